Context: an optimization exercise on an open-source flow, tuned for small area, a short achievable clock period and few clock cycles per item. The choices shown serve that exercise and are no tape-out recipe. Where RTL was checked, it was by simulation tests only, not by an equivalence proof against the original. Runs are listed by start time; runs that overlapped did not see each other's results, and the first one shown may already differ from the original design. Some runs may be left out. An edit can pass the tests and still lose a function that they never use. Only the layout flow was run in runs 2, 4, 9, 15, 18 and 20; the RTL was not checked for function there. No activity file was given, so power comes from the tool's default toggle rates.

**config.mk**
```make
export PLATFORM = sky130hd
export DESIGN_NAME = ALU
export DESIGN_NICKNAME = ALU
export VERILOG_FILES = /design/flow/design.v
export SDC_FILE = /design/flow/constraint.sdc
export NUM_CORES = 4
export LEC_CHECK = 0
export CAP_MARGIN = 20
export CORE_MARGIN = 2
export CORE_UTILIZATION = 40
export PLACE_DENSITY = 0.6
export SLEW_MARGIN = 20
```
**constraint.sdc**
```tcl
create_clock -name core_clock -period 11.0 [get_ports {clk}]
set_input_delay 2.2000 -clock core_clock [delete_from_list [all_inputs] [get_ports {clk}]]
set_output_delay 2.2000 -clock core_clock [all_outputs]
set_load 0.01 [all_outputs]
```
**design.v**
```verilog
module add(
    input [31:0] A_in,
    input [31:0] B_in,
    input Ctr_in,  
    input en,
    input clk,
    output [31:0] S,
    output Cout,
    output reg done,
    output reg [3:0] flag
);  
    parameter OVERFLOW=3;
    parameter ZERO=2;
    parameter SIGN=1;
    parameter CARRY=0;
    reg [31:0] A;
    reg [31:0] B;
    reg Ctr;
    reg counter;
    always @(posedge clk) begin
        if(en) begin
            if(counter == 0) begin
                A <= A_in;
                Ctr <= Ctr_in;
                if(Ctr_in) begin
                    B <= ~B_in;
                end else begin
                    B <= B_in;
                end
                done <= 0;
                counter <= 1;
            end else begin
                if(Cout) begin
                    flag[CARRY] <= 1;
                    flag[OVERFLOW] <= 1;
                end else begin
                    flag[CARRY] <= 0;
                    flag[OVERFLOW] <= 0;
                end
                if(S[31]) begin
                    flag[SIGN] <= 1;
                end else begin
                    flag[SIGN] <= 0;
                end
                if(S == 0) begin
                    flag[ZERO] <= 1;
                end else begin
                    flag[ZERO] <= 0;
                end
                done <= 1;
                counter <= 0;
            end
        end else begin
            done <= 0;
            counter <= 0;
        end
    end
    genvar i;
    wire [6:0] Cout_temp;
    generate
        for(i = 0; i < 7; i = i + 1) begin : CLA_i_gen
            CLA CLA_i(
                .A(A[4*i+3:4*i]),
                .B(B[4*i+3:4*i]),
                .Cin(i == 0 ? Ctr : Cout_temp[i-1]),
                .S(S[4*i+3:4*i]),
                .Cout(Cout_temp[i])
            );
        end
        CLA CLA_7(
            .A(A[31:28]),
            .B(B[31:28]),
            .Cin(Cout_temp[6]),
            .S(S[31:28])
        );
    endgenerate
    assign Cout = A[31]&B[31]&(~S[31]) | (~A[31])&(~B[31])&S[31];
endmodule
module CLA(
    input [3:0] A,
    input [3:0] B,
    input Cin,
    output [3:0] S,
    output Cout
);  
    wire [3:0] G;
    wire [3:0] P;
    genvar i;
    generate
        for(i = 0; i < 4; i = i + 1) begin : P_G_gen
            assign G[i] = A[i] & B[i];  
            assign P[i] = A[i] | B[i];  
        end
    endgenerate
    wire [3:0] Gi_0;
    wire P3_0 = P[3] & P[2] & P[1] & P[0];
    genvar j;
    generate
        assign Gi_0[0] = G[0];
        for(j = 1; j < 4; j = j + 1) begin : Gi_gen
            assign Gi_0[j] = G[j] | (P[j] & Gi_0[j-1]);
        end
    endgenerate
    assign Cout = Gi_0[3] | (P3_0 & Cin);
    wire [2:0] Cout_temp;
    genvar k;
    generate
        FA Sum_0(
            .A(A[0]),
            .B(B[0]),
            .Cin(Cin),
            .S(S[0]),
            .Cout(Cout_temp[0])
        );
        for(k = 1; k < 3; k = k + 1) begin : Sum_gen
            FA Sum_i(
                .A(A[k]),
                .B(B[k]),
                .Cin(Cout_temp[k-1]),  
                .S(S[k]),
                .Cout(Cout_temp[k])
            );
        end
        FA Sum_3(
            .A(A[3]),
            .B(B[3]),
            .Cin(Cout_temp[2]),
            .S(S[3])
        );
    endgenerate
endmodule  
module FA(
    input A,
    input B,
    input Cin,
    output S,
    output Cout
);
    assign S = A ^ B ^ Cin;
    assign Cout = (A & B) | (A & Cin) | (B & Cin); 
endmodule
module mul(
    input [31:0] M_in,
    input [31:0] Q_in,
    input clk,
    input reset,
    input en,
    output reg done,
    output [63:0] A_out,  
    output reg [3:0] flag  
);
    parameter OVERFLOW=3;
    parameter ZERO=2;
    parameter SIGN=1;
    parameter CARRY=0;
reg [5:0] counter;
reg signed [31:0] M;
reg signed [31:0] Q;
reg signed [66:0] temp;  
wire signed [1:0] temp_s = {temp[66], temp[66]};  
assign A_out = temp[64:1];
wire signed [33:0] b_M;
wire signed [33:0] b_2M;
wire signed [33:0] b_M_in;
wire signed [33:0] b_2M_in;
assign b_2M = -2*M;  
assign b_M = - M;  
assign b_2M_in = -2*M_in;  
assign b_M_in = - M_in;  
reg signed [33:0] booth_p;  
always @(*) begin  
    if((counter == 0)) begin
        case ({Q_in[1:0],1'b0})  
            3'b000: booth_p <= 0;
            3'b001: booth_p <= {M_in[31], M_in[31], M_in};  
            3'b010: booth_p <= {M_in[31], M_in[31], M_in};
            3'b011: booth_p <= {M_in[31],M_in, 1'b0};  
            3'b100: booth_p <= b_2M_in; 
            3'b101: booth_p <= {b_M_in};  
            3'b110: booth_p <= b_M_in;
            3'b111: booth_p <= 0;
        endcase
    end else begin  
        case (temp[2:0])  
            3'b000: booth_p <= 0;
            3'b001: booth_p <= {M[31], M[31], M};  
            3'b010: booth_p <= {M[31], M[31], M};
            3'b011: booth_p <= {M[31], M, 1'b0};  
            3'b100: booth_p <= b_2M;
            3'b101: booth_p <= b_M;
            3'b110: booth_p <= b_M;
            3'b111: booth_p <= 0;
        endcase
    end
end
parameter MUL_CYCLE = 17;
always @(posedge clk) begin
    if(reset) begin
        M <= 0;
        Q <= 0;
        temp <= 0;
        counter <= 0;
        done <= 0;
    end else begin
        if(en) begin
            if(counter == 0) begin
                M <= M_in;
                Q <= Q_in;
                temp[66:35] <= 0;
                temp[34:0] <= {Q_in[31], Q_in[31],Q_in, 1'b0}; 
                done <= 0;
                counter <= counter + 1;
            end else if(counter == MUL_CYCLE) begin
                temp[66:33] <= {temp_s, temp[66:35]} + booth_p;  
                temp[32:0] <= temp[34:2];
                counter <= 0;
                done <= 1;
            end else begin
                temp[66:33] <= {temp_s, temp[66:35]} + booth_p;
                temp[32:0] <= temp[34:2];
                done <= 0;
                counter <= counter + 1;
            end
        end else begin
            temp <= temp;
            M <= M;
            Q <= Q;
            counter <= 0;
            done <= 0;
        end
    end
end
always @(*) begin
    flag[OVERFLOW] = 0;
    flag[CARRY] = 0;
    if(A_out == 0) begin
        flag[ZERO] = 1;
    end else begin
        flag[ZERO] = 0;
    end
    if(A_out[63]) begin
        flag[SIGN] = 1;
    end else begin
        flag[SIGN] = 0;
    end
end
endmodule
module div #(
        parameter WIDTH = 32
    )(
    input [2*WIDTH-1:0] Z_in,
    input [WIDTH-1:0] D_in,
    input clk,
    input reset,
    input en,
    output reg [WIDTH-1:0] Q,
    output reg [WIDTH-1:0] R,
    output reg done,
    output reg [3:0] flag  
);
    parameter OVERFLOW=3;
    parameter ZERO=2;
    parameter SIGN=1;
    parameter CARRY=0;
    parameter MAX_DIV_CYCLE = WIDTH+1;
    parameter MAX_CORRECT_CYCLE = 2;
    parameter CHECK_OVERFLOW = 2;
    reg [6:0] div_counter;  
    reg [4:0] correct_counter;  
    reg signed [2*WIDTH:0] S;  
    reg signed [WIDTH:0] D;  
    reg signed [WIDTH:0] Q_t;  
    reg signed [WIDTH:0] D_c;  
    reg Z_in_sign;    
    reg overflow;
    wire [2*WIDTH-1:0] Z_mag = Z_in[2*WIDTH-1] ? (~Z_in + 1'b1) : Z_in;
    wire [2*WIDTH-1:0] D_mag = D_in[WIDTH-1] ? {{WIDTH{1'b0}}, (~D_in + 1'b1)} : {{WIDTH{1'b0}}, D_in};
    wire [2*WIDTH-1:0] D_lim = (D_mag << (WIDTH-1)) + ((Z_in[2*WIDTH-1] ^ D_in[WIDTH-1]) ? D_mag : {2*WIDTH{1'b0}});
    wire div_overflow = (D_in == 0) || (Z_mag >= D_lim);
    wire signed [WIDTH:0] D_abs = (D_in[WIDTH-1] == 1) ? D_c : D;
    wire signed [WIDTH:0] S_abs = (S[2*WIDTH] == 1) ? (~S[2*WIDTH:WIDTH] + 1) : S[2*WIDTH:WIDTH];
    always @(posedge clk) begin
        if(div_counter == 0) begin
            D_c <= ~{D_in[WIDTH-1],D_in}+1;
        end else begin
            D_c <= ~D + 1;
        end
        if(div_counter == 0) begin
            Z_in_sign <= Z_in[2*WIDTH-1];
        end else begin
            Z_in_sign <= Z_in_sign;
        end
    end
    always @(posedge clk) begin
        if(reset) begin
            S <= 0;
            D <= 0;
            Q_t <= 0;
            div_counter <= 0;
            correct_counter <= 0;
            Q <= 0;
            R <= 0;
            done <= 0;
            overflow <= 0;
        end else begin
            if(en) begin
                if(div_counter == 0) begin
                    S <= {Z_in[2*WIDTH-1], Z_in};  
                    D <= {D_in[WIDTH-1], D_in};  
                    Q_t <= 0;
                    div_counter <= div_counter + 1;
                    correct_counter <= 0;
                    Q <= 0;
                    R <= 0;
                    done <= 0;
                    overflow <= 0;
                end else if(correct_counter == MAX_CORRECT_CYCLE) begin  
                    S <= 0;
                    D <= 0;
                    Q_t <= 0;
                    div_counter <= 0;
                    correct_counter <= 0;
                    Q <= Q_t[WIDTH-1:0];
                    R <= S[2*WIDTH-1:WIDTH];
                    done <= 1;
                    overflow <= 0;
                end else if((div_counter == MAX_DIV_CYCLE) && (correct_counter != 0) && (correct_counter != MAX_CORRECT_CYCLE)) begin  
                    if(S[2*WIDTH] ^ D[WIDTH]) begin  
                        Q_t <= Q_t - 1;
                        S[2*WIDTH:WIDTH] <= S[2*WIDTH:WIDTH] + D;
                    end else begin  
                        Q_t <= Q_t + 1;
                        S[2*WIDTH:WIDTH] <= S[2*WIDTH:WIDTH] + D_c;
                    end
                    div_counter <= div_counter;
                    correct_counter <= correct_counter + 1;  
                    Q <= 0;
                    R <= 0;
                    done <= 0;
                    overflow <= 0;
                end else if((div_counter == MAX_DIV_CYCLE) && (correct_counter == 0)) begin  
                    if((S_abs >= D_abs)||((Z_in_sign ^ S[2*WIDTH]) && (S[2*WIDTH:WIDTH] != 0))) begin  
                        S <= S;
                        D <= D;
                        Q_t[WIDTH] <= ~Q_t[WIDTH-1];  
                        Q_t[WIDTH-1:1] <= Q_t[WIDTH-2:0];  
                        Q_t[0] <= 1;  
                        div_counter <= div_counter;
                        correct_counter <= correct_counter + 1;  
                        Q <= 0;
                        R <= 0;
                        done <= 0;
                        overflow <= 0;  
                    end else begin  
                        S <= S;
                        D <= D;
                        Q_t <= 0;
                        div_counter <= 0;
                        correct_counter <= correct_counter + 1;  
                        Q[WIDTH-1:1] <= Q_t[WIDTH-2:0];  
                        Q[0] <= 1;  
                        R <= S[2*WIDTH-1:WIDTH];
                        done <= 1;
                        overflow <= 0;   
                    end 
                end else if(div_counter == CHECK_OVERFLOW )begin  
                    if(div_overflow) begin  
                        S <= 0;
                        D <= 0;
                        Q_t <= 0;
                        div_counter <= 0;
                        correct_counter <= 0;
                        Q <= 0;
                        R <= 0;
                        done <= 1;
                        overflow <= 1;
                    end else begin
                        if(S[2*WIDTH] ^ D[WIDTH]) begin  
                            S[2*WIDTH:WIDTH] <= S[2*WIDTH-1:WIDTH-1] + D;  
                            Q_t[0] <= 0; 
                        end else begin
                            S[2*WIDTH:WIDTH] <= S[2*WIDTH-1:WIDTH-1] + D_c;  
                            Q_t[0] <= 1; 
                        end
                        S[WIDTH-1:0] <= {S[WIDTH-2:0],1'b0};  
                        Q_t[WIDTH:1] <= Q_t[WIDTH-1:0];  
                        D <= D; 
                        div_counter <= div_counter + 1;
                        correct_counter <= 0;
                        Q <= 0;
                        R <= 0;
                        done <= 0;
                        overflow <= 0;
                    end
                end else begin  
                    if(S[2*WIDTH] ^ D[WIDTH]) begin  
                        S[2*WIDTH:WIDTH] <= S[2*WIDTH-1:WIDTH-1] + D;  
                        Q_t[0] <= 0; 
                    end else begin
                        S[2*WIDTH:WIDTH] <= S[2*WIDTH-1:WIDTH-1] + D_c;  
                        Q_t[0] <= 1; 
                    end
                    S[WIDTH-1:0] <= {S[WIDTH-2:0],1'b0};  
                    Q_t[WIDTH:1] <= Q_t[WIDTH-1:0];  
                    D <= D; 
                    div_counter <= div_counter + 1;
                    correct_counter <= 0;
                    Q <= 0;
                    R <= 0;
                    done <= 0;
                    overflow <= 0;
                end
            end else begin
                    S <= 0;
                    D <= 0;
                    Q_t <= 0;
                    div_counter <= 0;
                    correct_counter <= 0;
                    Q <= 0;
                    R <= 0;
                    done <= 0;
                    overflow <= 0;
            end
        end
    end
    always @(*) begin
        flag[OVERFLOW] = overflow;
        if(Q[WIDTH-1] == 1) begin
            flag[SIGN] = 1;
        end else begin
            flag[SIGN] = 0;
        end
        if(Q == 0) begin
            flag[ZERO] = 1;
        end else begin
            flag[ZERO] = 0;
        end
        flag[CARRY] = 0;
    end
endmodule
module ALU #(
    parameter WIDTH = 32
)(
    input [WIDTH-1:0] num_1,
    input [WIDTH-1:0] num_2,
    input [WIDTH-1:0] sub_reg_input,
    input [3:0] opcode,  
    input clk,
    output reg [WIDTH-1:0] result,
    output reg [WIDTH-1:0] sub_reg_result,
    output reg done,
    output reg [3:0] flag  
);
    parameter OVERFLOW=3;
    parameter ZERO=2;
    parameter SIGN=1;
    parameter CARRY=0;
    parameter ADD = 4'b0000;
    parameter SUB = 4'b0001;
    parameter MUL = 4'b0010;
    parameter DIV = 4'b0011;  
    parameter NEG = 4'b0100;  
    parameter AND = 4'b0101;
    parameter OR  = 4'b0110;
    parameter XOR = 4'b0111;
    parameter NOT = 4'b1000;  
    parameter ADD_CTR = 1'b0;
    parameter SUB_CTR = 1'b1;
    reg ADD_input_en;
    reg ADD_input_Ctr;
    wire signed [WIDTH-1:0] ADD_output_S;
    wire ADD_output_Cout;
    wire ADD_output_done;
    wire [3:0] ADD_output_flag;
    reg SUB_input_en;
    reg SUB_input_Ctr;
    wire signed [WIDTH-1:0] SUB_output_S;
    wire SUB_output_Cout;
    wire SUB_output_done;
    wire [3:0] SUB_output_flag;
    reg NEG_input_en;
    reg NEG_input_Ctr;
    wire signed [WIDTH-1:0] NEG_output_S;
    wire NEG_output_Cout;
    wire NEG_output_done;
    wire [3:0] NEG_output_flag;
    reg MUL_input_en;
    reg MUL_input_reset;
    wire signed [WIDTH*2-1:0] MUL_output_A;
    wire [3:0] MUL_output_flag;
    wire MUL_done;
    reg DIV_input_en;
    reg DIV_input_reset;
    wire signed [WIDTH-1:0] DIV_output_Q;
    wire signed [WIDTH-1:0] DIV_output_R;
    wire DIV_done;
    wire [3:0] DIV_flag;
    reg AND_en;
    reg [WIDTH-1:0] AND_output;
    reg [3:0] AND_flag;
    reg OR_en;
    reg [WIDTH-1:0] OR_output;
    reg [3:0] OR_flag;
    reg XOR_en;
    reg [WIDTH-1:0] XOR_output;
    reg [3:0] XOR_flag;
    reg NOT_en;
    reg [WIDTH-1:0] NOT_output;
    reg [3:0] NOT_flag;
    add ALU_ADD(
        .A_in(num_1),
        .B_in(num_2),
        .Ctr_in(ADD_CTR),
        .en(ADD_input_en),
        .clk(clk),
        .S(ADD_output_S),
        .Cout(ADD_output_Cout),
        .done(ADD_output_done),
        .flag(ADD_output_flag)
    );
    add ALU_SUB(
        .A_in(num_1),
        .B_in(num_2),
        .Ctr_in(SUB_CTR),
        .en(SUB_input_en),
        .clk(clk),
        .S(SUB_output_S),
        .Cout(SUB_output_Cout),
        .done(SUB_output_done),
        .flag(SUB_output_flag)
    );
    add ALU_NEG(
        .A_in(0),
        .B_in(num_1),
        .Ctr_in(SUB_CTR),
        .en(NEG_input_en),
        .clk(clk),
        .S(NEG_output_S),
        .Cout(NEG_output_Cout),
        .done(NEG_output_done),
        .flag(NEG_output_flag)
    );
    mul ALU_MUL(
        .M_in(num_1),
        .Q_in(num_2),
        .clk(clk),
        .reset(0),
        .en(MUL_input_en),
        .done(MUL_done),
        .A_out(MUL_output_A),
        .flag(MUL_output_flag)
    );
    div #(.WIDTH(WIDTH)) ALU_DIV(
        .Z_in({sub_reg_input, num_1}),
        .D_in(num_2),
        .clk(clk),
        .reset(DIV_input_reset),
        .en(DIV_input_en),
        .done(DIV_done),
        .Q(DIV_output_Q),
        .R(DIV_output_R),
        .flag(DIV_flag)
    );
    always @(*) begin : AND_module
        if(AND_en) begin
            AND_output = num_1 & num_2;
            if(AND_output == 0) begin
                AND_flag[ZERO] = 1;  
            end else begin
                AND_flag[ZERO] = 0;
            end
            AND_flag[OVERFLOW] = 0;
            AND_flag[SIGN] = AND_output[WIDTH-1];
            AND_flag[CARRY] = 0;
        end else begin
            AND_flag = 4'b0000;
            AND_output = 0;
        end
    end
    always @(*) begin : OR_module
        if(OR_en) begin
            OR_output = num_1 | num_2;
            if(OR_output == 0) begin
                OR_flag[ZERO] = 1;  
            end else begin
                OR_flag[ZERO] = 0;
            end
            OR_flag[OVERFLOW] = 0;
            OR_flag[SIGN] = OR_output[WIDTH-1];
            OR_flag[CARRY] = 0;
        end else begin
            OR_flag = 4'b0000;
            OR_output = 0;
        end
    end
    always @(*) begin : XOR_module
        if(XOR_en) begin
            XOR_output = num_1 ^ num_2;
            if(XOR_output == 0) begin
                XOR_flag[ZERO] = 1;  
            end else begin
                XOR_flag[ZERO] = 0;
            end
            XOR_flag[OVERFLOW] = 0;
            XOR_flag[SIGN] = XOR_output[WIDTH-1];
            XOR_flag[CARRY] = 0;
        end else begin
            XOR_flag = 4'b0000;
            XOR_output = 0;
        end
    end
    always @(*) begin : NOT_module
        if(NOT_en) begin
            NOT_output = ~num_1;
            if(NOT_output == 0) begin
                NOT_flag[ZERO] = 1;  
            end else begin
                NOT_flag[ZERO] = 0;
            end
            NOT_flag[OVERFLOW] = 0;
            NOT_flag[SIGN] = NOT_output[WIDTH-1];
            NOT_flag[CARRY] = 0;
        end else begin
            NOT_flag = 4'b0000;
            NOT_output = 0;
        end
    end
    always @(*) begin : OPCODE_drive_output
        ADD_input_en = 0;
        SUB_input_en = 0;
        NEG_input_en = 0;
        MUL_input_en = 0;
        DIV_input_en = 0;
        DIV_input_reset = 0;
        AND_en = 0;
        OR_en = 0;
        XOR_en = 0;
        NOT_en = 0;
        sub_reg_result = 0;
        case(opcode)
            ADD: begin
                ADD_input_en = ~ADD_output_done;  
                flag = ADD_output_flag;
                result = ADD_output_S;
                done = ADD_output_done;
            end
            SUB: begin
                SUB_input_en = ~SUB_output_done;  
                flag = SUB_output_flag;
                result = SUB_output_S;
                done = SUB_output_done;
            end
            NEG: begin
                NEG_input_en = ~NEG_output_done;  
                flag = NEG_output_flag;
                result = NEG_output_S;
                done = NEG_output_done;
            end
            MUL: begin
                MUL_input_en = ~MUL_done;  
                flag = MUL_output_flag;
                {sub_reg_result, result} = MUL_output_A;
                done = MUL_done;
            end
            DIV: begin
                DIV_input_en = ~DIV_done;  
                flag = DIV_flag;
                result = DIV_output_Q;
                sub_reg_result = DIV_output_R;
                done = DIV_done;
            end
            AND: begin
                AND_en = 1;
                flag = AND_flag;
                result = AND_output;
                done = 1;
            end
            OR: begin
                OR_en = 1;
                flag = OR_flag;
                result = OR_output;
                done = 1;
            end
            XOR: begin
                XOR_en = 1;
                flag = XOR_flag;
                result = XOR_output;
                done = 1;
            end
            NOT: begin
                NOT_en = 1;
                flag = NOT_flag;
                result = NOT_output;
                done = 1;
            end 
            default: begin
                result = 0;
                flag = 4'b1111;
                sub_reg_result = 0;
                done = 0;
            end
        endcase
    end
endmodule
```
**run.sh**
```bash
#!/bin/bash
# synth_recipe.tcl (not shown) runs the flow's synth.tcl, then flattens the netlist and writes it again
# the make line also repeats each setting of config.mk as NAME=value (left out here)
make -C /OpenROAD-flow-scripts/flow DESIGN_CONFIG=/design/flow/config.mk WORK_HOME=/design/flow/orfs CLKGATE_MAP_FILE= SYNTH_SCRIPT=/design/flow/synth_recipe.tcl finish
```
==> qor.yml, run 1 <==
dp_hpwl_mm: 161
clk_pin_slew_ns: 0.06
synth_cells: 5563
fin_util_pct: 46.6
start_util_pct: 40.3
io_pins: 170
cts-hold-fix-buffers: 0
worstPathMaxFanout: 4
area_delta_synth_final_pct: 15.7
ys_seq_elements: 522
grt_overflow_total: 0
synth-compound-area-share_pct: 18.7
finalNetCount: 6706
setup_viol: 0
yosysWarnings: 5
critPathCaptureType: "flop"
finalClockSkew_ns: 0.0580
crit_arrival_ns: 11.07
cpPeakStageDelay_ns: 0.62
status: "finished clean"
track_usage_pct: 32.8
synth_top_family_by_area: "adder cells"
slowest_stage: "fa_2"
ant_nets: 0
async_reset_ff_share_pct: 0
die_y_um: 351
drc_errors: 0
grt_pass1_wl_mm: 296
critPathLaunch: "num_1[8]"
worst_slew_pin_slew_ns: 1.26
drive_above_1_share_pct: 9.15
synth_nets: 6425
cpMostUsedCell: "fa_1"
wirelength_mm: 206
wl_per_cell_um: 27.5
synth_edf_count: 269
post-route-period-util_pct: 97.3
cap_violations: 0
synth_flop_cell: "edfxtp_1"
required_ns: 11.37
register_area_sq_mm: 0.0131
die_width_um: 351
core_area_sq_mm: 0.120
synthXorXnorAreaFrac_pct: 7.39
cts.path.max_buffers: 3
setup.worst_path.start_class: "primary input"
rsz0062_at_grt: "yes"
synthAdderAreaFrac_pct: 22.8
dieArea_sq_mm: 0.124
clock.fmax_mhz: 93.5
first_pass_iters: 7
synth.area.top_cells: "edfxtp_1 17%, ha_1 15%, dfxtp_1 10%"
hp-class: "reg -> reg"
drt-initial-drc-count: 5334
syn_avg_cell_area_sq_um: 8.68
cts_tree: "done"
max-slew-margin-rel_pct: 15.3
cts_sinks: 522
grt_pass1_vias: 43100
finalHoldViolCount: 0
fin_crit_ns: 10.70
fillers: 11700
rows: 127
path_class: "in -> reg"
final_cell_mix: "574 x ha_1, 537 x nand2_1, 487 x inv_1, 376 x nor2_1, 328 x a21oi_1"
vias: 45500
yosysSeqAreaShare_pct: 27.2
min-delay-start: "ALU_DIV.correct_counter[0]$_SDFF_PP0_"
multi_input_area_sq_mm: 0.0324
reg2reg_from: "ALU_MUL.temp[1]$_DFFE_PP_"
viasPerCell: 6.05
cts.htree.levels: 3
port-buffer-count: 169
slew_violations: 0
layout_commonest_cell: "ha_1"
synth_top_area_share_pct: 16.7
root_buffer: "clkbuf_16"
synth_top_cell_by_area: "edfxtp_1"
synth_simple_gate_area_share_pct: 16.7
cts_buffers: 68
syn_area_sq_mm: 0.0483
synth.distinct_cells: 102
gp_congestion: 1.04
clkLatencyLatePin_ns: 0.69
grt_max_degree: 83
synth.area.mux_share_pct: 1.21
antenna_found_initial: 6
-- kinds of logic after synthesis --
group | Yosys count
AO/OA/AOI/OAI | 1369
XOR/XNOR | 406
adder cells (fa/ha/maj) | 768
buffers and inverters | 769
flip-flops | 522
multiplexers | 58
AND/OR/NAND/NOR | 1671
-- synth_stat cells, types with 12 or more instances --
library cell	instances
o211ai_1	16
mux2i_1	54
xor2_1	116
o2111ai_1	13
nand2_1	538
o21ai_0	317
nor2b_1	33
nor4_1	96
a211o_1	14
fa_1	187
and3_1	47
nor2_1	382
xnor2_1	288
or2_2	14
a211oi_1	36
o22ai_1	41
a22oi_1	70
o41ai_1	17
a21boi_0	12
o221ai_1	21
a21o_1	94
dfxtp_1	253
edfxtp_1	269
ha_1	574
and2_1	42
a221oi_1	92
a31oi_1	43
nand2b_1	45
a22o_1	64
nor3_1	129
nand3_1	139
o21bai_1	27
clkbuf_1	234
buf_1	28
nand4_1	77
o31ai_1	37
inv_1	491
a21oi_1	329
or3_1	44
o21a_1	26
or4_1	22
-- sequential cells by signal, summed over array words and instances (netlist names), 3 cells and up --
signal	cells
ALU_ADD.A	32
ALU_ADD.B	32
ALU_ADD.flag	3
ALU_DIV.D	32
ALU_DIV.D_c	33
ALU_DIV.Q	32
ALU_DIV.Q_t	32
ALU_DIV.R	32
ALU_DIV.S	65
ALU_DIV.correct_counter	5
ALU_DIV.div_counter	7
ALU_MUL.M	32
ALU_MUL.counter	6
ALU_MUL.temp	67
ALU_NEG.B	32
ALU_NEG.flag	3
ALU_SUB.A	32
ALU_SUB.B	32
ALU_SUB.flag	3
-- cell type report --
type                    count  area share, %
repair buffers            486           7.32
flip-flops and latches    522           23.5
well taps                1612           3.61
inverters                 494           3.34
diodes                      4         0.0179
multi-input cells        4272           58.0
clock buffers              80           3.23
clock inverters            46          0.911
-- metal layers --
metal | share of wire, % | GRT usage, % | routed length (um)
met1 | 42 | 44.8 | 86100
met5 | 0 | 0 | 0
met2 | 42 | 49.3 | 87400
met4 | 6.3 | 17.9 | 13000
met3 | 9.6 | 5.44 | 19900
-- metrics by stage --
stage | setup slack [ns] | area, sq um | hold slack, ns | cells | TNS [ns]
after global placement | -0.501 | 53500 | 0.450 | 7385 | -4.40
after floorplan | 0.0619 | 48300 | 0.426 | 5563 | 0
after CTS | 0.0490 | 55800 | 0.476 | 7511 | 0
after global routing | -0.0837 | 55900 | 0.500 | 7512 | -0.226
final | 0.302 | 55900 | 0.468 | 7516 | 0
after detailed placement | -0.536 | 53500 | 0.463 | 7385 | -4.99
-- what timing repair did --
item	CTS	global route
hold endpoints to repair	0	0
endpoints found under the setup margin	0	13
resized for setup	0	22
setup buffers	0	1
-- critical path, delay by kind of cell --
kind                     cells  cell delay [ns]
adder cells (fa/ha/maj)     10             4.41
AO/OA/AOI/OAI               11             1.95
buffers and inverters        8             1.25
AND/OR/NAND/NOR              5             0.87
XOR/XNOR                     3             0.38
-- final timing paths --
| path | endpoint | slack [ns] | cells after the start |
|---|---|---|---|
| max reg2reg | ALU_MUL.temp[66]$_SDFFCE_PP0P_ | 4.66 | 20 |
| max | ALU_MUL.temp[66]$_SDFFCE_PP0P_ | 0.30 | 37 |
| min | ALU_DIV.correct_counter[0]$_SDFF_PP0_ | 0.47 | 1 |
| min reg2reg | ALU_DIV.correct_counter[0]$_SDFF_PP0_ | 0.47 | 1 |
Testbench counts, summed over its fixed seeds: cycles 286,387, ops 24,000.
Power of run 1 is not shown: default switching activity piles up to over one toggle a cycle in this logic, so the estimate is an artifact.
==> inputs of run 2 (changes only) <==
==> design.v (replaced) <==
module ALU #(
    parameter WIDTH = 32
)(
    input [WIDTH-1:0] num_1,
    input [WIDTH-1:0] num_2,
    input [WIDTH-1:0] sub_reg_input,
    input [3:0] opcode,
    input clk,
    output [WIDTH-1:0] result,
    output [WIDTH-1:0] sub_reg_result,
    output done,
    output [3:0] flag
);
    reg  [3:0] op_r;      
    reg        first_r;   
    reg        rdy_r;     
    reg  [3:0] cnt;
    reg        mul_r;     
    reg        div_r;     
    wire same = (opcode == op_r);
    assign done = rdy_r & same;
    wire s_add = (opcode == 4'd0);
    wire s_sub = (opcode == 4'd1);
    wire s_mul = (opcode == 4'd2);
    wire s_div = (opcode == 4'd3);
    wire s_neg = (opcode == 4'd4);
    wire s_and = (opcode == 4'd5);
    wire s_or  = (opcode == 4'd6);
    wire s_xor = (opcode == 4'd7);
    wire s_not = (opcode == 4'd8);
    wire s_idle = opcode[3] & (opcode[2:0] != 3'd0);
    reg [33:0] H;       
    reg [32:0] L;       
    reg        qm1;     
    reg [31:0] Yr;      
    reg        ovf_r;   
    reg        sz_r;    
    reg        neg_r;   
    reg        w_r;     
    always @(posedge clk) Yr <= opcode[0] ? num_2 : num_1;
    wire [35:0] ys = {{4{Yr[31]}}, Yr};
    wire        sz = sub_reg_input[31];
    wire        sd = num_2[31];
    wire [31:0] n_hi = sub_reg_input ^ {32{sz}};
    wire [31:0] n_lo = num_1 ^ {32{sz}};
    wire [35:0] a_s = {{4{num_1[31]}}, num_1};
    wire [35:0] b_s = {{4{num_2[31]}}, num_2};
    wire        st_b   = s_add | s_sub | s_div;
    wire        st_inv = s_sub | s_neg | (s_div & ~sd);
    wire [35:0] st_m   = (st_b ? b_s : 36'd0) | (s_neg ? a_s : 36'd0);
    wire [35:0] st_x   = ((s_add | s_sub) ? a_s : 36'd0) | (s_div ? {4'b0, n_hi} : 36'd0);
    function [2:0] booth;   
        input b1, b0, bm;
        booth = {b1, (b1 & ~b0 & ~bm) | (~b1 & b0 & bm), b0 ^ bm};
    endfunction
    wire [2:0] bt0 = booth(L[2], L[1], qm1);
    wire [2:0] bt1 = booth(L[4], L[3], L[2]);
    wire       dinv = ~Yr[31];           
    wire        i0 = div_r ? dinv : bt0[2];
    wire        i1 = div_r ? dinv : bt1[2];
    wire [35:0] M0 = div_r ? {ys[34:0], 1'b0} :
                     ((bt0[0] ? ys : 36'd0) | (bt0[1] ? {ys[34:0], 1'b0} : 36'd0));
    wire [35:0] M1 = div_r ? ys :
                     ((bt1[0] ? {ys[33:0], 2'b0} : 36'd0) | (bt1[1] ? {ys[32:0], 3'b0} : 36'd0));
    wire [35:0] X0 = mul_r ? {{2{H[33]}}, H} : {H, L[32], L[31]};
    wire [35:0] S0 = X0 + (M0 ^ {36{i0}}) + {35'd0, i0};
    wire [35:0] O0 = (div_r & S0[35]) ? X0 : S0;
    wire        c1 = first_r ? st_inv : i1;
    wire [35:0] Y1 = (first_r ? st_m : M1) ^ {36{c1}};
    wire [35:0] X1 = first_r ? st_x : O0;
    wire [35:0] S1 = X1 + Y1 + {35'd0, c1};
    wire [35:0] O1 = (div_r & S1[35]) ? X1 : S1;
    wire w0 = (&S0[35:1]) | (w_r & L[32]);
    wire w1 = (&S1) | (w0 & L[31]);
    always @(posedge clk) begin
        op_r  <= opcode;
        mul_r <= s_mul;
        div_r <= s_div;
        if (s_idle) begin
            first_r <= 1'b1;
            rdy_r   <= 1'b0;
        end else if (first_r) begin
            first_r <= 1'b0;
            rdy_r   <= ~(s_mul | s_div) | (s_div & ~S1[35]);
            cnt     <= 4'd0;
        end else if (rdy_r | ~same) begin
            first_r <= 1'b1;
            rdy_r   <= 1'b0;
        end else begin
            cnt     <= cnt + 4'd1;
            rdy_r   <= mul_r ? (cnt == 4'd7) : (cnt == 4'd15);
        end
    end
    always @(posedge clk) begin
        if (first_r) begin
            H     <= s_div ? {2'b0, n_hi} : 34'd0;
            L[32:1] <= s_mul ? num_2 :
                       s_div ? n_lo :
                       s_and ? (num_1 & num_2) :
                       s_or  ? (num_1 | num_2) :
                       s_xor ? (num_1 ^ num_2) :
                       s_not ? ~num_1 : S1[31:0];
            L[0]  <= 1'b0;
            qm1   <= 1'b0;
            ovf_r <= ((s_add | s_sub | s_neg) & (S1[32] ^ S1[31])) | (s_div & ~S1[35]);
            sz_r  <= s_div & sz;
            neg_r <= s_div & (sz ^ sd);
            w_r   <= s_div & sz & (&S1);
        end else begin
            H     <= mul_r ? {{2{S1[35]}}, S1[35:4]} : O1[33:0];
            L     <= mul_r ? {S1[3:0], L[32:5], L[0]} : {L[30:1], ~S0[35], ~S1[35], L[0]};
            qm1   <= L[4];
            w_r   <= sz_r & w1;
        end
    end
    wire [32:0] q = {1'b0, L[32:1] ^ {32{neg_r}}} + {32'd0, neg_r ^ w_r};
    wire l_nz = |L[32:1];
    wire range_ovf = neg_r ? (~q[31] & (l_nz | w_r)) : (q[31] | q[32]);
    wire div_ovf = div_r & (ovf_r | range_ovf);
    assign result = div_ovf ? 32'd0 : q[31:0];
    assign sub_reg_result = (mul_r | (div_r & ~div_ovf & ~w_r)) ? (H[31:0] ^ {32{sz_r}}) : 32'd0;
    assign flag[3] = div_ovf | (~div_r & ovf_r);
    assign flag[2] = div_ovf | (~l_nz & ~w_r & (~mul_r | (H[31:0] == 32'd0)));
    assign flag[1] = ~div_ovf & (mul_r ? H[31] : q[31]);
    assign flag[0] = ~div_r & ovf_r;
endmodule
--- a/config.mk
+++ b/config.mk
@@ -10,3 +10,4 @@
 export CORE_UTILIZATION = 40
 export PLACE_DENSITY = 0.6
+export SETUP_SLACK_MARGIN = 5
 export SLEW_MARGIN = 20
==> qor.yml, run 2 <==
synth_top_area_share_pct: 11.8  # -4.9 points
reg2reg_depth: 35  # +75%
hp-class: "reg -> reg"
antenna_found_initial: 7  # +1
r2r-end: "w_r$_DFF_P_"
wirelength_mm: 105  # -49%
cts.htree.levels: 4  # +1
largest_reg_flops: 34  # -49%
clock.fmax_mhz: 137  # +47%
r2r_slack_ns: 3.71  # -0.95 ns
register_area_sq_mm: 0.00240  # -82%
synth_cells: 2563  # -54%
rsz0062_at_grt: "yes"
cts_buffers: 17  # -75%
finalClockSkew_ns: 0.0179  # -0.0402 ns
regMostFlops: "H"
synth_top_cell_by_area: "dfxtp_1"
max-slew-margin-rel_pct: 19.2  # +3.8 points
syn_avg_cell_area_sq_um: 7.14  # -18%
reg2reg_from: "L[1]$_DFF_P_"
dieArea_sq_mm: 0.0474  # -62%
wl_per_cell_um: 30.0  # +9.2%
core_area_sq_mm: 0.0453  # -62%
io_pins: 170  # unchanged
area_delta_synth_final_pct: 50.8
min-delay-start: "cnt[0]$_SDFFCE_PP0P_"
final_area_sq_mm: 0.0276  # -51%
status: "finished clean"
cpPeakStageDelay_ns: 0.50  # -0.12 ns
synth_nets: 2801  # -56%
grt_pass1_wl_mm: 149  # -50%
track_usage_pct: 42.8  # +10 points
worst_hold_slack_ns: 0.591  # +0.122 ns
crit_arrival_ns: 7.68  # -3.39 ns
synth.distinct_cells: 90  # -12%
cts_tree: "done"
cts.path.max_buffers: 2  # -1
synth_edf_count: 7  # -97%
path_class: "reg -> reg"
yosys-top-cells-count: "230 x nand2_1, 218 x o21ai_0, 206 x a21oi_1"
critPathLaunch: "L[1]$_DFF_P_"
postPlaceCellArea_sq_mm: 0.0210  # -61%
grt_max_degree: 91  # +9.6%
cts_sinks: 115  # -78%
fillers: 4078  # -65%
synth_flop_cell: "dfxtp_1"
synth.area.top_cells: "dfxtp_1 12%, ha_1 9.2%, xnor2_1 8.3%"
cts-hold-fix-buffers: 0  # unchanged
synth.most_common_cell: "nand2_1"
die_width_um: 218  # -38%
slew_violations: 0  # unchanged
grt_overflow_total: 0  # unchanged
async_reset_ff_share_pct: 0  # unchanged
whs_endpoint: "cnt[0]$_SDFFCE_PP0P_"
drc_errors: 0  # unchanged
cap_violations: 0  # unchanged
final_cell_mix: "223 x buf_4, 214 x nand2_1, 160 x xnor2_1, 158 x o21ai_0, 153 x nor2_1"
die_y_um: 218  # -38%
yosysWarnings: 1  # -4
drt-initial-drc-count: 2997  # -44%
rows: 78  # -39%
min_path_cells: 1  # unchanged
vias: 23300  # -49%
critPathCaptureType: "flop"
cpMostUsedCell: "buf_12"
grt_pass1_vias: 21900  # -49%
layout_commonest_cell: "buf_4"
drive_above_1_share_pct: 33.2  # +24 points
post-route-period-util_pct: 66.3  # -31 points
ys_seq_elements: 115  # -78%
worstPathMaxFanout: 7  # +3
clkLatencyLatePin_ns: 0.47  # -0.22 ns
root_buffer: "clkbuf_16"
setup.worst_path.start_class: "flop"
finalHoldViolCount: 0  # unchanged
multi_input_area_sq_mm: 0.0181  # -44%
reg_top3: "H (34), L (32), Yr (32)"
placed_cells: 3195  # -57%
gp_congestion: 1.08  # +3.7%
viasPerCell: 6.65  # +9.9%
dp_hpwl_mm: 75.0  # -53%
clk_pin_slew_ns: 0.08  # +0.02 ns
fin_setup_tns_ns: 0  # unchanged
yosysSeqAreaShare_pct: 13.0  # -14 points
slowest_stage: "or4_1"
ant_nets: 0  # unchanged
syn_area_sq_mm: 0.0183  # -62%
fin_crit_ns: 7.29  # -3.41 ns
port-buffer-count: 169  # unchanged
required_ns: 11.40  # +0.03 ns
first_pass_iters: 7  # unchanged
setup_viol: 0  # unchanged
start_util_pct: 40.4  # +0.075 points
worst_slew_pin_slew_ns: 1.21  # -0.0506 ns
finalNetCount: 3130  # -53%
finalNonFillerCells: 3509  # -53%
## run 2: changes by cell type after synthesis, sizes merged, moves of 78 or more
cell / before / now
nor4: 99 / 21
o21ai: 318 / 222
fa: 187 / 2
clkbuf: 235 / 156
edfxtp: 269 / 7
inv: 492 / 112
nor2: 384 / 202
ha: 574 / 135
nand2: 540 / 232
xnor2: 290 / 174
a21oi: 329 / 206
dfxtp: 253 / 108
nand3: 139 / 44
nor3: 133 / 38
## run 2: worst max path at each step
stage | depth (start not counted) | to | slack [ns]
final | 35 | w_r$_DFF_P_ | 3.71
after CTS | 31 | w_r$_DFF_P_ | 3.96
after global routing | 34 | w_r$_DFF_P_ | 3.55
after global placement | 27 | H[30]$_DFF_P_ | 1.54
after floorplan | 20 | w_r$_DFF_P_ | 4.45
after detailed placement | 27 | H[30]$_DFF_P_ | 1.43
## run 2: repair_timing
action | in CTS | in global routing
buffers inserted | 187 | 70
endpoints found under the setup margin | 137 | 136
resized for setup | 836 | 195
cloned | 20 | 1
pin swaps | 164 | 103
## run 2: layer usage
metal	vias to the layer above	part of all wire, %	global-route usage [%]	wire [um]
li1	10100	-	-	-
met5	-	0.038	0	40
met1	11400	39	54.4	41100
met4	6	6.7	24.2	7000
met2	1486	43	64.2	44800
met3	357	12	13.0	12200
## run 2: layout make-up
class / instances / share of cell area, %
Clock buffer: 17 / 1.54
Sequential cell: 115 / 8.70
Tap cell: 600 / 2.72
Multi-Input combinational cell: 2145 / 65.6
Antenna cell: 4 / 0.0363
Timing Repair Buffer: 500 / 19.1
Inverter: 113 / 1.66
Clock inverter: 15 / 0.662
## run 2: cell families (layout without fill, tap and decap cells)
family	after synthesis	after routing	share of synthesized area [%]
xor gates and xnor gates	269	269	13.0
DFF	115	115	13.0
AOI/OAI and AO/OA	889	890	32.3
buffers and inverters	308	645	6.49
other	0	4	0
and+or+nand+nor	731	735	19.3
adders and majority gates	137	137	9.45
muxes	114	114	6.54
## run 2: worst max-delay path, delay by kind of cell (launching register included)
| kind | cells | cell delay (ns) |
|---|---|---|
| DFF | 1 | 0.39 |
| and+or+nand+nor | 9 | 1.79 |
| AOI/OAI and AO/OA | 13 | 2.77 |
| xor gates and xnor gates | 1 | 0.19 |
| buffers and inverters | 9 | 1.09 |
| adders and majority gates | 2 | 0.61 |
| muxes | 1 | 0.33 |
## run 2: metrics by stage
stage                     util, %  setup slack, ns
final                        60.9             3.71
after global routing         60.9             3.55
after global placement       46.4             1.54
after floorplan                 -             4.45
after CTS                    57.8             3.96
after detailed placement     46.4             1.43
Power of run 2 is not shown: the default activity estimate is doubtful for this run.
==> inputs of run 3 (changes only) <==
--- a/design.v
+++ b/design.v
@@ -71,6 +71,11 @@
     wire [35:0] S1 = X1 + Y1 + {35'd0, c1};
     wire [35:0] O1 = (div_r & S1[35]) ? X1 : S1;
-    wire w0 = (&S0[35:1]) | (w_r & L[32]);
-    wire w1 = (&S1) | (w0 & L[31]);
+    wire [35:0] a0 = X0, b0 = M0 ^ {36{i0}};
+    wire [35:0] a1 = X1, b1 = Y1;
+    wire e0 = (~(a0[1] ^ b0[1]) == ((a0[0] & b0[0]) | ((a0[0] | b0[0]) & i0))) &
+              (&(~(a0[35:2] ^ b0[35:2]) ~^ (a0[34:1] & b0[34:1])));
+    wire e1 = (~(a1[0] ^ b1[0]) == c1) & (&(~(a1[35:1] ^ b1[35:1]) ~^ (a1[34:0] & b1[34:0])));
+    wire w0 = e0 | (w_r & L[32]);
+    wire w1 = e1 | (w0 & L[31]);
     always @(posedge clk) begin
         op_r  <= opcode;
@@ -106,5 +111,5 @@
             sz_r  <= s_div & sz;
             neg_r <= s_div & (sz ^ sd);
-            w_r   <= s_div & sz & (&S1);
+            w_r   <= s_div & sz & e1;
         end else begin
             H     <= mul_r ? {{2{S1[35]}}, S1[35:4]} : O1[33:0];
==> qor.yml, run 3 <==
yosysWarnings: 1  # unchanged
cts_tree: "done"
drive_above_1_share_pct: 28.7  # -4.5 points
crit_arrival_ns: 7.41  # -0.27 ns
synth_top_area_share_pct: 11.4  # -0.40 points
synth.distinct_cells: 89  # -1.1%
slew_violations: 0  # unchanged
area_delta_synth_final_pct: 42.3
hp-class: "reg -> reg"
layout_commonest_cell: "inv_1"
port-buffer-count: 169  # unchanged
async_reset_ff_share_pct: 0  # unchanged
synth_top_cell_by_area: "dfxtp_1"
clock.fmax_mhz: 142  # +3.5%
reg_top3: "H (34), L (32), Yr (32)"
clk_pin_slew_ns: 0.06  # -0.02 ns
regMostFlops: "H"
finalNetCount: 3248  # +3.8%
worst_slew_pin_slew_ns: 1.31  # +0.107 ns
cts.htree.levels: 4  # unchanged
die_y_um: 222  # +1.7%
rows: 79  # +1.3%
worstPathMaxFanout: 8  # +1
antenna_found_initial: 3  # -4
gp_congestion: 1.04  # -3.3%
largest_reg_flops: 34  # unchanged
path_class: "reg -> reg"
synth.most_common_cell: "nor2_1"
cpPeakStageDelay_ns: 0.38  # -0.12 ns
fin_crit_ns: 7.04  # -0.244 ns
track_usage_pct: 38.9  # -3.9 points
synth_edf_count: 7  # unchanged
required_ns: 11.37  # -0.03 ns
cts_buffers: 17  # unchanged
max-slew-margin-rel_pct: 11.7  # -7.4 points
wl_per_cell_um: 28.1  # -6.1%
finalClockSkew_ns: 0.0149  # -0.00296 ns
yosysSeqAreaShare_pct: 12.5  # -0.44 points
vias: 22600  # -3.0%
root_buffer: "clkbuf_16"
syn_area_sq_mm: 0.0189  # +3.5%
start_util_pct: 40.6  # +0.20 points
first_pass_iters: 25  # +18
synth.area.top_cells: "dfxtp_1 11%, ha_1 9.0%, xnor2_1 8.6%"
setup_viol: 0  # unchanged
grt_overflow_total: 0  # unchanged
clkLatencyLatePin_ns: 0.46  # about the same
synth_cells: 2649  # +3.4%
grt_max_degree: 68  # -25%
status: "finished clean"
synth_nets: 2954  # +5.5%
io_pins: 170  # unchanged
drt-initial-drc-count: 2879  # -3.9%
cts.path.max_buffers: 2  # unchanged
yosys-top-cells-count: "266 x nor2_1, 261 x inv_1, 251 x nand2_1"
cap_violations: 0  # unchanged
finalHoldViolCount: 0  # unchanged
grt_pass1_vias: 21100  # -3.4%
dp_hpwl_mm: 72.3  # -3.7%
slowest_stage: "dfxtp_4"
rsz0062_at_grt: "yes"
viasPerCell: 6.34  # -4.5%
ant_nets: 0  # unchanged
synth_flop_cell: "dfxtp_1"
wirelength_mm: 100  # -4.6%
final_cell_mix: "252 x inv_1, 235 x nand2_1, 194 x nor2_1, 184 x buf_4, 155 x xnor2_1"
critical-path-top-delay-family: "compound AO/OA/AOI/OAI gates"
fin_setup_tns_ns: 0  # unchanged
cpMostUsedCell: "o21ai_4"
critPathCaptureType: "flop"
worst_hold_slack_ns: 0.591  # +0.000763 ns
ys_seq_elements: 115  # unchanged
cts_sinks: 115  # unchanged
critPathBufInv: 5  # -4
drc_errors: 0  # unchanged
core_area_sq_mm: 0.0467  # +3.0%
die_width_um: 222  # +1.7%
post-route-period-util_pct: 64.0  # -2.2 points
syn_avg_cell_area_sq_um: 7.15  # +0.18%
grt_pass1_wl_mm: 142  # -4.9%
setup.worst_path.start_class: "flop"
dieArea_sq_mm: 0.0491  # +3.5%
run 3: cell count changes in the layout (fill, tap and decap cells not counted), sizes merged, moves of 19 or more:
| cell | delta |
|---|---|
| a22o | +25 |
| buf | -52 |
| inv | +140 |
| and2 | -24 |
| fa | +66 |
| o21ai | -35 |
| nand2 | +19 |
| a21oi | -27 |
| nor2 | +64 |
| a221o | -24 |
| a221oi | -32 |
run 3: logic make-up (layout without fill, tap and decap cells):
family / count (synthesis) / after routing / share of synthesized area [%]
compound gates: 745 / 745 / 25.5
xor+xnor: 290 / 290 / 13.5
fa+ha+maj: 204 / 204 / 16.2
buf+inv: 451 / 743 / 9.20
flops: 115 / 115 / 12.5
mux: 90 / 92 / 4.98
other cells: 0 / 1 / 0
simple gates: 754 / 767 / 18.1
run 3: timing repair:
action / CTS / global route
setup buffers: 135 / 101
hold buffers: 0 / 0
resized for setup: 542 / 404
endpoints found under the setup margin: 137 / 136
pin swaps: 112 / 202
endpoints found under the hold margin: 0 / 0
cloned: 22 / 2
run 3: metrics by stage:
step	instances	cell area, sq um	setup WS (ns)	util, %
after global placement	3269	21200	2.06	45.5
after floorplan	2649	19400	4.79	-
after CTS	3459	24500	4.06	52.4
final	3564	26900	3.96	57.7
after global routing	3563	26900	3.79	57.7
after detailed placement	3270	21200	1.92	45.5
run 3: layout make-up:
type	instances	area [sq um]
fill	4287	19700
clock buffer	22	464
tap	607	759
sequential	115	2400
timing repair buffer	449	4380
clock inverter	10	108
antenna	1	2.50
inverter	262	992
multi-input combinational	2098	17800
run 3: worst register-to-register path, delay by kind of cell (launching register included):
kind / cells / cell delay [ns]
buffers and inverters: 5 / 0.54
flip-flops: 1 / 0.38
AND/OR/NAND/NOR: 7 / 1.37
multiplexers: 2 / 0.43
adder cells (fa/ha/maj): 4 / 1.12
AO/OA/AOI/OAI: 14 / 2.70
XOR/XNOR: 2 / 0.43
run 3: path summary, 6_finish.rpt:
kind	endpoint	cells past startpoint	slack, ns	from
min reg2reg	cnt[0]$_SDFFCE_PP0P_	1	0.59	cnt[0]$_SDFFCE_PP0P_
max reg2reg	H[28]$_DFF_P_	34	3.96	L[2]$_DFF_P_
max	H[28]$_DFF_P_	34	3.96	L[2]$_DFF_P_
min	cnt[0]$_SDFFCE_PP0P_	1	0.59	cnt[0]$_SDFFCE_PP0P_
run 3: metal layers:
layer	GRT usage, %	part of all wire [%]
met1	50.6	38
met2	59.6	43
met3	7.74	12
met4	23.2	7.5
met5	0	0.0090
Testbench counts for the RTL of run 3, summed over its fixed seeds: cycles 159,008, ops 24,000.
Power of run 3 is not shown: the default activity estimate is doubtful for this run.
==> inputs of run 4 (changes only) <==
==> design.v (replaced) <==
module ALU #(
    parameter WIDTH = 32
)(
    input [WIDTH-1:0] num_1,
    input [WIDTH-1:0] num_2,
    input [WIDTH-1:0] sub_reg_input,
    input [3:0] opcode,
    input clk,
    output [WIDTH-1:0] result,
    output [WIDTH-1:0] sub_reg_result,
    output done,
    output [3:0] flag
);
    reg  [3:0] op_r;      
    reg        first_r;   
    reg        rdy_r;     
    reg  [3:0] cnt;
    reg        mul_r;     
    reg        div_r;     
    wire same = (opcode == op_r);
    assign done = rdy_r & same;
    wire s_add = (opcode == 4'd0);
    wire s_sub = (opcode == 4'd1);
    wire s_mul = (opcode == 4'd2);
    wire s_div = (opcode == 4'd3);
    wire s_neg = (opcode == 4'd4);
    wire s_and = (opcode == 4'd5);
    wire s_or  = (opcode == 4'd6);
    wire s_xor = (opcode == 4'd7);
    wire s_not = (opcode == 4'd8);
    wire s_idle = opcode[3] & (opcode[2:0] != 3'd0);
    reg [33:0] H;       
    reg [32:0] L;       
    reg [31:0] Yr;      
    reg        ovf_r;   
    reg        sz_r;    
    reg        neg_r;   
    reg        w_r;     
    always @(posedge clk) Yr <= opcode[0] ? num_2 : num_1;
    wire [35:0] ys = {{4{Yr[31]}}, Yr};
    wire        sz = sub_reg_input[31];
    wire        sd = num_2[31];
    wire [31:0] n_hi = sub_reg_input ^ {32{sz}};
    wire [31:0] n_lo = num_1 ^ {32{sz}};
    wire [35:0] a_s = {{4{num_1[31]}}, num_1};
    wire [35:0] b_s = {{4{num_2[31]}}, num_2};
    wire        st_inv = opcode[2] | (opcode[1] ? ~sd : opcode[0]);
    wire [35:0] st_x   = opcode[2] ? 36'd0 : (opcode[1] ? {4'b0, n_hi} : a_s);
    wire [35:0] st_y   = opcode[2] ? ~a_s : (b_s ^ {36{st_inv}});
    function [2:0] booth;   
        input b1, b0, bm;
        booth = {b1, (b1 & ~b0 & ~bm) | (~b1 & b0 & bm), b0 ^ bm};
    endfunction
    reg  [2:0]  bt0, bt1;    
    wire [35:0] y0 = ((bt0[0] ? ys : 36'd0) | (bt0[1] ? {ys[34:0], 1'b0} : 36'd0)) ^ {36{bt0[2]}};
    wire [35:0] y1 = ((bt1[0] ? {ys[33:0], 2'b0} : 36'd0) | (bt1[1] ? {ys[32:0], 3'b0} : 36'd0)) ^ {36{bt1[2]}};
    wire [35:0] hx = {{2{H[33]}}, H};
    wire [35:0] cs_s = hx ^ y0 ^ y1;
    wire [35:0] cs_c = {(hx[34:0] & y0[34:0]) | (hx[34:0] & y1[34:0]) | (y0[34:0] & y1[34:0]), bt1[2]};
    wire        dinv = ~Yr[31];               
    wire [35:0] P = {H, L[32], L[31]};        
    wire [35:0] dm1 = ys ^ {36{dinv}};                   
    wire [35:0] dm2 = {ys[34:0], 1'b0} ^ {36{dinv}};     
    wire [35:0] a1 = mul_r ? cs_s : P;
    wire [35:0] b1 = mul_r ? cs_c : dm1;
    wire        c1 = mul_r ? bt0[2] : dinv;
    wire [35:0] S1 = a1 + b1 + {35'd0, c1};
    wire [35:0] S2 = P + dm2 + {35'd0, dinv};
    wire [35:0] d3_s = P ^ dm1 ^ dm2;
    wire [35:0] d3_c = {(P[34:0] & dm1[34:0]) | (P[34:0] & dm2[34:0]) | (dm1[34:0] & dm2[34:0]), dinv};
    wire [35:0] a3 = first_r ? st_x : d3_s;
    wire [35:0] b3 = first_r ? st_y : d3_c;
    wire        c3 = first_r ? st_inv : dinv;
    wire [35:0] S3 = a3 + b3 + {35'd0, c3};
    wire e1 = &S1, e2 = &S2, e3 = &S3;
    wire        st_arith = s_add | s_sub | s_neg;
    wire [31:0] l_other = s_mul ? num_2 :
                          s_div ? n_lo :
                          s_and ? (num_1 & num_2) :
                          s_or  ? (num_1 | num_2) :
                          s_xor ? (num_1 ^ num_2) : ~num_1;
    wire g1 = ~S1[35], g2 = ~S2[35], g3 = ~S3[35];
    wire [33:0] r_new = g3 ? S3[33:0] : g2 ? S2[33:0] : g1 ? S1[33:0] : P[33:0];
    always @(posedge clk) begin
        op_r  <= opcode;
        mul_r <= s_mul;
        div_r <= s_div;
        if (s_idle) begin
            first_r <= 1'b1;
            rdy_r   <= 1'b0;
        end else if (first_r) begin
            first_r <= 1'b0;
            rdy_r   <= ~(s_mul | s_div) | (s_div & ~S3[32]);
            cnt     <= 4'd0;
        end else if (rdy_r | ~same) begin
            first_r <= 1'b1;
            rdy_r   <= 1'b0;
        end else begin
            cnt     <= cnt + 4'd1;
            rdy_r   <= mul_r ? (cnt == 4'd7) : (cnt == 4'd15);
        end
    end
    always @(posedge clk) begin
        if (first_r) begin
            H     <= s_div ? {2'b0, n_hi} : 34'd0;
            L[32:1] <= st_arith ? S3[31:0] : l_other;
            L[0]  <= 1'b0;
            bt0   <= booth(num_2[1], num_2[0], 1'b0);
            bt1   <= booth(num_2[3], num_2[2], num_2[1]);
            ovf_r <= (st_arith & (S3[32] ^ S3[31])) | (s_div & ~S3[32]);
            sz_r  <= s_div & sz;
            neg_r <= s_div & (sz ^ sd);
            w_r   <= s_div & sz & (&S3[32:0]);
        end else begin
            H     <= mul_r ? {{2{S1[35]}}, S1[35:4]} : r_new;
            L     <= mul_r ? {S1[3:0], L[32:5], L[0]} : {L[30:1], g2, g3 | (g1 & ~g2), L[0]};
            bt0   <= booth(L[6], L[5], L[4]);
            bt1   <= booth(L[8], L[7], L[6]);
            w_r   <= sz_r & (e1 | e2 | e3 | (w_r & L[32] & L[31]));
        end
    end
    wire [32:0] q = {1'b0, L[32:1] ^ {32{neg_r}}} + {32'd0, neg_r ^ w_r};
    wire l_nz = |L[32:1];
    wire lo_nz  = |L[31:1];
    wire lo_one = &L[31:1];
    wire range_ovf = L[32] & (neg_r ? (lo_nz | w_r) : 1'b1) | (~neg_r & w_r & lo_one);
    wire div_ovf = div_r & (ovf_r | range_ovf);
    assign result = div_ovf ? 32'd0 : q[31:0];
    assign sub_reg_result = (mul_r | (div_r & ~div_ovf & ~w_r)) ? (H[31:0] ^ {32{sz_r}}) : 32'd0;
    assign flag[3] = div_ovf | (~div_r & ovf_r);
    assign flag[2] = div_ovf | (~l_nz & ~w_r & (~mul_r | (H[31:0] == 32'd0)));
    assign flag[1] = ~div_ovf & (mul_r ? H[31] : q[31]);
    assign flag[0] = ~div_r & ovf_r;
endmodule
==> qor.yml, run 4 <==
status: "finished clean"
port-buffer-count: 169  # unchanged
reg_top3: "H (34), L (32), Yr (32)"
grt_pass1_vias: 22400  # +6.0%
wirelength_mm: 103  # +2.9%
rsz0062_at_grt: "yes"
grt_max_degree: 140  # +110%
ant_nets: 0  # unchanged
slew_violations: 0  # unchanged
post-route-period-util_pct: 56.8  # -7.2 points
finalHoldViolCount: 0  # unchanged
critPathCaptureType: "flop"
cts.htree.levels: 4  # unchanged
fin_util_pct: 50.0  # -7.7 points
yosysWarnings: 1  # unchanged
p_leak_nw: 10.7
power.density_mw_per_mm2: 270
finalClockSkew_ns: 0.0129  # -0.00203 ns
ys_seq_elements: 120  # +4.3%
drive_above_1_share_pct: 12.1  # -17 points
setup.worst_path.start_class: "primary input"
setup_viol: 0  # unchanged
path_depth: 20  # -41%
dieArea_sq_mm: 0.0559  # +14%
grt_overflow_total: 0  # unchanged
clk_pin_slew_ns: 0.07  # about the same
largest_reg_flops: 34  # unchanged
syn_area_sq_mm: 0.0216  # +14%
die_y_um: 237  # +6.7%
finalNetCount: 3469  # +6.8%
reg2reg_depth: 18  # -47%
cts_sinks: 120  # +4.3%
die_width_um: 237  # +6.7%
synth_top_area_share_pct: 12.1  # +0.65 points
synth.most_common_cell: "nand2_1"
start_util_pct: 40.3  # -0.24 points
gp_congestion: 0.973  # -6.9%
cts_tree: "done"
cts_buffers: 17  # unchanged
clkLatencyLatePin_ns: 0.46  # about the same
grt_pass1_wl_mm: 148  # +4.4%
cap_violations: 0  # unchanged
top_layer_used: "met5"
fin_crit_ns: 6.25  # -0.792 ns
yosysSeqAreaShare_pct: 11.4  # -1.1 points
synth_flop_cell: "dfxtp_1"
wl_per_cell_um: 26.9  # -4.5%
first_pass_iters: 6  # -76%
layout_commonest_cell: "nand2_1"
wl_met1_mm: 45.9  # +20%
min-delay-start: "cnt[0]$_SDFFCE_PP0P_"
antenna_found_initial: 4  # +1
synth_edf_count: 7  # unchanged
max-slew-margin-rel_pct: 30.6  # +19 points
crit_arrival_ns: 6.61  # -0.80 ns
dr_wl_met3_mm: 12.2  # +3.0%
synth_top_cell_by_area: "xnor2_1"
fin_setup_tns_ns: 0  # unchanged
critPathBufInv: 4  # -1
rows: 85  # +7.6%
reg2reg_from: "bt1[2]$_DFF_P_"
drt-initial-drc-count: 3494  # +21%
core_area_sq_mm: 0.0536  # +15%
io_pins: 170  # unchanged
root_buffer: "clkbuf_16"
worst_slew_pin_slew_ns: 1.03  # -0.287 ns
ir_drop_mv: 0.271
track_usage_pct: 34.9  # -3.9 points
synth_cells: 3044  # +15%
syn_avg_cell_area_sq_um: 7.10  # -0.61%
clock.fmax_mhz: 160  # +13%
synth_nets: 3385  # +15%
cpPeakStageDelay_ns: 0.57  # +0.19 ns
worst_hold_slack_ns: 0.593  # +0.00138 ns
crit_chain: "clkbuf_8, buf_12, xnor2_1, nand2_1, o21ai_0, o22ai_1, ha_1, a21oi_1, o21ai_1, nand3_1, a21oi_2, o31ai_4, buf_6, o21ai_4, mux2i_2, and2_4, buf_12, nor4_1, a2111oi_1, o2bb2ai_1"
viasPerCell: 6.41  # +1.1%
worstPathMaxFanout: 35  # +27
required_ns: 11.36  # about the same
slowest_stage: "xnor2_1"
async_reset_ff_share_pct: 0  # unchanged
dp_hpwl_mm: 76.8  # +6.2%
drc_errors: 0  # unchanged
vias: 24600  # +8.9%
met2_wirelength_mm: 41.4  # -3.0%
area_delta_synth_final_pct: 24.0
min_path_cells: 1  # unchanged
regMostFlops: "H"
synth.area.top_cells: "xnor2_1 12%, dfxtp_1 10%, ha_1 9.8%"
yosys-top-cells-count: "329 x nand2_1, 298 x xnor2_1, 279 x nor2_1"
hp-class: "reg -> reg"
cts-hold-fix-buffers: 0  # unchanged
cts.path.max_buffers: 2  # unchanged
synth.distinct_cells: 82  # -7.9%
path_class: "in -> reg"
critical-path-top-delay-family: "compound AO/OA/AOI/OAI gates"
final_cell_mix: "321 x nand2_1, 278 x xnor2_1, 261 x nor2_1, 238 x a21oi_1, 192 x o21ai_0"
cpMostUsedCell: "buf_12"
critPathLaunch: "sub_reg_input[31]"
==> run 4: cell types whose count changed after synthesis, moves of 23 or more <==
cell      change
a21o_1       +41
a21oi_1      +80
a222oi_1     +28
a22o_1       -30
clkbuf_1     +54
ha_1         +34
inv_1       -100
nand2_1      +78
o211ai_1     +62
o21ai_0      +38
o22ai_1      +36
xnor2_1     +112
xor2_1       -23
==> run 4: final timing paths <==
kind / slack (ns) / endpoint
setup / recovery: 4.75 / H[20]$_DFF_P_
hold / removal: 0.59 / cnt[0]$_SDFFCE_PP0P_
setup reg to reg: 4.81 / w_r$_DFF_P_
hold reg to reg: 0.59 / cnt[0]$_SDFFCE_PP0P_
==> run 4: power by group <==
group	leakage [nW]	switching (mW)	internal [mW]
Sequential	1.02	0.337	0.545
Combinational	9.38	3.50	2.26
Clock	0.295	0.272	0.328
Total	10.7	4.11	3.13
==> run 4: final cells by class <==
cell class / count / area, sq um
timing repair buffer: 301 / 3300
multi-input combinational: 2525 / 18900
sequential: 120 / 2490
clock inverter: 14 / 150
fill: 5356 / 26800
clock buffer: 18 / 439
tap: 696 / 871
antenna: 3 / 7.51
inverter: 163 / 618
==> run 4: repair_timing <==
item / CTS / global route
cloned: 10 / 7
hold endpoints to repair: 0 / 0
pin swaps: 38 / 106
gates resized for setup: 102 / 183
endpoints found under the setup margin: 132 / 89
setup buffers: 39 / 44
==> run 4: worst reg2reg max path: stages, from the launching register on <==
cell and delay (ns):
dfxtp_1 0.31, buf_4 0.32, inv_2 0.36, fa_1 0.64, a21oi_1 0.09, fa_1 0.46
fa_1 0.50, a21o_1 0.22, nand4_1 0.15, a31oi_1 0.19, o31ai_2 0.56, o21bai_1 0.22
a31oi_1 0.42, xor2_1 0.27, or3_1 0.35, or4_1 0.50, nor4_1 0.19, a31oi_1 0.21
o31ai_2 0.12
==> run 4: logic make-up after synthesis <==
logic type	count (synthesis)	synth area share [%]
flip-flops	120	11.4
AO/OA/AOI/OAI	987	29.5
multiplexers	53	2.53
buffers and inverters	401	7.06
XOR/XNOR	377	15.3
AND/OR/NAND/NOR	866	17.9
adder cells (fa/ha/maj)	240	16.3
==> run 4: through the flow <==
step	area [sq um]	power, mW	setup WS (ns)	instances
4_1_cts	25400	6.38	4.88	3786
3_3_place_gp	23800	5.46	2.98	3705
5_1_grt	26800	7.59	4.64	3837
2_1_floorplan	21900	3.92	4.97	3044
6_report	26800	7.25	4.75	3840
3_5_place_dp	23800	5.45	2.90	3705
==> run 4: metal layers <==
metal	vias to the layer above	GRT usage, %
met2	1561	48.7
met4	4	10.7
met3	206	7.57
met1	11800	52.8
li1	11000	-
met5	-	0
==> inputs of run 5 (changes only) <==
--- a/design.v
+++ b/design.v
@@ -46,6 +46,7 @@
     wire [35:0] b_s = {{4{num_2[31]}}, num_2};
     wire        st_inv = opcode[2] | (opcode[1] ? ~sd : opcode[0]);
-    wire [35:0] st_x   = opcode[2] ? 36'd0 : (opcode[1] ? {4'b0, n_hi} : a_s);
-    wire [35:0] st_y   = opcode[2] ? ~a_s : (b_s ^ {36{st_inv}});
+    wire [32:0] st_x   = opcode[2] ? 33'd0 : (opcode[1] ? {1'b0, n_hi} : a_s[32:0]);
+    wire [32:0] st_y   = opcode[2] ? ~a_s[32:0] : (b_s[32:0] ^ {33{st_inv}});
+    wire [32:0] S0     = st_x + st_y + {32'd0, st_inv};    
     function [2:0] booth;   
         input b1, b0, bm;
@@ -69,8 +70,5 @@
     wire [35:0] d3_s = P ^ dm1 ^ dm2;
     wire [35:0] d3_c = {(P[34:0] & dm1[34:0]) | (P[34:0] & dm2[34:0]) | (dm1[34:0] & dm2[34:0]), dinv};
-    wire [35:0] a3 = first_r ? st_x : d3_s;
-    wire [35:0] b3 = first_r ? st_y : d3_c;
-    wire        c3 = first_r ? st_inv : dinv;
-    wire [35:0] S3 = a3 + b3 + {35'd0, c3};
+    wire [35:0] S3 = d3_s + d3_c + {35'd0, dinv};
     wire e1 = &S1, e2 = &S2, e3 = &S3;
     wire        st_arith = s_add | s_sub | s_neg;
@@ -91,5 +89,5 @@
         end else if (first_r) begin
             first_r <= 1'b0;
-            rdy_r   <= ~(s_mul | s_div) | (s_div & ~S3[32]);
+            rdy_r   <= ~(s_mul | s_div) | (s_div & ~S0[32]);
             cnt     <= 4'd0;
         end else if (rdy_r | ~same) begin
@@ -104,12 +102,12 @@
         if (first_r) begin
             H     <= s_div ? {2'b0, n_hi} : 34'd0;
-            L[32:1] <= st_arith ? S3[31:0] : l_other;
+            L[32:1] <= st_arith ? S0[31:0] : l_other;
             L[0]  <= 1'b0;
             bt0   <= booth(num_2[1], num_2[0], 1'b0);
             bt1   <= booth(num_2[3], num_2[2], num_2[1]);
-            ovf_r <= (st_arith & (S3[32] ^ S3[31])) | (s_div & ~S3[32]);
+            ovf_r <= (st_arith & (S0[32] ^ S0[31])) | (s_div & ~S0[32]);
             sz_r  <= s_div & sz;
             neg_r <= s_div & (sz ^ sd);
-            w_r   <= s_div & sz & (&S3[32:0]);
+            w_r   <= s_div & sz & (&S0);
         end else begin
             H     <= mul_r ? {{2{S1[35]}}, S1[35:4]} : r_new;
==> flow/run.sh (new file) <==
#!/bin/bash
# The standard layout (standard.sh: ORFS synth .. finish), with the
# ports buffered by buf_2 cells instead of the delay cells buffer_ports picks.
# Clock period and constraints unchanged.
set -euo pipefail
bash standard.sh finish "BUFFER_PORTS_ARGS=-buffer_cell sky130_fd_sc_hd__buf_2" > standard.log 2>&1
==> standard.sh (new file) <==
#!/bin/bash
# synth_recipe.tcl (not shown) runs the flow's synth.tcl, then flattens the netlist and writes it again
# the make line also repeats each setting of config.mk as NAME=value (left out here)
make -C /OpenROAD-flow-scripts/flow DESIGN_CONFIG=/design/flow/config.mk WORK_HOME=/design/flow/orfs CLKGATE_MAP_FILE= SYNTH_SCRIPT=/design/flow/synth_recipe.tcl "${@:-finish}"
removed: run.sh
==> qor.yml, run 5 <==
yosysWarnings: 1  # unchanged
core_area_sq_mm: 0.0577  # +7.6%
track_usage_pct: 30.4  # -4.5 points
drt-initial-drc-count: 2897  # -17%
drive_above_1_share_pct: 10.2  # -1.9 points
synth_nets: 3667  # +8.3%
crit_arrival_ns: 6.49  # -0.12 ns
ant_nets: 0  # unchanged
share_seq_of_total_power_pct: 13.0  # +0.8 points
io_pins: 170  # unchanged
cpMostUsedCell: "nand4_1"
finalClockSkew_ns: 0.0164  # +0.00354 ns
first_pass_iters: 6  # unchanged
worst_slew_pin_slew_ns: 1.10  # +0.0738 ns
cts_buffers: 17  # unchanged
r2r-end: "w_r$_DFF_P_"
post-route-period-util_pct: 55.3  # -1.5 points
cts.htree.levels: 4  # unchanged
synth.most_common_cell: "nor2_1"
intPower_mw: 2.59  # -17%
cts-hold-fix-buffers: 0  # unchanged
reg_top3: "H (34), L (32), Yr (32)"
setup.worst_path.start_class: "flop"
cts_sinks: 120  # unchanged
clk_pin_slew_ns: 0.07  # about the same
grt_pass1_wl_mm: 142  # -4.4%
combPwrFrac_pct: 77.5  # -2.0 points
async_reset_ff_share_pct: 0  # unchanged
synth_flop_cell: "dfxtp_1"
antenna_cells: 0  # -3
largest_reg_flops: 34  # unchanged
reg2reg_depth: 15  # -3
required_ns: 11.41  # +0.05 ns
cap_violations: 0  # unchanged
endpoint: "w_r$_DFF_P_"
crit_chain: "buf_4, xnor2_1, fa_1, ha_1, o211ai_1, o21ai_0, nand4_1, a21o_1, a211oi_1, nand4_1, nor4_1, nand4_1, nor4_1, a211oi_1, nand2_1"
critPathLaunch: "Yr[31]$_DFF_P_"
layout_commonest_cell: "nor2_1"
clockPowerShare_pct: 9.4  # +1.1 points
fin_crit_ns: 6.08  # -0.170 ns
die_width_um: 246  # +3.8%
viasPerCell: 6.07  # -5.3%
p_sw_mw: 3.49  # -15%
synth.area.top_cells: "xnor2_1 12%, ha_1 11%, dfxtp_1 9.7%"
cts_tree: "done"
p_sw_share_pct: 57.4  # +0.64 points
gp_congestion: 1.01  # +4.1%
wl_per_cell_um: 22.9  # -15%
setup_viol: 0  # unchanged
syn_avg_cell_area_sq_um: 7.08  # -0.30%
slew_violations: 0  # unchanged
finalHoldViolCount: 0  # unchanged
status: "finished clean"
grt_overflow_total: 0  # unchanged
finalNetCount: 3672  # +5.9%
vias: 24800  # +0.61%
min_path_cells: 1  # unchanged
yosys-top-cells-count: "346 x nor2_1, 332 x nand2_1, 310 x xnor2_1"
path_depth: 15  # -25%
synth_top_cell_by_area: "xnor2_1"
antenna_found_initial: 2  # -2
dieArea_sq_mm: 0.0603  # +7.8%
slowest_stage: "xnor2_1"
wirelength_mm: 93.4  # -9.5%
clock.fmax_mhz: 164  # +2.8%
hp-class: "reg -> reg"
clkLatencyLatePin_ns: 0.47  # about the same
start_util_pct: 40.5  # +0.12 points
rows: 88  # +3.5%
p_leak_nw: 10.4  # -3.0%
synth_top_area_share_pct: 11.6  # -0.44 points
critical-path-top-delay-family: "compound AO/OA/AOI/OAI gates"
cts.path.max_buffers: 2  # unchanged
cpPeakStageDelay_ns: 0.72  # +0.15 ns
root_buffer: "clkbuf_16"
fin_setup_tns_ns: 0  # unchanged
drc_errors: 0  # unchanged
finalNonFillerCells: 4079  # +6.2%
reg2reg_from: "Yr[31]$_DFF_P_"
yosysSeqAreaShare_pct: 10.6  # -0.84 points
final_cell_mix: "341 x nor2_1, 331 x nand2_1, 309 x xnor2_1, 287 x a21oi_1, 225 x o21ai_0"
worstPathMaxFanout: 40  # +14%
grt_pass1_vias: 23000  # +2.6%
dp_hpwl_mm: 73.5  # -4.3%
die_y_um: 246  # +3.8%
path_class: "reg -> reg"
critPathCaptureType: "flop"
syn_area_sq_mm: 0.0233  # +7.9%
r2r_slack_ns: 4.92  # +0.11 ns
power.density_mw_per_mm2: 239  # -12%
ys_seq_elements: 120  # unchanged
placed_cells: 4024  # +8.6%
synth_edf_count: 7  # unchanged
fillers: 6159  # +15%
critPathBufInv: 1  # -3
rsz0062_at_grt: "yes"
ir_drop_mv: 0.135  # -50%
max-slew-margin-rel_pct: 26.5  # -4.1 points
synth_cells: 3296  # +8.3%
port-buffer-count: 169  # unchanged
regMostFlops: "H"
grt_max_degree: 101  # -28%
synth.distinct_cells: 93  # +13%
area_delta_synth_final_pct: 9.33
-- run 5: layout make-up --
cell class	count	area (sq um)	share of cell area, %
multi-input combinational	2804	19600	76.8
sequential	120	2480	9.73
timing repair buffer	224	1400	5.48
tap	765	957	3.75
inverter	134	512	2.01
clock buffer	18	429	1.68
clock inverter	14	139	0.544
-- run 5: repair_timing --
action                                  in CTS  in global routing
endpoints found under the setup margin      42                 27
resized for setup                           21                 35
gates cloned                                 3                  0
setup buffers                                6                 14
pin swaps                                    3                 10
-- run 5: cell families after synthesis --
family	count (synthesis)	share of synthesized area (%)
AO/OA/AOI/OAI	1064	29.2
XOR/XNOR	398	14.9
adder cells (fa/ha/maj)	270	16.8
buffers and inverters	373	6.09
multiplexers	59	2.61
AND/OR/NAND/NOR	1012	19.8
flip-flops	120	10.6
-- run 5: per-stage QoR --
stage               hold WS [ns]  cell area (sq um)  power, mW  worst slack [ns]  utilization [%]
finish                     0.587              25500       6.09              4.92             44.2
global route               0.609              25500       6.53              4.94             44.2
CTS                        0.589              25300       5.94              4.99             43.8
detailed placement         0.585              24500       5.33              3.35             42.5
global placement           0.581              24500       5.35              3.50             42.5
floorplan                  0.492              23400       4.02              4.94                -
-- run 5: worst min path at each step --
stage | startpoint | slack, ns | to
floorplan | first_r$_SDFF_PP1_ | 0.49 | neg_r$_DFFE_PP_
global placement | cnt[0]$_SDFFCE_PP0P_ | 0.58 | cnt[0]$_SDFFCE_PP0P_
detailed placement | cnt[0]$_SDFFCE_PP0P_ | 0.59 | cnt[0]$_SDFFCE_PP0P_
CTS | cnt[0]$_SDFFCE_PP0P_ | 0.59 | cnt[0]$_SDFFCE_PP0P_
global route | cnt[0]$_SDFFCE_PP0P_ | 0.61 | cnt[0]$_SDFFCE_PP0P_
finish | cnt[0]$_SDFFCE_PP0P_ | 0.59 | cnt[0]$_SDFFCE_PP0P_
-- run 5: per-layer routing --
layer	vias to the layer above	part of all wire, %	GRT usage (%)
met5	-	0	0
met4	0	3.9	11.3
met3	152	8.0	4.32
met2	1071	44	47.2
met1	11700	44	42.6
li1	11800	-	-
-- run 5: power by group through the flow --
| stage | sequential [mW] | clock [mW] | combinational, mW |
|---|---|---|---|
| 2_1_floorplan | 0.642 | 0 | 3.37 |
| 3_3_place_gp | 0.801 | 0 | 4.55 |
| 3_5_place_dp | 0.799 | 0 | 4.53 |
| 6_report | 0.795 | 0.575 | 4.72 |
| 5_1_grt | 0.809 | 0.592 | 5.12 |
| 4_1_cts | 0.789 | 0.577 | 4.57 |
Testbench counts for the RTL of run 5, summed over its fixed seeds: cycles 159,008, ops 24,000.
==> inputs of run 6 (changes only) <==
==> run.sh (new file) <==
#!/bin/bash
# synth_recipe.tcl (not shown) runs the flow's synth.tcl, then flattens the netlist and writes it again
# the make line also repeats each setting of config.mk as NAME=value (left out here)
make -C /OpenROAD-flow-scripts/flow DESIGN_CONFIG=/design/flow/config.mk WORK_HOME=/design/flow/orfs CLKGATE_MAP_FILE= SYNTH_SCRIPT=/design/flow/synth_recipe.tcl finish
--- a/config.mk
+++ b/config.mk
@@ -8,6 +8,6 @@
 export CAP_MARGIN = 20
 export CORE_MARGIN = 2
-export CORE_UTILIZATION = 40
-export PLACE_DENSITY = 0.6
+export CORE_UTILIZATION = 60
+export PLACE_DENSITY = 0.75
 export SETUP_SLACK_MARGIN = 5
 export SLEW_MARGIN = 20
removed: flow/run.sh
removed: standard.sh
==> qor.yml, run 6 <==
status: "finished clean"
finalHoldViolCount: 0  # unchanged
finalClockSkew_ns: 0.0189  # +0.00252 ns
ant_nets: 0  # unchanged
dp_hpwl_mm: 71.3  # -3.0%
largest_reg_flops: 34  # unchanged
setup.worst_path.start_class: "flop"
yosysWarnings: 1  # unchanged
cts.path.max_buffers: 2  # unchanged
async_reset_ff_share_pct: 0  # unchanged
fin_setup_tns_ns: 0  # unchanged
grt_max_degree: 85  # -16%
cts_tree: "done"
post-route-period-util_pct: 53.6  # -1.7 points
port-buffer-count: 169  # unchanged
regMostFlops: "H"
synth_top_area_share_pct: 11.6  # unchanged
layout_commonest_cell: "nor2_1"
fin_util_pct: 68.1  # +24 points
ir_drop_mv: 0.110  # -19%
r2r_slack_ns: 5.15  # +0.23 ns
vias: 26200  # +5.7%
final_cell_mix: "343 x nor2_1, 331 x nand2_1, 302 x xnor2_1, 287 x a21oi_1, 229 x o21ai_0"
cts-hold-fix-buffers: 0  # unchanged
rows: 72  # -18%
power.density_mw_per_mm2: 235  # -1.6%
dieArea_sq_mm: 0.0405  # -33%
io_pins: 170  # unchanged
clk_pin_slew_ns: 0.06  # about the same
finalNetCount: 3674  # +0.054%
cts_buffers: 17  # unchanged
area_delta_synth_final_pct: 12.5
yosys-top-cells-count: "346 x nor2_1, 332 x nand2_1, 310 x xnor2_1"
max-slew-margin-rel_pct: 39.3  # +13 points
cts.htree.levels: 4  # unchanged
cts_sinks: 120  # unchanged
wl_per_cell_um: 24.5  # +6.9%
clkLatencyLatePin_ns: 0.45  # -0.02 ns
critPathCaptureType: "output port"
drt-initial-drc-count: 3364  # +16%
fin_crit_ns: 5.90  # -0.182 ns
gp_congestion: 1.09  # +7.5%
hp-class: "reg -> reg"
crit_arrival_ns: 3.70  # -2.79 ns
slew_violations: 0  # unchanged
die_width_um: 201  # -18%
p_leak_nw: 10.5  # +0.99%
worstPathMaxFanout: 9  # -78%
yosysSeqAreaShare_pct: 10.6  # unchanged
synth.most_common_cell: "nor2_1"
syn_area_sq_mm: 0.0233  # unchanged
synth_flop_cell: "dfxtp_1"
grt_pass1_wl_mm: 143  # +0.81%
grt_overflow_total: 0  # unchanged
grt_pass1_vias: 24600  # +7.1%
synth.area.top_cells: "xnor2_1 12%, ha_1 11%, dfxtp_1 9.7%"
clock.fmax_mhz: 169  # +3.1%
synth.distinct_cells: 93  # unchanged
antenna_found_initial: 4  # +2
setup_viol: 0  # unchanged
synth_cells: 3296  # unchanged
track_usage_pct: 44.8  # +14 points
drive_above_1_share_pct: 5.79  # -4.4 points
first_pass_iters: 7  # +1
synth_top_cell_by_area: "xnor2_1"
required_ns: 8.80  # -2.61 ns
syn_avg_cell_area_sq_um: 7.08  # unchanged
die_y_um: 201  # -18%
core_area_sq_mm: 0.0386  # -33%
root_buffer: "clkbuf_16"
path_class: "reg -> out"
synth_edf_count: 7  # unchanged
cap_violations: 0  # unchanged
start_util_pct: 60.5  # +20 points
ys_seq_elements: 120  # unchanged
wirelength_mm: 93.9  # +0.54%
worst_slew_pin_slew_ns: 0.905  # -0.197 ns
synth_nets: 3667  # unchanged
viasPerCell: 6.83  # +12%
rsz0062_at_grt: "yes"
drc_errors: 0  # unchanged
reg_top3: "H (34), L (32), Yr (32)"
## run 6: timing repair
action | 4_1_cts | 5_1_grt
setup endpoints to repair | 63 | 56
setup buffers | 7 | 10
gates resized for setup | 54 | 47
pin swaps | 9 | 13
gates cloned | 3 | 3
hold endpoints to repair | 0 | 0
## run 6: kinds of logic (layout without fill, tap and decap cells)
logic type	count (synthesis)	in the layout	share of synthesized area (%)
AO/OA/AOI/OAI	1064	1064	29.2
adder cells (fa/ha/maj)	270	270	16.8
AND/OR/NAND/NOR	1012	1012	19.8
XOR/XNOR	398	398	14.9
flip-flops	120	120	10.6
multiplexers	59	59	2.61
buffers and inverters	373	393	6.09
other	0	2	0
## run 6: path summary, 6_finish.rpt
kind              depth (start not counted)            startpoint                    to
setup / recovery                         14       neg_r$_DFFE_PP_            result[31]
hold / removal                            1  cnt[0]$_SDFFCE_PP0P_  cnt[0]$_SDFFCE_PP0P_
setup reg to reg                         17        bt0[2]$_DFF_P_           w_r$_DFF_P_
hold reg to reg                           1  cnt[0]$_SDFFCE_PP0P_  cnt[0]$_SDFFCE_PP0P_
## run 6: through the flow
stage	setup WS [ns]	power, mW	hold slack, ns	std cells	cell area [sq um]
floorplan	4.94	4.02	0.492	3296	23400
global placement	3.47	5.24	0.573	3779	25000
detailed placement	3.26	5.32	0.609	3779	25000
CTS	4.85	5.92	0.620	3821	25900
global route	4.91	6.56	0.637	3834	26300
finish	5.10	6.17	0.612	3836	26300
## run 6: critical path: stages, from the launching register on
cell and delay (ns):
edfxtp_1 0.43, buf_12 0.17, buf_4 0.17, and4b_1 0.28, a22o_1 0.18, nand2_2 0.14
nor3_4 0.31, nand2b_4 0.11, nor2_4 0.18, nand3_1 0.14, mux2_2 0.32, nand2_1 0.08
xnor2_1 0.08, nor2_1 0.12, clkdlybuf4s50_1 0.54
## run 6: where the power goes
part / switching [mW] / internal (mW) / leakage, nW
Sequential: 0.264 / 0.536 / 1.02
Combinational: 2.98 / 1.82 / 9.18
Clock: 0.253 / 0.315 / 0.274
Total: 3.49 / 2.67 / 10.5
## run 6: final cells by class
class	instances	area (sq um)
Antenna cell	2	5.00
Clock buffer	17	425
Clock inverter	15	138
Fill cell	3412	12300
Inverter	134	509
Multi-Input combinational cell	2803	19700
Sequential cell	120	2480
Tap cell	518	648
Timing Repair Buffer	227	2350
## run 6: per-layer routing
metal  routed length, um  GRT usage, %  up-vias
met3               11000          8.33      373
met5                   0             0        -
li1                    -             -    11800
met1               34500          56.0    12200
met2               42200          72.7     1806
met4                6270          25.1        0
==> inputs of run 7 (changes only) <==
--- a/config.mk
+++ b/config.mk
@@ -8,6 +8,6 @@
 export CAP_MARGIN = 20
 export CORE_MARGIN = 2
-export CORE_UTILIZATION = 60
-export PLACE_DENSITY = 0.75
+export CORE_UTILIZATION = 40
+export PLACE_DENSITY = 0.6
 export SETUP_SLACK_MARGIN = 5
 export SLEW_MARGIN = 20
==> qor.yml, run 7 <==
status: "finished clean"
synth.most_common_cell: "nor2_1"
synth.area.top_cells: "xnor2_1 12%, ha_1 11%, dfxtp_1 9.7%"
postPlaceCellArea_sq_mm: 0.0254  # +1.3%
synth_cells: 3296  # unchanged
power.density_mw_per_mm2: 231  # -1.5%
worstPathMaxFanout: 15  # +6
wl_per_cell_um: 22.6  # -7.8%
finalNonFillerCells: 4077  # +6.3%
syn_area_sq_mm: 0.0233  # unchanged
power_mw: 6.09  # -1.2%
ys_seq_elements: 120  # unchanged
setup.worst_path.start_class: "flop"
wirelength_mm: 92.1  # -2.0%
track_usage_pct: 29.7  # -15 points
grt_max_degree: 79  # -7.1%
ir_drop_mv: 0.180  # +65%
path_depth: 15  # +1
critical-path-top-delay-family: "buffers and inverters"
placed_cells: 4028  # +6.6%
rows: 88  # +22%
cts.htree.levels: 4  # unchanged
gp_congestion: 1.01  # -7.4%
async_reset_ff_share_pct: 0  # unchanged
required_ns: 8.80  # about the same
final_area_sq_mm: 0.0263  # +0.29%
dp_hpwl_mm: 72.2  # +1.3%
worst_slew_pin_slew_ns: 1.10  # +0.195 ns
fin_util_pct: 45.7  # -22 points
synth.area.mux_share_pct: 2.61  # unchanged
grt_pass1_wl_mm: 138  # -3.1%
max-slew-margin-rel_pct: 26.7  # -13 points
fin_setup_tns_ns: 0  # unchanged
cts_tree: "done"
vias: 24700  # -5.7%
io_pins: 170  # unchanged
slowest_stage: "clkdlybuf4s50_1"
synth_flop_cell: "dfxtp_1"
clk_pin_slew_ns: 0.06  # about the same
cts_buffers: 17  # unchanged
port-buffer-count: 169  # unchanged
slew_violations: 0  # unchanged
first_pass_iters: 6  # -1
reg2reg_depth: 15  # -2
clock.fmax_mhz: 168  # -1.2%
finalNetCount: 3669  # -0.14%
path_class: "reg -> out"
hp-class: "reg -> reg"
yosysWarnings: 1  # unchanged
critPathCaptureType: "output port"
reg_top3: "H (34), L (32), Yr (32)"
finalHoldViolCount: 0  # unchanged
clkLatencyLatePin_ns: 0.45  # about the same
synth.distinct_cells: 93  # unchanged
synth_top_cell_by_area: "xnor2_1"
crit_chain: "buf_12, clkinvlp_4, ha_1, inv_1, ha_4, ha_4, inv_1, or4b_4, nor3_4, buf_4, nor2_1, a21oi_1, xor2_1, nor2_1, clkdlybuf4s50_1"
ant_nets: 0  # unchanged
cts_sinks: 120  # unchanged
fin_crit_ns: 5.97  # +0.0686 ns
start_util_pct: 40.5  # -20 points
cts-hold-fix-buffers: 0  # unchanged
min_path_cells: 1  # unchanged
viasPerCell: 6.06  # -11%
synthXorXnorAreaFrac_pct: 14.9  # unchanged
synth_simple_gate_area_share_pct: 19.8  # unchanged
die_y_um: 246  # +22%
crit_arrival_ns: 3.77  # +0.07 ns
synth-compound-area-share_pct: 29.2  # unchanged
largest_reg_flops: 34  # unchanged
worst_slack_ns: 5.03  # -0.0686 ns
synth_edf_count: 7  # unchanged
synthAdderAreaFrac_pct: 16.8  # unchanged
drc_errors: 0  # unchanged
drive_above_1_share_pct: 5.10  # -0.69 points
synth_top_family_by_area: "compound AO/OA/AOI/OAI gates"
setup_viol: 0  # unchanged
finalClockSkew_ns: 0.00823  # -0.0107 ns
synth_top_area_share_pct: 11.6  # unchanged
synth_nets: 3667  # unchanged
final_cell_mix: "343 x nor2_1, 331 x nand2_1, 310 x xnor2_1, 287 x a21oi_1, 227 x o21ai_0"
cts.path.max_buffers: 2  # unchanged
cpPeakStageDelay_ns: 0.56  # +0.02 ns
dieArea_sq_mm: 0.0603  # +49%
syn_avg_cell_area_sq_um: 7.08  # unchanged
grt_overflow_total: 0  # unchanged
pre_cts_slack_ns: 3.24  # -0.0172 ns
critPathBufInv: 6  # +3
post-route-period-util_pct: 54.3  # +0.62 points
worst_hold_slack_ns: 0.587  # -0.0252 ns
grt_pass1_vias: 22500  # -8.6%
cap_violations: 0  # unchanged
yosysSeqAreaShare_pct: 10.6  # unchanged
layout_commonest_cell: "nor2_1"
core_area_sq_mm: 0.0577  # +50%
drt-initial-drc-count: 2555  # -24%
root_buffer: "clkbuf_16"
die_width_um: 246  # +22%
rsz0062_at_grt: "yes"
area_delta_synth_final_pct: 12.8
antenna_found_initial: 2  # -2
regMostFlops: "H"
yosys-top-cells-count: "346 x nor2_1, 332 x nand2_1, 310 x xnor2_1"
p_leak_nw: 10.3  # -1.2%
-- run 7: cell type report --
cell class                      count  area, sq um
Fill cell                        6052        31400
Clock inverter                     14          140
Sequential cell                   120         2480
Antenna cell                        1         2.50
Multi-Input combinational cell   2803        19600
Inverter                          134          509
Tap cell                          765          957
Clock buffer                       18          429
Timing Repair Buffer              222         2220
-- run 7: kinds of logic after synthesis --
kind of cell,count (synthesis)
adder cells (fa/ha/maj),270
AND/OR/NAND/NOR,1012
multiplexers,59
AO/OA/AOI/OAI,1064
flip-flops,120
XOR/XNOR,398
buffers and inverters,373
-- run 7: what timing repair did --
action / CTS / global route
setup buffers: 10 / 2
pin swaps: 9 / 5
cloned: 4 / 0
setup endpoints to repair: 51 / 15
resized for setup: 35 / 25
-- run 7: worst reg2reg max path: stages (launching register included) --
cell and delay, ns:
dfxtp_2 0.31, buf_4 0.32, xnor2_1 0.73, fa_1 0.56, ha_1 0.42, o211ai_1 0.14
o21ai_0 0.54, nand4_1 0.41, a21o_1 0.31, a211oi_1 0.60, nand4_1 0.21, nor4_1 0.37
nand4_1 0.14, nor4_1 0.44, a211oi_1 0.16, nand2_1 0.09
-- run 7: path summary, 6_finish.rpt --
| check | end | startpoint | slack (ns) |
|---|---|---|---|
| max | result[22] | neg_r$_DFFE_PP_ | 5.03 |
| min | cnt[0]$_SDFFCE_PP0P_ | cnt[0]$_SDFFCE_PP0P_ | 0.59 |
| max reg2reg | w_r$_DFF_P_ | Yr[31]$_DFF_P_ | 5.19 |
| min reg2reg | cnt[0]$_SDFFCE_PP0P_ | cnt[0]$_SDFFCE_PP0P_ | 0.59 |
-- run 7: layer usage --
layer  share of wire (%)  track usage (%)  vias to the layer above
met1                  45             41.2                    11800
met3                 7.1             3.51                      141
li1                    -                -                    11800
met4                 3.7             10.8                        0
met2                  45             47.2                      993
met5                   0                0                        -
-- run 7: power by group --
group	internal [mW]	leakage, nW	total [mW]	switching (mW)
combinational	1.81	9.06	4.74	2.93
clock	0.316	0.268	0.559	0.243
sequential	0.536	1.02	0.796	0.260
==> inputs of run 8 (changes only) <==
==> flow/run.sh (new file) <==
#!/bin/bash
# The standard layout (standard.sh: ORFS synth .. finish), with the
# ports buffered by buf_2 cells instead of the delay cells buffer_ports picks.
# Setup repair aims 5.6 ns below the period. Clock period and constraints unchanged.
set -euo pipefail
bash standard.sh finish "BUFFER_PORTS_ARGS=-buffer_cell sky130_fd_sc_hd__buf_2" SETUP_SLACK_MARGIN=5.6 > standard.log 2>&1
==> standard.sh (new file) <==
#!/bin/bash
# synth_recipe.tcl (not shown) runs the flow's synth.tcl, then flattens the netlist and writes it again
# the make line also repeats each setting of config.mk as NAME=value (left out here)
make -C /OpenROAD-flow-scripts/flow DESIGN_CONFIG=/design/flow/config.mk WORK_HOME=/design/flow/orfs CLKGATE_MAP_FILE= SYNTH_SCRIPT=/design/flow/synth_recipe.tcl "${@:-finish}"
removed: run.sh
==> qor.yml, run 8 <==
post-route-period-util_pct: 51.9  # -2.4 points
slowest_stage: "or4b_4"
fin_setup_tns_ns: 0  # unchanged
drc_errors: 0  # unchanged
wirelength_mm: 94.2  # +2.3%
dp_hpwl_mm: 72.3  # +0.12%
min_path_cells: 1  # unchanged
cts.htree.levels: 4  # unchanged
area_delta_synth_final_pct: 15.2
vias: 25100  # +1.6%
yosysWarnings: 1  # unchanged
syn_area_sq_mm: 0.0233  # unchanged
power_mw: 6.17  # +1.3%
grt_overflow_total: 0  # unchanged
synth_top_cell_by_area: "xnor2_1"
reg_top3: "H (34), L (32), Yr (32)"
finalNetCount: 3737  # +1.9%
clkLatencyLatePin_ns: 0.46  # about the same
cts_buffers: 17  # unchanged
wl_per_cell_um: 22.7  # +0.64%
power.density_mw_per_mm2: 229  # -0.77%
status: "finished clean"
r2r-end: "w_r$_DFF_P_"
r2r_slack_ns: 5.32  # +0.13 ns
rows: 88  # unchanged
setup.worst_path.start_class: "flop"
cts_tree: "done"
first_pass_iters: 6  # unchanged
root_buffer: "clkbuf_16"
crit_arrival_ns: 3.51  # -0.26 ns
finalNonFillerCells: 4146  # +1.7%
cts.path.max_buffers: 2  # unchanged
die_y_um: 246  # unchanged
synth_top_area_share_pct: 11.6  # unchanged
required_ns: 8.80  # about the same
synth_flop_cell: "dfxtp_1"
synth.distinct_cells: 93  # unchanged
finalHoldViolCount: 0  # unchanged
crit_chain: "buf_12, or4b_4, o32ai_4, o21ai_2, or4b_4, nor3_4, a21boi_4, and2_4, a21o_1, a22oi_2, xnor2_1, nor2_1, buf_2"
clk_pin_slew_ns: 0.06  # about the same
grt_max_degree: 98  # +24%
min-delay-start: "cnt[0]$_SDFFCE_PP0P_"
gp_congestion: 0.989  # -1.9%
ys_seq_elements: 120  # unchanged
async_reset_ff_share_pct: 0  # unchanged
worst_hold_slack_ns: 0.592  # +0.00459 ns
finalClockSkew_ns: 0.0110  # +0.00273 ns
drt-initial-drc-count: 2518  # -1.4%
setup_viol: 0  # unchanged
pre_cts_slack_ns: 4.14  # +0.901 ns
path_depth: 13  # -2
viasPerCell: 6.05  # -0.12%
synth_cells: 3296  # unchanged
layout_commonest_cell: "nor2_1"
hp-class: "reg -> reg"
core_area_sq_mm: 0.0577  # unchanged
yosys-top-cells-count: "346 x nor2_1, 332 x nand2_1, 310 x xnor2_1"
grt_pass1_wl_mm: 140  # +1.3%
largest_reg_flops: 34  # unchanged
cpPeakStageDelay_ns: 0.55  # about the same
synth.most_common_cell: "nor2_1"
cts_sinks: 120  # unchanged
fin_crit_ns: 5.71  # -0.264 ns
postPlaceCellArea_sq_mm: 0.0246  # -2.9%
reg2reg_depth: 15  # unchanged
synth_nets: 3667  # unchanged
path_class: "reg -> out"
cap_violations: 0  # unchanged
fin_util_pct: 46.6  # +0.94 points
die_width_um: 246  # unchanged
drive_above_1_share_pct: 14.1  # +9.0 points
max-slew-margin-rel_pct: 35.6  # +8.9 points
track_usage_pct: 30.2  # +0.47 points
ir_drop_mv: 0.149  # -18%
ant_nets: 0  # unchanged
critical-path-top-delay-family: "simple AND/OR/NAND/NOR gates"
final_area_sq_mm: 0.0269  # +2.1%
reg2reg_from: "Yr[31]$_DFF_P_"
syn_avg_cell_area_sq_um: 7.08  # unchanged
worst_slack_ns: 5.29  # +0.264 ns
regMostFlops: "H"
yosysSeqAreaShare_pct: 10.6  # unchanged
slew_violations: 0  # unchanged
grt_pass1_vias: 22900  # +1.7%
placed_cells: 4033  # +0.12%
synth_edf_count: 7  # unchanged
worstPathMaxFanout: 5  # -10
cpMostUsedCell: "or4b_4"
start_util_pct: 40.5  # unchanged
synth.area.top_cells: "xnor2_1 12%, ha_1 11%, dfxtp_1 9.7%"
rsz0062_at_grt: "yes"
p_leak_nw: 11.1  # +7.0%
antenna_found_initial: 5  # +3
worst_slew_pin_slew_ns: 0.959  # -0.141 ns
port-buffer-count: 169  # unchanged
whs_endpoint: "cnt[0]$_SDFFCE_PP0P_"
final_cell_mix: "340 x nor2_1, 326 x nand2_1, 294 x xnor2_1, 273 x a21oi_1, 221 x o21ai_0"
critPathCaptureType: "output port"
dieArea_sq_mm: 0.0603  # unchanged
clock.fmax_mhz: 175  # +4.6%
io_pins: 170  # unchanged
critPathBufInv: 2  # -4
[run 8: cell counts after synthesis]
Identical to the previous run, type by type.
[run 8: final cells by class]
class,count,area [sq um]
Fill cell,5962,30800
Multi-Input combinational cell,2803,20100
Sequential cell,120,2480
Timing Repair Buffer,290,2280
Tap cell,765,957
Inverter,134,512
Clock buffer,17,425
Clock inverter,15,155
Antenna cell,2,5.00
[run 8: worst max path at each step]
stage / start / endpoint / slack, ns
after global routing: neg_r$_DFFE_PP_ / result[30] / 5.16
after detailed placement: sub_reg_input[31] / w_r$_DFF_P_ / 4.14
after CTS: neg_r$_DFFE_PP_ / result[30] / 5.29
after global placement: sub_reg_input[31] / w_r$_DFF_P_ / 4.41
final: neg_r$_DFFE_PP_ / result[30] / 5.29
after floorplan: opcode[1] / w_r$_DFF_P_ / 5.51
[run 8: worst register-to-register path, stage by stage (launching register included)]
cell and delay, ns:
dfxtp_2 0.31, clkbuf_8 0.30, xnor2_1 0.85, fa_1 0.59
ha_1 0.48, nand2_1 0.08, o21ai_0 0.25, a221o_1 0.30
mux2_2 0.36, a211oi_1 0.58, nand4_1 0.19, nor4_1 0.45
nand4_1 0.17, nor4_1 0.43, a211oi_1 0.18, nand2_1 0.11
[run 8: repair_timing]
item | in CTS | in global routing
cloned | 10 | 0
pin swaps | 37 | 34
hold endpoints to repair | 0 | 0
setup endpoints to repair | 121 | 85
hold buffers | 0 | 0
gates resized for setup | 97 | 71
setup buffers | 45 | 24
[run 8: per-layer routing]
layer / vias up / GRT usage, % / part of all wire (%)
met5: - / 0 / 0.034
met4: 4 / 12.1 / 4.0
met3: 155 / 3.85 / 7.8
met2: 1033 / 47.5 / 44
met1: 12000 / 41.6 / 44
li1: 12000 / - / -
[run 8: logic make-up after synthesis]
logic type               Yosys count  share of synthesized area, %
AO/OA/AOI/OAI                   1064                          29.2
AND/OR/NAND/NOR                 1012                          19.8
XOR/XNOR                         398                          14.9
buffers and inverters            373                          6.09
adder cells (fa/ha/maj)          270                          16.8
flip-flops                       120                          10.6
multiplexers                      59                          2.61
[run 8: where the power goes]
part / internal [mW] / total, mW / switching [mW]
combinational: 1.81 / 4.80 / 2.98
clock: 0.319 / 0.576 / 0.256
sequential: 0.535 / 0.796 / 0.261
==> inputs of run 9 (changes only) <==
--- a/design.v
+++ b/design.v
@@ -33,9 +33,13 @@
     reg [32:0] L;       
     reg [31:0] Yr;      
+    reg        dinv;    
     reg        ovf_r;   
     reg        sz_r;    
     reg        neg_r;   
     reg        w_r;     
-    always @(posedge clk) Yr <= opcode[0] ? num_2 : num_1;
+    always @(posedge clk) begin
+        Yr   <= opcode[0] ? (num_2 ^ {32{~num_2[31]}}) : num_1;
+        dinv <= ~num_2[31];
+    end
     wire [35:0] ys = {{4{Yr[31]}}, Yr};
     wire        sz = sub_reg_input[31];
@@ -59,8 +63,7 @@
     wire [35:0] cs_s = hx ^ y0 ^ y1;
     wire [35:0] cs_c = {(hx[34:0] & y0[34:0]) | (hx[34:0] & y1[34:0]) | (y0[34:0] & y1[34:0]), bt1[2]};
-    wire        dinv = ~Yr[31];               
     wire [35:0] P = {H, L[32], L[31]};        
-    wire [35:0] dm1 = ys ^ {36{dinv}};                   
-    wire [35:0] dm2 = {ys[34:0], 1'b0} ^ {36{dinv}};     
+    wire [35:0] dm1 = ys;                     
+    wire [35:0] dm2 = {ys[34:0], dinv};       
     wire [35:0] a1 = mul_r ? cs_s : P;
     wire [35:0] b1 = mul_r ? cs_c : dm1;
==> run.sh (new file) <==
#!/bin/bash
# synth_recipe.tcl (not shown) runs the flow's synth.tcl, then flattens the netlist and writes it again
# the make line also repeats each setting of config.mk as NAME=value (left out here)
make -C /OpenROAD-flow-scripts/flow DESIGN_CONFIG=/design/flow/config.mk WORK_HOME=/design/flow/orfs CLKGATE_MAP_FILE= SYNTH_SCRIPT=/design/flow/synth_recipe.tcl finish
removed: flow/run.sh
removed: standard.sh
==> qor.yml, run 9 <==
status: "finished clean"
hp-class: "reg -> reg"
rsz0062_at_grt: "no"
fillers: 6049  # +1.5%
final_area_sq_mm: 0.0269  # about the same
synth_cells: 3297  # +0.030%
ir_drop_mv: 0.134  # -9.9%
clk_pin_slew_ns: 0.07  # about the same
path_class: "reg -> out"
worst_slew_pin_slew_ns: 1.28  # +0.321 ns
power.density_mw_per_mm2: 223  # -2.8%
port-buffer-count: 169  # unchanged
synth.area.top_cells: "ha_1 11%, xnor2_1 9.8%, dfxtp_1 9.6%"
grt_overflow_total: 0  # unchanged
finalNetCount: 3675  # -1.7%
dieArea_sq_mm: 0.0617  # +2.2%
fin_setup_tns_ns: 0  # unchanged
finalNonFillerCells: 4082  # -1.5%
grt_pass1_vias: 23100  # +1.1%
synth_top_cell_by_area: "ha_1"
drc_errors: 0  # unchanged
met2_wirelength_mm: 43.1  # +3.3%
r2r-end: "w_r$_DFF_P_"
r2r_slack_ns: 5.25  # -0.07 ns
antenna_found_initial: 5  # unchanged
core_area_sq_mm: 0.0590  # +2.3%
critPathCaptureType: "output port"
first_pass_iters: 6  # unchanged
die_width_um: 248  # +1.1%
postPlaceCellArea_sq_mm: 0.0258  # +4.9%
grt_max_degree: 77  # -21%
reg2reg_from: "bt0[0]$_DFF_P_"
ant_nets: 0  # unchanged
cts.htree.levels: 4  # unchanged
cts_tree: "done"
worst_slack_ns: 5.16  # -0.130 ns
gp_congestion: 1.01  # +2.6%
synth.most_common_cell: "nor2_1"
synth.distinct_cells: 100  # +7.5%
async_reset_ff_share_pct: 0  # unchanged
cts_buffers: 17  # unchanged
placed_cells: 4026  # -0.17%
start_util_pct: 40.4  # about the same
crit_arrival_ns: 3.64  # +0.13 ns
viasPerCell: 6.22  # +2.7%
worstPathMaxFanout: 14  # +9
vias: 25400  # +1.1%
die_y_um: 248  # +1.1%
grt_pass1_wl_mm: 145  # +3.1%
final_cell_mix: "368 x nor2_1, 272 x a21oi_1, 264 x xnor2_1, 246 x nand2_1, 203 x ha_1"
cts_sinks: 121  # +0.83%
max-slew-margin-rel_pct: 13.5  # -22 points
setup.worst_path.start_class: "flop"
min-delay-start: "rdy_r$_SDFF_PP0_"
area_delta_synth_final_pct: 12.7
setup_viol: 0  # unchanged
largest_reg_flops: 34  # unchanged
synth_flop_cell: "dfxtp_1"
top_layer_used: "met5"
p_leak_nw: 10.4  # -6.5%
min_path_cells: 3  # +2
drt-initial-drc-count: 2466  # -2.1%
post-route-period-util_pct: 53.0  # +1.2 points
io_pins: 170  # unchanged
reg2reg_depth: 17  # +2
register_area_sq_mm: 0.00250  # +0.81%
fin_crit_ns: 5.84  # +0.130 ns
finalClockSkew_ns: 0.0153  # +0.00429 ns
power_mw: 6.00  # -2.7%
whs_endpoint: "rdy_r$_SDFF_PP0_"
rows: 89  # +1.1%
layout_commonest_cell: "nor2_1"
track_usage_pct: 30.8  # +0.57 points
dp_hpwl_mm: 75.8  # +4.8%
regMostFlops: "H"
yosysSeqAreaShare_pct: 10.4  # -0.15 points
syn_area_sq_mm: 0.0239  # +2.3%
required_ns: 8.80  # about the same
yosys-top-cells-count: "372 x nor2_1, 274 x a21oi_1, 266 x xnor2_1"
clock.fmax_mhz: 171  # -2.2%
synth_edf_count: 7  # unchanged
synth_nets: 3677  # +0.27%
slew_violations: 0  # unchanged
finalHoldViolCount: 0  # unchanged
syn_avg_cell_area_sq_um: 7.24  # +2.2%
root_buffer: "clkbuf_16"
pre_cts_slack_ns: 4.09  # -0.0534 ns
ys_seq_elements: 121  # +0.83%
dr_wl_met3_mm: 7.73  # +5.7%
multi_input_area_sq_mm: 0.0201  # about the same
yosysWarnings: 1  # unchanged
cts.path.max_buffers: 2  # unchanged
drive_above_1_share_pct: 6.95  # -7.1 points
cap_violations: 0  # unchanged
synth_top_area_share_pct: 10.8  # -0.83 points
wl_per_cell_um: 23.8  # +4.5%
reg_top3: "H (34), L (32), Yr (32)"
wirelength_mm: 97.0  # +2.9%
wl_met1_mm: 41.4  # about the same
clkLatencyLatePin_ns: 0.46  # about the same
[run 9: cell count changes after synthesis, sizes merged, moves of 14 or more]
cell    delta
a211oi    +15
a221oi    +31
a31oi     -14
buf       +22
mux2      +31
nand2     -84
nor2      +26
nor3      +14
o21a      +15
o21ai     -26
o221ai    +15
xnor2     -42
[run 9: final cells by class]
class | instances | area share [%]
antenna | 1 | 0.00930
clock buffer | 19 | 1.65
clock inverter | 13 | 0.460
inverter | 140 | 1.98
multi-input combinational | 2787 | 74.5
sequential | 121 | 9.30
tap | 773 | 3.60
timing repair buffer | 228 | 8.47
[run 9: cell families after synthesis]
logic type | after synthesis | synth area share [%]
compound gates | 1093 | 30.5
simple gates | 978 | 19.0
buf+inv | 390 | 6.45
xor+xnor | 354 | 13.1
fa+ha+maj | 279 | 16.9
flops | 121 | 10.4
mux | 82 | 3.68
[run 9: through the flow]
stage / hold slack [ns] / utilization (%)
after floorplan: 0.492 / -
after global placement: 0.547 / 43.7
after detailed placement: 0.533 / 43.8
after CTS: 0.552 / 45.1
after global routing: 0.596 / 45.6
final: 0.554 / 45.6
[run 9: critical path, stage by stage, from the launching register on]
cell and delay [ns]:
edfxtp_1 0.40, buf_12 0.16, clkinvlp_4 0.11, ha_1 0.31
inv_1 0.06, ha_2 0.23, ha_4 0.18, o211ai_1 0.13
or2_4 0.32, a211oi_4 0.27, mux2i_1 0.24, xor2_1 0.09
nor2_1 0.12, clkdlybuf4s50_1 0.55
[run 9: repair_timing]
| action | in CTS | in global routing |
|---|---|---|
| gates resized for setup | 37 | 27 |
| pin swaps | 3 | 5 |
| buffers inserted | 10 | 9 |
| endpoints found under the setup margin | 68 | 38 |
| cloned | 1 | 3 |
| hold buffers | 0 | 0 |
[run 9: report_power, final]
| part | total, mW | internal (mW) | switching [mW] |
|---|---|---|---|
| sequential | 0.836 | 0.540 | 0.296 |
| combinational | 4.62 | 1.76 | 2.85 |
| clock | 0.546 | 0.317 | 0.229 |
[run 9: metal layers]
layer / vias to the layer above / GRT usage, %
li1: 12000 / -
met1: 12000 / 42.0
met2: 1167 / 48.1
met3: 193 / 4.15
met4: 4 / 13.6
met5: - / 0
[run 9: worst max path at each step]
stage                    startpoint           to  cells after the start
floorplan                 opcode[0]  w_r$_DFF_P_                     20
global placement          num_2[31]  w_r$_DFF_P_                     20
detailed placement        num_2[31]  w_r$_DFF_P_                     20
CTS                 neg_r$_DFFE_PP_   result[30]                     15
global route        neg_r$_DFFE_PP_   result[24]                     13
finish              neg_r$_DFFE_PP_   result[24]                     13
==> inputs of run 10 (changes only) <==
--- a/design.v
+++ b/design.v
@@ -66,13 +66,14 @@
     wire [35:0] dm1 = ys;                     
     wire [35:0] dm2 = {ys[34:0], dinv};       
-    wire [35:0] a1 = mul_r ? cs_s : P;
-    wire [35:0] b1 = mul_r ? cs_c : dm1;
+    wire [35:0] S2 = P + dm2 + {35'd0, dinv};
+    wire        g2 = ~S2[35];
+    wire [35:0] d3_s = P ^ dm1 ^ dm2;
+    wire [35:0] d3_c = {(P[34:0] & dm1[34:0]) | (P[34:0] & dm2[34:0]) | (dm1[34:0] & dm2[34:0]), dinv};
+    wire [35:0] a1 = mul_r ? cs_s : (g2 ? d3_s : P);
+    wire [35:0] b1 = mul_r ? cs_c : (g2 ? d3_c : dm1);
     wire        c1 = mul_r ? bt0[2] : dinv;
     wire [35:0] S1 = a1 + b1 + {35'd0, c1};
-    wire [35:0] S2 = P + dm2 + {35'd0, dinv};
-    wire [35:0] d3_s = P ^ dm1 ^ dm2;
-    wire [35:0] d3_c = {(P[34:0] & dm1[34:0]) | (P[34:0] & dm2[34:0]) | (dm1[34:0] & dm2[34:0]), dinv};
-    wire [35:0] S3 = d3_s + d3_c + {35'd0, dinv};
-    wire e1 = &S1, e2 = &S2, e3 = &S3;
+    wire        g1 = ~S1[35];
+    wire e1 = &S1, e2 = &S2;
     wire        st_arith = s_add | s_sub | s_neg;
     wire [31:0] l_other = s_mul ? num_2 :
@@ -81,6 +82,5 @@
                           s_or  ? (num_1 | num_2) :
                           s_xor ? (num_1 ^ num_2) : ~num_1;
-    wire g1 = ~S1[35], g2 = ~S2[35], g3 = ~S3[35];
-    wire [33:0] r_new = g3 ? S3[33:0] : g2 ? S2[33:0] : g1 ? S1[33:0] : P[33:0];
+    wire [33:0] r_new = g1 ? S1[33:0] : g2 ? S2[33:0] : P[33:0];
     always @(posedge clk) begin
         op_r  <= opcode;
@@ -115,8 +115,8 @@
         end else begin
             H     <= mul_r ? {{2{S1[35]}}, S1[35:4]} : r_new;
-            L     <= mul_r ? {S1[3:0], L[32:5], L[0]} : {L[30:1], g2, g3 | (g1 & ~g2), L[0]};
+            L     <= mul_r ? {S1[3:0], L[32:5], L[0]} : {L[30:1], g2, g1, L[0]};
             bt0   <= booth(L[6], L[5], L[4]);
             bt1   <= booth(L[8], L[7], L[6]);
-            w_r   <= sz_r & (e1 | e2 | e3 | (w_r & L[32] & L[31]));
+            w_r   <= sz_r & (e1 | e2 | (w_r & L[32] & L[31]));
         end
     end
==> qor.yml, run 10 <==
finalNonFillerCells: 3760  # -7.9%
io_pins: 170  # unchanged
root_buffer: "clkbuf_16"
max-slew-margin-rel_pct: 24.2  # +11 points
vias: 24000  # -5.6%
wl_per_cell_um: 25.1  # +5.7%
synth_edf_count: 7  # unchanged
fillers: 5336  # -12%
drive_above_1_share_pct: 11.7  # +4.7 points
worst_slack_ns: 5.00  # -0.162 ns
setup.worst_path.start_class: "primary input"
reg2reg_depth: 23  # +6
hp-class: "reg -> reg"
worst_slew_pin_slew_ns: 1.13  # -0.155 ns
cts.htree.levels: 4  # unchanged
wirelength_mm: 94.4  # -2.6%
setup_viol: 0  # unchanged
status: "finished clean"
required_ns: 11.37  # +2.57 ns
synth.distinct_cells: 79  # -21%
antenna_found_initial: 7  # +2
min-delay-start: "cnt[0]$_SDFFCE_PP0P_"
ir_drop_mv: 0.172  # +28%
fin_crit_ns: 6.00  # +0.162 ns
cts-hold-fix-buffers: 0  # unchanged
cts.path.max_buffers: 2  # unchanged
yosysWarnings: 1  # unchanged
synth_cells: 2992  # -9.3%
finalHoldViolCount: 0  # unchanged
syn_avg_cell_area_sq_um: 7.22  # -0.29%
path_class: "in -> reg"
synth_top_cell_by_area: "xnor2_1"
intPower_mw: 3.12  # +19%
grt_pass1_vias: 22600  # -2.3%
finalClockSkew_ns: 0.0179  # +0.00263 ns
pre_cts_slack_ns: 3.28  # -0.803 ns
placed_cells: 3668  # -8.9%
regMostFlops: "H"
power.density_mw_per_mm2: 270  # +21%
yosys-top-cells-count: "312 x nor2_1, 278 x nand2_1, 271 x xnor2_1"
reg2reg_from: "Yr[27]$_DFF_P_"
finalNetCount: 3391  # -7.7%
cts_tree: "done"
rsz0062_at_grt: "yes"
share_seq_of_total_power_pct: 12.6  # -1.3 points
synth.most_common_cell: "nor2_1"
synth_nets: 3334  # -9.3%
critPathBufInv: 1  # -3
clk_pin_slew_ns: 0.07  # about the same
post-route-period-util_pct: 54.5  # +1.5 points
grt_pass1_wl_mm: 140  # -3.4%
start_util_pct: 40.3  # -0.15 points
track_usage_pct: 32.5  # +1.7 points
grt_max_degree: 83  # +7.8%
synth_top_area_share_pct: 11.0  # +0.19 points
r2r_slack_ns: 5.12  # -0.13 ns
clock.fmax_mhz: 167  # -2.7%
p_sw_mw: 3.90  # +16%
dieArea_sq_mm: 0.0559  # -9.4%
core_area_sq_mm: 0.0536  # -9.2%
synth_flop_cell: "dfxtp_1"
dp_hpwl_mm: 68.6  # -9.4%
crit_arrival_ns: 6.37  # +2.73 ns
ys_seq_elements: 121  # unchanged
power_mw: 7.02  # +17%
die_width_um: 236  # -4.8%
postPlaceCellArea_sq_mm: 0.0237  # -8.5%
async_reset_ff_share_pct: 0  # unchanged
ant_nets: 0  # unchanged
r2r-end: "w_r$_DFF_P_"
gp_congestion: 0.990  # -2.5%
final_cell_mix: "302 x nor2_1, 273 x nand2_1, 257 x xnor2_1, 166 x a21oi_1, 150 x clkdlybuf4s50_1"
grt_overflow_total: 0  # unchanged
worst_hold_slack_ns: 0.587  # +0.0325 ns
p_sw_share_pct: 55.6  # -0.71 points
drt-initial-drc-count: 2447  # -0.77%
syn_area_sq_mm: 0.0216  # -9.5%
first_pass_iters: 7  # +1
layout_commonest_cell: "nor2_1"
viasPerCell: 6.37  # +2.4%
combPwrFrac_pct: 79.3  # +2.3 points
area_delta_synth_final_pct: 20.4
die_y_um: 236  # -4.8%
drc_errors: 0  # unchanged
crit_chain: "clkdlybuf4s50_1, nor2_1, a211oi_2, ha_1, a211oi_1, o21ai_1, a21o_1, o21bai_1, o22a_1, o2111ai_1, a31oi_1, nand4_1, nor4_4, nor3_2, o31ai_2"
port-buffer-count: 169  # unchanged
rows: 85  # -4.5%
slew_violations: 0  # unchanged
cpPeakStageDelay_ns: 0.70  # +0.15 ns
worstPathMaxFanout: 6  # -8
slowest_stage: "clkdlybuf4s50_1"
critical-path-top-delay-family: "compound AO/OA/AOI/OAI gates"
clockPowerShare_pct: 8.1  # -1.0 points
largest_reg_flops: 34  # unchanged
critPathCaptureType: "flop"
cap_violations: 0  # unchanged
multi_input_area_sq_mm: 0.0188  # -6.3%
reg_top3: "H (34), L (32), Yr (32)"
register_area_sq_mm: 0.00263  # +5.3%
yosysSeqAreaShare_pct: 11.5  # +1.1 points
p_leak_nw: 9.91  # -4.3%
cts_buffers: 17  # unchanged
cts_sinks: 121  # unchanged
min_path_cells: 1  # -2
fin_setup_tns_ns: 0  # unchanged
whs_endpoint: "cnt[0]$_SDFFCE_PP0P_"
final_area_sq_mm: 0.0260  # -3.3%
fin_util_pct: 48.5  # +2.9 points
clkLatencyLatePin_ns: 0.46  # about the same
synth.area.top_cells: "xnor2_1 11%, dfxtp_1 11%, ha_1 9.8%"
==> run 10: cell types whose count changed after synthesis, sizes merged, moves of 22 or more <==
cell / delta
a21oi: -94
xor2: -35
inv: -29
o21ai: +37
nor3b: +35
ha: -37
nor2: -61
mux2: -43
nand4: -22
a211oi: -82
nand2: +30
mux2i: +33
a2111oi: +34
==> run 10: cell type report <==
cell class,count,area share [%]
clock inverters,15,0.544
inverters,110,1.61
clock buffers,17,1.64
diodes,2,0.0192
repair buffers,260,10.5
multi-input cells,2539,72.2
flip-flops and latches,121,10.1
well taps,696,3.35
==> run 10: cell families after synthesis <==
family,share of synthesized area [%]
adder cells (fa/ha/maj),16.5
XOR/XNOR,13.1
multiplexers,3.35
buffers and inverters,5.84
AND/OR/NAND/NOR,20.7
flip-flops,11.5
AO/OA/AOI/OAI,29.1
==> run 10: power groups by stage <==
| stage | clock (mW) | sequential (mW) | combinational (mW) |
|---|---|---|---|
| after floorplan | 0 | 0.683 | 3.47 |
| after global placement | 0 | 0.861 | 4.78 |
| after detailed placement | 0 | 0.862 | 4.79 |
| after CTS | 0.570 | 0.865 | 5.01 |
| after global routing | 0.590 | 0.902 | 5.96 |
| final | 0.570 | 0.882 | 5.57 |
==> run 10: worst max path at each step <==
stage                     cells past startpoint            end               from  slack (ns)
final                                        15    w_r$_DFF_P_           num_1[1]        5.00
after global routing                         26  H[11]$_DFF_P_      H[26]$_DFF_P_        4.93
after CTS                                    24    w_r$_DFF_P_     Yr[27]$_DFF_P_        4.84
after detailed placement                     24    w_r$_DFF_P_      L[31]$_DFF_P_        3.28
after global placement                       25    w_r$_DFF_P_      L[31]$_DFF_P_        3.39
after floorplan                              18    w_r$_DFF_P_  sub_reg_input[31]        5.02
==> run 10: timing repair <==
item                                    in CTS  in global routing
resized for setup                          145                162
endpoints found under the hold margin        0                  0
buffers inserted                            11                 38
pin swaps                                   13                 47
cloned                                       6                  3
endpoints found under the setup margin     125                109
==> run 10: per-layer routing <==
metal,track usage [%],part of all wire (%),up-vias,wire length (um)
met4,14.9,4.9,6,4650
met2,52.5,46,1155,43400
met1,41.3,40,11600,38100
li1,-,-,11000,-
met3,6.82,8.6,241,8130
met5,0,0.035,-,33
Testbench counts for the RTL of run 10, summed over its fixed seeds: cycles 159,008, ops 24,000.
==> inputs of run 11 (changes only) <==
==> flow/run.sh (new file) <==
#!/bin/bash
# The standard layout (standard.sh: ORFS synth .. finish), with the
# ports buffered by buf_2 cells instead of the delay cells buffer_ports picks.
# Setup repair aims 5.3 ns below the period. Clock period and constraints unchanged.
set -euo pipefail
bash standard.sh finish "BUFFER_PORTS_ARGS=-buffer_cell sky130_fd_sc_hd__buf_2" SETUP_SLACK_MARGIN=5.3 > standard.log 2>&1
==> standard.sh (new file) <==
#!/bin/bash
# synth_recipe.tcl (not shown) runs the flow's synth.tcl, then flattens the netlist and writes it again
# the make line also repeats each setting of config.mk as NAME=value (left out here)
make -C /OpenROAD-flow-scripts/flow DESIGN_CONFIG=/design/flow/config.mk WORK_HOME=/design/flow/orfs CLKGATE_MAP_FILE= SYNTH_SCRIPT=/design/flow/synth_recipe.tcl "${@:-finish}"
removed: run.sh
==> qor.yml, run 11 <==
die_width_um: 236  # unchanged
synth.area.mux_share_pct: 3.35  # unchanged
dr_wl_met3_mm: 9.10  # +12%
grt_max_degree: 74  # -11%
rows: 85  # unchanged
worst_slack_ns: 5.17  # +0.163 ns
root_buffer: "clkbuf_16"
clk_pin_slew_ns: 0.06  # about the same
gp_congestion: 0.985  # -0.52%
synth_top_family_by_area: "compound AO/OA/AOI/OAI gates"
placed_cells: 3665  # -0.082%
path_class: "reg -> reg"
post-route-period-util_pct: 53.0  # -1.5 points
area_delta_synth_final_pct: 23.5
synth_top_area_share_pct: 11.0  # unchanged
rsz0062_at_grt: "yes"
synth.most_common_cell: "nor2_1"
required_ns: 11.37  # about the same
met2_wirelength_mm: 43.2  # -0.45%
synth_flop_cell: "dfxtp_1"
core_area_sq_mm: 0.0536  # unchanged
critPathCaptureType: "flop"
dp_hpwl_mm: 67.4  # -1.9%
largest_reg_flops: 34  # unchanged
drc_errors: 0  # unchanged
p_leak_nw: 10.5  # +5.8%
finalClockSkew_ns: 0.00995  # -0.00794 ns
worst_slew_pin_slew_ns: 1.10  # -0.0218 ns
status: "finished clean"
finalNetCount: 3477  # +2.5%
fin_setup_tns_ns: 0  # unchanged
final_area_sq_mm: 0.0267  # +2.6%
synthXorXnorAreaFrac_pct: 13.1  # unchanged
slew_violations: 0  # unchanged
synth-compound-area-share_pct: 29.1  # unchanged
pre_cts_slack_ns: 3.26  # -0.0190 ns
worstPathMaxFanout: 6  # unchanged
cts.path.max_buffers: 2  # unchanged
cap_violations: 0  # unchanged
power.density_mw_per_mm2: 301  # +11%
p_sw_mw: 4.35  # +11%
io_pins: 170  # unchanged
whs_endpoint: "cnt[0]$_SDFFCE_PP0P_"
synth.distinct_cells: 79  # unchanged
dieArea_sq_mm: 0.0559  # unchanged
top_layer_used: "met5"
reg_top3: "H (34), L (32), Yr (32)"
finalHoldViolCount: 0  # unchanged
synth_nets: 3334  # unchanged
grt_overflow_total: 0  # unchanged
synth_simple_gate_area_share_pct: 20.7  # unchanged
clock.fmax_mhz: 171  # +2.8%
worst_hold_slack_ns: 0.591  # +0.00398 ns
viasPerCell: 6.49  # +1.9%
layout_commonest_cell: "nor2_1"
start_util_pct: 40.3  # unchanged
cts_tree: "done"
max-slew-margin-rel_pct: 26.2  # +2.1 points
min-delay-start: "cnt[0]$_SDFFCE_PP0P_"
antenna_found_initial: 7  # unchanged
grt_pass1_vias: 23300  # +3.0%
r2r-end: "w_r$_DFF_P_"
track_usage_pct: 32.9  # +0.40 points
first_pass_iters: 8  # +1
yosys-top-cells-count: "312 x nor2_1, 278 x nand2_1, 271 x xnor2_1"
ant_nets: 0  # unchanged
cts-hold-fix-buffers: 0  # unchanged
combPwrFrac_pct: 82.2  # +2.9 points
setup_viol: 0  # unchanged
finalNonFillerCells: 3849  # +2.4%
synth_cells: 2992  # unchanged
synthAdderAreaFrac_pct: 16.5  # unchanged
postPlaceCellArea_sq_mm: 0.0229  # -3.1%
power_mw: 8.02  # +14%
synth.area.top_cells: "xnor2_1 11%, dfxtp_1 11%, ha_1 9.8%"
wirelength_mm: 97.2  # +3.0%
reg2reg_depth: 24  # +4.3%
yosysSeqAreaShare_pct: 11.5  # unchanged
grt_pass1_wl_mm: 142  # +1.6%
ys_seq_elements: 121  # unchanged
fin_crit_ns: 5.83  # -0.163 ns
syn_avg_cell_area_sq_um: 7.22  # unchanged
drt-initial-drc-count: 2662  # +8.8%
crit_arrival_ns: 6.21  # -0.16 ns
async_reset_ff_share_pct: 0  # unchanged
final_cell_mix: "301 x nor2_1, 267 x nand2_1, 260 x xnor2_1, 164 x buf_2, 157 x a21oi_1"
port-buffer-count: 169  # unchanged
synth_edf_count: 7  # unchanged
vias: 25000  # +4.3%
ir_drop_mv: 0.192  # +12%
hp-class: "reg -> reg"
share_seq_of_total_power_pct: 10.9  # -1.7 points
synth_top_cell_by_area: "xnor2_1"
r2r_slack_ns: 5.17  # +0.05 ns
reg2reg_from: "H[6]$_DFF_P_"
wl_per_cell_um: 25.2  # +0.57%
setup.worst_path.start_class: "flop"
cts_sinks: 121  # unchanged
clkLatencyLatePin_ns: 0.46  # about the same
intPower_mw: 3.67  # +18%
die_y_um: 236  # unchanged
yosysWarnings: 1  # unchanged
p_sw_share_pct: 54.3  # -1.3 points
wl_met1_mm: 38.6  # +1.2%
cts_buffers: 17  # unchanged
regMostFlops: "H"
cts.htree.levels: 4  # unchanged
clockPowerShare_pct: 6.9  # -1.2 points
syn_area_sq_mm: 0.0216  # unchanged
fin_util_pct: 49.8  # +1.3 points
drive_above_1_share_pct: 21.4  # +9.8 points
min_path_cells: 1  # unchanged
==> run 11: cell counts after synthesis <==
Identical to the previous run, type by type.
==> run 11: worst max path at each step <==
stage	start	to	slack (ns)
after floorplan	opcode[1]	ovf_r$_DFFE_PP_	5.25
after global placement	L[31]$_DFF_P_	H[9]$_DFF_P_	3.36
after detailed placement	L[31]$_DFF_P_	w_r$_DFF_P_	3.26
after CTS	opcode[0]	w_r$_DFF_P_	5.20
after global routing	H[6]$_DFF_P_	w_r$_DFF_P_	5.00
final	H[6]$_DFF_P_	w_r$_DFF_P_	5.17
==> run 11: worst max-delay path, stage by stage, from the launching register on <==
cell,delay [ns]
dfxtp_4,0.44
ha_4,0.26
a21oi_4,0.19
o211ai_1,0.15
a211oi_2,0.22
buf_4,0.16
a21oi_4,0.07
o22ai_4,0.25
buf_12,0.17
xor2_4,0.26
mux2i_1,0.23
o21ai_1,0.11
fa_2,0.46
fa_2,0.38
a211oi_2,0.25
o21ai_2,0.12
o211ai_1,0.35
nand3_1,0.22
a31oi_2,0.30
xnor2_2,0.19
and4_1,0.28
and4_1,0.28
and4_1,0.26
nor3_2,0.07
o31ai_2,0.07
==> run 11: power groups by stage <==
stage / Clock [mW] / Combinational [mW] / Sequential [mW]
after floorplan: 0 / 3.49 / 0.684
after global placement: 0 / 4.69 / 0.849
after detailed placement: 0 / 4.72 / 0.851
after CTS: 0.557 / 5.49 / 0.861
after global routing: 0.578 / 6.93 / 0.887
final: 0.556 / 6.59 / 0.871
==> run 11: layout make-up <==
| class | instances | area [sq um] |
|---|---|---|
| sequential | 121 | 2680 |
| clock inverter | 14 | 124 |
| tap | 696 | 871 |
| multi-input combinational | 2544 | 19400 |
| clock buffer | 18 | 429 |
| fill | 5260 | 26900 |
| timing repair buffer | 341 | 2710 |
| inverter | 110 | 425 |
| antenna | 5 | 12.5 |
==> run 11: kinds of logic (layout without fill, tap and decap cells) <==
group                    count (synthesis)  in the layout
AND/OR/NAND/NOR                        955            957
AO/OA/AOI/OAI                          949            949
buffers and inverters                  332            483
XOR/XNOR                               322            325
adder cells (fa/ha/maj)                241            241
flip-flops                             121            121
multiplexers                            72             72
other                                    0              5
==> run 11: what timing repair did <==
item,in CTS,in global routing
gates resized for setup,234,176
gates cloned,10,8
endpoints found under the setup margin,124,79
setup buffers,57,71
pin swaps,42,69
==> run 11: per-layer routing <==
layer  vias up  GRT usage (%)
met4         4           17.6
met1     12000           41.8
met3       371           6.27
li1      11200              -
met5         -              0
met2      1425           52.5
==> inputs of run 12 (changes only) <==
==> flow/run.sh (replaced) <==
#!/bin/bash
# The standard layout (standard.sh: ORFS synth .. finish), with the
# ports buffered by buf_2 cells instead of the delay cells buffer_ports picks.
# Clock period and constraints unchanged.
set -euo pipefail
bash standard.sh finish "BUFFER_PORTS_ARGS=-buffer_cell sky130_fd_sc_hd__buf_2" > standard.log 2>&1
--- a/config.mk
+++ b/config.mk
@@ -12,2 +12,3 @@
 export SETUP_SLACK_MARGIN = 5
 export SLEW_MARGIN = 20
+export TNS_END_PERCENT = 10
==> qor.yml, run 12 <==
layout_commonest_cell: "nor2_1"
dieArea_sq_mm: 0.0559  # unchanged
status: "finished clean"
p_sw_share_pct: 56.2  # +1.9 points
syn_area_sq_mm: 0.0216  # unchanged
track_usage_pct: 31.8  # -1.0 points
synth_top_area_share_pct: 11.0  # unchanged
grt_max_degree: 75  # +1.4%
hp-class: "reg -> reg"
cpPeakStageDelay_ns: 0.39  # -0.07 ns
required_ns: 11.37  # about the same
fin_setup_tns_ns: 0  # unchanged
synth_cells: 2992  # unchanged
ant_nets: 0  # unchanged
critPathCaptureType: "flop"
ir_drop_mv: 0.162  # -16%
clock.fmax_mhz: 166  # -3.4%
fin_crit_ns: 6.04  # +0.205 ns
cts.htree.levels: 4  # unchanged
grt_pass1_wl_mm: 138  # -2.9%
wl_per_cell_um: 24.9  # -1.5%
slowest_stage: "a2111o_1"
antenna_found_initial: 2  # -5
start_util_pct: 40.3  # unchanged
synth.area.top_cells: "xnor2_1 11%, dfxtp_1 11%, ha_1 9.8%"
pre_cts_slack_ns: 2.83  # -0.433 ns
area_delta_synth_final_pct: 16.2
syn_avg_cell_area_sq_um: 7.22  # unchanged
finalHoldViolCount: 0  # unchanged
gp_congestion: 1.01  # +2.6%
share_seq_of_total_power_pct: 12.5  # +1.6 points
yosysSeqAreaShare_pct: 11.5  # unchanged
yosysWarnings: 1  # unchanged
rsz0062_at_grt: "yes"
cpMostUsedCell: "buf_4"
synth_edf_count: 7  # unchanged
first_pass_iters: 10  # +2
yosys-top-cells-count: "312 x nor2_1, 278 x nand2_1, 271 x xnor2_1"
max-slew-margin-rel_pct: 23.2  # -3.0 points
cts-hold-fix-buffers: 0  # unchanged
synth.distinct_cells: 79  # unchanged
synth_top_cell_by_area: "xnor2_1"
clockPowerShare_pct: 7.7  # +0.8 points
grt_pass1_vias: 22900  # -1.6%
worstPathMaxFanout: 8  # +2
finalNetCount: 3396  # -2.3%
wirelength_mm: 93.6  # -3.7%
reg_top3: "H (34), L (32), Yr (32)"
clk_pin_slew_ns: 0.07  # about the same
port-buffer-count: 169  # unchanged
worst_slack_ns: 4.96  # -0.205 ns
final_cell_mix: "303 x nor2_1, 275 x nand2_1, 264 x xnor2_1, 165 x a21oi_1, 165 x buf_2"
vias: 24300  # -2.9%
crit_chain: "buf_4, buf_12, o21ai_4, nor2_4, buf_12, buf_4, a221oi_1, ha_1, o21ai_0, a21oi_1, o211ai_1, buf_4, a2111o_1, nand3_1, o211ai_1, nor4_4, nand4_1, nor4_4, nor3_2, o31ai_2"
finalClockSkew_ns: 0.0142  # +0.00424 ns
dp_hpwl_mm: 67.6  # +0.41%
crit_arrival_ns: 6.41  # +0.20 ns
ys_seq_elements: 121  # unchanged
rows: 85  # unchanged
setup.worst_path.start_class: "primary input"
worst_slew_pin_slew_ns: 1.14  # +0.0356 ns
async_reset_ff_share_pct: 0  # unchanged
intPower_mw: 3.08  # -16%
cts.path.max_buffers: 2  # unchanged
post-route-period-util_pct: 54.9  # +1.9 points
p_leak_nw: 9.93  # -5.3%
postPlaceCellArea_sq_mm: 0.0228  # -0.29%
path_class: "in -> reg"
setup_viol: 0  # unchanged
cap_violations: 0  # unchanged
p_sw_mw: 3.95  # -9.3%
viasPerCell: 6.45  # -0.68%
synth_flop_cell: "dfxtp_1"
io_pins: 170  # unchanged
combPwrFrac_pct: 79.9  # -2.3 points
synth.most_common_cell: "nor2_1"
drive_above_1_share_pct: 16.6  # -4.8 points
die_y_um: 236  # unchanged
drt-initial-drc-count: 2650  # -0.45%
slew_violations: 0  # unchanged
final_area_sq_mm: 0.0251  # -5.9%
synth_nets: 3334  # unchanged
die_width_um: 236  # unchanged
core_area_sq_mm: 0.0536  # unchanged
drc_errors: 0  # unchanged
clkLatencyLatePin_ns: 0.46  # about the same
root_buffer: "clkbuf_16"
grt_overflow_total: 0  # unchanged
cts_tree: "done"
cts_sinks: 121  # unchanged
largest_reg_flops: 34  # unchanged
power.density_mw_per_mm2: 280  # -6.9%
regMostFlops: "H"
cts_buffers: 17  # unchanged
[run 12: final cells by class]
cell class / instances / area [sq um]
Clock buffer: 17 / 425
Sequential cell: 121 / 2600
Fill cell: 5425 / 28500
Antenna cell: 1 / 2.50
Timing Repair Buffer: 265 / 2010
Tap cell: 696 / 871
Multi-Input combinational cell: 2539 / 18700
Clock inverter: 15 / 118
Inverter: 110 / 418
[run 12: final timing paths]
kind                            cells after the start  slack [ns]            endpoint             start
worst max-delay path                               20        4.96         w_r$_DFF_P_         opcode[1]
worst min-delay path                                2        0.59  first_r$_SDFF_PP1_  rdy_r$_SDFF_PP0_
worst max register to register                     26        5.04         w_r$_DFF_P_     Yr[7]$_DFF_P_
worst min register to register                      2        0.59  first_r$_SDFF_PP1_  rdy_r$_SDFF_PP0_
[run 12: cell families (layout without fill, tap and decap cells)]
logic type                 Yosys count  after routing  share of synthesized area [%]
AOI/OAI and AO/OA                  949            949                           29.1
xor gates and xnor gates           322            322                           13.1
adders and majority gates          241            241                           16.5
buffers and inverters              332            407                           5.84
DFF                                121            121                           11.5
muxes                               72             72                           3.35
other                                0              1                              0
and+or+nand+nor                    955            955                           20.7
[run 12: per-stage QoR]
| stage | utilization (%) | hold slack, ns | instances | power (mW) |
|---|---|---|---|---|
| finish | 46.8 | 0.593 | 3764 | 7.02 |
| global route | 46.8 | 0.637 | 3763 | 7.41 |
| CTS | 45.0 | 0.599 | 3718 | 6.43 |
| detailed placement | 42.6 | 0.587 | 3669 | 5.59 |
| global placement | 42.6 | 0.562 | 3669 | 5.55 |
| floorplan | - | 0.492 | 2992 | 4.16 |
[run 12: timing repair]
action / in CTS / in global routing
gates resized for setup: 124 / 131
endpoints found under the setup margin: 82 / 51
buffers inserted: 11 / 39
pin swaps: 10 / 43
gates cloned: 6 / 6
[run 12: power groups by stage]
stage / combinational, mW / clock (mW) / sequential [mW]
2_1_floorplan: 3.47 / 0 / 0.683
3_3_place_gp: 4.70 / 0 / 0.853
3_5_place_dp: 4.73 / 0 / 0.857
4_1_cts: 5.03 / 0.542 / 0.858
5_1_grt: 5.95 / 0.561 / 0.894
6_report: 5.61 / 0.538 / 0.876
[run 12: routing by layer]
layer | share of wire, % | global-route usage (%)
met3 | 9.0 | 4.82
met2 | 45 | 50.7
met5 | 0 | 0
met1 | 40 | 40.6
met4 | 6.4 | 19.2
[run 12: critical path, delay by kind of cell]
kind	cells	cell delay (ns)
adders and majority gates	1	0.33
and+or+nand+nor	6	1.29
AOI/OAI and AO/OA	8	1.78
buffers and inverters	5	0.78
==> inputs of run 13 (changes only) <==
--- a/config.mk
+++ b/config.mk
@@ -6,4 +6,5 @@
 export NUM_CORES = 4
 export LEC_CHECK = 0
+export ABC_AREA = 1
 export CAP_MARGIN = 20
 export CORE_MARGIN = 2
==> qor.yml, run 13 <==
antenna_found_initial: 4  # +2
pre_cts_slack_ns: 3.84  # +1.01 ns
synth_top_cell_by_area: "nand2_1"
cpPeakStageDelay_ns: 0.33  # -0.06 ns
multi_input_area_sq_mm: 0.0178  # -4.8%
wl_per_cell_um: 22.9  # -7.9%
synth_simple_gate_area_share_pct: 28.7  # +8.0 points
synth_nets: 4131  # +24%
fin_setup_tns_ns: 0  # unchanged
critPathCaptureType: "output port"
grt_pass1_wl_mm: 157  # +14%
critPathBufInv: 5  # unchanged
io_pins: 170  # unchanged
synth.area.top_cells: "nand2_1 14%, dfxtp_1 10%, ha_1 9.3%"
wirelength_mm: 106  # +13%
drc_errors: 0  # unchanged
setup.worst_path.start_class: "primary input"
final_cell_mix: "839 x nand2_1, 522 x inv_1, 363 x nor2_1, 325 x a21oi_1, 256 x o21ai_0"
ir_drop_mv: 0.135  # -17%
dieArea_sq_mm: 0.0590  # +5.6%
root_buffer: "clkbuf_16"
post-route-period-util_pct: 54.0  # -0.91 points
synth_flop_cell: "dfxtp_1"
synth_top_area_share_pct: 13.8  # +2.8 points
fin_util_pct: 44.8  # -2.1 points
p_sw_share_pct: 61.0  # +4.8 points
synth_edf_count: 7  # unchanged
layout_commonest_cell: "nand2_1"
cts_sinks: 121  # unchanged
worstPathMaxFanout: 44  # +36
power.density_mw_per_mm2: 265  # -5.1%
crit_arrival_ns: 3.74  # -2.67 ns
die_y_um: 243  # +2.8%
yosysWarnings: 1  # unchanged
grt_max_degree: 80  # +6.7%
required_ns: 8.80  # -2.57 ns
critical-path-top-delay-family: "buffers and inverters"
regMostFlops: "H"
combPwrFrac_pct: 79.6  # -0.3 points
cap_violations: 0  # unchanged
max-slew-margin-rel_pct: 26.8  # +3.5 points
synth.most_common_cell: "nand2_1"
viasPerCell: 5.83  # -9.6%
intPower_mw: 2.61  # -15%
die_width_um: 243  # +2.8%
clk_pin_slew_ns: 0.07  # about the same
synth.area.mux_share_pct: 0.132  # -3.2 points
dp_hpwl_mm: 82.2  # +22%
crit_chain: "buf_2, buf_8, buf_8, xor2_1, nor4_2, inv_1, nor2_1, buf_2"
drt-initial-drc-count: 2805  # +5.8%
final_area_sq_mm: 0.0252  # +0.52%
area_delta_synth_final_pct: 10.5
synthAdderAreaFrac_pct: 15.6  # -0.89 points
register_area_sq_mm: 0.00256  # -1.8%
cts.htree.levels: 4  # unchanged
ant_nets: 0  # unchanged
p_sw_mw: 4.09  # +3.6%
slew_violations: 0  # unchanged
clockPowerShare_pct: 8.9  # +1.2 points
worst_slew_pin_slew_ns: 1.10  # -0.0419 ns
slowest_stage: "buf_8"
clkLatencyLatePin_ns: 0.47  # about the same
cts.path.max_buffers: 2  # unchanged
setup_viol: 0  # unchanged
drive_above_1_share_pct: 10.5  # -6.1 points
track_usage_pct: 34.8  # +3.0 points
gp_congestion: 1.03  # +2.0%
largest_reg_flops: 34  # unchanged
clock.fmax_mhz: 168  # +1.7%
synth_cells: 3789  # +27%
power_mw: 6.70  # -4.6%
path_class: "in -> out"
synth_top_family_by_area: "simple AND/OR/NAND/NOR gates"
syn_avg_cell_area_sq_um: 6.03  # -17%
p_leak_nw: 12.3  # +24%
yosysSeqAreaShare_pct: 10.9  # -0.62 points
finalClockSkew_ns: 0.0170  # +0.00282 ns
share_seq_of_total_power_pct: 11.4  # -1.1 points
rsz0062_at_grt: "yes"
cts_tree: "done"
vias: 27000  # +11%
finalNetCount: 4199  # +24%
reg_top3: "H (34), L (32), Yr (32)"
synthXorXnorAreaFrac_pct: 8.47  # -4.6 points
core_area_sq_mm: 0.0564  # +5.2%
postPlaceCellArea_sq_mm: 0.0242  # +6.0%
fin_crit_ns: 5.94  # -0.101 ns
start_util_pct: 40.5  # +0.19 points
first_pass_iters: 6  # -4
grt_overflow_total: 0  # unchanged
cts_buffers: 17  # unchanged
yosys-top-cells-count: "841 x nand2_1, 526 x inv_1, 368 x nor2_1"
fillers: 6243  # +15%
syn_area_sq_mm: 0.0228  # +5.7%
finalHoldViolCount: 0  # unchanged
grt_pass1_vias: 25700  # +12%
synth-compound-area-share_pct: 24.1  # -5.0 points
ys_seq_elements: 121  # unchanged
status: "finished clean"
port-buffer-count: 169  # unchanged
hp-class: "reg -> reg"
rows: 87  # +2.4%
synth.distinct_cells: 62  # -22%
async_reset_ff_share_pct: 0  # unchanged
worst_slack_ns: 5.06  # +0.101 ns
run 13: cell types whose count changed after synthesis, sizes merged, moves of 47 or more:
| cell | delta |
|---|---|
| nand2 | +580 |
| inv | +423 |
| xnor2 | -171 |
| a21oi | +147 |
| o22ai | +121 |
| a211oi | -110 |
| nand3 | +97 |
| nor2 | +68 |
| mux2i | -66 |
| xor2 | +65 |
| a22oi | -63 |
| clkbuf | -53 |
| o211ai | +47 |
run 13: power by group through the flow:
stage               clock [mW]  sequential, mW  combinational [mW]
floorplan                    0           0.668                3.53
global placement             0           0.760                4.95
detailed placement           0           0.759                4.91
CTS                      0.597           0.750                5.00
global route             0.615           0.776                5.82
finish                   0.599           0.766                5.34
run 13: routing by layer:
| metal | track usage, % | vias to the layer above | routed length [um] |
|---|---|---|---|
| met3 | 5.90 | 333 | 9250 |
| met5 | 0 | - | 41 |
| met2 | 57.0 | 1480 | 48100 |
| met1 | 43.5 | 12500 | 42100 |
| li1 | - | 12700 | - |
| met4 | 18.8 | 6 | 6420 |
run 13: final timing paths:
| path | slack, ns | endpoint | cells after the start | from |
|---|---|---|---|---|
| hold reg to reg | 0.51 | first_r$_SDFF_PP1_ | 2 | rdy_r$_SDFF_PP0_ |
| setup reg to reg | 5.21 | w_r$_DFF_P_ | 26 | Yr[25]$_DFF_P_ |
| hold / removal | 0.51 | first_r$_SDFF_PP1_ | 2 | rdy_r$_SDFF_PP0_ |
| setup / recovery | 5.06 | done | 8 | opcode[0] |
run 13: kinds of logic (layout without fill, tap and decap cells):
logic type	Yosys count	in the layout
other	0	2
AO/OA/AOI/OAI	959	959
multiplexers	3	3
buffers and inverters	710	788
XOR/XNOR	216	216
AND/OR/NAND/NOR	1539	1542
flip-flops	121	121
adder cells (fa/ha/maj)	241	241
run 13: cell type report:
| type | instances | area share, % |
|---|---|---|
| multi-input combinational | 2961 | 70.4 |
| sequential | 121 | 10.1 |
| inverter | 537 | 8.03 |
| timing repair buffer | 219 | 5.30 |
| tap | 756 | 3.75 |
| clock buffer | 20 | 1.90 |
| clock inverter | 12 | 0.461 |
| antenna | 2 | 0.0198 |
run 13: metrics by stage:
stage	cells	hold WS, ns
2_1_floorplan	3789	0.467
3_3_place_gp	4582	0.496
3_5_place_dp	4582	0.493
4_1_cts	4616	0.510
5_1_grt	4627	0.550
6_report	4628	0.509
run 13: timing repair:
action / in CTS / in global routing
endpoints found under the setup margin: 53 / 48
gates cloned: 2 / 1
buffers inserted: 0 / 9
hold buffers: 0 / 0
pin swaps: 1 / 4
gates resized for setup: 32 / 67
run 13: worst register-to-register path: stages, from the launching register on:
cell and delay, ns:
dfxtp_1 0.56, ha_1 0.35, inv_1 0.09, o21ai_0 0.13
a21oi_1 0.19, nand2_1 0.13, a21oi_2 0.28, nand3_4 0.25
nand2_8 0.25, nand2_8 0.25, o21ai_0 0.24, a21oi_1 0.08
fa_2 0.45, fa_1 0.54, nand3_1 0.13, nand3_1 0.19
nand3_1 0.13, nand3_1 0.16, xor2_1 0.29, nand2_1 0.09
nor2_1 0.16, nand3_1 0.19, nor3_1 0.27, nand4_1 0.12
nand3_1 0.10, nand2_1 0.06, nand2_1 0.06
==> inputs of run 14 (changes only) <==
--- a/config.mk
+++ b/config.mk
@@ -6,5 +6,4 @@
 export NUM_CORES = 4
 export LEC_CHECK = 0
-export ABC_AREA = 1
 export CAP_MARGIN = 20
 export CORE_MARGIN = 2
@@ -13,3 +12,2 @@
 export SETUP_SLACK_MARGIN = 5
 export SLEW_MARGIN = 20
-export TNS_END_PERCENT = 10
==> qor.yml, run 14 <==
status: "finished clean"
multi_input_area_sq_mm: 0.0188  # +5.9%
yosysWarnings: 1  # unchanged
critPathBufInv: 3  # -2
grt.busiest_layer: "met2"
gr-usage-met1_pct: 41.1  # -2.4 points
die_width_um: 236  # -2.7%
cts.htree.levels: 4  # unchanged
cts-hold-fix-buffers: 0  # unchanged
dieArea_sq_mm: 0.0559  # -5.3%
p_leak_nw: 9.98  # -19%
synth.area.mux_share_pct: 3.35  # +3.2 points
yosys-top-cells-count: "312 x nor2_1, 278 x nand2_1, 271 x xnor2_1"
post-route-period-util_pct: 54.6  # +0.64 points
use_met3_pct: 4.65  # -1.3 points
async_reset_ff_share_pct: 0  # unchanged
rsz0062_at_grt: "yes"
synth.most_common_cell: "nor2_1"
synth.area.top_cells: "xnor2_1 11%, dfxtp_1 11%, ha_1 9.8%"
synth_simple_gate_area_share_pct: 20.7  # -8.0 points
slowest_stage: "or3b_4"
worstPathMaxFanout: 6  # -86%
wl_per_cell_um: 25.0  # +9.0%
root_buffer: "clkbuf_16"
crit_arrival_ns: 6.38  # +2.64 ns
clock.fmax_mhz: 166  # -1.2%
synth_flop_cell: "dfxtp_1"
layout_commonest_cell: "nor2_1"
pre_cts_slack_ns: 2.83  # -1.01 ns
dp_hpwl_mm: 67.6  # -18%
syn_area_sq_mm: 0.0216  # -5.4%
required_ns: 11.38  # +2.58 ns
regMostFlops: "H"
ant_nets: 0  # unchanged
first_pass_iters: 8  # +2
power.density_mw_per_mm2: 285  # +7.3%
start_util_pct: 40.3  # -0.19 points
hp-class: "reg -> reg"
fin_crit_ns: 6.01  # +0.0701 ns
syn_avg_cell_area_sq_um: 7.22  # +20%
path_class: "in -> reg"
io_pins: 170  # unchanged
synth_top_area_share_pct: 11.0  # -2.8 points
max-slew-margin-rel_pct: 24.3  # -2.4 points
synth_top_family_by_area: "compound AO/OA/AOI/OAI gates"
cap_violations: 0  # unchanged
synth-compound-area-share_pct: 29.1  # +5.0 points
clk_pin_slew_ns: 0.07  # about the same
die_y_um: 236  # -2.7%
postPlaceCellArea_sq_mm: 0.0228  # -5.7%
largest_reg_flops: 34  # unchanged
track_usage_pct: 32.0  # -2.8 points
area_delta_synth_final_pct: 17.2
cts_buffers: 17  # unchanged
setup_viol: 0  # unchanged
port-buffer-count: 169  # unchanged
cpPeakStageDelay_ns: 0.43  # +0.10 ns
reg_top3: "H (34), L (32), Yr (32)"
finalHoldViolCount: 0  # unchanged
antenna_cells: 0  # -2
register_area_sq_mm: 0.00261  # +2.0%
drive_above_1_share_pct: 17.1  # +6.6 points
setup.worst_path.start_class: "primary input"
antenna_found_initial: 3  # -1
fin_setup_tns_ns: 0  # unchanged
worst_hold_slack_ns: 0.596  # +0.0866 ns
viasPerCell: 6.48  # +11%
finalNetCount: 3396  # -19%
grt_pass1_vias: 23000  # -11%
synth_nets: 3334  # -19%
met2_usage_pct: 51.0  # -6.1 points
wirelength_mm: 94.0  # -11%
worst_slack_ns: 4.99  # -0.0701 ns
drt-initial-drc-count: 2665  # -5.0%
clkLatencyLatePin_ns: 0.46  # about the same
synth_edf_count: 7  # unchanged
fillers: 5413  # -13%
final_cell_mix: "302 x nor2_1, 273 x nand2_1, 263 x xnor2_1, 164 x buf_2, 163 x a21oi_1"
critPathCaptureType: "flop"
grt_overflow_total: 0  # unchanged
grt_max_degree: 75  # -6.3%
cts_sinks: 121  # unchanged
synthAdderAreaFrac_pct: 16.5  # +0.89 points
synthXorXnorAreaFrac_pct: 13.1  # +4.6 points
cts_tree: "done"
worst_slew_pin_slew_ns: 1.12  # +0.0259 ns
grt_pass1_wl_mm: 139  # -12%
synth_cells: 2992  # -21%
synth.distinct_cells: 79  # +27%
rows: 85  # -2.3%
core_area_sq_mm: 0.0536  # -4.9%
yosysSeqAreaShare_pct: 11.5  # +0.62 points
drc_errors: 0  # unchanged
cts.path.max_buffers: 2  # unchanged
synth_top_cell_by_area: "xnor2_1"
finalClockSkew_ns: 0.0155  # -0.00154 ns
critical-path-top-delay-family: "simple AND/OR/NAND/NOR gates"
final_area_sq_mm: 0.0253  # +0.32%
ir_drop_mv: 0.159  # +17%
gp_congestion: 1.01  # -1.9%
vias: 24400  # -9.6%
ys_seq_elements: 121  # unchanged
slew_violations: 0  # unchanged
crit_chain: "buf_6, buf_12, o21ai_4, nand2b_4, buf_12, nor2_4, a221oi_2, fa_2, fa_2, a211oi_2, nor2_2, o211a_4, o21ai_4, a21oi_1, or3b_4, nor4_4, nand4_1, nor4_4, nor3_2, o31ai_2"
## run 14: stage by stage
stage	utilization (%)	instances	power [mW]
finish	47.2	3763	7.21
CTS	45.5	3725	6.51
global route	47.2	3763	7.60
floorplan	-	2992	4.16
detailed placement	42.6	3669	5.59
global placement	42.6	3669	5.55
## run 14: worst reg2reg max path, stage by stage, from the launching register on
cell	delay (ns)
dfxtp_4	0.42
ha_2	0.34
a211oi_2	0.24
o21ai_1	0.12
a221oi_2	0.32
nand3_1	0.14
o22ai_2	0.15
buf_6	0.16
xnor2_4	0.14
buf_12	0.22
nand2_1	0.09
and3_1	0.17
a21oi_1	0.07
fa_2	0.47
fa_2	0.44
a211oi_2	0.26
o21ai_2	0.14
o21ai_2	0.24
a31oi_4	0.15
a41o_4	0.33
a221o_1	0.37
xnor2_2	0.19
nor4_2	0.30
and4_1	0.28
nor3_2	0.06
o31ai_2	0.07
## run 14: power breakdown
part / internal [mW] / switching (mW) / total [mW]
Combinational: 2.34 / 3.45 / 5.80
Clock: 0.291 / 0.246 / 0.538
Sequential: 0.558 / 0.322 / 0.880
## run 14: path summary, 6_finish.rpt
path | slack, ns | end | start | depth (start not counted)
worst max-delay path | 4.99 | w_r$_DFF_P_ | opcode[1] | 20
worst min-delay path | 0.60 | first_r$_SDFF_PP1_ | rdy_r$_SDFF_PP0_ | 2
worst max register to register | 5.06 | w_r$_DFF_P_ | Yr[27]$_DFF_P_ | 25
worst min register to register | 0.60 | first_r$_SDFF_PP1_ | rdy_r$_SDFF_PP0_ | 2
## run 14: final cells by class
type | count | share of cell area [%]
clock inverter | 15 | 0.465
sequential | 121 | 10.3
clock buffer | 17 | 1.68
inverter | 110 | 1.65
multi-input combinational | 2539 | 74.4
timing repair buffer | 265 | 8.11
tap | 696 | 3.44
## run 14: cell families after synthesis
logic type | after synthesis
compound gates | 949
xor+xnor | 322
fa+ha+maj | 241
buf+inv | 332
flops | 121
mux | 72
simple gates | 955
## run 14: repair_timing
item | 4_1_cts | 5_1_grt
setup buffers | 16 | 33
gates cloned | 8 | 5
gates resized for setup | 169 | 114
endpoints found under the hold margin | 0 | 0
pin swaps | 17 | 48
endpoints found under the setup margin | 82 | 49
## run 14: metal layers
| layer | wire length [um] | vias to the layer above |
|---|---|---|
| met1 | 37700 | 11800 |
| met4 | 5870 | 2 |
| met3 | 8130 | 268 |
| li1 | - | 11000 |
| met5 | 13 | - |
| met2 | 42200 | 1355 |
==> inputs of run 15 (changes only) <==
--- a/design.v
+++ b/design.v
@@ -68,8 +68,6 @@
     wire [35:0] S2 = P + dm2 + {35'd0, dinv};
     wire        g2 = ~S2[35];
-    wire [35:0] d3_s = P ^ dm1 ^ dm2;
-    wire [35:0] d3_c = {(P[34:0] & dm1[34:0]) | (P[34:0] & dm2[34:0]) | (dm1[34:0] & dm2[34:0]), dinv};
-    wire [35:0] a1 = mul_r ? cs_s : (g2 ? d3_s : P);
-    wire [35:0] b1 = mul_r ? cs_c : (g2 ? d3_c : dm1);
+    wire [35:0] a1 = mul_r ? cs_s : (g2 ? S2 : P);
+    wire [35:0] b1 = mul_r ? cs_c : dm1;
     wire        c1 = mul_r ? bt0[2] : dinv;
     wire [35:0] S1 = a1 + b1 + {35'd0, c1};
==> qor.yml, run 15 <==
layout_commonest_cell: "nor2_1"
reg_top3: "H (34), L (32), Yr (32)"
largest_reg_flops: 34  # unchanged
synth_nets: 3073  # -7.8%
worstPathMaxFanout: 5  # -1
vias: 22400  # -8.1%
root_buffer: "clkbuf_16"
cts_sinks: 121  # unchanged
area_delta_synth_final_pct: 24.3
die_width_um: 230  # -2.9%
setup_viol: 0  # unchanged
core_area_sq_mm: 0.0502  # -6.4%
yosys-top-cells-count: "281 x nor2_1, 253 x xnor2_1, 218 x nand2_1"
drc_errors: 0  # unchanged
max-slew-margin-rel_pct: 26.6  # +2.3 points
synth_top_area_share_pct: 11.2  # +0.23 points
worst_slew_pin_slew_ns: 1.10  # -0.0222 ns
yosysWarnings: 1  # unchanged
synth_edf_count: 7  # unchanged
synth.most_common_cell: "nor2_1"
die_y_um: 230  # -2.9%
rsz0062_at_grt: "yes"
cts_buffers: 17  # unchanged
regMostFlops: "H"
required_ns: 11.39  # about the same
p_leak_nw: 10.4  # +3.8%
grt_overflow_total: 0  # unchanged
final_cell_mix: "274 x nor2_1, 244 x xnor2_1, 210 x nand2_1, 164 x buf_2, 162 x o21ai_0"
r2r_slack_ns: 4.87  # -0.19 ns
drive_above_1_share_pct: 24.5  # +7.4 points
dieArea_sq_mm: 0.0527  # -5.7%
synth_top_cell_by_area: "dfxtp_1"
synth.distinct_cells: 84  # +6.3%
rows: 82  # -3.5%
synth_cells: 2763  # -7.7%
syn_area_sq_mm: 0.0203  # -5.8%
ir_drop_mv: 0.170  # +7.5%
clk_pin_slew_ns: 0.07  # about the same
setup.worst_path.start_class: "flop"
grt_pass1_vias: 21400  # -7.1%
grt.busiest_layer: "met2"
grt_pass1_wl_mm: 131  # -5.3%
first_pass_iters: 8  # unchanged
wirelength_mm: 87.8  # -6.6%
path_class: "reg -> reg"
finalNetCount: 3238  # -4.7%
placed_cells: 3429  # -6.5%
synth.area.top_cells: "dfxtp_1 11%, xnor2_1 11%, ha_1 10%"
cpPeakStageDelay_ns: 0.56  # +0.13 ns
clock.fmax_mhz: 163  # -2.0%
dp_hpwl_mm: 62.3  # -7.9%
finalClockSkew_ns: 0.00962  # -0.00584 ns
cts.path.max_buffers: 2  # unchanged
drt-initial-drc-count: 2250  # -16%
hp-class: "reg -> reg"
syn_avg_cell_area_sq_um: 7.36  # +2.0%
ant_nets: 0  # unchanged
power.density_mw_per_mm2: 272  # -4.3%
clkLatencyLatePin_ns: 0.45  # about the same
cpMostUsedCell: "a21o_1"
slowest_stage: "or4_1"
slew_violations: 0  # unchanged
cap_violations: 0  # unchanged
fin_setup_tns_ns: 0  # unchanged
wl_per_cell_um: 24.3  # -2.7%
critPathCaptureType: "flop"
viasPerCell: 6.20  # -4.3%
synth_flop_cell: "dfxtp_1"
status: "finished clean"
fillers: 4806  # -11%
grt_max_degree: 79  # +5.3%
use_met3_pct: 6.44  # +1.8 points
gp_congestion: 1.01  # -0.13%
start_util_pct: 40.5  # +0.25 points
io_pins: 170  # unchanged
crit_arrival_ns: 6.53  # +0.15 ns
port-buffer-count: 169  # unchanged
post-route-period-util_pct: 55.8  # +1.1 points
finalNonFillerCells: 3614  # -4.0%
yosysSeqAreaShare_pct: 12.3  # +0.71 points
fin_crit_ns: 6.13  # +0.125 ns
antenna_found_initial: 6  # +3
cts_tree: "done"
met2_usage_pct: 50.4  # -0.57 points
cts.htree.levels: 4  # unchanged
track_usage_pct: 32.2  # +0.18 points
gr-usage-met1_pct: 41.6  # +0.49 points
cts-hold-fix-buffers: 0  # unchanged
ys_seq_elements: 121  # unchanged
async_reset_ff_share_pct: 0  # unchanged
finalHoldViolCount: 0  # unchanged
run 15: changes by cell type in the layout (fill, tap and decap cells not counted), moves of 28 or more:
cell	delta
buf_4	+78
mux2_2	+49
fa_1	-32
o21ai_1	-81
nor2_1	-28
nand2_1	-63
run 15: timing repair:
item | in CTS | in global routing
endpoints found under the hold margin | 0 | 0
setup endpoints to repair | 76 | 46
pin swaps | 93 | 64
cloned | 12 | 1
resized for setup | 293 | 81
setup buffers | 106 | 33
run 15: report_power, final:
| part | internal [mW] | switching, mW | total, mW |
|---|---|---|---|
| Combinational | 2.49 | 3.05 | 5.54 |
| Sequential | 0.551 | 0.210 | 0.761 |
| Clock | 0.338 | 0.252 | 0.591 |
| Total | 3.38 | 3.51 | 6.89 |
run 15: final timing paths:
| path | cells after the start | to | startpoint |
|---|---|---|---|
| max | 28 | w_r$_DFF_P_ | H[2]$_DFF_P_ |
| max reg2reg | 28 | w_r$_DFF_P_ | H[2]$_DFF_P_ |
| min reg2reg | 2 | first_r$_SDFF_PP1_ | rdy_r$_SDFF_PP0_ |
| min | 2 | first_r$_SDFF_PP1_ | rdy_r$_SDFF_PP0_ |
run 15: cell type report:
cell class,count,area [sq um],share of cell area (%)
clock inverters,15,164,0.648
diodes,1,2.50,0.00990
multi-input cells,2323,18100,71.7
repair buffers,348,2670,10.6
clock buffers,17,425,1.68
inverters,117,444,1.76
flip-flops and latches,121,2600,10.3
well taps,672,841,3.32
run 15: per-layer routing:
layer  share of wire, %  vias to the layer above
met2                 44                     1145
li1                   -                    10300
met4                5.9                        6
met3                8.8                      252
met1                 41                    10700
met5              0.036                        -
run 15: kinds of logic (layout without fill, tap and decap cells):
kind of cell / count (synthesis) / count (layout) / synth area share, %
AO/OA/AOI/OAI: 784 / 784 / 25.6
multiplexers: 139 / 139 / 7.25
XOR/XNOR: 334 / 338 / 14.4
other: 0 / 1 / 0
flip-flops: 121 / 121 / 12.3
buffers and inverters: 323 / 497 / 6.08
AND/OR/NAND/NOR: 853 / 853 / 20.1
adder cells (fa/ha/maj): 209 / 209 / 14.3
run 15: critical path: cells and delay by family (launching register included):
kind                     cells  cell delay (ns)
AO/OA/AOI/OAI               12             2.19
XOR/XNOR                     2             0.30
adder cells (fa/ha/maj)      3             1.09
buffers and inverters        4             0.67
flip-flops                   1             0.36
multiplexers                 1             0.11
AND/OR/NAND/NOR              6             1.33
run 15: metrics by stage:
stage	worst slack, ns	area (sq um)	util (%)	hold WS (ns)	power, mW
after global placement	2.83	21600	43.0	0.571	4.56
after floorplan	4.80	20500	-	0.528	3.44
after detailed placement	2.91	21600	43.0	0.586	4.56
final	4.87	25300	50.4	0.589	6.89
after global routing	4.71	25300	50.4	0.614	7.21
after CTS	4.89	24700	49.2	0.599	6.34
==> inputs of run 16 (changes only) <==
--- a/design.v
+++ b/design.v
@@ -16,4 +16,6 @@
     reg        rdy_r;     
     reg  [3:0] cnt;
+    reg        skp;       
+    reg        noskip;    
     reg        mul_r;     
     reg        div_r;     
@@ -68,6 +70,8 @@
     wire [35:0] S2 = P + dm2 + {35'd0, dinv};
     wire        g2 = ~S2[35];
-    wire [35:0] a1 = mul_r ? cs_s : (g2 ? S2 : P);
-    wire [35:0] b1 = mul_r ? cs_c : dm1;
+    wire [35:0] d3_s = P ^ dm1 ^ dm2;
+    wire [35:0] d3_c = {(P[34:0] & dm1[34:0]) | (P[34:0] & dm2[34:0]) | (dm1[34:0] & dm2[34:0]), dinv};
+    wire [35:0] a1 = mul_r ? cs_s : (g2 ? d3_s : P);
+    wire [35:0] b1 = mul_r ? cs_c : (g2 ? d3_c : dm1);
     wire        c1 = mul_r ? bt0[2] : dinv;
     wire [35:0] S1 = a1 + b1 + {35'd0, c1};
@@ -75,5 +79,7 @@
     wire e1 = &S1, e2 = &S2;
     wire        st_arith = s_add | s_sub | s_neg;
+    wire        skp_st = s_div & ~noskip & (n_hi == 32'd0) & ((num_2 ^ {32{sd}}) >= 32'd8);
     wire [31:0] l_other = s_mul ? num_2 :
+                          skp_st ? {n_lo[17:0], 14'd0} :
                           s_div ? n_lo :
                           s_and ? (num_1 & num_2) :
@@ -88,12 +94,18 @@
             first_r <= 1'b1;
             rdy_r   <= 1'b0;
+            noskip  <= 1'b0;
         end else if (first_r) begin
             first_r <= 1'b0;
             rdy_r   <= ~(s_mul | s_div) | (s_div & ~S0[32]);
-            cnt     <= 4'd0;
-        end else if (rdy_r | ~same) begin
+            cnt     <= skp_st ? 4'd7 : 4'd0;
+            skp     <= skp_st;
+            noskip  <= 1'b0;
+        end else if (rdy_r | ~same | (skp & g1 & g2)) begin
             first_r <= 1'b1;
             rdy_r   <= 1'b0;
+            noskip  <= skp & same;
+            skp     <= 1'b0;
         end else begin
+            skp     <= 1'b0;
             cnt     <= cnt + 4'd1;
             rdy_r   <= mul_r ? (cnt == 4'd7) : (cnt == 4'd15);
@@ -102,5 +114,5 @@
     always @(posedge clk) begin
         if (first_r) begin
-            H     <= s_div ? {2'b0, n_hi} : 34'd0;
+            H     <= ~s_div ? 34'd0 : skp_st ? {20'd0, n_lo[31:18]} : {2'b0, n_hi};
             L[32:1] <= st_arith ? S0[31:0] : l_other;
             L[0]  <= 1'b0;
==> qor.yml, run 16 <==
cts_buffers: 17  # unchanged
die_y_um: 239  # +4.0%
path_class: "reg -> reg"
first_pass_iters: 9  # +1
clockPowerShare_pct: 8.7  # about the same
power_mw: 6.89  # about the same
crit_arrival_ns: 6.52  # about the same
cap_violations: 0  # unchanged
required_ns: 11.39  # about the same
cts.htree.levels: 4  # unchanged
rsz0062_at_grt: "yes"
finalNonFillerCells: 3814  # +5.5%
ys_seq_elements: 123  # +1.7%
grt_max_degree: 75  # -5.1%
drt-initial-drc-count: 3555  # +58%
critical-path-top-delay-family: "compound AO/OA/AOI/OAI gates"
cts.path.max_buffers: 2  # unchanged
hp-class: "reg -> reg"
layout_commonest_cell: "nand2_1"
whs_endpoint: "noskip$_SDFFE_PP0N_"
power.density_mw_per_mm2: 272  # about the same
wirelength_mm: 105  # +20%
placed_cells: 3706  # +8.1%
reg2reg_depth: 26  # -7.1%
fin_setup_tns_ns: 0  # unchanged
vias: 25100  # +12%
final_cell_mix: "313 x nand2_1, 277 x nor2_1, 248 x xnor2_1, 194 x o21ai_0, 189 x a21oi_1"
regMostFlops: "H"
worst_hold_slack_ns: 0.587  # -0.00194 ns
synth_top_cell_by_area: "dfxtp_1"
synth_flop_cell: "dfxtp_1"
core_area_sq_mm: 0.0548  # +9.2%
start_util_pct: 40.3  # -0.29 points
setup.worst_path.start_class: "flop"
dp_hpwl_mm: 78.5  # +26%
yosys-top-cells-count: "315 x nand2_1, 287 x nor2_1, 249 x xnor2_1"
area_delta_synth_final_pct: 14.8
post-route-period-util_pct: 55.8  # about the same
p_leak_nw: 10.2  # -1.3%
antenna_found_initial: 3  # -3
cpMostUsedCell: "buf_4"
ir_drop_mv: 0.148  # -13%
min_path_cells: 2  # unchanged
syn_area_sq_mm: 0.0221  # +8.4%
synth_top_area_share_pct: 10.4  # -0.78 points
min-delay-start: "noskip$_SDFFE_PP0N_"
die_width_um: 239  # +4.0%
fin_crit_ns: 6.13  # +0.000250 ns
grt_overflow_total: 0  # unchanged
r2r-end: "w_r$_DFF_P_"
synth.area.top_cells: "dfxtp_1 10%, xnor2_1 9.9%, ha_1 9.6%"
finalClockSkew_ns: 0.0150  # +0.00537 ns
cts_tree: "done"
fillers: 5505  # +15%
ant_nets: 0  # unchanged
intPower_mw: 3.08  # -8.8%
p_sw_share_pct: 55.3  # +4.3 points
clkLatencyLatePin_ns: 0.46  # about the same
io_pins: 170  # unchanged
status: "finished clean"
synth_edf_count: 8  # +1
viasPerCell: 6.57  # +5.9%
clk_pin_slew_ns: 0.07  # about the same
yosysSeqAreaShare_pct: 11.5  # -0.72 points
synth_cells: 3047  # +10%
setup_viol: 0  # unchanged
grt_pass1_vias: 22900  # +7.4%
finalHoldViolCount: 0  # unchanged
drc_errors: 0  # unchanged
slowest_stage: "or4_1"
fin_util_pct: 46.2  # -4.2 points
r2r_slack_ns: 4.87  # about the same
gp_congestion: 1.01  # +0.34%
worst_slew_pin_slew_ns: 1.26  # +0.163 ns
clock.fmax_mhz: 163  # about the same
wl_per_cell_um: 27.7  # +14%
port-buffer-count: 169  # unchanged
dieArea_sq_mm: 0.0570  # +8.3%
drive_above_1_share_pct: 16.8  # -7.7 points
track_usage_pct: 35.8  # +3.5 points
root_buffer: "clkbuf_16"
async_reset_ff_share_pct: 0  # unchanged
p_sw_mw: 3.81  # +8.4%
synth.most_common_cell: "nand2_1"
max-slew-margin-rel_pct: 14.9  # -12 points
synth.distinct_cells: 90  # +7.1%
reg_top3: "H (34), L (32), Yr (32)"
slew_violations: 0  # unchanged
syn_avg_cell_area_sq_um: 7.24  # -1.7%
grt_pass1_wl_mm: 154  # +17%
share_seq_of_total_power_pct: 12.7  # +1.7 points
critPathCaptureType: "flop"
yosysWarnings: 1  # unchanged
rows: 86  # +4.9%
reg2reg_from: "Yr[3]$_DFF_P_"
cpPeakStageDelay_ns: 0.47  # -0.09 ns
worstPathMaxFanout: 15  # +10
finalNetCount: 3436  # +6.1%
largest_reg_flops: 34  # unchanged
cts_sinks: 123  # +1.7%
critPathBufInv: 4  # unchanged
synth_nets: 3389  # +10%
combPwrFrac_pct: 78.6  # -1.8 points
==> run 16: cell count changes in the layout (fill, tap and decap cells not counted), moves of 23 or more <==
cell       delta
a221oi_1     +30
nand2_1     +103
a31oi_1      +27
a2111oi_0    -33
o211ai_1     +31
o21ai_0      +32
mux2_2       -49
nor3b_1      -35
buf_4        -55
a21oi_1      +42
o21ai_1      +29
fa_1         +33
ha_4         -23
==> run 16: worst max path at each step <==
stage	from	end	slack, ns	depth (start not counted)
3_5_place_dp	Yr[31]$_DFF_P_	w_r$_DFF_P_	3.32	25
3_3_place_gp	Yr[31]$_DFF_P_	w_r$_DFF_P_	3.34	25
2_1_floorplan	sub_reg_input[31]	w_r$_DFF_P_	5.00	20
4_1_cts	L[31]$_DFF_P_	w_r$_DFF_P_	4.85	27
5_1_grt	Yr[3]$_DFF_P_	w_r$_DFF_P_	4.70	26
6_report	Yr[3]$_DFF_P_	w_r$_DFF_P_	4.87	26
==> run 16: what timing repair did <==
action	in CTS	in global routing
gates resized for setup	167	79
buffers inserted	42	25
setup endpoints to repair	77	56
gates cloned	4	2
hold buffers	0	0
endpoints found under the hold margin	0	0
pin swaps	25	16
==> run 16: final cells by class <==
type / count / area, sq um / share of cell area, %
Antenna cell: 3 / 7.51 / 0.0297
Clock buffer: 18 / 429 / 1.70
Clock inverter: 14 / 160 / 0.633
Inverter: 112 / 425 / 1.68
Multi-Input combinational cell: 2559 / 18700 / 74.0
Sequential cell: 123 / 2720 / 10.7
Tap cell: 704 / 881 / 3.48
Timing Repair Buffer: 281 / 1970 / 7.78
==> run 16: power groups by stage <==
| stage | Clock, mW | Combinational (mW) | Sequential, mW |
|---|---|---|---|
| floorplan | 0 | 3.31 | 0.691 |
| global placement | 0 | 4.56 | 0.871 |
| detailed placement | 0 | 4.53 | 0.874 |
| CTS | 0.598 | 4.99 | 0.863 |
| global route | 0.618 | 5.79 | 0.889 |
| finish | 0.597 | 5.42 | 0.875 |
==> run 16: metal layers <==
| metal | global-route usage [%] | part of all wire, % | up-vias |
|---|---|---|---|
| met5 | 0 | 0 | - |
| met4 | 14.7 | 4.8 | 0 |
| met3 | 5.01 | 9.1 | 244 |
| met2 | 55.4 | 44 | 1468 |
| met1 | 49.7 | 42 | 12200 |
| li1 | - | - | 11200 |
==> run 16: logic make-up after synthesis <==
logic type / count (synthesis) / share of synthesized area (%)
flip-flops: 123 / 11.5
XOR/XNOR: 341 / 13.6
multiplexers: 80 / 3.71
adder cells (fa/ha/maj): 241 / 16.1
AO/OA/AOI/OAI: 979 / 29.4
AND/OR/NAND/NOR: 918 / 19.1
buffers and inverters: 365 / 6.49
==> run 16: through the flow <==
stage / area, sq um / setup WS [ns]
finish: 25300 / 4.87
detailed placement: 23200 / 3.32
global route: 25300 / 4.70
CTS: 24700 / 4.85
global placement: 23200 / 3.34
floorplan: 22200 / 5.00
==> run 16: worst min-delay path, delay by kind of cell (launching register included) <==
kind / cells / cell delay (ns)
flip-flops: 1 / 0.33
multiplexers: 1 / 0.14
AND/OR/NAND/NOR: 1 / 0.07
Testbench counts for the RTL of run 16, summed over its fixed seeds: cycles 149,117, ops 24,000.
==> inputs of run 17 (changes only) <==
--- a/config.mk
+++ b/config.mk
@@ -10,4 +10,4 @@
 export CORE_UTILIZATION = 40
 export PLACE_DENSITY = 0.6
-export SETUP_SLACK_MARGIN = 5
+export SETUP_SLACK_MARGIN = 4.5
 export SLEW_MARGIN = 20
==> qor.yml, run 17 <==
finalHoldViolCount: 0  # unchanged
slew_violations: 0  # unchanged
regMostFlops: "H"
synthAdderAreaFrac_pct: 16.1  # unchanged
port-buffer-count: 169  # unchanged
syn_area_sq_mm: 0.0221  # unchanged
cap_violations: 0  # unchanged
grt_max_degree: 80  # +6.7%
root_buffer: "clkbuf_16"
path_class: "reg -> reg"
antenna_found_initial: 3  # unchanged
core_area_sq_mm: 0.0548  # unchanged
die_y_um: 239  # unchanged
finalClockSkew_ns: 0.0113  # -0.00369 ns
dr_wl_met3_mm: 9.69  # +1.3%
dieArea_sq_mm: 0.0570  # unchanged
io_pins: 170  # unchanged
wirelength_mm: 104  # -1.2%
finalNonFillerCells: 3792  # -0.58%
largest_reg_flops: 34  # unchanged
worstPathMaxFanout: 9  # -6
final_cell_mix: "313 x nand2_1, 281 x nor2_1, 247 x xnor2_1, 197 x a21oi_1, 195 x o21ai_0"
first_pass_iters: 6  # -3
vias: 25200  # +0.70%
pre_cts_slack_ns: 2.81  # -0.506 ns
slowest_stage: "a311o_2"
hp-class: "reg -> reg"
p_sw_share_pct: 55.5  # +0.25 points
max-slew-margin-rel_pct: 23.5  # +8.6 points
reg_top3: "H (34), L (32), Yr (32)"
top_layer_used: "met5"
synth_cells: 3047  # unchanged
cpPeakStageDelay_ns: 0.50  # +0.03 ns
clock.fmax_mhz: 157  # -3.6%
syn_avg_cell_area_sq_um: 7.24  # unchanged
intPower_mw: 2.99  # -3.0%
grt_overflow_total: 0  # unchanged
drc_errors: 0  # unchanged
yosysWarnings: 1  # unchanged
synth_top_family_by_area: "compound AO/OA/AOI/OAI gates"
clk_pin_slew_ns: 0.06  # about the same
p_leak_nw: 10.2  # -0.45%
setup_viol: 0  # unchanged
cts.path.max_buffers: 2  # unchanged
worst_slew_pin_slew_ns: 1.14  # -0.128 ns
grt_pass1_vias: 23200  # +1.0%
p_sw_mw: 3.73  # -2.1%
synth_top_area_share_pct: 10.4  # unchanged
synth_edf_count: 8  # unchanged
fin_setup_tns_ns: 0  # unchanged
setup.worst_path.start_class: "flop"
cts_sinks: 123  # unchanged
required_ns: 11.38  # about the same
worst_slack_ns: 4.63  # -0.232 ns
wl_per_cell_um: 27.5  # -0.62%
synth.area.mux_share_pct: 3.71  # unchanged
die_width_um: 239  # unchanged
dp_hpwl_mm: 77.7  # -1.1%
wl_met1_mm: 42.4  # -5.3%
status: "finished clean"
cts_buffers: 17  # unchanged
synth.distinct_cells: 90  # unchanged
ys_seq_elements: 123  # unchanged
async_reset_ff_share_pct: 0  # unchanged
postPlaceCellArea_sq_mm: 0.0231  # -0.22%
synth_simple_gate_area_share_pct: 19.1  # unchanged
yosys-top-cells-count: "315 x nand2_1, 287 x nor2_1, 249 x xnor2_1"
post-route-period-util_pct: 57.9  # +2.1 points
met2_wirelength_mm: 45.4  # -1.5%
clockPowerShare_pct: 8.9  # +0.2 points
ir_drop_mv: 0.163  # +10%
layout_commonest_cell: "nand2_1"
synthXorXnorAreaFrac_pct: 13.6  # unchanged
synth.area.top_cells: "dfxtp_1 10%, xnor2_1 9.9%, ha_1 9.6%"
cts.htree.levels: 4  # unchanged
synth_top_cell_by_area: "dfxtp_1"
clkLatencyLatePin_ns: 0.44  # -0.02 ns
final_area_sq_mm: 0.0251  # -0.79%
share_seq_of_total_power_pct: 12.6  # about the same
worst_hold_slack_ns: 0.604  # +0.0167 ns
placed_cells: 3707  # +0.027%
combPwrFrac_pct: 78.5  # about the same
start_util_pct: 40.3  # unchanged
gp_congestion: 0.997  # -1.5%
synth-compound-area-share_pct: 29.4  # unchanged
cts_tree: "done"
drive_above_1_share_pct: 15.6  # -1.1 points
ant_nets: 0  # unchanged
synth_nets: 3389  # unchanged
viasPerCell: 6.65  # +1.3%
finalNetCount: 3416  # -0.58%
drt-initial-drc-count: 3312  # -6.8%
yosysSeqAreaShare_pct: 11.5  # unchanged
area_delta_synth_final_pct: 13.9
fin_crit_ns: 6.37  # +0.232 ns
synth.most_common_cell: "nand2_1"
critPathCaptureType: "flop"
grt_pass1_wl_mm: 153  # -0.62%
power.density_mw_per_mm2: 268  # -1.7%
rsz0062_at_grt: "yes"
cts-hold-fix-buffers: 0  # unchanged
crit_arrival_ns: 6.74  # +0.22 ns
rows: 86  # unchanged
track_usage_pct: 35.5  # -0.30 points
synth_flop_cell: "dfxtp_1"
## run 17: worst paths after layout
check                           slack, ns  depth (start not counted)          start      endpoint
worst max-delay path                 4.63                         27  L[32]$_DFF_P_   w_r$_DFF_P_
worst min-delay path                 0.60                          2   L[1]$_DFF_P_  L[3]$_DFF_P_
worst max register to register       4.63                         27  L[32]$_DFF_P_   w_r$_DFF_P_
worst min register to register       0.60                          2   L[1]$_DFF_P_  L[3]$_DFF_P_
## run 17: worst max-delay path, delay by kind of cell (launching register included)
| kind | cells | cell delay (ns) |
|---|---|---|
| muxes | 1 | 0.18 |
| AOI/OAI and AO/OA | 12 | 2.60 |
| DFF | 1 | 0.40 |
| adders and majority gates | 3 | 1.07 |
| buffers and inverters | 4 | 0.65 |
| xor gates and xnor gates | 2 | 0.46 |
| and+or+nand+nor | 5 | 0.92 |
## run 17: through the flow
stage / util, % / power, mW
after CTS: 44.4 / 6.17
after global placement: 42.2 / 5.27
after global routing: 45.8 / 7.12
after floorplan: - / 3.98
after detailed placement: 42.2 / 5.27
final: 45.8 / 6.72
## run 17: cell type report
class	instances	area (sq um)
Multi-Input combinational cell	2561	18700
Tap cell	704	881
Clock buffer	20	500
Antenna cell	1	2.50
Inverter	112	427
Fill cell	5559	29700
Sequential cell	123	2690
Clock inverter	12	119
Timing Repair Buffer	259	1740
## run 17: power by group through the flow
stage	registers, mW	clock network (mW)	logic [mW]
global route	0.863	0.627	5.63
floorplan	0.689	0	3.29
CTS	0.839	0.604	4.73
detailed placement	0.835	0	4.44
global placement	0.834	0	4.43
finish	0.846	0.599	5.27
## run 17: kinds of logic after synthesis
kind of cell / after synthesis
xor gates and xnor gates: 341
DFF: 123
adders and majority gates: 241
buffers and inverters: 365
AOI/OAI and AO/OA: 979
muxes: 80
and+or+nand+nor: 918
## run 17: what timing repair did
| action | 4_1_cts | 5_1_grt |
|---|---|---|
| setup buffers | 14 | 32 |
| gates cloned | 3 | 3 |
| endpoints found under the setup margin | 61 | 54 |
| pin swaps | 14 | 34 |
| resized for setup | 139 | 107 |
## run 17: per-layer routing
metal / track usage, % / vias up
li1: - / 11100
met1: 47.8 / 12200
met2: 54.5 / 1579
met3: 4.90 / 273
met4: 19.5 / 2
met5: 0 / -
==> inputs of run 18 (changes only) <==
--- a/design.v
+++ b/design.v
@@ -70,8 +70,6 @@
     wire [35:0] S2 = P + dm2 + {35'd0, dinv};
     wire        g2 = ~S2[35];
-    wire [35:0] d3_s = P ^ dm1 ^ dm2;
-    wire [35:0] d3_c = {(P[34:0] & dm1[34:0]) | (P[34:0] & dm2[34:0]) | (dm1[34:0] & dm2[34:0]), dinv};
-    wire [35:0] a1 = mul_r ? cs_s : (g2 ? d3_s : P);
-    wire [35:0] b1 = mul_r ? cs_c : (g2 ? d3_c : dm1);
+    wire [35:0] a1 = mul_r ? cs_s : (g2 ? S2 : P);
+    wire [35:0] b1 = mul_r ? cs_c : dm1;
     wire        c1 = mul_r ? bt0[2] : dinv;
     wire [35:0] S1 = a1 + b1 + {35'd0, c1};
--- a/config.mk
+++ b/config.mk
@@ -10,4 +10,4 @@
 export CORE_UTILIZATION = 40
 export PLACE_DENSITY = 0.6
-export SETUP_SLACK_MARGIN = 4.5
+export SETUP_SLACK_MARGIN = 5
 export SLEW_MARGIN = 20
==> qor.yml, run 18 <==
yosysSeqAreaShare_pct: 12.1  # +0.60 points
layout_commonest_cell: "nor2_1"
slew_violations: 0  # unchanged
grt_overflow_total: 0  # unchanged
required_ns: 11.38  # about the same
syn_avg_cell_area_sq_um: 7.22  # -0.21%
finalHoldViolCount: 0  # unchanged
synth_top_cell_by_area: "dfxtp_1"
clkLatencyLatePin_ns: 0.46  # +0.02 ns
cts_sinks: 123  # unchanged
synth_nets: 3213  # -5.2%
register_area_sq_mm: 0.00266  # -1.3%
clockPowerShare_pct: 10.0  # +1.1 points
core_area_sq_mm: 0.0516  # -5.8%
clock.fmax_mhz: 155  # -1.4%
rsz0062_at_grt: "yes"
top_layer_used: "met5"
critical-path-top-delay-family: "simple AND/OR/NAND/NOR gates"
gp_congestion: 1.13  # +13%
setup.worst_path.start_class: "flop"
dr_wl_met3_mm: 10.6  # +9.2%
async_reset_ff_share_pct: 0  # unchanged
port-buffer-count: 169  # unchanged
yosys-top-cells-count: "274 x nor2_1, 243 x nand2_1, 237 x xnor2_1"
finalNetCount: 3295  # -3.5%
grt_pass1_wl_mm: 148  # -3.4%
cts.htree.levels: 4  # unchanged
wirelength_mm: 103  # -1.1%
synth.area.top_cells: "dfxtp_1 11%, ha_1 10%, xnor2_1 9.9%"
ant_nets: 0  # unchanged
postPlaceCellArea_sq_mm: 0.0223  # -3.7%
setup_viol: 0  # unchanged
first_pass_iters: 8  # +2
synth.distinct_cells: 78  # -13%
dp_hpwl_mm: 77.3  # -0.49%
finalClockSkew_ns: 0.0189  # +0.00756 ns
synth_flop_cell: "dfxtp_1"
pre_cts_slack_ns: 2.99  # +0.176 ns
final_area_sq_mm: 0.0247  # -1.5%
drt-initial-drc-count: 3496  # +5.6%
wl_met1_mm: 43.1  # +1.6%
combPwrFrac_pct: 77.5  # -1.0 points
synth.most_common_cell: "nor2_1"
power.density_mw_per_mm2: 255  # -4.8%
final_cell_mix: "266 x nor2_1, 234 x nand2_1, 230 x xnor2_1, 219 x o21ai_0, 171 x a21oi_1"
track_usage_pct: 36.4  # +0.98 points
worst_slack_ns: 4.54  # -0.0911 ns
fin_crit_ns: 6.46  # +0.0911 ns
vias: 24300  # -3.9%
root_buffer: "clkbuf_16"
cpPeakStageDelay_ns: 0.50  # about the same
viasPerCell: 6.59  # -0.90%
antenna_found_initial: 9  # +6
worst_slew_pin_slew_ns: 1.07  # -0.0623 ns
dieArea_sq_mm: 0.0543  # -4.9%
worst_hold_slack_ns: 0.612  # +0.00786 ns
clk_pin_slew_ns: 0.06  # about the same
worstPathMaxFanout: 4  # -5
die_y_um: 233  # -2.5%
path_class: "reg -> reg"
cap_violations: 0  # unchanged
p_sw_mw: 3.31  # -11%
drc_errors: 0  # unchanged
p_leak_nw: 9.98  # -1.9%
slowest_stage: "o41a_1"
largest_reg_flops: 34  # unchanged
post-route-period-util_pct: 58.7  # +0.83 points
area_delta_synth_final_pct: 18.0
yosysWarnings: 1  # unchanged
ys_seq_elements: 123  # unchanged
grt_pass1_vias: 21900  # -5.5%
io_pins: 170  # unchanged
syn_area_sq_mm: 0.0210  # -4.9%
share_seq_of_total_power_pct: 12.5  # about the same
cts_tree: "done"
die_width_um: 233  # -2.5%
fillers: 5108  # -8.1%
synth_top_area_share_pct: 11.0  # +0.54 points
regMostFlops: "H"
critPathBufInv: 2  # -2
cts.path.max_buffers: 2  # unchanged
intPower_mw: 2.99  # about the same
cts_buffers: 17  # unchanged
reg_top3: "H (34), L (32), Yr (32)"
fin_util_pct: 47.9  # +2.1 points
grt_max_degree: 91  # +14%
met2_wirelength_mm: 43.6  # -3.8%
antenna_cells: 0  # -1
critPathCaptureType: "flop"
hp-class: "reg -> reg"
synth_edf_count: 8  # unchanged
multi_input_area_sq_mm: 0.0181  # -3.3%
p_sw_share_pct: 52.6  # -2.9 points
max-slew-margin-rel_pct: 27.7  # +4.2 points
status: "finished clean"
drive_above_1_share_pct: 18.8  # +3.2 points
synth_cells: 2903  # -4.7%
wl_per_cell_um: 28.0  # +2.0%
fin_setup_tns_ns: 0  # unchanged
crit_arrival_ns: 6.84  # +0.10 ns
rows: 83  # -3.5%
start_util_pct: 40.6  # +0.36 points
ir_drop_mv: 0.242  # +48%
run 18: cell count changes in the layout (fill, tap and decap cells not counted), sizes merged, moves of 13 or more:
cell and change:
nand2 -72, mux2 +43, fa -32, a31oi -31, o211ai -27, buf +24, a2111oi +18, o221ai -18
nor3b +16, a21oi -15, nor2 -15, a222oi -13
run 18: power by group through the flow:
stage          Clock [mW]  Combinational (mW)  Sequential [mW]
6_report            0.628                4.88            0.789
5_1_grt             0.644                5.18            0.800
4_1_cts             0.628                4.30            0.782
3_5_place_dp            0                3.89            0.788
3_3_place_gp            0                3.86            0.786
2_1_floorplan           0                2.87            0.651
run 18: repair_timing:
item,4_1_cts,5_1_grt
setup buffers,37,35
gates resized for setup,151,126
endpoints found under the hold margin,0,0
pin swaps,34,33
gates cloned,4,4
hold buffers,0,0
endpoints found under the setup margin,81,71
run 18: cell families (layout without fill, tap and decap cells):
| kind of cell | Yosys count | after routing | share of synthesized area [%] |
|---|---|---|---|
| AOI/OAI and AO/OA | 904 | 904 | 28.3 |
| and+or+nand+nor | 873 | 873 | 19.6 |
| buffers and inverters | 344 | 438 | 6.26 |
| xor gates and xnor gates | 328 | 329 | 13.7 |
| adders and majority gates | 209 | 209 | 13.9 |
| DFF | 123 | 123 | 12.1 |
| muxes | 122 | 122 | 6.10 |
run 18: routing by layer:
metal	GRT usage, %	vias up
met4	17.4	8
met3	7.35	258
met1	50.1	11700
met2	54.1	1539
li1	-	10800
met5	0	-
run 18: area by class of cell:
type | instances | share of cell area, %
multi-input combinational | 2437 | 73.3
sequential | 123 | 10.7
timing repair buffer | 286 | 8.15
tap | 680 | 3.44
clock buffer | 22 | 1.88
inverter | 120 | 1.86
clock inverter | 10 | 0.662
run 18: worst register-to-register path, delay by kind of cell, from the launching register on:
family                     cells  cell delay [ns]
buffers and inverters          2             0.38
DFF                            1             0.38
adders and majority gates      3             1.07
xor gates and xnor gates       2             0.28
and+or+nand+nor                9             2.67
AOI/OAI and AO/OA              9             1.60
run 18: metrics by stage:
step           power, mW  instances
2_1_floorplan       3.52       2903
3_3_place_gp        4.65       3564
3_5_place_dp        4.68       3566
4_1_cts             5.71       3639
5_1_grt             6.63       3678
6_report            6.30       3678
run 18: path summary, 6_finish.rpt:
| path | startpoint | end | slack, ns | depth (start not counted) |
|---|---|---|---|---|
| setup / recovery | H[11]$_DFF_P_ | w_r$_DFF_P_ | 4.54 | 25 |
| hold reg to reg | L[2]$_DFF_P_ | L[4]$_DFF_P_ | 0.61 | 2 |
| hold / removal | L[2]$_DFF_P_ | L[4]$_DFF_P_ | 0.61 | 2 |
| setup reg to reg | H[11]$_DFF_P_ | w_r$_DFF_P_ | 4.54 | 25 |
==> inputs of run 19 (changes only) <==
--- a/design.v
+++ b/design.v
@@ -70,6 +70,8 @@
     wire [35:0] S2 = P + dm2 + {35'd0, dinv};
     wire        g2 = ~S2[35];
-    wire [35:0] a1 = mul_r ? cs_s : (g2 ? S2 : P);
-    wire [35:0] b1 = mul_r ? cs_c : dm1;
+    wire [35:0] d3_s = P ^ dm1 ^ dm2;
+    wire [35:0] d3_c = {(P[34:0] & dm1[34:0]) | (P[34:0] & dm2[34:0]) | (dm1[34:0] & dm2[34:0]), dinv};
+    wire [35:0] a1 = mul_r ? cs_s : (g2 ? d3_s : P);
+    wire [35:0] b1 = mul_r ? cs_c : (g2 ? d3_c : dm1);
     wire        c1 = mul_r ? bt0[2] : dinv;
     wire [35:0] S1 = a1 + b1 + {35'd0, c1};
--- a/config.mk
+++ b/config.mk
@@ -8,6 +8,6 @@
 export CAP_MARGIN = 20
 export CORE_MARGIN = 2
-export CORE_UTILIZATION = 40
-export PLACE_DENSITY = 0.6
+export CORE_UTILIZATION = 55
+export PLACE_DENSITY = 0.7
 export SETUP_SLACK_MARGIN = 5
 export SLEW_MARGIN = 20
==> qor.yml, run 19 <==
critPathCaptureType: "flop"
grt_pass1_vias: 23800  # +8.8%
synth_nets: 3389  # +5.5%
path_depth: 26  # +4.0%
track_usage_pct: 46.0  # +9.6 points
yosys-top-cells-count: "315 x nand2_1, 287 x nor2_1, 249 x xnor2_1"
async_reset_ff_share_pct: 0  # unchanged
port-buffer-count: 169  # unchanged
cts.path.max_buffers: 2  # unchanged
dieArea_sq_mm: 0.0417  # -23%
cts_tree: "done"
power.density_mw_per_mm2: 283  # +11%
yosysSeqAreaShare_pct: 11.5  # -0.60 points
combPwrFrac_pct: 80.5  # +3.0 points
cts.htree.levels: 4  # unchanged
antenna_found_initial: 8  # -1
synthAdderAreaFrac_pct: 16.1  # +2.2 points
p_sw_share_pct: 53.9  # +1.3 points
share_seq_of_total_power_pct: 11.4  # -1.1 points
dp_hpwl_mm: 71.3  # -7.8%
drive_above_1_share_pct: 17.8  # -1.0 points
grt_max_degree: 79  # -13%
synth_simple_gate_area_share_pct: 19.1  # -0.50 points
ant_nets: 0  # unchanged
worstPathMaxFanout: 5  # +1
wirelength_mm: 99.4  # -3.5%
synth_cells: 3047  # +5.0%
placed_cells: 3524  # -1.2%
post-route-period-util_pct: 56.3  # -2.4 points
final_cell_mix: "309 x nand2_1, 281 x nor2_1, 247 x xnor2_1, 189 x o21ai_0, 185 x a21oi_1"
regMostFlops: "H"
cpMostUsedCell: "a21o_1"
synth_flop_cell: "dfxtp_1"
worst_slew_pin_slew_ns: 1.04  # -0.0321 ns
reg2reg_from: "H[2]$_DFF_P_"
yosysWarnings: 1  # unchanged
cpPeakStageDelay_ns: 0.44  # -0.06 ns
core_area_sq_mm: 0.0396  # -23%
hp-class: "reg -> reg"
synth.area.top_cells: "dfxtp_1 10%, xnor2_1 9.9%, ha_1 9.6%"
synth_top_cell_by_area: "dfxtp_1"
slowest_stage: "or4_4"
setup.worst_path.start_class: "flop"
finalNonFillerCells: 3642  # -0.98%
grt_pass1_wl_mm: 147  # -0.71%
synth.distinct_cells: 90  # +15%
clkLatencyLatePin_ns: 0.45  # about the same
reg2reg_depth: 26  # +4.0%
fin_crit_ns: 6.19  # -0.269 ns
power_mw: 7.21  # +15%
clockPowerShare_pct: 8.0  # -2.0 points
layout_commonest_cell: "nand2_1"
critPathBufInv: 2  # unchanged
intPower_mw: 3.33  # +11%
drt-initial-drc-count: 3920  # +12%
p_leak_nw: 10.4  # +3.8%
start_util_pct: 55.6  # +15 points
synth_edf_count: 8  # unchanged
ir_drop_mv: 0.226  # -6.3%
r2r_slack_ns: 4.81  # +0.27 ns
grt_overflow_total: 0  # unchanged
endpoint: "w_r$_DFF_P_"
ys_seq_elements: 123  # unchanged
fin_setup_tns_ns: 0  # unchanged
required_ns: 11.38  # about the same
fillers: 3574  # -30%
clk_pin_slew_ns: 0.06  # about the same
first_pass_iters: 9  # +1
finalHoldViolCount: 0  # unchanged
drc_errors: 0  # unchanged
cts_buffers: 17  # unchanged
setup_viol: 0  # unchanged
synth_top_area_share_pct: 10.4  # -0.54 points
synth-compound-area-share_pct: 29.4  # +1.1 points
syn_avg_cell_area_sq_um: 7.24  # +0.22%
multi_input_area_sq_mm: 0.0189  # +4.2%
cap_violations: 0  # unchanged
r2r-end: "w_r$_DFF_P_"
root_buffer: "clkbuf_16"
max-slew-margin-rel_pct: 30.3  # +2.7 points
register_area_sq_mm: 0.00271  # +1.8%
p_sw_mw: 3.89  # +17%
crit_arrival_ns: 6.57  # -0.27 ns
critical-path-top-delay-family: "simple AND/OR/NAND/NOR gates"
synthXorXnorAreaFrac_pct: 13.6  # -0.091 points
io_pins: 170  # unchanged
synth.area.mux_share_pct: 3.71  # -2.4 points
finalNetCount: 3445  # +4.6%
largest_reg_flops: 34  # unchanged
synth_top_family_by_area: "compound AO/OA/AOI/OAI gates"
wl_per_cell_um: 27.3  # -2.6%
slew_violations: 0  # unchanged
syn_area_sq_mm: 0.0221  # +5.2%
critPathLaunch: "H[2]$_DFF_P_"
synth.most_common_cell: "nand2_1"
rsz0062_at_grt: "yes"
gp_congestion: 1.03  # -8.8%
rows: 73  # -12%
area_delta_synth_final_pct: 15.5
viasPerCell: 7.06  # +7.0%
finalClockSkew_ns: 0.0199  # +0.00108 ns
cts_sinks: 123  # unchanged
status: "finished clean"
vias: 25700  # +6.0%
reg_top3: "H (34), L (32), Yr (32)"
clock.fmax_mhz: 162  # +4.3%
path_class: "reg -> reg"
die_y_um: 204  # -12%
die_width_um: 204  # -12%
-- run 19: cell count changes after synthesis, moves of 16 or more --
cell | before | now
a2111oi_0 | 21 | 3
nor3b_1 | 21 | 5
a31oi_1 | 16 | 46
o21ai_0 | 235 | 204
mux2_2 | 46 | 3
o21ai_1 | 8 | 32
o221ai_1 | 14 | 32
nand2_1 | 243 | 315
fa_1 | 40 | 72
o211ai_1 | 26 | 52
-- run 19: routing by layer --
| layer | track usage, % | vias up | part of all wire (%) |
|---|---|---|---|
| met2 | 72.2 | 1894 | 44 |
| li1 | - | 11200 | - |
| met4 | 28.9 | 8 | 8.1 |
| met1 | 57.9 | 12200 | 37 |
| met5 | 0 | - | 0.052 |
| met3 | 9.04 | 424 | 12 |
-- run 19: kinds of logic (layout without fill, tap and decap cells) --
group | Yosys count | count (layout)
multiplexers | 80 | 80
AND/OR/NAND/NOR | 918 | 918
XOR/XNOR | 341 | 341
AO/OA/AOI/OAI | 979 | 979
flip-flops | 123 | 123
buffers and inverters | 365 | 434
other | 0 | 1
adder cells (fa/ha/maj) | 241 | 241
-- run 19: worst register-to-register path, stage by stage (launching register included) --
cell and delay (ns):
dfxtp_4 0.37, ha_4 0.26, a21o_1 0.21, a21o_1 0.20, o31ai_4 0.30, o22ai_2 0.12, a311oi_2 0.30, nor2_2 0.10
buf_6 0.13, xor2_4 0.18, buf_12 0.21, nand2_1 0.08, a21o_1 0.13, o21ai_2 0.06, fa_2 0.41, fa_2 0.39
a21o_1 0.20, a21oi_1 0.17, xnor2_1 0.26, nand4_1 0.22, nor4_4 0.39, and3_1 0.21, and3_4 0.19, nand4_1 0.09
or4_1 0.41, or4_4 0.44, nand3_2 0.07
-- run 19: metrics by stage --
stage          setup WS [ns]  hold slack, ns  cell area (sq um)  util, %
4_1_cts                 4.97           0.574              24500     61.9
3_5_place_dp            3.54           0.562              22900     57.8
3_3_place_gp            3.62           0.557              22900     57.8
6_report                4.81           0.583              25500     64.2
5_1_grt                 4.67           0.597              25500     64.2
2_1_floorplan           5.00           0.506              22200        -
-- run 19: final cells by class --
class	count	area share [%]
flip-flops and latches	123	10.6
inverters	112	1.69
well taps	525	2.58
repair buffers	290	8.56
clock inverters	9	0.339
diodes	1	0.00983
multi-input cells	2559	74.2
clock buffers	23	1.96
-- run 19: power groups by stage --
stage,sequential (mW),combinational [mW],clock [mW]
global route,0.839,6.13,0.595
detailed placement,0.818,4.41,0
global placement,0.814,4.38,0
CTS,0.813,4.90,0.576
finish,0.825,5.81,0.578
floorplan,0.691,3.31,0
-- run 19: how the worst min path moves through the flow --
stage	from	endpoint	slack, ns	depth (start not counted)
6_report	noskip$_SDFFE_PP0N_	noskip$_SDFFE_PP0N_	0.58	2
5_1_grt	noskip$_SDFFE_PP0N_	noskip$_SDFFE_PP0N_	0.60	2
4_1_cts	noskip$_SDFFE_PP0N_	noskip$_SDFFE_PP0N_	0.57	2
3_5_place_dp	noskip$_SDFFE_PP0N_	noskip$_SDFFE_PP0N_	0.56	2
3_3_place_gp	noskip$_SDFFE_PP0N_	noskip$_SDFFE_PP0N_	0.56	2
2_1_floorplan	noskip$_SDFFE_PP0N_	noskip$_SDFFE_PP0N_	0.51	2
-- run 19: what timing repair did --
| action | CTS | global route |
|---|---|---|
| gates cloned | 5 | 6 |
| setup endpoints to repair | 77 | 65 |
| hold buffers | 0 | 0 |
| setup buffers | 32 | 42 |
| resized for setup | 186 | 115 |
| pin swaps | 32 | 42 |
Testbench counts for the RTL of run 19, summed over its fixed seeds: cycles 149,117, ops 24,000.
==> inputs of run 20 (changes only) <==
--- a/design.v
+++ b/design.v
@@ -79,5 +79,6 @@
     wire e1 = &S1, e2 = &S2;
     wire        st_arith = s_add | s_sub | s_neg;
-    wire        skp_st = s_div & ~noskip & (n_hi == 32'd0) & ((num_2 ^ {32{sd}}) >= 32'd8);
+    wire        skp_st = s_div & ~noskip & ((sub_reg_input == 32'd0) | (&sub_reg_input)) &
+                         (|num_2[30:3]) & ~(&num_2[30:3]);    
     wire [31:0] l_other = s_mul ? num_2 :
                           skp_st ? {n_lo[17:0], 14'd0} :
--- a/config.mk
+++ b/config.mk
@@ -8,6 +8,6 @@
 export CAP_MARGIN = 20
 export CORE_MARGIN = 2
-export CORE_UTILIZATION = 55
-export PLACE_DENSITY = 0.7
+export CORE_UTILIZATION = 40
+export PLACE_DENSITY = 0.6
 export SETUP_SLACK_MARGIN = 5
 export SLEW_MARGIN = 20
==> qor.yml, run 20 <==
syn_area_sq_mm: 0.0224  # +1.6%
yosysSeqAreaShare_pct: 11.3  # -0.18 points
synth.distinct_cells: 87  # -3.3%
hp-class: "reg -> reg"
synth_edf_count: 8  # unchanged
synth_top_area_share_pct: 10.7  # +0.31 points
cts_buffers: 17  # unchanged
regMostFlops: "H"
setup_viol: 0  # unchanged
track_usage_pct: 35.5  # -11 points
cts.path.max_buffers: 2  # unchanged
reg2reg_from: "H[1]$_DFF_P_"
syn_avg_cell_area_sq_um: 7.31  # +0.98%
register_area_sq_mm: 0.00268  # -0.97%
path_class: "reg -> reg"
clock.fmax_mhz: 157  # -2.8%
power.density_mw_per_mm2: 285  # +0.72%
fillers: 5502  # +54%
r2r-end: "H[5]$_DFF_P_"
finalNetCount: 3505  # +1.7%
grt_max_degree: 71  # -10%
worstPathMaxFanout: 20  # +15
yosys-top-cells-count: "276 x nor2_1, 275 x xnor2_1, 263 x o21ai_0"
rows: 86  # +18%
reg_top3: "H (34), L (32), Yr (32)"
antenna_found_initial: 11  # +3
placed_cells: 3763  # +6.8%
start_util_pct: 40.6  # -15 points
synth_cells: 3066  # +0.62%
whs_endpoint: "L[4]$_DFF_P_"
die_y_um: 241  # +18%
layout_commonest_cell: "xnor2_1"
slowest_stage: "o21ai_1"
finalHoldViolCount: 0  # unchanged
async_reset_ff_share_pct: 0  # unchanged
critical-path-top-delay-family: "compound AO/OA/AOI/OAI gates"
drt-initial-drc-count: 2996  # -24%
ir_drop_mv: 0.195  # -14%
critPathBufInv: 6  # +4
cpPeakStageDelay_ns: 0.48  # +0.04 ns
synth.area.top_cells: "xnor2_1 11%, dfxtp_1 10%, ha_1 9.5%"
area_delta_synth_final_pct: 20.2
grt_pass1_vias: 24100  # +1.2%
yosysWarnings: 1  # unchanged
fin_util_pct: 48.8  # -15 points
p_leak_nw: 10.7  # +2.9%
synth_nets: 3410  # +0.62%
largest_reg_flops: 34  # unchanged
drc_errors: 0  # unchanged
cts-hold-fix-buffers: 0  # unchanged
vias: 25500  # -0.91%
rsz0062_at_grt: "yes"
finalNonFillerCells: 3929  # +7.9%
die_width_um: 241  # +18%
root_buffer: "clkbuf_16"
synth_flop_cell: "dfxtp_1"
power_mw: 7.68  # +6.5%
port-buffer-count: 169  # unchanged
viasPerCell: 6.48  # -8.2%
first_pass_iters: 7  # -2
min-delay-start: "L[2]$_DFF_P_"
wirelength_mm: 105  # +5.7%
synth_top_cell_by_area: "xnor2_1"
core_area_sq_mm: 0.0552  # +39%
critPathLaunch: "H[1]$_DFF_P_"
cap_violations: 0  # unchanged
worst_slew_pin_slew_ns: 1.11  # +0.0723 ns
final_cell_mix: "267 x xnor2_1, 266 x nor2_1, 249 x nand2_1, 237 x o21ai_0, 206 x a21oi_1"
fin_crit_ns: 6.37  # +0.180 ns
cts_tree: "done"
slew_violations: 0  # unchanged
dieArea_sq_mm: 0.0579  # +39%
multi_input_area_sq_mm: 0.0197  # +4.3%
grt_overflow_total: 0  # unchanged
finalClockSkew_ns: 0.0117  # -0.00826 ns
grt_pass1_wl_mm: 154  # +4.9%
clk_pin_slew_ns: 0.07  # about the same
r2r_slack_ns: 4.63  # -0.18 ns
required_ns: 11.35  # -0.03 ns
max-slew-margin-rel_pct: 25.0  # -5.4 points
wl_per_cell_um: 26.7  # -2.1%
reg2reg_depth: 27  # +3.8%
crit_arrival_ns: 6.72  # +0.15 ns
fin_setup_tns_ns: 0  # unchanged
drive_above_1_share_pct: 19.9  # +2.1 points
gp_congestion: 1.02  # -1.2%
ys_seq_elements: 123  # unchanged
min_path_cells: 2  # unchanged
dp_hpwl_mm: 77.1  # +8.1%
ant_nets: 0  # unchanged
clkLatencyLatePin_ns: 0.48  # +0.03 ns
critPathCaptureType: "flop"
cts.htree.levels: 4  # unchanged
cts_sinks: 123  # unchanged
status: "finished clean"
post-route-period-util_pct: 57.9  # +1.6 points
setup.worst_path.start_class: "flop"
io_pins: 170  # unchanged
synth.most_common_cell: "nor2_1"
-- run 20: cell count changes in the layout (fill, tap and decap cells not counted), sizes merged, moves of 26 or more --
cell,previous run,this run
nand2,315,251
a31oi,47,15
o21ai,236,274
mux2i,77,120
buf,280,315
a21oi,205,231
-- run 20: final cells by class --
cell class / instances / area share (%)
multi-input cells: 2580 / 73.2
clock buffers: 17 / 1.58
diodes: 7 / 0.0651
flip-flops and latches: 123 / 9.95
inverters: 113 / 1.61
repair buffers: 326 / 9.54
well taps: 748 / 3.48
clock inverters: 15 / 0.539
-- run 20: power breakdown --
| part | total (mW) | switching, mW | internal, mW |
|---|---|---|---|
| clock | 0.570 | 0.270 | 0.299 |
| sequential | 0.862 | 0.293 | 0.569 |
| combinational | 6.25 | 3.62 | 2.63 |
| total | 7.68 | 4.18 | 3.50 |
-- run 20: worst register-to-register path, cell delays in order (launching register included) --
cell,delay [ns]
dfxtp_4,0.40
ha_4,0.30
nand2_1,0.11
a21oi_2,0.23
o211ai_1,0.12
buf_4,0.18
o2111ai_4,0.23
a41oi_4,0.19
o21ba_4,0.27
o21ai_4,0.27
xor2_4,0.22
buf_6,0.13
buf_12,0.10
buf_16,0.18
mux2i_1,0.25
o21ai_0,0.11
ha_2,0.47
a21oi_1,0.10
o21ai_1,0.48
o21ba_4,0.26
o211ai_1,0.17
a2111o_1,0.47
o211ai_2,0.08
buf_6,0.17
nor2_4,0.06
buf_4,0.16
a222oi_1,0.40
o21ai_1,0.12
-- run 20: cells by family (layout without fill, tap and decap cells) --
kind of cell             after synthesis  after routing  share of synthesized area (%)
AO/OA/AOI/OAI                        996            996                           28.6
AND/OR/NAND/NOR                      853            854                           18.1
buffers and inverters                365            471                           6.20
XOR/XNOR                             358            359                           14.0
adder cells (fa/ha/maj)              243            243                           16.0
multiplexers                         128            128                           5.76
flip-flops                           123            123                           11.3
other                                  0              7                              0
-- run 20: through the flow --
step	hold WS (ns)	instance area (sq um)	setup WS [ns]
floorplan	0.467	22500	4.82
global placement	0.577	23600	2.84
detailed placement	0.607	23600	2.79
CTS	0.616	26300	4.80
global route	0.644	26900	4.40
finish	0.601	26900	4.63
-- run 20: per-layer routing --
metal  vias to the layer above  share of wire, %  track usage (%)
met4                         6               7.4             22.8
met3                       324               7.9             5.02
li1                      11400                 -                -
met5                         -             0.041                0
met2                      1367                46             58.5
met1                     12400                38             43.4
-- run 20: what timing repair did --
item | in CTS | in global routing
pin swaps | 67 | 65
cloned | 13 | 2
endpoints found under the setup margin | 85 | 56
buffers inserted | 88 | 24
resized for setup | 273 | 89
-- run 20: worst max path at each step --
stage | end | slack (ns) | cells after the start
2_1_floorplan | w_r$_DFF_P_ | 4.82 | 22
3_3_place_gp | H[15]$_DFF_P_ | 2.84 | 25
3_5_place_dp | w_r$_DFF_P_ | 2.79 | 20
4_1_cts | H[15]$_DFF_P_ | 4.80 | 30
5_1_grt | w_r$_DFF_P_ | 4.40 | 27
6_report | H[5]$_DFF_P_ | 4.63 | 27

[re-timing with driven ports]
Ports are ideal in the flow. The routed layouts listed here were re-timed in OpenROAD.
Step 1 sets driving cells, clkbuf_16 on the clock port and buf_2 on the other inputs (assumed; they add their load-dependent delay and slew).
Step 2 also shifts input and output timing later by t, the mid clock arrival at the registers, as if the neighbouring blocks saw the same clock.
Slacks: ideal / step 1 / step 2; pairs: ideal / step 1.
run	t (ns)	setup WS [ns]	clock arrival spread, ns	pins driven straight from the clock port
run 1	0.736	0.302 / 0.348 / -0.389	0.059 / 0.059	1
run 2	0.511	3.711 / 3.711 / 3.345	0.018 / 0.018	1
run 3	0.508	3.955 / 3.955 / 3.708	0.015 / 0.015	1
run 4	0.506	4.747 / 4.680 / 4.174	0.013 / 0.014	1
run 5	0.520	4.918 / 4.918 / 4.700	0.017 / 0.017	1
run 6	0.495	5.099 / 5.032 / 4.537	0.019 / 0.019	1
run 7	0.506	5.031 / 4.974 / 4.550	0.009 / 0.008	1
run 8	0.514	5.295 / 5.237 / 4.925	0.011 / 0.011	1
run 9	0.506	5.165 / 5.107 / 4.713	0.015 / 0.016	1
run 10	0.512	5.003 / 5.032 / 4.520	0.019 / 0.020	1
run 11	0.512	5.166 / 5.106 / 4.594	0.010 / 0.010	1
run 12	0.508	4.961 / 4.994 / 4.486	0.014 / 0.014	1
run 13	0.521	5.061 / 5.037 / 4.701	0.017 / 0.018	1
run 14	0.507	4.991 / 5.013 / 4.506	0.016 / 0.016	1
run 15	0.497	4.866 / 4.866 / 4.386	0.012 / 0.012	1
run 16	0.510	4.866 / 4.866 / 4.468	0.015 / 0.015	1
run 17	0.492	4.634 / 4.634 / 4.198	0.013 / 0.013	1
run 18	0.518	4.543 / 4.543 / 4.209	0.020 / 0.020	1
run 19	0.492	4.812 / 4.812 / 4.377	0.020 / 0.021	1
run 20	0.542	4.632 / 4.632 / 4.181	0.013 / 0.013	1
Met with ideal ports but missed after step 2: setup timing in run 1. The setup slack of run 1, which loses most, moves by +0.046 ns with the drivers and by -0.691 ns with both steps.
